This is an optimization exercise on Yosys and OpenROAD, whose aim is small area, not a production implementation.
At most, simulation tests tie the RTL to the original design; equivalence was not proved.
Runs are listed by start time; runs that overlapped did not see each other's results, and the first one shown may already differ from the original design.
The series may have gaps, and a smaller design here may also do less where the tests do not look.
Function not checked in runs 5 and 6: the RTL went through the layout flow alone.

==> flow/design.v <==
module dff
  #(parameter [0:0] reset_val_p = 1'b0)
  (input [0:0] clk_i
  ,input [0:0] reset_i  
  ,input [0:0] d_i
  ,input [0:0] en_i
  ,output [0:0] q_o);
   logic [0:0] q_r;
   always_ff @(posedge clk_i) begin
      if(reset_i) begin  
	q_r <= reset_val_p;
      end else if (en_i) begin
	q_r <= d_i;
      end
   end
   assign q_o = q_r;
endmodule
module inv
  (input [0:0] a_i
  ,output [0:0] b_o);
   assign b_o = ~a_i;
endmodule
module mux2
  (input [0:0] a_i
  ,input [0:0] b_i
  ,input [0:0] select_i
  ,output [0:0] c_o);
  logic [0:0] c_l;
  always_comb begin
    c_l = a_i;
    if (select_i) begin
    c_l = b_i;
    end
  end
  assign c_o = c_l;
endmodule
module hex2ssd
  (input [3:0] hex_i
  ,output [6:0] ssd_o
  );
logic [6:0] ssd_l;
always_comb begin
  case (hex_i)
  4'h0 : ssd_l = 7'b1000000;  
  4'h1 : ssd_l = 7'b1111001;  
  4'h2 : ssd_l = 7'b0100100;  
  4'h3 : ssd_l = 7'b0110000;  
  4'h4 : ssd_l = 7'b0011001;  
  4'h5 : ssd_l = 7'b0010010;  
  4'h6 : ssd_l = 7'b0000010;  
  4'h7 : ssd_l = 7'b1111000;  
  4'h8 : ssd_l = 7'b0000000;  
  4'h9 : ssd_l = 7'b0011000;  
  4'hA : ssd_l = 7'b0001000;  
  4'hB : ssd_l = 7'b0000011;  
  4'hC : ssd_l = 7'b1000110;  
  4'hD : ssd_l = 7'b0100001;  
  4'hE : ssd_l = 7'b0000110;  
  4'hF : ssd_l = 7'b0001110;  
  default: ssd_l = 7'b1111111; 
  endcase
end
assign ssd_o = ssd_l;
endmodule
module counter
  #(parameter width_p = 4,
    /*verilator lint_off WIDTHTRUNC*/
    parameter [width_p-1:0] reset_val_p = '0)
    /*verilator lint_on WIDTHTRUNC*/
   (input [0:0] clk_i
   ,input [0:0] reset_i
   ,input [0:0] up_i
   ,input [0:0] down_i
   ,output [width_p-1:0] count_o);
   logic [width_p-1:0] count_l;
  always_ff @(posedge clk_i) begin
    if (reset_i)
      count_l <= reset_val_p;
    else if (up_i && !down_i)
      count_l <= count_l + 1'b1;
    else if (!up_i && down_i)
      count_l <= count_l - 1'b1;
    else
      count_l <= count_l;
  end
  assign count_o = count_l;
endmodule
module counter_sat
  #(parameter width_p = 4,
    /*verilator lint_off WIDTHTRUNC*/
    parameter [width_p-1:0] reset_val_p = '0,
    parameter [width_p-1:0] sat_val_p = '0
    )
    /*verilator lint_on WIDTHTRUNC*/
   (input [0:0] clk_i
   ,input [0:0] reset_i
   ,input [0:0] up_i
   ,input [0:0] down_i
   ,output [width_p-1:0] count_o);
  logic [width_p-1:0] count_l;
  always_ff @(posedge clk_i) begin
    if (reset_i)
      count_l <= reset_val_p;
    else if ((up_i && !down_i) && (count_l != sat_val_p))
      count_l <= count_l + 1'b1;
    else if ((!up_i && down_i) && (count_l != {width_p{1'b0}}))
      count_l <= count_l - 1'b1;
    else
      count_l <= count_l;
  end
  assign count_o = count_l;
endmodule
module debounce
  #(parameter min_delay_p = 4
    )
   (input [0:0] clk_i
   ,input [0:0] reset_i
   ,input [0:0] button_i
   ,output [0:0] button_o);
  wire [$clog2(min_delay_p):0] count_l;
  counter_sat
    #(.width_p($clog2(min_delay_p)+1),
      .reset_val_p(0),
      .sat_val_p(min_delay_p)
    )
  counter_sat_inst (
    .clk_i(clk_i),
    .reset_i(reset_i),
    .up_i(button_i),
    .down_i(~button_i),
    .count_o(count_l)
  );
  assign button_o = (count_l == (($clog2(min_delay_p)+1)'(min_delay_p)));
endmodule
module detect_edge
   (input [0:0] clk_i
   ,input [0:0] reset_i
   ,input [0:0] button_i
   ,output [0:0] button_o
   ,output [0:0] unbutton_o
   );
   logic [0:0] button_l;
   logic [0:0] unbutton_l;
   logic [0:0] prevbutton_l;
   always_ff @(posedge clk_i) begin
      if (reset_i) begin
         prevbutton_l <= 1'b0;
         button_l <= 1'b0;
         unbutton_l <= 1'b0;
      end
      else begin
         button_l <= (button_i && !prevbutton_l);
         unbutton_l <= (!button_i && prevbutton_l);
         prevbutton_l <= button_i;
      end
   end
   assign button_o = button_l;
   assign unbutton_o = unbutton_l;
endmodule
module top
  (input [0:0] clk_12mhz_i
  ,input [0:0] reset_n_async_unsafe_i
  ,input [3:1] button_async_unsafe_i
  ,output [7:0] ssd_o
  ,output [5:1] led_o);
   wire [0:0] reset_n_sync_r;
   wire [0:0] reset_sync_r;
   wire [0:0] reset_r;  
   dff
     #()
   sync_a
     (.clk_i(clk_12mhz_i)
     ,.reset_i(1'b0)
     ,.en_i(1'b1)
     ,.d_i(reset_n_async_unsafe_i)
     ,.q_o(reset_n_sync_r));
   inv
     #()
   inv
     (.a_i(reset_n_sync_r)
     ,.b_o(reset_sync_r));
   dff
     #()
   sync_b
     (.clk_i(clk_12mhz_i)
     ,.reset_i(1'b0)
     ,.en_i(1'b1)
     ,.d_i(reset_sync_r)
     ,.q_o(reset_r));
  wire [21:0] time_count_w;
  counter
    #(.width_p(22))
  counter_time_inst (
    .clk_i(clk_12mhz_i),
    .reset_i(reset_r),
    .up_i(1'b1),
    .down_i(1'b0),
    .count_o(time_count_w)
  );
  wire [0:0] button1_w;
  assign button1_w = button_async_unsafe_i[1];
  wire [0:0] button2_w;
  assign button2_w = button_async_unsafe_i[2];
  wire [0:0] button1_db;
  debounce
    #(.min_delay_p(4))
  debounce_button1_inst (
    .clk_i(clk_12mhz_i),
    .reset_i(reset_r),
    .button_i(button1_w),
    .button_o(button1_db)
  );
  wire [0:0] button2_db;
  debounce
    #(.min_delay_p(4))
  debounce_button2_inst (
    .clk_i(clk_12mhz_i),
    .reset_i(reset_r),
    .button_i(button2_w),
    .button_o(button2_db)
  );
  wire [0:0] button1_edge;
  wire [0:0] button1_unedge;
  detect_edge
    #()
  detect_button1edge_inst (
    .clk_i(clk_12mhz_i),
    .reset_i(reset_r),
    .button_i(button1_db),
    .button_o(button1_edge),
    .unbutton_o(button1_unedge)
  );
  wire [0:0] button2_edge;
  wire [0:0] button2_unedge;
  detect_edge
    #()
  detect_button2edge_inst (
    .clk_i(clk_12mhz_i),
    .reset_i(reset_r),
    .button_i(button2_db),
    .button_o(button2_edge),
    .unbutton_o(button2_unedge)
  );
  wire [7:0] count_w;
  counter
    #(.width_p(8))
  counter_count_inst (
    .clk_i(clk_12mhz_i),
    .reset_i(reset_r),
    .up_i(button1_edge),
    .down_i(button2_edge),
    .count_o(count_w)
  );
  wire [7:0] top8_w;
  assign top8_w = count_w[7:0];
  wire [3:0] tophex_w;
  assign tophex_w = top8_w[7:4];
  wire [3:0] bottomhex_w;
  assign bottomhex_w = top8_w[3:0];
  wire [6:0] topssd_w;
  wire [6:0] bottomssd_w;
  hex2ssd
    #()
  hex2ssd_top_inst (
    .hex_i(tophex_w),
    .ssd_o(topssd_w)
  );
  hex2ssd
    #()
  hex2ssd_bottom_inst (
    .hex_i(bottomhex_w),
    .ssd_o(bottomssd_w)
  );
  wire [13:0] digit_count_w;
  counter
    #(.width_p(14))
  counter_digit_inst (
    .clk_i(clk_12mhz_i),
    .reset_i(reset_r),
    .up_i(1'b1),
    .down_i(1'b0),
    .count_o(digit_count_w)
  );
  wire [0:0] digit_w;
  assign digit_w = digit_count_w[13];
  wire [6:0] ssd_w;
  genvar i;
  generate
    for (i = 0; i < 7; i++) begin : mux
      mux2 
        #()
      mux2_inst (
        .a_i(bottomssd_w[i]),   
        .b_i(topssd_w[i]),      
        .select_i(~digit_w),         
        .c_o(ssd_w[i])         
      );
    end
  endgenerate
  assign ssd_o = {digit_w, ssd_w}; 
  assign led_o = {time_count_w[21], button1_db, digit_count_w[13], button1_unedge, reset_r};
endmodule
==> flow/run.sh <==
#!/bin/bash
# synth_recipe.tcl (not shown) runs the flow's synth.tcl, then flattens the netlist and writes it again
# the make line also repeats each setting of config.mk as NAME=value (left out here)
make -C /OpenROAD-flow-scripts/flow DESIGN_CONFIG=/design/flow/config.mk WORK_HOME=/design/flow/orfs CLKGATE_MAP_FILE= SYNTH_SCRIPT=/design/flow/synth_recipe.tcl finish
==> flow/config.mk <==
export PLATFORM = sky130hd
export DESIGN_NAME = top
export DESIGN_NICKNAME = top
export VERILOG_FILES = /design/flow/design.v
export SDC_FILE = /design/flow/constraint.sdc
export NUM_CORES = 4
export LEC_CHECK = 0
export CAP_MARGIN = 20
export CORE_MARGIN = 2
export CORE_UTILIZATION = 40
export SLEW_MARGIN = 20
==> flow/constraint.sdc <==
create_clock -name core_clock -period 10.0 [get_ports {clk_12mhz_i}]
set_input_delay 2.0000 -clock core_clock [delete_from_list [all_inputs] [get_ports {clk_12mhz_i}]]
set_output_delay 2.0000 -clock core_clock [all_outputs]
set_load 0.01 [all_outputs]
==> impl_results.md, run 1 <==
* I/O pin count at 18
* Cts hold-fix bufs at 0
* Vias in the first global route at 2,491
* Max Freq at 259 MHz
* Reg clk slew, reported paths at 70 ps
* Total number of vias at 2,536
* TritonCTS Sinks at 71
* Port bufs at 16
* Routed wire length at 6030 um
* H-tree Lvls at 3
* Final Setup Violations at 0
* Diodes inserted at 0
* Setup crit start kind: flop
* Fin. max-slew vios at 0
* CTS Root Cell: clkbuf_8
* Die extent in x at 97.9 um
* GRT overflow at 0
* WL per Instance at 11.9 um
* Worst EP required at 8000 ps
* Total negative slack at 0 ps
* Top_reg_cell synth: dfxtp_1
* Area Growth Syn to Fin at 9.02%
* Vias per cell at 4.99
* Worst-Skew Late Latency at 340 ps
* EDFF count, synth at 0
* CP Data Arrival Time at 1860 ps
* Drt drc at 0
* Synth warnings at 8
* Final hold violations at 0
* Area share of the largest cell type after synthesis at 40.3%
* Initial Util at 40.8%
* Syn Area/Cell at 8.92 sq um
* Largest net degree at the start of global routing at 66
* # Max-Cap Violations at 0
* Final Net Count at 423
* Top post-synthesis cells by count: dfxtp_1 (71), nor2_1 (48), nand2_1 (27)
* Seq cells post-synth at 71
* Slowest cell on crit path: dfxtp_1
* Ys async rst share at 0%
* Crit path max fanout at 10
* Distinct cells, synth at 50
* Antenna violations before repair at 0
* Core area at 8640 sq um
* Layout cells sized above 1 at 7.25%
* Filler cells at 854
* Detail Route Antenna Nets at 0
* Critical path buffers and inverters at 1
* Worst hold path class: reg -> reg
* CTS tree: yes
* Fin crit period at 3860 ps
* Tcrit/Tclk final at 38.6%
* Routability Congestion at 0.771
* HPWL Detailed at 4070 um
* CP peak stage delay at 650 ps
* CP delay by family, top: flip-flops
* Clk_skew at 8.33 ps
* Syn Nets at 423
* Postcts setup bufs at 0
* RSZ-0062 raised after global routing: false
* Post-synthesis cell area at 3520 sq um
* Cell with the most instances after synthesis: dfxtp_1
* Cts repair resizes at 0
* Router iterations before antenna repair at 4
* Worst Tran Pin Value at 654 ps
* Num rows at 34
* Crit path kind: reg -> out
* Die Height at 97.9 um
* Mapped Cells at 395
* Clock buffer count from CTS at 9
* Full die area at 9580 sq um
* First-pass GRT wire length at 10,800 um
* Area leader, netlist: dfxtp_1
* Register area share after synthesis at 40.3%
* Gr usage total at 13.8%
* Status: finished clean
* CP Cell Sequence: mux2_2 > clkdlybuf4s50_1
* Largest cells by area after synthesis: dfxtp_1 (40%), ha_1 (7.1%), xor2_1 (5.5%)
* Clock Tree Buf Depth at 2
* Starting DRT DRC Count at 48
* CP endpoint kind: output pin
* Slew margin rel. at 56.4%
registers in the layout, summed over array words and instances, names as in the netlist:
register	flops
detect_button2edge_inst.prevbutton_l	1
hex2ssd_top_inst.ssd_l	7
detect_button2edge_inst.button_l	1
detect_button1edge_inst.unbutton_l	1
sync_a.q_r	1
counter_digit_inst.count_l	14
detect_button1edge_inst.button_l	1
sync_b.q_r	1
bottomssd_w	7
debounce_button1_inst.counter_sat_inst.count_l	3
debounce_button2_inst.counter_sat_inst.count_l	3
counter_count_inst.count_l	8
counter_time_inst.count_l	22
detect_button1edge_inst.prevbutton_l	1
path summary, 6_finish.rpt:
| kind | startpoint | to | slack, ps | cells past startpoint |
|---|---|---|---|---|
| min | sync_a.q_r | sync_b.q_r | 360 | 1 |
| max reg2reg | detect_button2edge_inst.button_l | hex2ssd_top_inst.ssd_l[3] | 6910 | 14 |
| min reg2reg | sync_a.q_r | sync_b.q_r | 360 | 1 |
| max | counter_digit_inst.count_l[13] | ssd_o[3] | 6140 | 2 |
metal layers:
| metal | routed length [um] | global-route usage (%) | vias up |
|---|---|---|---|
| met5 | 0 | 0 | - |
| met4 | 63 | 4.70 | 0 |
| met3 | 190 | 4.22 | 7 |
| met2 | 2890 | 22.9 | 28 |
| met1 | 2890 | 16.9 | 1169 |
| li1 | - | - | 1332 |
kinds of logic (layout without fill, tap and decap cells):
family | Yosys count | in the layout | share of synthesized area [%]
multiplexers | 17 | 17 | 5.26
adder cells (fa/ha/maj) | 23 | 23 | 8.81
flip-flops | 71 | 71 | 40.3
buffers and inverters | 50 | 55 | 6.96
XOR/XNOR | 34 | 34 | 8.45
AND/OR/NAND/NOR | 136 | 136 | 18.4
AO/OA/AOI/OAI | 64 | 64 | 11.8
metrics by stage:
stage	setup WS [ps]	util, %	instance area, sq um	cells	hold WS, ps
after detailed placement	6310	42.4	3660	492	352
after CTS	6090	44.5	3840	508	371
after floorplan	6890	-	3520	395	338
after global routing	6050	44.5	3840	508	379
final	6140	44.5	3840	508	364
after global placement	6400	42.4	3660	492	349
final cells by class:
| class | count | area (sq um) | share of cell area [%] |
|---|---|---|---|
| tap | 108 | 135 | 3.52 |
| clock inverter | 3 | 17.5 | 0.456 |
| timing repair buffer | 17 | 168 | 4.36 |
| inverter | 22 | 82.6 | 2.15 |
| multi-input combinational | 274 | 1860 | 48.3 |
| clock buffer | 13 | 159 | 4.14 |
| sequential | 71 | 1420 | 37.0 |
layout by cell type (no fill, tap or decap), drive strengths merged, types with 2 or more instances in the layout:
master / n
clkbuf: 13
nor3: 6
a211oi: 9
mux2i: 8
inv: 22
a21o: 3
dfxtp: 71
xor2: 22
nand4: 5
nand2b: 5
o31ai: 2
and3: 8
ha: 20
nor2b: 6
fa: 3
o22ai: 4
o2bb2ai: 4
nor2: 48
o21ai: 16
a21oi: 15
nor3b: 2
clkinv: 2
mux2: 9
xnor2: 12
nand2: 27
nand3: 19
or3: 5
o211ai: 2
clkdlybuf4s50: 16
Power of run 1 is not shown: the default activity estimate is doubtful for this run.
==> run 2, diff against run 1 <==
--- a/flow/design.v
+++ b/flow/design.v
@@ -163,140 +163,105 @@
   ,input [3:1] button_async_unsafe_i
   ,output [7:0] ssd_o
   ,output [5:1] led_o);
-   wire [0:0] reset_n_sync_r;
-   wire [0:0] reset_sync_r;
-   wire [0:0] reset_r;  
-   dff
-     #()
-   sync_a
-     (.clk_i(clk_12mhz_i)
-     ,.reset_i(1'b0)
-     ,.en_i(1'b1)
-     ,.d_i(reset_n_async_unsafe_i)
-     ,.q_o(reset_n_sync_r));
-   inv
-     #()
-   inv
-     (.a_i(reset_n_sync_r)
-     ,.b_o(reset_sync_r));
-   dff
-     #()
-   sync_b
-     (.clk_i(clk_12mhz_i)
-     ,.reset_i(1'b0)
-     ,.en_i(1'b1)
-     ,.d_i(reset_sync_r)
-     ,.q_o(reset_r));
-  wire [21:0] time_count_w;
-  counter
-    #(.width_p(22))
-  counter_time_inst (
-    .clk_i(clk_12mhz_i),
-    .reset_i(reset_r),
-    .up_i(1'b1),
-    .down_i(1'b0),
-    .count_o(time_count_w)
-  );
-  wire [0:0] button1_w;
-  assign button1_w = button_async_unsafe_i[1];
-  wire [0:0] button2_w;
-  assign button2_w = button_async_unsafe_i[2];
-  wire [0:0] button1_db;
-  debounce
-    #(.min_delay_p(4))
-  debounce_button1_inst (
-    .clk_i(clk_12mhz_i),
-    .reset_i(reset_r),
-    .button_i(button1_w),
-    .button_o(button1_db)
-  );
-  wire [0:0] button2_db;
-  debounce
-    #(.min_delay_p(4))
-  debounce_button2_inst (
-    .clk_i(clk_12mhz_i),
-    .reset_i(reset_r),
-    .button_i(button2_w),
-    .button_o(button2_db)
-  );
-  wire [0:0] button1_edge;
-  wire [0:0] button1_unedge;
-  detect_edge
-    #()
-  detect_button1edge_inst (
-    .clk_i(clk_12mhz_i),
-    .reset_i(reset_r),
-    .button_i(button1_db),
-    .button_o(button1_edge),
-    .unbutton_o(button1_unedge)
-  );
-  wire [0:0] button2_edge;
-  wire [0:0] button2_unedge;
-  detect_edge
-    #()
-  detect_button2edge_inst (
-    .clk_i(clk_12mhz_i),
-    .reset_i(reset_r),
-    .button_i(button2_db),
-    .button_o(button2_edge),
-    .unbutton_o(button2_unedge)
-  );
-  wire [7:0] count_w;
-  counter
-    #(.width_p(8))
-  counter_count_inst (
-    .clk_i(clk_12mhz_i),
-    .reset_i(reset_r),
-    .up_i(button1_edge),
-    .down_i(button2_edge),
-    .count_o(count_w)
-  );
-  wire [7:0] top8_w;
-  assign top8_w = count_w[7:0];
-  wire [3:0] tophex_w;
-  assign tophex_w = top8_w[7:4];
-  wire [3:0] bottomhex_w;
-  assign bottomhex_w = top8_w[3:0];
-  wire [6:0] topssd_w;
-  wire [6:0] bottomssd_w;
-  hex2ssd
-    #()
-  hex2ssd_top_inst (
-    .hex_i(tophex_w),
-    .ssd_o(topssd_w)
-  );
-  hex2ssd
-    #()
-  hex2ssd_bottom_inst (
-    .hex_i(bottomhex_w),
-    .ssd_o(bottomssd_w)
-  );
-  wire [13:0] digit_count_w;
-  counter
-    #(.width_p(14))
-  counter_digit_inst (
-    .clk_i(clk_12mhz_i),
-    .reset_i(reset_r),
-    .up_i(1'b1),
-    .down_i(1'b0),
-    .count_o(digit_count_w)
-  );
-  wire [0:0] digit_w;
-  assign digit_w = digit_count_w[13];
-  wire [6:0] ssd_w;
-  genvar i;
-  generate
-    for (i = 0; i < 7; i++) begin : mux
-      mux2 
-        #()
-      mux2_inst (
-        .a_i(bottomssd_w[i]),   
-        .b_i(topssd_w[i]),      
-        .select_i(~digit_w),         
-        .c_o(ssd_w[i])         
-      );
-    end
-  endgenerate
-  assign ssd_o = {digit_w, ssd_w}; 
-  assign led_o = {time_count_w[21], button1_db, digit_count_w[13], button1_unedge, reset_r};
-endmodule
+   logic [0:0] reset_n_sync_r;
+   logic [0:0] reset_r;
+   always_ff @(posedge clk_12mhz_i) begin
+      reset_n_sync_r <= reset_n_async_unsafe_i;
+      reset_r <= ~reset_n_sync_r;
+   end
+   logic [12:0] tlo_r;
+   logic [0:0]  t13_r;
+   logic [7:0]  thi_r;    
+   wire [0:0] tlo_zero_w = ~|tlo_r[11:0];
+   wire [0:0] tlo_fb_w = tlo_r[12] ^ tlo_r[3] ^ tlo_r[2] ^ tlo_r[0] ^ tlo_zero_w;
+   wire [0:0] tlo_wrap_w = tlo_r[12] & tlo_zero_w;
+   always_ff @(posedge clk_12mhz_i) begin
+      if (reset_r) begin
+         tlo_r <= '0;
+         t13_r <= 1'b0;
+         thi_r <= '0;
+      end else begin
+         tlo_r <= {tlo_r[11:0], tlo_fb_w};
+         t13_r <= t13_r ^ tlo_wrap_w;
+         thi_r <= thi_r + {7'b0, tlo_wrap_w & t13_r};
+      end
+   end
+   wire [2:0] b1_w;    
+   wire [0:0] b2_w;    
+   btn1_fsm btn1 (.clk_i(clk_12mhz_i), .reset_i(reset_r), .b_i(button_async_unsafe_i[1]), .o_o(b1_w));
+   btn2_fsm btn2 (.clk_i(clk_12mhz_i), .reset_i(reset_r), .b_i(button_async_unsafe_i[2]), .o_o(b2_w));
+   wire [0:0] rise1_w = b1_w[0];
+   wire [0:0] rise2_w = b2_w[0];
+   logic [7:0] count_r;
+   always_ff @(posedge clk_12mhz_i) begin
+      if (reset_r)
+        count_r <= '0;
+      else if (rise1_w && !rise2_w)
+        count_r <= count_r + 8'd1;
+      else if (rise2_w && !rise1_w)
+        count_r <= count_r - 8'd1;
+   end
+   wire [3:0] digit_w = t13_r ? count_r[3:0] : count_r[7:4];
+   logic [6:0] seg_l;
+   always_comb begin
+      case (digit_w)
+        4'h0 : seg_l = 7'b1000000;
+        4'h1 : seg_l = 7'b1111001;
+        4'h2 : seg_l = 7'b0100100;
+        4'h3 : seg_l = 7'b0110000;
+        4'h4 : seg_l = 7'b0011001;
+        4'h5 : seg_l = 7'b0010010;
+        4'h6 : seg_l = 7'b0000010;
+        4'h7 : seg_l = 7'b1111000;
+        4'h8 : seg_l = 7'b0000000;
+        4'h9 : seg_l = 7'b0011000;
+        4'hA : seg_l = 7'b0001000;
+        4'hB : seg_l = 7'b0000011;
+        4'hC : seg_l = 7'b1000110;
+        4'hD : seg_l = 7'b0100001;
+        4'hE : seg_l = 7'b0000110;
+        default : seg_l = 7'b0001110;
+      endcase
+   end
+   assign ssd_o = {t13_r, seg_l};
+   assign led_o = {thi_r[7], b1_w[2], t13_r, b1_w[1], reset_r};
+endmodule
+module btn1_fsm(input clk_i, input reset_i, input b_i, output [2:0] o_o);
+  logic [3:0] st_r, st_n; logic [2:0] o_l;
+  always_comb begin
+    case (st_r)
+      4'd0: begin st_n = b_i ? 4'd1 : 4'd0; o_l = 3'b000; end
+      4'd1: begin st_n = b_i ? 4'd2 : 4'd0; o_l = 3'b000; end
+      4'd2: begin st_n = b_i ? 4'd4 : 4'd1; o_l = 3'b000; end
+      4'd3: begin st_n = b_i ? 4'd4 : 4'd1; o_l = 3'b010; end
+      4'd4: begin st_n = b_i ? 4'd7 : 4'd2; o_l = 3'b000; end
+      4'd5: begin st_n = b_i ? 4'd8 : 4'd3; o_l = 3'b000; end
+      4'd6: begin st_n = b_i ? 4'd8 : 4'd3; o_l = 3'b001; end
+      4'd7: begin st_n = b_i ? 4'd10 : 4'd6; o_l = 3'b100; end
+      4'd8: begin st_n = b_i ? 4'd10 : 4'd6; o_l = 3'b110; end
+      4'd9: begin st_n = b_i ? 4'd9 : 4'd5; o_l = 3'b100; end
+      4'd10: begin st_n = b_i ? 4'd9 : 4'd5; o_l = 3'b101; end
+      default: begin st_n = '0; o_l = '0; end
+    endcase
+  end
+  always_ff @(posedge clk_i) st_r <= reset_i ? '0 : st_n;
+  assign o_o = o_l;
+endmodule
+module btn2_fsm(input clk_i, input reset_i, input b_i, output [0:0] o_o);
+  logic [2:0] st_r, st_n; logic [0:0] o_l;
+  always_comb begin
+    case (st_r)
+      3'd0: begin st_n = b_i ? 3'd1 : 3'd0; o_l = 1'b0; end
+      3'd1: begin st_n = b_i ? 3'd2 : 3'd0; o_l = 1'b0; end
+      3'd2: begin st_n = b_i ? 3'd3 : 3'd1; o_l = 1'b0; end
+      3'd3: begin st_n = b_i ? 3'd5 : 3'd2; o_l = 1'b0; end
+      3'd4: begin st_n = b_i ? 3'd5 : 3'd2; o_l = 1'b1; end
+      3'd5: begin st_n = b_i ? 3'd7 : 3'd4; o_l = 1'b0; end
+      3'd6: begin st_n = b_i ? 3'd6 : 3'd3; o_l = 1'b0; end
+      3'd7: begin st_n = b_i ? 3'd6 : 3'd3; o_l = 1'b1; end
+      default: begin st_n = '0; o_l = '0; end
+    endcase
+  end
+  always_ff @(posedge clk_i) st_r <= reset_i ? '0 : st_n;
+  assign o_o = o_l;
+endmodule
==> run 2 against run 1 <==
- still clean
- worst setup slack lost 940 ps
- non-clock buffer count unchanged
- synthesized area shrank 38%
- die area is 37% lower
- wire length decreased by 37%
- register-to-register slack better by 320 ps
- highest routed layer unchanged
==> impl_results.md, run 2 <==
* Clock Tree Buf Depth at 2 (unchanged)
* Slew margin rel. at 42.2% (was 56.4%)
* Top post-synthesis cells by count: dfxtp_1 (39), nor2_1 (28), nand2_1 (17), nor2b_1 (17) (was dfxtp_1 (71), nor2_1 (48), nand2_1 (27))
* TritonCTS Sinks at 39 (was 71)
* Final Setup Violations at 0 (unchanged)
* CTS Root Cell: clkbuf_8 (unchanged)
* RSZ-0062 raised after global routing: false (unchanged)
* Total number of vias at 1,709 (was 2,536)
* M3 GR Usage at 3.84% (was 4.22%)
* Die Height at 77.9 um (was 97.9 um)
* Routability Congestion at 0.727 (was 0.771)
* Distinct cells, synth at 51 (was 50)
* Register area share after synthesis at 35.7% (was 40.3%)
* GRT overflow at 0 (unchanged)
* Syn Area/Cell at 8.70 sq um (was 8.92 sq um)
* Status: finished clean (unchanged)
* Die extent in x at 77.9 um (was 97.9 um)
* Commonest cells after routing, fill and taps aside: dfxtp_1 (39), nor2_1 (28), nand2_1 (17), nor2b_1 (17), clkdlybuf4s50_1 (16) (was dfxtp_1 (70), nor2_1 (48), nand2_1 (27))
* Seq cells post-synth at 39 (was 71)
* Routed wire length at 3780 um (was 6030 um)
* Area Growth Syn to Fin at 12.1% (was 9.02%)
* Tcrit/Tclk final at 48.0% (was 38.6%)
* Antenna violations before repair at 0 (unchanged)
* Worst Tran Pin Value at 843 ps (was 654 ps)
* Diodes inserted at 0 (unchanged)
* Postcts setup bufs at 0 (unchanged)
* Full die area at 6070 sq um (was 9580 sq um)
* Final Net Count at 279 (was 423)
* Mapped Cells at 251 (was 395)
* I/O pin count at 18 (unchanged)
* Cell with the most instances after synthesis: dfxtp_1 (unchanged)
* Total negative slack at 0 ps (unchanged)
* Clock buffer count from CTS at 5 (was 9)
* Area share of the largest cell type after synthesis at 35.7% (was 40.3%)
* Synth warnings at 3 (was 8)
* Fin. max-slew vios at 0 (unchanged)
* Post-synthesis cell area at 2180 sq um (was 3520 sq um)
* Worst hold path class: reg -> reg (unchanged)
* H-tree Lvls at 2 (was 3)
* Clk_skew at 6.22 ps (was 8.33 ps)
* Drt drc at 0 (unchanged)
* GR peak layer: met2 (unchanged)
* Vias in the first global route at 1,608 (was 2,491)
* HPWL Detailed at 2620 um (was 4070 um)
* Ys async rst share at 0% (unchanged)
* Reg clk slew, reported paths at 80 ps (was 70 ps)
* Final hold violations at 0 (unchanged)
* Most common cell after layout, fill and taps aside: dfxtp_1 (unchanged)
* Crit path kind: reg -> out (unchanged)
* Largest Register: tlo_r (was counter_time_inst.count_l)
* First-pass GRT wire length at 6840 um (was 10,800 um)
* WL per Instance at 11.5 um (was 11.9 um)
* Cts repair resizes at 0 (unchanged)
* EDFF count, synth at 0 (unchanged)
* CP Data Arrival Time at 2800 ps (was 1860 ps)
* Largest net degree at the start of global routing at 40 (was 66)
* Fin crit period at 4800 ps (was 3860 ps)
* Setup crit start kind: flop (unchanged)
* Worst-Skew Late Latency at 290 ps (was 340 ps)
* Filler cells at 526 (was 854)
* Starting DRT DRC Count at 81 (was 48)
* Max Freq at 208 MHz (was 259 MHz)
* Layout cells sized above 1 at 6.18% (was 7.25%)
* Router iterations before antenna repair at 4 (unchanged)
* Port bufs at 16 (unchanged)
* CP endpoint kind: output pin (unchanged)
* Detail Route Antenna Nets at 0 (unchanged)
* CTS tree: yes (unchanged)
* Area leader, netlist: dfxtp_1 (unchanged)
* Met2 Use GR at 22.7% (was 22.9%)
* Num rows at 26 (was 34)
* Largest cells by area after synthesis: dfxtp_1 (36%), ha_1 (8.6%), nor2b_1 (4.9%) (was dfxtp_1 (40%), ha_1 (7.1%), xor2_1 (5.5%))
* Core area at 5200 sq um (was 8640 sq um)
* Max FFs per register at 13 (was 22)
* Initial Util at 42.0% (was 40.8%)
* Worst EP required at 8000 ps (about the same)
* Top_reg_cell synth: dfxtp_1 (unchanged)
* Vias per cell at 5.19 (was 4.99)
* Gr usage total at 13.7% (was 13.8%)
* # Max-Cap Violations at 0 (unchanged)
* Crit path max fanout at 8 (was 10)
* Cts hold-fix bufs at 0 (unchanged)
* GR Util met1 at 17.4% (was 16.9%)
* Regs by FF count: tlo_r: 13 flops, count_r: 8 flops, thi_r: 8 flops (was counter_time_inst.count_l: 22 flops, counter_digit_inst.count_l: 14 flops, counter_count_inst.count_l: 8 flops)
* Syn Nets at 272 (was 423)
==> run 2: worst paths after layout <==
| check | cells past startpoint | slack, ps | startpoint | end |
|---|---|---|---|---|
| worst max-delay path | 5 | 5200 | t13_r | ssd_o[3] |
| worst min-delay path | 1 | 360 | reset_n_sync_r | reset_r |
| worst max register to register | 10 | 7230 | btn1.st_r[2] | count_r[7] |
| worst min register to register | 1 | 360 | reset_n_sync_r | reset_r |
==> run 2: worst max-delay path, stage by stage, from the launching register on <==
cell,delay [ps]
dfxtp_1,600
mux2i_1,510
ha_1,390
mux2i_1,150
a221o_1,380
clkdlybuf4s50_1,470
==> run 2: cell families (layout without fill, tap and decap cells) <==
logic type      Yosys count  count (layout)  share of synthesized area [%]
buf+inv                  25              33                           6.13
fa+ha+maj                16              16                           9.51
xor+xnor                 16              16                           6.41
mux                      10              10                           5.10
flops                    39              39                           35.7
compound gates           50              50                           15.2
simple gates             95              95                           21.9
==> run 2: per-stage QoR <==
step	utilization [%]	hold WS (ps)	setup WS (ps)	area, sq um	instances
2_1_floorplan	-	338	6260	2180	251
3_3_place_gp	44.9	351	5560	2340	321
3_5_place_dp	44.9	348	5530	2340	321
4_1_cts	47.0	366	5190	2450	329
5_1_grt	47.0	387	5030	2450	329
6_report	47.0	361	5200	2450	329
==> run 2: layout make-up <==
cell class / instances / area, sq um / share of cell area (%)
clock inverter: 3 / 43.8 / 1.79
multi-input combinational: 187 / 1270 / 51.9
sequential: 39 / 781 / 31.9
timing repair buffer: 17 / 168 / 6.85
inverter: 8 / 30.0 / 1.23
tap: 70 / 87.6 / 3.58
clock buffer: 5 / 68.8 / 2.81
==> run 2: per-layer routing <==
layer	routed length, um	up-vias
met3	100	6
met4	45	0
li1	-	883
met1	1930	805
met5	0	-
met2	1700	15
Power of run 2 is not shown: the default activity estimate is doubtful for this run.
==> run 3, diff against run 2 <==
--- a/flow/design.v
+++ b/flow/design.v
@@ -170,22 +170,26 @@
       reset_r <= ~reset_n_sync_r;
    end
    logic [12:0] tlo_r;
-   logic [0:0]  t13_r;
-   logic [7:0]  thi_r;    
+   logic [8:0]  thi_r;    
    wire [0:0] tlo_zero_w = ~|tlo_r[11:0];
    wire [0:0] tlo_fb_w = tlo_r[12] ^ tlo_r[3] ^ tlo_r[2] ^ tlo_r[0] ^ tlo_zero_w;
-   wire [0:0] tlo_wrap_w = tlo_r[12] & tlo_zero_w;
+   logic [9:0] thi_carry_l;
+   always_comb begin
+      thi_carry_l[0] = tlo_r[12] & tlo_zero_w;
+      for (int j = 0; j < 9; j++)
+        thi_carry_l[j+1] = thi_carry_l[j] & thi_r[j];
+   end
    always_ff @(posedge clk_12mhz_i) begin
       if (reset_r) begin
          tlo_r <= '0;
-         t13_r <= 1'b0;
          thi_r <= '0;
       end else begin
          tlo_r <= {tlo_r[11:0], tlo_fb_w};
-         t13_r <= t13_r ^ tlo_wrap_w;
-         thi_r <= thi_r + {7'b0, tlo_wrap_w & t13_r};
-      end
-   end
+         thi_r <= thi_r ^ thi_carry_l[8:0];
+      end
+   end
+   wire [0:0] t13_w = thi_r[0];
+   wire [0:0] t21_w = thi_r[8];
    wire [2:0] b1_w;    
    wire [0:0] b2_w;    
    btn1_fsm btn1 (.clk_i(clk_12mhz_i), .reset_i(reset_r), .b_i(button_async_unsafe_i[1]), .o_o(b1_w));
@@ -193,15 +197,19 @@
    wire [0:0] rise1_w = b1_w[0];
    wire [0:0] rise2_w = b2_w[0];
    logic [7:0] count_r;
+   logic [8:0] count_carry_l;
+   always_comb begin
+      count_carry_l[0] = rise1_w ^ rise2_w;
+      for (int j = 0; j < 8; j++)
+        count_carry_l[j+1] = count_carry_l[j] & (count_r[j] ^ rise2_w);
+   end
    always_ff @(posedge clk_12mhz_i) begin
       if (reset_r)
         count_r <= '0;
-      else if (rise1_w && !rise2_w)
-        count_r <= count_r + 8'd1;
-      else if (rise2_w && !rise1_w)
-        count_r <= count_r - 8'd1;
-   end
-   wire [3:0] digit_w = t13_r ? count_r[3:0] : count_r[7:4];
+      else
+        count_r <= count_r ^ count_carry_l[7:0];
+   end
+   wire [3:0] digit_w = t13_w ? count_r[3:0] : count_r[7:4];
    logic [6:0] seg_l;
    always_comb begin
       case (digit_w)
@@ -223,25 +231,29 @@
         default : seg_l = 7'b0001110;
       endcase
    end
-   assign ssd_o = {t13_r, seg_l};
-   assign led_o = {thi_r[7], b1_w[2], t13_r, b1_w[1], reset_r};
+   assign ssd_o = {t13_w, seg_l};
+   assign led_o = {t21_w, b1_w[2], t13_w, b1_w[1], reset_r};
 endmodule
 module btn1_fsm(input clk_i, input reset_i, input b_i, output [2:0] o_o);
   logic [3:0] st_r, st_n; logic [2:0] o_l;
   always_comb begin
     case (st_r)
-      4'd0: begin st_n = b_i ? 4'd1 : 4'd0; o_l = 3'b000; end
-      4'd1: begin st_n = b_i ? 4'd2 : 4'd0; o_l = 3'b000; end
-      4'd2: begin st_n = b_i ? 4'd4 : 4'd1; o_l = 3'b000; end
-      4'd3: begin st_n = b_i ? 4'd4 : 4'd1; o_l = 3'b010; end
-      4'd4: begin st_n = b_i ? 4'd7 : 4'd2; o_l = 3'b000; end
-      4'd5: begin st_n = b_i ? 4'd8 : 4'd3; o_l = 3'b000; end
-      4'd6: begin st_n = b_i ? 4'd8 : 4'd3; o_l = 3'b001; end
-      4'd7: begin st_n = b_i ? 4'd10 : 4'd6; o_l = 3'b100; end
-      4'd8: begin st_n = b_i ? 4'd10 : 4'd6; o_l = 3'b110; end
-      4'd9: begin st_n = b_i ? 4'd9 : 4'd5; o_l = 3'b100; end
-      4'd10: begin st_n = b_i ? 4'd9 : 4'd5; o_l = 3'b101; end
-      default: begin st_n = '0; o_l = '0; end
+      4'd0: begin st_n = b_i ? 4'd4 : 4'd0; o_l = 3'b000; end
+      4'd1: begin st_n = b_i ? 4'd11 : 4'd10; o_l = 3'b000; end
+      4'd2: begin st_n = b_i ? 4'd4 : 4'd0; o_l = 3'b010; end  
+      4'd3: begin st_n = b_i ? 4'd4 : 4'd0; o_l = 3'b010; end  
+      4'd4: begin st_n = b_i ? 4'd8 : 4'd0; o_l = 3'b000; end
+      4'd5: begin st_n = b_i ? 4'd11 : 4'd10; o_l = 3'b001; end
+      4'd6: begin st_n = b_i ? 4'd4 : 4'd0; o_l = 3'b010; end  
+      4'd7: begin st_n = b_i ? 4'd4 : 4'd0; o_l = 3'b010; end  
+      4'd8: begin st_n = b_i ? 4'd12 : 4'd4; o_l = 3'b000; end
+      4'd9: begin st_n = b_i ? 4'd9 : 4'd1; o_l = 3'b100; end
+      4'd10: begin st_n = b_i ? 4'd12 : 4'd4; o_l = 3'b010; end
+      4'd11: begin st_n = b_i ? 4'd13 : 4'd5; o_l = 3'b110; end
+      4'd12: begin st_n = b_i ? 4'd15 : 4'd8; o_l = 3'b000; end
+      4'd13: begin st_n = b_i ? 4'd9 : 4'd1; o_l = 3'b101; end
+      4'd14: begin st_n = b_i ? 4'd4 : 4'd0; o_l = 3'b010; end  
+      default: begin st_n = b_i ? 4'd13 : 4'd5; o_l = 3'b100; end
     endcase
   end
   always_ff @(posedge clk_i) st_r <= reset_i ? '0 : st_n;
@@ -252,14 +264,13 @@
   always_comb begin
     case (st_r)
       3'd0: begin st_n = b_i ? 3'd1 : 3'd0; o_l = 1'b0; end
-      3'd1: begin st_n = b_i ? 3'd2 : 3'd0; o_l = 1'b0; end
-      3'd2: begin st_n = b_i ? 3'd3 : 3'd1; o_l = 1'b0; end
-      3'd3: begin st_n = b_i ? 3'd5 : 3'd2; o_l = 1'b0; end
-      3'd4: begin st_n = b_i ? 3'd5 : 3'd2; o_l = 1'b1; end
-      3'd5: begin st_n = b_i ? 3'd7 : 3'd4; o_l = 1'b0; end
-      3'd6: begin st_n = b_i ? 3'd6 : 3'd3; o_l = 1'b0; end
-      3'd7: begin st_n = b_i ? 3'd6 : 3'd3; o_l = 1'b1; end
-      default: begin st_n = '0; o_l = '0; end
+      3'd1: begin st_n = b_i ? 3'd3 : 3'd0; o_l = 1'b0; end
+      3'd2: begin st_n = b_i ? 3'd5 : 3'd4; o_l = 1'b0; end
+      3'd3: begin st_n = b_i ? 3'd7 : 3'd1; o_l = 1'b0; end
+      3'd4: begin st_n = b_i ? 3'd2 : 3'd3; o_l = 1'b1; end
+      3'd5: begin st_n = b_i ? 3'd6 : 3'd7; o_l = 1'b1; end
+      3'd6: begin st_n = b_i ? 3'd6 : 3'd7; o_l = 1'b0; end
+      default: begin st_n = b_i ? 3'd2 : 3'd3; o_l = 1'b0; end
     endcase
   end
   always_ff @(posedge clk_i) st_r <= reset_i ? '0 : st_n;
==> run 3 against run 2 <==
- clock-buffer cell count did not move
- cell count fell by 19%
- synthesized cell count fell by 20%
==> impl_results.md, run 3 <==
* EDFF count, synth at 0 (unchanged)
* Clock buffer count from CTS at 5 (unchanged)
* Fin crit period at 4690 ps (was 4800 ps)
* First-pass GRT wire length at 5420 um (was 6840 um)
* Post-synthesis cell area at 1890 sq um (was 2180 sq um)
* H-tree Lvls at 2 (unchanged)
* Die extent in x at 72.7 um (was 77.9 um)
* Filler cells at 440 (was 526)
* Max Freq at 213 MHz (was 208 MHz)
* Seq cells post-synth at 39 (unchanged)
* Slew margin rel. at 59.2% (was 42.2%)
* Area share of the largest cell type after synthesis at 41.4% (was 35.7%)
* CP peak stage delay at 570 ps (was 600 ps)
* Vias in the first global route at 1,239 (was 1,608)
* Layout cells sized above 1 at 6.48% (was 6.18%)
* Initial Util at 42.4% (was 42.0%)
* Largest Register: tlo_r (unchanged)
* TritonCTS Sinks at 39 (unchanged)
* Routed wire length at 3030 um (was 3780 um)
* RSZ-0062 raised after global routing: false (unchanged)
* Slowest cell on crit path: dfxtp_1 (unchanged)
* Distinct cells, synth at 34 (was 51)
* Clock Tree Buf Depth at 2 (unchanged)
* Worst hold path class: reg -> reg (unchanged)
* Synth warnings at 3 (unchanged)
* Vias per cell at 5.04 (was 5.19)
* Antenna violations before repair at 0 (unchanged)
* Final hold violations at 0 (unchanged)
* Syn Nets at 220 (was 272)
* Total number of vias at 1,351 (was 1,709)
* Gr usage total at 13.2% (was 13.7%)
* Starting DRT DRC Count at 51 (was 81)
* Reg clk slew, reported paths at 80 ps (about the same)
* Tcrit/Tclk final at 46.9% (was 48.0%)
* Status: finished clean (unchanged)
* Commonest cells after routing, fill and taps aside: dfxtp_1 (39), nor2b_1 (22), nor2_1 (21) (was dfxtp_1 (39), nor2_1 (28), nand2_1 (17), nor2b_1 (17), clkdlybuf4s50_1 (16))
* Largest cells by area after synthesis: dfxtp_1 (41%), ha_1 (9.3%), xnor2_1 (7.4%) (was dfxtp_1 (36%), ha_1 (8.6%), nor2b_1 (4.9%))
* Final Setup Violations at 0 (unchanged)
* Worst-Skew Late Latency at 290 ps (about the same)
* Die Height at 72.7 um (was 77.9 um)
* Total negative slack at 0 ps (unchanged)
* Setup crit start kind: flop (unchanged)
* Core area at 4440 sq um (was 5200 sq um)
* Cts repair resizes at 0 (unchanged)
* Num rows at 24 (was 26)
* Final setup margin at 5310 ps (was 5200 ps)
* Ys async rst share at 0% (unchanged)
* Final Net Count at 234 (was 279)
* Port bufs at 16 (unchanged)
* Area Growth Syn to Fin at 13.9% (was 12.1%)
* Top_reg_cell synth: dfxtp_1 (unchanged)
* Syn Area/Cell at 9.38 sq um (was 8.70 sq um)
* CTS Root Cell: clkbuf_8 (unchanged)
* Postcts setup bufs at 0 (unchanged)
* Worst slack at placement at 5590 ps (was 5530 ps)
* Max FFs per register at 13 (unchanged)
* Largest net degree at the start of global routing at 38 (was 40)
* GRT overflow at 0 (unchanged)
* Cell with the most instances after synthesis: dfxtp_1 (unchanged)
* Diodes inserted at 0 (unchanged)
* HPWL Detailed at 2080 um (was 2620 um)
* WL per Instance at 11.3 um (was 11.5 um)
* Register area share after synthesis at 41.4% (was 35.7%)
* Crit path max fanout at 9 (was 8)
* Crit path kind: reg -> out (unchanged)
* I/O pin count at 18 (unchanged)
* Fin. max-slew vios at 0 (unchanged)
* Most common cell after layout, fill and taps aside: dfxtp_1 (unchanged)
* Mapped Cells at 201 (was 251)
* Worst Tran Pin Value at 595 ps (was 843 ps)
* Cts hold-fix bufs at 0 (unchanged)
* Drt drc at 0 (unchanged)
* CP endpoint kind: output pin (unchanged)
* CTS tree: yes (unchanged)
* Regs by FF count: tlo_r: 13 flops, thi_r: 9 flops, count_r: 8 flops (was tlo_r: 13 flops, count_r: 8 flops, thi_r: 8 flops)
* Worst EP required at 8000 ps (about the same)
* # Max-Cap Violations at 0 (unchanged)
* Top post-synthesis cells by count: dfxtp_1 (39), nor2b_1 (22), nor2_1 (21) (was dfxtp_1 (39), nor2_1 (28), nand2_1 (17), nor2b_1 (17))
* CP Data Arrival Time at 2690 ps (was 2800 ps)
* Detail Route Antenna Nets at 0 (unchanged)
* Routability Congestion at 0.830 (was 0.727)
* Full die area at 5280 sq um (was 6070 sq um)
* CP Cell Sequence: mux2i_1 > inv_1 > ha_1 > o31ai_1 > clkdlybuf4s50_1 (was mux2i_1 > ha_1 > mux2i_1 > a221o_1 > clkdlybuf4s50_1)
* Clk_skew at 5.10 ps (was 6.22 ps)
* Area leader, netlist: dfxtp_1 (unchanged)
* Router iterations before antenna repair at 4 (unchanged)
==> run 3: kinds of logic (layout without fill, tap and decap cells) <==
kind of cell	count (synthesis)	count (layout)	synth area share [%]
multiplexers	7	7	3.85
AO/OA/AOI/OAI	33	33	12.7
AND/OR/NAND/NOR	76	76	21.0
XOR/XNOR	16	16	7.43
adder cells (fa/ha/maj)	14	14	9.29
flip-flops	39	39	41.4
buffers and inverters	16	31	4.38
==> run 3: critical path: cells and delay by family (launching register included) <==
kind | cells | cell delay, ps
DFF | 1 | 570
buffers and inverters | 2 | 730
adders and majority gates | 1 | 300
AOI/OAI and AO/OA | 1 | 250
muxes | 1 | 550
==> run 3: final cells by class <==
type / count / area (sq um) / area share, %
clock buffers: 5 / 68.8 / 3.21
clock inverters: 3 / 20.0 / 0.932
inverters: 6 / 22.5 / 1.05
multi-input cells: 146 / 1020 / 47.6
flip-flops and latches: 39 / 781 / 36.4
well taps: 52 / 65.1 / 3.03
repair buffers: 17 / 168 / 7.81
==> run 3: worst paths after layout <==
| kind | start | end | slack [ps] | depth (start not counted) |
|---|---|---|---|---|
| max | thi_r[0] | ssd_o[2] | 5310 | 5 |
| max reg2reg | tlo_r[2] | thi_r[7] | 7580 | 12 |
| min reg2reg | reset_n_sync_r | reset_r | 370 | 1 |
| min | reset_n_sync_r | reset_r | 370 | 1 |
==> run 3: per-layer routing <==
metal / part of all wire [%] / vias to the layer above / global-route usage, %
met5: 0 / - / 0
met4: 1.6 / 0 / 5.56
met3: 3.5 / 5 / 4.14
met2: 42 / 18 / 19.7
met1: 53 / 613 / 17.5
li1: - / 715 / -
==> run 3: metrics by stage <==
step | utilization [%] | instances | cell area (sq um) | hold slack [ps]
final | 48.3 | 268 | 2150 | 365
after global routing | 48.3 | 268 | 2150 | 397
after CTS | 48.3 | 268 | 2150 | 368
after detailed placement | 46.3 | 260 | 2060 | 346
after global placement | 46.3 | 260 | 2060 | 338
after floorplan | - | 201 | 1890 | 338
Power of run 3 is not shown: the default activity estimate is doubtful for this run.
==> run 4, diff against run 3 <==
==> flow/flow/run.sh (new file) <==
#!/bin/bash
# Own layout flow: the standard layout (standard.sh), with
#  - synthesis by flow/my_synth.tcl: the standard synthesis script with ABC's mapping
#    script replaced by flow/area.abc and no adder extraction (registers unchanged);
#  - small port buffers and a clock tree without dummy loads.
# Each step's full output goes to a log file of its own in this folder.
set -euo pipefail
here=$(pwd)
bash standard.sh SYNTH_SCRIPT="$here/flow/my_synth.tcl" ADDER_MAP_FILE= synth > "$here/synth.log" 2>&1
bash standard.sh \
  BUFFER_PORTS_ARGS="-buffer_cell sky130_fd_sc_hd__buf_1" \
  CTS_ARGS="-sink_clustering_enable -repair_clock_nets -dont_use_dummy_load -buf_list sky130_fd_sc_hd__clkbuf_4 sky130_fd_sc_hd__clkbuf_8" \
  finish > "$here/layout.log" 2>&1
==> flow/flow/area.abc (new file) <==
strash
&get -n
&syn2
&dch -f
&nf -R 1000
&put
strash
&get -n
&syn2
&dch -f
&nf -R 1000
&put
==> flow/flow/my_synth.tcl (new file) <==
# The standard synthesis (synth_recipe.tcl), with ABC's mapping script replaced by an
# area-oriented one. Registers are mapped by dfflibmap before ABC runs, so they are
# the standard synthesis's, with the same names and cells.
proc synth {args} { yosys synth -nofsm -noshare {*}$args }
set ::my_abc_script [file join [file dirname [file normalize [info script]]] area.abc]
proc abc {args} {
  set i [lsearch -exact $args -script]
  if { $i >= 0 } { lset args [expr { $i + 1 }] $::my_abc_script }
  yosys abc {*}$args
}
source $::env(SCRIPTS_DIR)/synth.tcl
# left out here: clear keep_hierarchy, flatten, clean up, hide names made inside functions, write 1_2_yosys.v
==> flow/standard.sh (new file) <==
#!/bin/bash
# synth_recipe.tcl (not shown) runs the flow's synth.tcl, then flattens the netlist and writes it again
# the make line also repeats each setting of config.mk as NAME=value (left out here)
make -C /OpenROAD-flow-scripts/flow DESIGN_CONFIG=/design/flow/config.mk WORK_HOME=/design/flow/orfs CLKGATE_MAP_FILE= SYNTH_SCRIPT=/design/flow/synth_recipe.tcl "${@:-finish}"
removed: flow/run.sh
==> run 4 against run 3 <==
- the flow now stops in clock tree synthesis (4_1_cts)
- synthesized cell count down 9.0%
- synthesized area down 13%
==> impl_results.md, run 4 <==
* Status: aborted with a tool error (was finished clean)
* Stop stage: clock tree synthesis (4_1_cts)
* Stop err: [ERROR STA-0564] clock_tree_synthesis positional arguments not supported.
* Die extent in x at 68.1 um (was 72.7 um)
* Area share of the largest cell type after synthesis at 47.6% (was 41.4%)
* Placed Area at 1740 sq um (was 2060 sq um)
* Syn Area/Cell at 8.97 sq um (was 9.38 sq um)
* EDFF count, synth at 0 (unchanged)
* Routability Congestion at 0.743 (was 0.830)
* Cells after DPL at 246 (was 260)
* Port bufs at 16 (unchanged)
* Register area share after synthesis at 47.6% (was 41.4%)
* Top_reg_cell synth: dfxtp_1 (unchanged)
* Ys async rst share at 0% (unchanged)
* Synth warnings at 3 (unchanged)
* HPWL Detailed at 2100 um (was 2080 um)
* Post-synthesis cell area at 1640 sq um (was 1890 sq um)
* Num rows at 23 (was 24)
* Cell with the most instances after synthesis: dfxtp_1 (unchanged)
* Mapped Cells at 183 (was 201)
* Die Height at 68.1 um (was 72.7 um)
* Distinct cells, synth at 29 (was 34)
* Area leader, netlist: dfxtp_1 (unchanged)
* Syn Nets at 188 (was 220)
* Initial Util at 41.3% (was 42.4%)
* Seq cells post-synth at 39 (unchanged)
* Top post-synthesis cells by count: dfxtp_1 (39), nor2_1 (21), a21oi_1 (16) (was dfxtp_1 (39), nor2b_1 (22), nor2_1 (21))
* I/O pin count at 18 (unchanged)
* Largest cells by area after synthesis: dfxtp_1 (48%), xnor2_1 (5.9%), nor2b_1 (5.0%) (was dfxtp_1 (41%), ha_1 (9.3%), xnor2_1 (7.4%))
-- run 4: kinds of logic after synthesis --
logic type	Yosys count	synth area share, %
xor+xnor	15	8.00
simple gates	82	26.0
compound gates	33	11.8
buf+inv	8	2.74
mux	6	3.89
flops	39	47.6
-- run 4: worst max-delay path by stage --
| stage | startpoint | endpoint | cells after the start |
|---|---|---|---|
| floorplan | thi_r[0] | ssd_o[0] | 4 |
| detailed placement | thi_r[0] | ssd_o[0] | 5 |
| global placement | thi_r[0] | ssd_o[0] | 5 |
-- run 4: per-stage QoR --
step,setup WS (ps),util [%]
detailed placement,6160,43.9
global placement,6320,43.9
floorplan,6460,-
==> run 5, diff against run 4 <==
==> flow/design.v (replaced) <==
module dff
  #(parameter [0:0] reset_val_p = 1'b0)
  (input [0:0] clk_i
  ,input [0:0] reset_i  
  ,input [0:0] d_i
  ,input [0:0] en_i
  ,output [0:0] q_o);
   logic [0:0] q_r;
   always_ff @(posedge clk_i) begin
      if(reset_i) begin  
	q_r <= reset_val_p;
      end else if (en_i) begin
	q_r <= d_i;
      end
   end
   assign q_o = q_r;
endmodule
module inv
  (input [0:0] a_i
  ,output [0:0] b_o);
   assign b_o = ~a_i;
endmodule
module mux2
  (input [0:0] a_i
  ,input [0:0] b_i
  ,input [0:0] select_i
  ,output [0:0] c_o);
  logic [0:0] c_l;
  always_comb begin
    c_l = a_i;
    if (select_i) begin
    c_l = b_i;
    end
  end
  assign c_o = c_l;
endmodule
module hex2ssd
  (input [3:0] hex_i
  ,output [6:0] ssd_o
  );
logic [6:0] ssd_l;
always_comb begin
  case (hex_i)
  4'h0 : ssd_l = 7'b1000000;  
  4'h1 : ssd_l = 7'b1111001;  
  4'h2 : ssd_l = 7'b0100100;  
  4'h3 : ssd_l = 7'b0110000;  
  4'h4 : ssd_l = 7'b0011001;  
  4'h5 : ssd_l = 7'b0010010;  
  4'h6 : ssd_l = 7'b0000010;  
  4'h7 : ssd_l = 7'b1111000;  
  4'h8 : ssd_l = 7'b0000000;  
  4'h9 : ssd_l = 7'b0011000;  
  4'hA : ssd_l = 7'b0001000;  
  4'hB : ssd_l = 7'b0000011;  
  4'hC : ssd_l = 7'b1000110;  
  4'hD : ssd_l = 7'b0100001;  
  4'hE : ssd_l = 7'b0000110;  
  4'hF : ssd_l = 7'b0001110;  
  default: ssd_l = 7'b1111111; 
  endcase
end
assign ssd_o = ssd_l;
endmodule
module counter
  #(parameter width_p = 4,
    /*verilator lint_off WIDTHTRUNC*/
    parameter [width_p-1:0] reset_val_p = '0)
    /*verilator lint_on WIDTHTRUNC*/
   (input [0:0] clk_i
   ,input [0:0] reset_i
   ,input [0:0] up_i
   ,input [0:0] down_i
   ,output [width_p-1:0] count_o);
   logic [width_p-1:0] count_l;
  always_ff @(posedge clk_i) begin
    if (reset_i)
      count_l <= reset_val_p;
    else if (up_i && !down_i)
      count_l <= count_l + 1'b1;
    else if (!up_i && down_i)
      count_l <= count_l - 1'b1;
    else
      count_l <= count_l;
  end
  assign count_o = count_l;
endmodule
module counter_sat
  #(parameter width_p = 4,
    /*verilator lint_off WIDTHTRUNC*/
    parameter [width_p-1:0] reset_val_p = '0,
    parameter [width_p-1:0] sat_val_p = '0
    )
    /*verilator lint_on WIDTHTRUNC*/
   (input [0:0] clk_i
   ,input [0:0] reset_i
   ,input [0:0] up_i
   ,input [0:0] down_i
   ,output [width_p-1:0] count_o);
  logic [width_p-1:0] count_l;
  always_ff @(posedge clk_i) begin
    if (reset_i)
      count_l <= reset_val_p;
    else if ((up_i && !down_i) && (count_l != sat_val_p))
      count_l <= count_l + 1'b1;
    else if ((!up_i && down_i) && (count_l != {width_p{1'b0}}))
      count_l <= count_l - 1'b1;
    else
      count_l <= count_l;
  end
  assign count_o = count_l;
endmodule
module debounce
  #(parameter min_delay_p = 4
    )
   (input [0:0] clk_i
   ,input [0:0] reset_i
   ,input [0:0] button_i
   ,output [0:0] button_o);
  wire [$clog2(min_delay_p):0] count_l;
  counter_sat
    #(.width_p($clog2(min_delay_p)+1),
      .reset_val_p(0),
      .sat_val_p(min_delay_p)
    )
  counter_sat_inst (
    .clk_i(clk_i),
    .reset_i(reset_i),
    .up_i(button_i),
    .down_i(~button_i),
    .count_o(count_l)
  );
  assign button_o = (count_l == (($clog2(min_delay_p)+1)'(min_delay_p)));
endmodule
module detect_edge
   (input [0:0] clk_i
   ,input [0:0] reset_i
   ,input [0:0] button_i
   ,output [0:0] button_o
   ,output [0:0] unbutton_o
   );
   logic [0:0] button_l;
   logic [0:0] unbutton_l;
   logic [0:0] prevbutton_l;
   always_ff @(posedge clk_i) begin
      if (reset_i) begin
         prevbutton_l <= 1'b0;
         button_l <= 1'b0;
         unbutton_l <= 1'b0;
      end
      else begin
         button_l <= (button_i && !prevbutton_l);
         unbutton_l <= (!button_i && prevbutton_l);
         prevbutton_l <= button_i;
      end
   end
   assign button_o = button_l;
   assign unbutton_o = unbutton_l;
endmodule
module top
  (input [0:0] clk_12mhz_i
  ,input [0:0] reset_n_async_unsafe_i
  ,input [3:1] button_async_unsafe_i
  ,output [7:0] ssd_o
  ,output [5:1] led_o);
   logic [0:0] btn1_st_r_0;
   logic [0:0] btn1_st_r_1;
   logic [0:0] btn1_st_r_2;
   logic [0:0] btn1_st_r_3;
   logic [0:0] btn2_st_r_0;
   logic [0:0] btn2_st_r_1;
   logic [0:0] btn2_st_r_2;
   logic [0:0] count_r_0;
   logic [0:0] count_r_1;
   logic [0:0] count_r_2;
   logic [0:0] count_r_3;
   logic [0:0] count_r_4;
   logic [0:0] count_r_5;
   logic [0:0] count_r_6;
   logic [0:0] count_r_7;
   logic [0:0] reset_n_sync_r;
   logic [0:0] reset_r;
   logic [0:0] thi_r_0;
   logic [0:0] thi_r_1;
   logic [0:0] thi_r_2;
   logic [0:0] thi_r_3;
   logic [0:0] thi_r_4;
   logic [0:0] thi_r_5;
   logic [0:0] thi_r_6;
   logic [0:0] thi_r_7;
   logic [0:0] thi_r_8;
   logic [0:0] tlo_r_0;
   logic [0:0] tlo_r_1;
   logic [0:0] tlo_r_10;
   logic [0:0] tlo_r_11;
   logic [0:0] tlo_r_12;
   logic [0:0] tlo_r_2;
   logic [0:0] tlo_r_3;
   logic [0:0] tlo_r_4;
   logic [0:0] tlo_r_5;
   logic [0:0] tlo_r_6;
   logic [0:0] tlo_r_7;
   logic [0:0] tlo_r_8;
   logic [0:0] tlo_r_9;
   wire [0:0] n20;
   wire [0:0] n21;
   wire [0:0] n23;
   wire [0:0] n25;
   wire [0:0] n27;
   wire [0:0] n29;
   wire [0:0] n31;
   wire [0:0] n32;
   wire [0:0] n34;
   wire [0:0] n36;
   wire [0:0] n38;
   wire [0:0] n40;
   wire [0:0] n42;
   wire [0:0] n44;
   wire [0:0] n46;
   wire [0:0] n48;
   wire [0:0] n50;
   wire [0:0] n52;
   wire [0:0] n54;
   wire [0:0] n56;
   wire [0:0] n58;
   wire [0:0] n59;
   wire [0:0] n61;
   wire [0:0] n62;
   wire [0:0] n64;
   wire [0:0] n65;
   wire [0:0] n67;
   wire [0:0] n68;
   wire [0:0] n69;
   wire [0:0] n72;
   wire [0:0] n73;
   wire [0:0] n74;
   wire [0:0] n75;
   wire [0:0] n76;
   wire [0:0] n77;
   wire [0:0] n78;
   wire [0:0] n79;
   wire [0:0] n80;
   wire [0:0] n81;
   wire [0:0] n82;
   wire [0:0] n85;
   wire [0:0] n86;
   wire [0:0] n87;
   wire [0:0] n88;
   wire [0:0] n89;
   wire [0:0] n90;
   wire [0:0] n91;
   wire [0:0] n92;
   wire [0:0] n93;
   wire [0:0] n94;
   wire [0:0] n95;
   wire [0:0] n96;
   wire [0:0] n97;
   wire [0:0] n98;
   wire [0:0] n99;
   wire [0:0] n100;
   wire [0:0] n101;
   wire [0:0] n102;
   wire [0:0] n103;
   wire [0:0] n104;
   wire [0:0] n105;
   wire [0:0] n106;
   wire [0:0] n107;
   wire [0:0] n108;
   wire [0:0] n109;
   wire [0:0] n110;
   wire [0:0] n111;
   wire [0:0] n112;
   wire [0:0] n113;
   wire [0:0] n114;
   wire [0:0] n115;
   wire [0:0] n116;
   wire [0:0] n117;
   wire [0:0] n119;
   wire [0:0] n120;
   wire [0:0] n121;
   wire [0:0] n122;
   wire [0:0] n123;
   wire [0:0] n124;
   wire [0:0] n125;
   wire [0:0] n127;
   wire [0:0] n128;
   wire [0:0] n130;
   wire [0:0] n131;
   wire [0:0] n132;
   wire [0:0] n133;
   wire [0:0] n134;
   wire [0:0] n135;
   wire [0:0] n136;
   wire [0:0] n137;
   wire [0:0] n138;
   wire [0:0] n139;
   wire [0:0] n140;
   wire [0:0] n141;
   wire [0:0] n142;
   wire [0:0] n144;
   wire [0:0] n146;
   wire [0:0] n148;
   wire [0:0] n150;
   wire [0:0] n152;
   wire [0:0] n154;
   wire [0:0] n156;
   wire [0:0] n157;
   wire [0:0] n158;
   wire [0:0] n159;
   wire [0:0] n160;
   wire [0:0] n161;
   wire [0:0] n162;
   wire [0:0] n163;
   wire [0:0] n164;
   wire [0:0] n165;
   wire [0:0] n166;
   wire [0:0] n167;
   wire [0:0] n168;
   wire [0:0] n169;
   wire [0:0] n170;
   wire [0:0] n171;
   wire [0:0] n172;
   wire [0:0] n173;
   wire [0:0] n174;
   wire [0:0] n175;
   wire [0:0] n176;
   wire [0:0] n177;
   wire [0:0] n178;
   wire [0:0] n179;
   wire [0:0] n180;
   wire [0:0] n181;
   wire [0:0] n182;
   wire [0:0] n183;
   wire [0:0] n184;
   wire [0:0] n185;
   wire [0:0] n186;
   wire [0:0] n187;
   wire [0:0] n188;
   wire [0:0] n189;
   wire [0:0] n190;
   wire [0:0] n191;
   wire [0:0] n192;
   wire [0:0] n193;
   wire [0:0] n194;
   wire [0:0] n195;
   wire [0:0] n196;
   wire [0:0] n197;
   wire [0:0] n198;
   wire [0:0] n199;
   wire [0:0] n200;
   wire [0:0] n201;
   wire [0:0] n202;
   wire [0:0] n203;
   wire [0:0] n204;
   wire [0:0] n205;
   wire [0:0] n206;
   wire [0:0] n207;
   wire [0:0] n208;
   wire [0:0] n209;
   wire [0:0] n210;
   wire [0:0] n211;
   wire [0:0] n212;
   wire [0:0] n213;
   always_ff @(posedge clk_12mhz_i) btn1_st_r_0 <= n179;
   always_ff @(posedge clk_12mhz_i) btn1_st_r_1 <= n178;
   always_ff @(posedge clk_12mhz_i) btn1_st_r_2 <= n176;
   always_ff @(posedge clk_12mhz_i) btn1_st_r_3 <= n196;
   always_ff @(posedge clk_12mhz_i) btn2_st_r_0 <= n188;
   always_ff @(posedge clk_12mhz_i) btn2_st_r_1 <= n182;
   always_ff @(posedge clk_12mhz_i) btn2_st_r_2 <= n206;
   always_ff @(posedge clk_12mhz_i) count_r_0 <= n115;
   always_ff @(posedge clk_12mhz_i) count_r_1 <= n111;
   always_ff @(posedge clk_12mhz_i) count_r_2 <= n107;
   always_ff @(posedge clk_12mhz_i) count_r_3 <= n105;
   always_ff @(posedge clk_12mhz_i) count_r_4 <= n213;
   always_ff @(posedge clk_12mhz_i) count_r_5 <= n210;
   always_ff @(posedge clk_12mhz_i) count_r_6 <= n194;
   always_ff @(posedge clk_12mhz_i) count_r_7 <= n204;
   always_ff @(posedge clk_12mhz_i) reset_n_sync_r <= reset_n_async_unsafe_i[0];
   always_ff @(posedge clk_12mhz_i) reset_r <= n58;
   always_ff @(posedge clk_12mhz_i) thi_r_0 <= n172;
   always_ff @(posedge clk_12mhz_i) thi_r_1 <= n170;
   always_ff @(posedge clk_12mhz_i) thi_r_2 <= n168;
   always_ff @(posedge clk_12mhz_i) thi_r_3 <= n166;
   always_ff @(posedge clk_12mhz_i) thi_r_4 <= n164;
   always_ff @(posedge clk_12mhz_i) thi_r_5 <= n162;
   always_ff @(posedge clk_12mhz_i) thi_r_6 <= n160;
   always_ff @(posedge clk_12mhz_i) thi_r_7 <= n158;
   always_ff @(posedge clk_12mhz_i) thi_r_8 <= n198;
   always_ff @(posedge clk_12mhz_i) tlo_r_0 <= n140;
   always_ff @(posedge clk_12mhz_i) tlo_r_1 <= n128;
   always_ff @(posedge clk_12mhz_i) tlo_r_10 <= n117;
   always_ff @(posedge clk_12mhz_i) tlo_r_11 <= n116;
   always_ff @(posedge clk_12mhz_i) tlo_r_12 <= n199;
   always_ff @(posedge clk_12mhz_i) tlo_r_2 <= n127;
   always_ff @(posedge clk_12mhz_i) tlo_r_3 <= n125;
   always_ff @(posedge clk_12mhz_i) tlo_r_4 <= n124;
   always_ff @(posedge clk_12mhz_i) tlo_r_5 <= n123;
   always_ff @(posedge clk_12mhz_i) tlo_r_6 <= n122;
   always_ff @(posedge clk_12mhz_i) tlo_r_7 <= n121;
   always_ff @(posedge clk_12mhz_i) tlo_r_8 <= n120;
   always_ff @(posedge clk_12mhz_i) tlo_r_9 <= n119;
   g_inv u0 (.A(count_r_2), .Y(n20));
   g_inv u1 (.A(thi_r_0), .Y(n21));
   g_inv u2 (.A(btn1_st_r_1), .Y(n23));
   g_inv u3 (.A(btn1_st_r_2), .Y(n25));
   g_inv u4 (.A(btn2_st_r_0), .Y(n27));
   g_inv u5 (.A(btn2_st_r_1), .Y(n29));
   g_inv u6 (.A(btn2_st_r_2), .Y(n31));
   g_inv u7 (.A(button_async_unsafe_i[2]), .Y(n32));
   g_inv u8 (.A(count_r_4), .Y(n34));
   g_inv u9 (.A(count_r_5), .Y(n36));
   g_inv u10 (.A(tlo_r_0), .Y(n38));
   g_inv u11 (.A(tlo_r_3), .Y(n40));
   g_inv u12 (.A(tlo_r_2), .Y(n42));
   g_inv u13 (.A(tlo_r_5), .Y(n44));
   g_inv u14 (.A(tlo_r_4), .Y(n46));
   g_inv u15 (.A(tlo_r_7), .Y(n48));
   g_inv u16 (.A(tlo_r_6), .Y(n50));
   g_inv u17 (.A(tlo_r_9), .Y(n52));
   g_inv u18 (.A(tlo_r_10), .Y(n54));
   g_inv u19 (.A(tlo_r_12), .Y(n56));
   g_inv u20 (.A(reset_n_sync_r), .Y(n58));
   g_inv u21 (.A(reset_r), .Y(n59));
   g_o22ai u22 (.A1(thi_r_0), .A2(count_r_4), .B1(n21), .B2(count_r_0), .Y(n61));
   g_inv u23 (.A(n61), .Y(n62));
   g_o22ai u24 (.A1(count_r_6), .A2(thi_r_0), .B1(count_r_2), .B2(n21), .Y(n64));
   g_inv u25 (.A(n64), .Y(n65));
   g_o22ai u26 (.A1(thi_r_0), .A2(count_r_5), .B1(n21), .B2(count_r_1), .Y(n67));
   g_inv u27 (.A(n67), .Y(n68));
   g_nor2 u28 (.A(n64), .B(n68), .Y(n69));
   g_o22ai u29 (.A1(thi_r_0), .A2(count_r_7), .B1(n21), .B2(count_r_3), .Y(n72));
   g_nand2 u30 (.A(n69), .B(n72), .Y(n73));
   g_nand3 u31 (.A(n69), .B(n72), .C(n61), .Y(n74));
   g_nor2 u32 (.A(n65), .B(n68), .Y(n75));
   g_o21ai u33 (.A1(n62), .A2(n65), .B1(n74), .Y(n76));
   g_nor2 u34 (.A(n75), .B(n76), .Y(n77));
   g_inv u35 (.A(n77), .Y(n78));
   g_nor2 u36 (.A(n65), .B(n67), .Y(n79));
   g_nor2 u37 (.A(n62), .B(n79), .Y(n80));
   g_or2 u38 (.A(n69), .B(n72), .X(n81));
   g_nand2 u39 (.A(n73), .B(n81), .Y(n82));
   g_nor2 u40 (.A(n80), .B(n82), .Y(ssd_o[5]));
   g_nor2 u41 (.A(n78), .B(ssd_o[5]), .Y(ssd_o[1]));
   g_and2 u42 (.A(btn1_st_r_0), .B(btn1_st_r_3), .X(led_o[4]));
   g_a31oi u43 (.A1(btn1_st_r_0), .A2(btn1_st_r_3), .A3(btn1_st_r_2), .B1(n23), .Y(led_o[2]));
   g_nor2 u44 (.A(n62), .B(n72), .Y(n85));
   g_o22ai u45 (.A1(n69), .A2(n79), .B1(n62), .B2(n72), .Y(n86));
   g_inv u46 (.A(n86), .Y(n87));
   g_o21ai u47 (.A1(n80), .A2(n87), .B1(n74), .Y(ssd_o[3]));
   g_o21ai u48 (.A1(n62), .A2(n65), .B1(n72), .Y(n88));
   g_o22ai u49 (.A1(n77), .A2(n88), .B1(n72), .B2(n86), .Y(ssd_o[0]));
   g_o22a u50 (.A1(n72), .A2(n75), .B1(n62), .B2(n69), .X(ssd_o[4]));
   g_o21ai u51 (.A1(n62), .A2(n67), .B1(n81), .Y(n89));
   g_nor2 u52 (.A(n87), .B(n89), .Y(ssd_o[6]));
   g_o221a u53 (.A1(n68), .A2(n85), .B1(n65), .B2(n72), .C1(n88), .X(ssd_o[2]));
   g_nor2 u54 (.A(btn2_st_r_1), .B(n31), .Y(n90));
   g_inv u55 (.A(n90), .Y(n91));
   g_nand2 u56 (.A(n23), .B(btn1_st_r_0), .Y(n92));
   g_nor2 u57 (.A(n25), .B(n92), .Y(n93));
   g_inv u58 (.A(n93), .Y(n94));
   g_nand2 u59 (.A(count_r_0), .B(n91), .Y(n95));
   g_nand4 u60 (.A(count_r_0), .B(n91), .C(n93), .D(count_r_1), .Y(n96));
   g_or3 u61 (.A(n91), .B(n93), .C(count_r_0), .X(n97));
   g_o21ai u62 (.A1(count_r_1), .A2(n97), .B1(n96), .Y(n98));
   g_nand2 u63 (.A(n20), .B(n98), .Y(n99));
   g_nor2 u64 (.A(n91), .B(n99), .Y(n100));
   g_inv u65 (.A(n100), .Y(n101));
   g_o21ai u66 (.A1(n20), .A2(n96), .B1(n101), .Y(n102));
   g_and2 u67 (.A(count_r_3), .B(n102), .X(n103));
   g_o21ai u68 (.A1(count_r_3), .A2(n102), .B1(n59), .Y(n104));
   g_nor2 u69 (.A(n103), .B(n104), .Y(n105));
   g_o21a u70 (.A1(n20), .A2(n98), .B1(n99), .X(n106));
   g_nor2 u71 (.A(reset_r), .B(n106), .Y(n107));
   g_o21ai u72 (.A1(n94), .A2(n95), .B1(n97), .Y(n108));
   g_nand2 u73 (.A(count_r_1), .B(n108), .Y(n109));
   g_o21ai u74 (.A1(count_r_1), .A2(n108), .B1(n109), .Y(n110));
   g_nor2 u75 (.A(reset_r), .B(n110), .Y(n111));
   g_o21ai u76 (.A1(count_r_0), .A2(n91), .B1(n95), .Y(n112));
   g_nand2 u77 (.A(n93), .B(n112), .Y(n113));
   g_o21ai u78 (.A1(n93), .A2(n112), .B1(n113), .Y(n114));
   g_nor2 u79 (.A(reset_r), .B(n114), .Y(n115));
   g_nor2 u80 (.A(n54), .B(reset_r), .Y(n116));
   g_nor2 u81 (.A(n52), .B(reset_r), .Y(n117));
   g_and2 u82 (.A(tlo_r_8), .B(n59), .X(n119));
   g_nor2 u83 (.A(n48), .B(reset_r), .Y(n120));
   g_nor2 u84 (.A(n50), .B(reset_r), .Y(n121));
   g_nor2 u85 (.A(n44), .B(reset_r), .Y(n122));
   g_nor2 u86 (.A(n46), .B(reset_r), .Y(n123));
   g_nor2 u87 (.A(n40), .B(reset_r), .Y(n124));
   g_nor2 u88 (.A(n42), .B(reset_r), .Y(n125));
   g_and2 u89 (.A(tlo_r_1), .B(n59), .X(n127));
   g_nor2 u90 (.A(n38), .B(reset_r), .Y(n128));
   g_nor2 u91 (.A(tlo_r_8), .B(tlo_r_11), .Y(n130));
   g_nand4 u92 (.A(n44), .B(n46), .C(n48), .D(n50), .Y(n131));
   g_or4 u93 (.A(tlo_r_0), .B(tlo_r_3), .C(tlo_r_1), .D(tlo_r_2), .X(n132));
   g_nor2 u94 (.A(n131), .B(n132), .Y(n133));
   g_nand4 u95 (.A(n52), .B(n54), .C(n130), .D(n133), .Y(n134));
   g_nand3 u96 (.A(n40), .B(n134), .C(n38), .Y(n135));
   g_o21ai u97 (.A1(n38), .A2(n40), .B1(n135), .Y(n136));
   g_o22ai u98 (.A1(tlo_r_2), .A2(tlo_r_12), .B1(n42), .B2(n56), .Y(n137));
   g_nand2 u99 (.A(n136), .B(n137), .Y(n138));
   g_o21ai u100 (.A1(n136), .A2(n137), .B1(n138), .Y(n139));
   g_nor2 u101 (.A(reset_r), .B(n139), .Y(n140));
   g_nor2 u102 (.A(n56), .B(n134), .Y(n141));
   g_and2 u103 (.A(thi_r_0), .B(n141), .X(n142));
   g_and3 u104 (.A(thi_r_0), .B(n141), .C(thi_r_1), .X(n144));
   g_and2 u105 (.A(thi_r_2), .B(n144), .X(n146));
   g_and2 u106 (.A(thi_r_3), .B(n146), .X(n148));
   g_and2 u107 (.A(thi_r_4), .B(n148), .X(n150));
   g_and2 u108 (.A(thi_r_5), .B(n150), .X(n152));
   g_and3 u109 (.A(thi_r_5), .B(n150), .C(thi_r_6), .X(n154));
   g_and2 u110 (.A(thi_r_7), .B(n154), .X(n156));
   g_o21ai u111 (.A1(thi_r_7), .A2(n154), .B1(n59), .Y(n157));
   g_nor2 u112 (.A(n156), .B(n157), .Y(n158));
   g_o21ai u113 (.A1(thi_r_6), .A2(n152), .B1(n59), .Y(n159));
   g_nor2 u114 (.A(n154), .B(n159), .Y(n160));
   g_o21ai u115 (.A1(thi_r_5), .A2(n150), .B1(n59), .Y(n161));
   g_nor2 u116 (.A(n152), .B(n161), .Y(n162));
   g_o21ai u117 (.A1(thi_r_4), .A2(n148), .B1(n59), .Y(n163));
   g_nor2 u118 (.A(n150), .B(n163), .Y(n164));
   g_o21ai u119 (.A1(thi_r_3), .A2(n146), .B1(n59), .Y(n165));
   g_nor2 u120 (.A(n148), .B(n165), .Y(n166));
   g_o21ai u121 (.A1(thi_r_2), .A2(n144), .B1(n59), .Y(n167));
   g_nor2 u122 (.A(n146), .B(n167), .Y(n168));
   g_o21ai u123 (.A1(thi_r_1), .A2(n142), .B1(n59), .Y(n169));
   g_nor2 u124 (.A(n144), .B(n169), .Y(n170));
   g_o21ai u125 (.A1(thi_r_0), .A2(n141), .B1(n59), .Y(n171));
   g_nor2 u126 (.A(n142), .B(n171), .Y(n172));
   g_o21ai u127 (.A1(btn1_st_r_0), .A2(n25), .B1(btn1_st_r_3), .Y(n173));
   g_nand2 u128 (.A(button_async_unsafe_i[1]), .B(n59), .Y(n174));
   g_o21ai u129 (.A1(reset_r), .A2(n173), .B1(n174), .Y(n175));
   g_o311a u130 (.A1(btn1_st_r_1), .A2(n25), .A3(btn1_st_r_3), .B1(n175), .C1(n92), .X(n176));
   g_o2111a u131 (.A1(btn1_st_r_0), .A2(btn1_st_r_3), .B1(n23), .C1(n59), .D1(n173), .X(n177));
   g_o21a u132 (.A1(btn1_st_r_0), .A2(button_async_unsafe_i[1]), .B1(n177), .X(n178));
   g_o21a u133 (.A1(led_o[4]), .A2(n177), .B1(n175), .X(n179));
   g_nor2 u134 (.A(n27), .B(n32), .Y(n180));
   g_nor2 u135 (.A(btn2_st_r_2), .B(n180), .Y(n181));
   g_nor2 u136 (.A(reset_r), .B(n181), .Y(n182));
   g_nor2 u137 (.A(btn2_st_r_2), .B(n32), .Y(n183));
   g_nor2 u138 (.A(n27), .B(n29), .Y(n184));
   g_nor2 u139 (.A(btn2_st_r_2), .B(n184), .Y(n185));
   g_nor2 u140 (.A(button_async_unsafe_i[2]), .B(n185), .Y(n186));
   g_nor2 u141 (.A(n183), .B(n186), .Y(n187));
   g_nor2 u142 (.A(reset_r), .B(n187), .Y(n188));
   g_nand2 u143 (.A(n34), .B(n100), .Y(n189));
   g_nor2 u144 (.A(count_r_3), .B(n189), .Y(n190));
   g_and3 u145 (.A(count_r_4), .B(n101), .C(n103), .X(n191));
   g_o22ai u146 (.A1(n36), .A2(n191), .B1(count_r_5), .B2(n190), .Y(n192));
   g_xor2 u147 (.A(count_r_6), .B(n192), .X(n193));
   g_nor2 u148 (.A(reset_r), .B(n193), .Y(n194));
   g_o21ai u149 (.A1(btn1_st_r_1), .A2(n25), .B1(n173), .Y(n195));
   g_a31o u150 (.A1(button_async_unsafe_i[1]), .A2(n59), .A3(n195), .B1(n177), .X(n196));
   g_o21ai u151 (.A1(thi_r_8), .A2(n156), .B1(n59), .Y(n197));
   g_a31oi u152 (.A1(thi_r_8), .A2(n154), .A3(thi_r_7), .B1(n197), .Y(n198));
   g_and2 u153 (.A(tlo_r_11), .B(n59), .X(n199));
   g_nor2 u154 (.A(count_r_6), .B(n90), .Y(n200));
   g_a311oi u155 (.A1(n29), .A2(btn2_st_r_2), .A3(count_r_6), .B1(n200), .C1(n192), .Y(n201));
   g_nand2 u156 (.A(count_r_7), .B(n201), .Y(n202));
   g_o21ai u157 (.A1(count_r_7), .A2(n201), .B1(n202), .Y(n203));
   g_nor2 u158 (.A(reset_r), .B(n203), .Y(n204));
   g_o21ai u159 (.A1(n27), .A2(n31), .B1(n29), .Y(n205));
   g_o311a u160 (.A1(n27), .A2(n29), .A3(n183), .B1(n205), .C1(n59), .X(n206));
   g_nor2 u161 (.A(n190), .B(n191), .Y(n207));
   g_nand2 u162 (.A(n36), .B(n207), .Y(n208));
   g_o21ai u163 (.A1(n36), .A2(n207), .B1(n208), .Y(n209));
   g_nor2 u164 (.A(reset_r), .B(n209), .Y(n210));
   g_o21ai u165 (.A1(n34), .A2(n100), .B1(n189), .Y(n211));
   g_o21ai u166 (.A1(n103), .A2(n211), .B1(n59), .Y(n212));
   g_a31oi u167 (.A1(count_r_3), .A2(n102), .A3(n211), .B1(n212), .Y(n213));
   assign ssd_o[7] = thi_r_0;
   assign led_o[1] = reset_r;
   assign led_o[3] = thi_r_0;
   assign led_o[5] = thi_r_8;
endmodule
module g_a311oi (input [0:0] A1, input [0:0] A2, input [0:0] A3, input [0:0] B1, input [0:0] C1, output [0:0] Y);
   assign Y = (~A1&~B1&~C1) | (~A2&~B1&~C1) | (~A3&~B1&~C1);
endmodule
module g_a31o (input [0:0] A1, input [0:0] A2, input [0:0] A3, input [0:0] B1, output [0:0] X);
   assign X = (A1&A2&A3) | (B1);
endmodule
module g_a31oi (input [0:0] A1, input [0:0] A2, input [0:0] A3, input [0:0] B1, output [0:0] Y);
   assign Y = (~A1&~B1) | (~A2&~B1) | (~A3&~B1);
endmodule
module g_and2 (input [0:0] A, input [0:0] B, output [0:0] X);
   assign X = (A&B);
endmodule
module g_and3 (input [0:0] A, input [0:0] B, input [0:0] C, output [0:0] X);
   assign X = (A&B&C);
endmodule
module g_inv (input [0:0] A, output [0:0] Y);
   assign Y = (~A);
endmodule
module g_nand2 (input [0:0] A, input [0:0] B, output [0:0] Y);
   assign Y = (~A) | (~B);
endmodule
module g_nand3 (input [0:0] A, input [0:0] B, input [0:0] C, output [0:0] Y);
   assign Y = (~A) | (~B) | (~C);
endmodule
module g_nand4 (input [0:0] A, input [0:0] B, input [0:0] C, input [0:0] D, output [0:0] Y);
   assign Y = (~A) | (~B) | (~C) | (~D);
endmodule
module g_nor2 (input [0:0] A, input [0:0] B, output [0:0] Y);
   assign Y = (~A&~B);
endmodule
module g_o2111a (input [0:0] A1, input [0:0] A2, input [0:0] B1, input [0:0] C1, input [0:0] D1, output [0:0] X);
   assign X = (A1&B1&C1&D1) | (A2&B1&C1&D1);
endmodule
module g_o21a (input [0:0] A1, input [0:0] A2, input [0:0] B1, output [0:0] X);
   assign X = (A1&B1) | (A2&B1);
endmodule
module g_o21ai (input [0:0] A1, input [0:0] A2, input [0:0] B1, output [0:0] Y);
   assign Y = (~A1&~A2) | (~B1);
endmodule
module g_o221a (input [0:0] A1, input [0:0] A2, input [0:0] B1, input [0:0] B2, input [0:0] C1, output [0:0] X);
   assign X = (A1&B1&C1) | (A2&B1&C1) | (A1&B2&C1) | (A2&B2&C1);
endmodule
module g_o22a (input [0:0] A1, input [0:0] A2, input [0:0] B1, input [0:0] B2, output [0:0] X);
   assign X = (A1&B1) | (A2&B1) | (A1&B2) | (A2&B2);
endmodule
module g_o22ai (input [0:0] A1, input [0:0] A2, input [0:0] B1, input [0:0] B2, output [0:0] Y);
   assign Y = (~B1&~B2) | (~A1&~A2);
endmodule
module g_o311a (input [0:0] A1, input [0:0] A2, input [0:0] A3, input [0:0] B1, input [0:0] C1, output [0:0] X);
   assign X = (A1&B1&C1) | (A2&B1&C1) | (A3&B1&C1);
endmodule
module g_or2 (input [0:0] A, input [0:0] B, output [0:0] X);
   assign X = (A) | (B);
endmodule
module g_or3 (input [0:0] A, input [0:0] B, input [0:0] C, output [0:0] X);
   assign X = (A) | (B) | (C);
endmodule
module g_or4 (input [0:0] A, input [0:0] B, input [0:0] C, input [0:0] D, output [0:0] X);
   assign X = (A) | (B) | (C) | (D);
endmodule
module g_xor2 (input [0:0] A, input [0:0] B, output [0:0] X);
   assign X = (A&~B) | (~A&B);
endmodule
==> flow/run.sh (new file) <==
#!/bin/bash
# synth_recipe.tcl (not shown) runs the flow's synth.tcl, then flattens the netlist and writes it again
# the make line also repeats each setting of config.mk as NAME=value (left out here)
make -C /OpenROAD-flow-scripts/flow DESIGN_CONFIG=/design/flow/config.mk WORK_HOME=/design/flow/orfs CLKGATE_MAP_FILE= SYNTH_SCRIPT=/design/flow/synth_recipe.tcl finish
--- a/flow/config.mk
+++ b/flow/config.mk
@@ -8,4 +8,9 @@
 export CAP_MARGIN = 20
 export CORE_MARGIN = 2
 export CORE_UTILIZATION = 40
+export CTS_BUF_LIST = sky130_fd_sc_hd__clkbuf_4
+export CTS_CLUSTER_DIAMETER = 200
+export CTS_CLUSTER_SIZE = 50
 export SLEW_MARGIN = 20
+export SYNTH_HIERARCHICAL = 1
+export SYNTH_MINIMUM_KEEP_SIZE = 0
removed: flow/flow/run.sh
removed: flow/flow/area.abc
removed: flow/flow/my_synth.tcl
removed: flow/standard.sh
==> run 5 against run 4 <==
- the run now finishes clean
- synthesized area down 1.4%
- synthesized cell count up 15%
==> impl_results.md, run 5 <==
* Top post-synthesis cells by count: nor2_1 (52), dfxtp_1 (39), inv_1 (30), o21ai_1 (30), nand2_1 (12) (was dfxtp_1 (39), nor2_1 (21), a21oi_1 (16))
* Cell with the most instances after synthesis: nor2_1 (was dfxtp_1)
* Crit path kind: reg -> out
* CP peak stage delay at 550 ps
* Antenna violations before repair at 0
* Final hold violations at 0
* Final Setup Violations at 0
* Register area share after synthesis at 48.2% (was 47.6%)
* Syn Nets at 216 (was 188)
* Slew margin rel. at 49.3%
* First-pass GRT wire length at 4800 um
* CP Data Arrival Time at 2650 ps
* Gr usage total at 14.0%
* CP Cell Sequence: inv_1 > o22ai_1 > inv_1 > nor2_1 > nand3_1 > o21ai_1 > nor2_1 > o22ai_1 > clkdlybuf4s50_1
* Vias in the first global route at 1,194
* Largest cells by area after synthesis: dfxtp_1 (48%), nor2_1 (12%), o21ai_1 (9.3%) (was dfxtp_1 (48%), xnor2_1 (5.9%), nor2b_1 (5.0%))
* Clock buffer count from CTS at 5
* Syn Area/Cell at 7.67 sq um (was 8.97 sq um)
* Full die area at 4570 sq um
* HPWL Detailed at 1950 um (was 2100 um)
* Fin crit period at 4650 ps
* CP endpoint kind: output pin
* Starting DRT DRC Count at 40
* Die Height at 67.6 um (was 68.1 um)
* Largest net degree at the start of global routing at 22
* Setup crit start kind: flop
* WL per Instance at 9.80 um
* Max Freq at 215 MHz
* Worst EP required at 8000 ps
* Postcts setup bufs at 0
* Vias per cell at 4.72
* Reg clk slew, reported paths at 110 ps
* Core area at 3940 sq um
* Synth warnings at 7 (was 3)
* GRT overflow at 0
* Total negative slack at 0 ps
* Final Net Count at 235
* Initial Util at 41.1% (was 41.3%)
* Worst-Skew Late Latency at 330 ps
* Area Growth Syn to Fin at 15.1%
* Router iterations before antenna repair at 6
* I/O pin count at 18 (unchanged)
* Crit path max fanout at 10
* Port bufs at 16 (unchanged)
* Status: finished clean (was aborted with a tool error)
* Seq cells post-synth at 39 (unchanged)
* Fin. max-slew vios at 0
* Cts repair resizes at 0
* Most common cell after layout, fill and taps aside: nor2_1
* RSZ-0062 raised after global routing: false
* Slowest cell on crit path: clkdlybuf4s50_1
* Reg2reg setup slack at 7050 ps
* Worst Tran Pin Value at 760 ps
* Top_reg_cell synth: dfxtp_1 (unchanged)
* Clk_skew at 7.67 ps
* Routability Congestion at 0.751 (was 0.743)
* Distinct cells, synth at 23 (was 29)
* Clock Tree Buf Depth at 2
* Tcrit/Tclk final at 46.5%
* # Max-Cap Violations at 0
* Routed wire length at 2750 um
* Ys async rst share at 0% (unchanged)
* Area share of the largest cell type after synthesis at 48.2% (was 47.6%)
* TritonCTS Sinks at 39
* Layout cells sized above 1 at 2.60%
* Num rows at 23 (unchanged)
* Detail Route Antenna Nets at 0
* Diodes inserted at 0
* Die extent in x at 67.6 um (was 68.1 um)
* Drt drc at 0
* Area leader, netlist: dfxtp_1 (unchanged)
* Commonest cells after routing, fill and taps aside: nor2_1 (52), dfxtp_1 (39), inv_1 (30), o21ai_1 (30), clkdlybuf4s50_1 (16)
* CTS Root Cell: clkbuf_4
* Total number of vias at 1,326
* H-tree Lvls at 2
* CTS tree: yes
* Mapped Cells at 211 (was 183)
* EDFF count, synth at 0 (unchanged)
* Cts hold-fix bufs at 0
* Worst hold path class: reg -> reg
* Post-synthesis cell area at 1620 sq um (was 1640 sq um)
==> run 5: cell count changes after synthesis, sizes merged, moves of 6 or more <==
cell,before,now
xnor2,11,0
o22ai,0,8
nor2b,13,0
nor2,21,52
inv,0,30
a21oi,16,0
and2,4,11
and3,9,3
o21ai,6,30
nor3,13,0
==> run 5: worst max-delay path, delay by kind of cell (launching register included) <==
| family | cells | cell delay [ps] |
|---|---|---|
| AOI/OAI and AO/OA | 3 | 490 |
| buffers and inverters | 3 | 800 |
| DFF | 1 | 520 |
| and+or+nand+nor | 3 | 510 |
==> run 5: final cells by class <==
cell class              count  area, sq um
flip-flops and latches     39          781
clock buffers               6         45.0
multi-input cells         138          696
inverters                  30          113
clock inverters             2         7.51
well taps                  50         62.6
repair buffers             16          160
fillers                   404         2080
==> run 5: final timing paths <==
kind | endpoint | cells past startpoint | start
worst min-delay path | reset_r | 1 | reset_n_sync_r
worst max-delay path | ssd_o[0] | 9 | thi_r_0
worst min register to register | reset_r | 1 | reset_n_sync_r
worst max register to register | count_r_7 | 16 | btn2_st_r_2
==> run 5: metrics by stage <==
step                      std cells  hold WS [ps]  utilization, %  instance area, sq um  setup WS, ps
after floorplan                 211           338               -                  1620          6440
after global placement          273           339            46.0                  1810          5740
after CTS                       281           369            47.3                  1860          5330
final                           281           365            47.3                  1860          5350
after detailed placement        273           343            46.0                  1810          5740
after global routing            281           374            47.3                  1860          5010
==> run 5: logic make-up (layout without fill, tap and decap cells) <==
group	after synthesis	after routing	synth area share, %
flip-flops	39	39	48.2
AND/OR/NAND/NOR	86	86	23.3
AO/OA/AOI/OAI	51	51	19.2
XOR/XNOR	1	1	0.541
buffers and inverters	34	54	8.81
==> run 5: Yosys stat by module, one instance, submodules excluded, a selection <==
module	copies in the design	flip-flops and latches	area, sq um	cells
g_nor2	52	0	3.75	1
g_and2	11	0	6.26	1
g_o311a	2	0	10.0	1
g_o22ai	8	0	6.26	1
g_a31o	1	0	8.76	1
g_nand2	12	0	3.75	1
g_or2	1	0	6.26	1
g_or4	1	0	7.51	1
g_or3	1	0	6.26	1
g_nand4	3	0	6.26	1
==> run 5: per-layer routing <==
metal | wire, um | GRT usage, % | up-vias
li1 | - | - | 735
met1 | 1380 | 16.5 | 569
met2 | 1210 | 23.3 | 16
met3 | 104 | 4.50 | 6
met4 | 55 | 6.12 | 0
met5 | 0 | 0 | -
Power of run 5 is not shown: the default activity estimate is doubtful for this run.
==> run 6, diff against run 5 <==
--- a/flow/config.mk
+++ b/flow/config.mk
@@ -8,9 +8,6 @@
 export CAP_MARGIN = 20
 export CORE_MARGIN = 2
 export CORE_UTILIZATION = 40
-export CTS_BUF_LIST = sky130_fd_sc_hd__clkbuf_4
-export CTS_CLUSTER_DIAMETER = 200
-export CTS_CLUSTER_SIZE = 50
 export SLEW_MARGIN = 20
 export SYNTH_HIERARCHICAL = 1
 export SYNTH_MINIMUM_KEEP_SIZE = 0
==> run 6 against run 5 <==
- clock skew down 4.5 ps
- sequential cell count unchanged
- worst hold slack got worse by 8.0 ps
- register-to-register slack hardly changed
- critical path type unchanged
- wire length grew 2.0%
- sequential share of layout area is 1.0 points lower
- final area is 2.6% higher
- synthesized area did not move
- global-route usage rose by 0.33 points
- maximum frequency is 1.6% higher
- worst setup slack better by 75 ps
==> impl_results.md, run 6 <==
* Die Height at 67.6 um (unchanged)
* HPWL Detailed at 1950 um (unchanged)
* Total negative slack at 0 ps (unchanged)
* Area Growth Syn to Fin at 18.1% (was 15.1%)
* WL per Instance at 9.99 um (was 9.80 um)
* Crit path max fanout at 10 (unchanged)
* Worst hold path endpoint: reset_r (unchanged)
* Core area at 3940 sq um (unchanged)
* Routability Congestion at 0.751 (unchanged)
* Filler cells at 397 (was 404)
* Largest net degree at the start of global routing at 22 (unchanged)
* Setup crit start kind: flop (unchanged)
* Worst Tran Pin Value at 762 ps (was 760 ps)
* Cell count of the worst hold path at 1 (unchanged)
* Layout cells sized above 1 at 3.03% (was 2.60%)
* HP Start: reset_n_sync_r (unchanged)
* Post-Synth Adder-Cell Area at 0% (unchanged)
* Top post-synthesis cells by count: nor2_1 (52), dfxtp_1 (39), inv_1 (30), o21ai_1 (30), nand2_1 (12) (unchanged)
* Cts hold-fix bufs at 0 (unchanged)
* CP peak stage delay at 550 ps (about the same)
* Largest cells by area after synthesis: dfxtp_1 (48%), nor2_1 (12%), o21ai_1 (9.3%) (unchanged)
* Post-synthesis mux area share at 0% (unchanged)
* Distinct cells, synth at 23 (unchanged)
* Num rows at 23 (unchanged)
* Main combinational cell family by area after synthesis: simple AND/OR/NAND/NOR gates (unchanged)
* XOR/XNOR Fraction of Synth Area at 0.541% (unchanged)
* Status: finished clean (unchanged)
* Seq cells post-synth at 39 (unchanged)
* Crit path from: thi_r_0 (unchanged)
* Reg2reg path depth at 16 (unchanged)
* Fin. max-slew vios at 0 (unchanged)
* Starting DRT DRC Count at 23 (was 40)
* Critical R2R Launch: btn2_st_r_2 (unchanged)
* Antenna violations before repair at 0 (unchanged)
* Mapped Cells at 211 (unchanged)
* Cts repair resizes at 0 (unchanged)
* Commonest cells after routing, fill and taps aside: nor2_1 (52), dfxtp_1 (39), inv_1 (30), o21ai_1 (30), clkdlybuf4s50_1 (16) (unchanged)
* Final hold violations at 0 (unchanged)
* Synth warnings at 7 (unchanged)
* Slew margin rel. at 49.1% (was 49.3%)
* Compound-Gate Fraction of Synth Area at 19.2% (unchanged)
* H-tree Lvls at 2 (unchanged)
* Clk_skew at 3.20 ps (was 7.67 ps)
* Most common cell after layout, fill and taps aside: nor2_1 (unchanged)
* Post-synthesis cell area at 1620 sq um (unchanged)
* Crit path kind: reg -> out (unchanged)
* First-pass GRT wire length at 4820 um (was 4800 um)
* Initial Util at 41.1% (unchanged)
* I/O pin count at 18 (unchanged)
* Vias per cell at 4.69 (was 4.72)
* Detail Route Antenna Nets at 0 (unchanged)
* Critical path buffers and inverters at 3 (unchanged)
* CP endpoint kind: output pin (unchanged)
* EDFF count, synth at 0 (unchanged)
* Reg clk slew, reported paths at 70 ps (was 110 ps)
* Postcts setup bufs at 0 (unchanged)
* Vias in the first global route at 1,194 (unchanged)
* CTS Root Cell: clkbuf_8 (was clkbuf_4)
* Final Setup Violations at 0 (unchanged)
* CTS tree: yes (unchanged)
* Ys async rst share at 0% (unchanged)
* Register area share after synthesis at 48.2% (unchanged)
* Worst EP required at 8000 ps (about the same)
* Port bufs at 16 (unchanged)
* Top_reg_cell synth: dfxtp_1 (unchanged)
* R2R Path End: count_r_7 (unchanged)
* Max Freq at 219 MHz (was 215 MHz)
* # Max-Cap Violations at 0 (unchanged)
* CP Data Arrival Time at 2570 ps (was 2650 ps)
* Routed wire length at 2810 um (was 2750 um)
* CP delay by family, top: buffers and inverters (unchanged)
* CP Cell Sequence: inv_1 > o22ai_1 > inv_1 > nor2_1 > nand3_1 > o21ai_1 > nor2_1 > o22ai_1 > clkdlybuf4s50_1 (unchanged)
* Diodes inserted at 0 (unchanged)
* Worst-Skew Late Latency at 290 ps (was 330 ps)
* RSZ-0062 raised after global routing: false (unchanged)
* Cell with the most instances after synthesis: nor2_1 (unchanged)
* Clock Tree Buf Depth at 2 (unchanged)
* Drt drc at 0 (unchanged)
* Syn Nets at 216 (unchanged)
* Full die area at 4570 sq um (unchanged)
* Clock buffer count from CTS at 5 (unchanged)
* GRT overflow at 0 (unchanged)
* Reg2reg setup slack at 7040 ps (was 7050 ps)
* Die extent in x at 67.6 um (unchanged)
* Gr usage total at 14.4% (was 14.0%)
* Tcrit/Tclk final at 45.7% (was 46.5%)
* Slowest cell on crit path: clkdlybuf4s50_1 (unchanged)
* Area share of the largest cell type after synthesis at 48.2% (unchanged)
* Final Net Count at 235 (unchanged)
* TritonCTS Sinks at 39 (unchanged)
* Total number of vias at 1,317 (was 1,326)
* Area leader, netlist: dfxtp_1 (unchanged)
* Worst hold path class: reg -> reg (unchanged)
* Router iterations before antenna repair at 4 (was 6)
* Syn Area/Cell at 7.67 sq um (unchanged)
* Simple-gate share of the synthesized area at 23.3% (unchanged)
* Fin crit period at 4570 ps (was 4650 ps)
run 6: stage by stage:
stage	area, sq um	std cells	setup WS, ps	hold slack, ps	utilization, %
after floorplan	1620	211	6440	338	-
after global placement	1810	273	5740	339	46.0
after detailed placement	1810	273	5740	343	46.0
after CTS	1910	281	5410	360	48.5
after global routing	1910	281	5080	363	48.5
final	1910	281	5430	357	48.5
run 6: how the worst max path moves through the flow:
stage / end / slack [ps] / depth (start not counted)
after floorplan: ssd_o[1] / 6440 / 8
after global placement: ssd_o[0] / 5740 / 9
after detailed placement: ssd_o[0] / 5740 / 9
after CTS: ssd_o[0] / 5410 / 9
after global routing: ssd_o[0] / 5080 / 9
final: ssd_o[0] / 5430 / 9
run 6: area by class of cell:
class | instances | area (sq um) | share of cell area [%]
Sequential cell | 39 | 781 | 40.8
Clock buffer | 8 | 100 | 5.24
Multi-Input combinational cell | 138 | 696 | 36.4
Timing Repair Buffer | 16 | 160 | 8.38
Inverter | 30 | 113 | 5.89
Tap cell | 50 | 62.6 | 3.27
run 6: per-layer routing:
layer	track usage (%)	share of wire (%)	vias up
li1	-	-	736
met1	16.8	52	564
met2	23.0	43	13
met3	4.50	2.7	4
met4	8.42	1.6	0
met5	0	0	-
run 6: logic make-up after synthesis:
kind of cell | after synthesis
buf+inv | 34
simple gates | 86
flops | 39
xor+xnor | 1
compound gates | 51
run 6: modules after synthesis (local to each module, per instance), a selection:
module    times used  cells inside  flops+latches  cell area [sq um]
g_nand4            3             1              0               6.26
g_or3              1             1              0               6.26
g_o221a            1             1              0               11.3
g_or2              1             1              0               6.26
g_o2111a           1             1              0               11.3
g_a31oi            3             1              0               6.26
g_inv             30             1              0               3.75
g_or4              1             1              0               7.51
g_o22ai            8             1              0               6.26
g_o22a             1             1              0               8.76
g_and3             3             1              0               6.26
g_o21ai           30             1              0               5.00
g_nand2           12             1              0               3.75
run 6: worst reg2reg max path, stage by stage, from the launching register on:
cell	delay, ps
dfxtp_1	400
inv_1	80
nor2_1	170
inv_1	120
or3_1	380
o21ai_1	180
nand2_1	90
nor2_1	180
inv_1	80
o21ai_1	140
and2_1	200
and3_1	190
o22ai_1	120
a311oi_1	290
nand2_1	80
o21ai_1	80
nor2_1	60
Power of run 6 is not shown: the default activity estimate is doubtful for this run.
==> run 7, diff against run 6 <==
==> flow/design.v (replaced) <==
module dff
  #(parameter [0:0] reset_val_p = 1'b0)
  (input [0:0] clk_i
  ,input [0:0] reset_i  
  ,input [0:0] d_i
  ,input [0:0] en_i
  ,output [0:0] q_o);
   logic [0:0] q_r;
   always_ff @(posedge clk_i) begin
      if(reset_i) begin  
	q_r <= reset_val_p;
      end else if (en_i) begin
	q_r <= d_i;
      end
   end
   assign q_o = q_r;
endmodule
module inv
  (input [0:0] a_i
  ,output [0:0] b_o);
   assign b_o = ~a_i;
endmodule
module mux2
  (input [0:0] a_i
  ,input [0:0] b_i
  ,input [0:0] select_i
  ,output [0:0] c_o);
  logic [0:0] c_l;
  always_comb begin
    c_l = a_i;
    if (select_i) begin
    c_l = b_i;
    end
  end
  assign c_o = c_l;
endmodule
module hex2ssd
  (input [3:0] hex_i
  ,output [6:0] ssd_o
  );
logic [6:0] ssd_l;
always_comb begin
  case (hex_i)
  4'h0 : ssd_l = 7'b1000000;  
  4'h1 : ssd_l = 7'b1111001;  
  4'h2 : ssd_l = 7'b0100100;  
  4'h3 : ssd_l = 7'b0110000;  
  4'h4 : ssd_l = 7'b0011001;  
  4'h5 : ssd_l = 7'b0010010;  
  4'h6 : ssd_l = 7'b0000010;  
  4'h7 : ssd_l = 7'b1111000;  
  4'h8 : ssd_l = 7'b0000000;  
  4'h9 : ssd_l = 7'b0011000;  
  4'hA : ssd_l = 7'b0001000;  
  4'hB : ssd_l = 7'b0000011;  
  4'hC : ssd_l = 7'b1000110;  
  4'hD : ssd_l = 7'b0100001;  
  4'hE : ssd_l = 7'b0000110;  
  4'hF : ssd_l = 7'b0001110;  
  default: ssd_l = 7'b1111111; 
  endcase
end
assign ssd_o = ssd_l;
endmodule
module counter
  #(parameter width_p = 4,
    /*verilator lint_off WIDTHTRUNC*/
    parameter [width_p-1:0] reset_val_p = '0)
    /*verilator lint_on WIDTHTRUNC*/
   (input [0:0] clk_i
   ,input [0:0] reset_i
   ,input [0:0] up_i
   ,input [0:0] down_i
   ,output [width_p-1:0] count_o);
   logic [width_p-1:0] count_l;
  always_ff @(posedge clk_i) begin
    if (reset_i)
      count_l <= reset_val_p;
    else if (up_i && !down_i)
      count_l <= count_l + 1'b1;
    else if (!up_i && down_i)
      count_l <= count_l - 1'b1;
    else
      count_l <= count_l;
  end
  assign count_o = count_l;
endmodule
module counter_sat
  #(parameter width_p = 4,
    /*verilator lint_off WIDTHTRUNC*/
    parameter [width_p-1:0] reset_val_p = '0,
    parameter [width_p-1:0] sat_val_p = '0
    )
    /*verilator lint_on WIDTHTRUNC*/
   (input [0:0] clk_i
   ,input [0:0] reset_i
   ,input [0:0] up_i
   ,input [0:0] down_i
   ,output [width_p-1:0] count_o);
  logic [width_p-1:0] count_l;
  always_ff @(posedge clk_i) begin
    if (reset_i)
      count_l <= reset_val_p;
    else if ((up_i && !down_i) && (count_l != sat_val_p))
      count_l <= count_l + 1'b1;
    else if ((!up_i && down_i) && (count_l != {width_p{1'b0}}))
      count_l <= count_l - 1'b1;
    else
      count_l <= count_l;
  end
  assign count_o = count_l;
endmodule
module debounce
  #(parameter min_delay_p = 4
    )
   (input [0:0] clk_i
   ,input [0:0] reset_i
   ,input [0:0] button_i
   ,output [0:0] button_o);
  wire [$clog2(min_delay_p):0] count_l;
  counter_sat
    #(.width_p($clog2(min_delay_p)+1),
      .reset_val_p(0),
      .sat_val_p(min_delay_p)
    )
  counter_sat_inst (
    .clk_i(clk_i),
    .reset_i(reset_i),
    .up_i(button_i),
    .down_i(~button_i),
    .count_o(count_l)
  );
  assign button_o = (count_l == (($clog2(min_delay_p)+1)'(min_delay_p)));
endmodule
module detect_edge
   (input [0:0] clk_i
   ,input [0:0] reset_i
   ,input [0:0] button_i
   ,output [0:0] button_o
   ,output [0:0] unbutton_o
   );
   logic [0:0] button_l;
   logic [0:0] unbutton_l;
   logic [0:0] prevbutton_l;
   always_ff @(posedge clk_i) begin
      if (reset_i) begin
         prevbutton_l <= 1'b0;
         button_l <= 1'b0;
         unbutton_l <= 1'b0;
      end
      else begin
         button_l <= (button_i && !prevbutton_l);
         unbutton_l <= (!button_i && prevbutton_l);
         prevbutton_l <= button_i;
      end
   end
   assign button_o = button_l;
   assign unbutton_o = unbutton_l;
endmodule
module top
  (input [0:0] clk_12mhz_i
  ,input [0:0] reset_n_async_unsafe_i
  ,input [3:1] button_async_unsafe_i
  ,output [7:0] ssd_o
  ,output [5:1] led_o);
   logic [0:0] btn1_st_r_0;
   logic [0:0] btn1_st_r_1;
   logic [0:0] btn1_st_r_2;
   logic [0:0] btn1_st_r_3;
   logic [0:0] btn2_st_r_0;
   logic [0:0] btn2_st_r_1;
   logic [0:0] btn2_st_r_2;
   logic [0:0] count_r_0;
   logic [0:0] count_r_1;
   logic [0:0] count_r_2;
   logic [0:0] count_r_3;
   logic [0:0] count_r_4;
   logic [0:0] count_r_5;
   logic [0:0] count_r_6;
   logic [0:0] count_r_7;
   logic [0:0] reset_n_sync_r;
   logic [0:0] reset_r;
   logic [0:0] thi_r_0;
   logic [0:0] thi_r_1;
   logic [0:0] thi_r_2;
   logic [0:0] thi_r_3;
   logic [0:0] thi_r_4;
   logic [0:0] thi_r_5;
   logic [0:0] thi_r_6;
   logic [0:0] thi_r_7;
   logic [0:0] thi_r_8;
   logic [0:0] tlo_r_0;
   logic [0:0] tlo_r_1;
   logic [0:0] tlo_r_10;
   logic [0:0] tlo_r_11;
   logic [0:0] tlo_r_12;
   logic [0:0] tlo_r_2;
   logic [0:0] tlo_r_3;
   logic [0:0] tlo_r_4;
   logic [0:0] tlo_r_5;
   logic [0:0] tlo_r_6;
   logic [0:0] tlo_r_7;
   logic [0:0] tlo_r_8;
   logic [0:0] tlo_r_9;
   wire [0:0] n20;
   wire [0:0] n21;
   wire [0:0] n23;
   wire [0:0] n25;
   wire [0:0] n27;
   wire [0:0] n29;
   wire [0:0] n31;
   wire [0:0] n32;
   wire [0:0] n34;
   wire [0:0] n36;
   wire [0:0] n38;
   wire [0:0] n40;
   wire [0:0] n42;
   wire [0:0] n44;
   wire [0:0] n46;
   wire [0:0] n48;
   wire [0:0] n50;
   wire [0:0] n52;
   wire [0:0] n54;
   wire [0:0] n56;
   wire [0:0] n58;
   wire [0:0] n59;
   wire [0:0] n61;
   wire [0:0] n62;
   wire [0:0] n64;
   wire [0:0] n65;
   wire [0:0] n67;
   wire [0:0] n68;
   wire [0:0] n69;
   wire [0:0] n72;
   wire [0:0] n73;
   wire [0:0] n74;
   wire [0:0] n75;
   wire [0:0] n76;
   wire [0:0] n77;
   wire [0:0] n78;
   wire [0:0] n79;
   wire [0:0] n80;
   wire [0:0] n81;
   wire [0:0] n82;
   wire [0:0] n85;
   wire [0:0] n86;
   wire [0:0] n87;
   wire [0:0] n88;
   wire [0:0] n89;
   wire [0:0] n90;
   wire [0:0] n91;
   wire [0:0] n92;
   wire [0:0] n93;
   wire [0:0] n94;
   wire [0:0] n95;
   wire [0:0] n96;
   wire [0:0] n97;
   wire [0:0] n98;
   wire [0:0] n99;
   wire [0:0] n100;
   wire [0:0] n101;
   wire [0:0] n102;
   wire [0:0] n103;
   wire [0:0] n104;
   wire [0:0] n105;
   wire [0:0] n106;
   wire [0:0] n107;
   wire [0:0] n108;
   wire [0:0] n109;
   wire [0:0] n110;
   wire [0:0] n111;
   wire [0:0] n112;
   wire [0:0] n113;
   wire [0:0] n114;
   wire [0:0] n115;
   wire [0:0] n116;
   wire [0:0] n117;
   wire [0:0] n119;
   wire [0:0] n120;
   wire [0:0] n121;
   wire [0:0] n122;
   wire [0:0] n123;
   wire [0:0] n124;
   wire [0:0] n125;
   wire [0:0] n127;
   wire [0:0] n128;
   wire [0:0] n130;
   wire [0:0] n131;
   wire [0:0] n132;
   wire [0:0] n133;
   wire [0:0] n134;
   wire [0:0] n135;
   wire [0:0] n136;
   wire [0:0] n137;
   wire [0:0] n138;
   wire [0:0] n139;
   wire [0:0] n140;
   wire [0:0] n141;
   wire [0:0] n142;
   wire [0:0] n144;
   wire [0:0] n146;
   wire [0:0] n148;
   wire [0:0] n150;
   wire [0:0] n152;
   wire [0:0] n154;
   wire [0:0] n156;
   wire [0:0] n157;
   wire [0:0] n158;
   wire [0:0] n159;
   wire [0:0] n160;
   wire [0:0] n161;
   wire [0:0] n162;
   wire [0:0] n163;
   wire [0:0] n164;
   wire [0:0] n165;
   wire [0:0] n166;
   wire [0:0] n167;
   wire [0:0] n168;
   wire [0:0] n169;
   wire [0:0] n170;
   wire [0:0] n171;
   wire [0:0] n172;
   wire [0:0] n173;
   wire [0:0] n174;
   wire [0:0] n175;
   wire [0:0] n176;
   wire [0:0] n177;
   wire [0:0] n178;
   wire [0:0] n179;
   wire [0:0] n180;
   wire [0:0] n181;
   wire [0:0] n182;
   wire [0:0] n183;
   wire [0:0] n184;
   wire [0:0] n185;
   wire [0:0] n186;
   wire [0:0] n187;
   wire [0:0] n188;
   wire [0:0] n189;
   wire [0:0] n190;
   wire [0:0] n191;
   wire [0:0] n192;
   wire [0:0] n193;
   wire [0:0] n194;
   wire [0:0] n195;
   wire [0:0] n196;
   wire [0:0] n197;
   wire [0:0] n198;
   wire [0:0] n199;
   wire [0:0] n200;
   wire [0:0] n201;
   wire [0:0] n202;
   wire [0:0] n203;
   wire [0:0] n204;
   wire [0:0] n205;
   wire [0:0] n206;
   wire [0:0] n207;
   wire [0:0] n208;
   wire [0:0] n209;
   wire [0:0] n210;
   wire [0:0] n211;
   wire [0:0] n212;
   wire [0:0] n213;
   always_ff @(posedge clk_12mhz_i) btn1_st_r_0 <= n179;
   always_ff @(posedge clk_12mhz_i) btn1_st_r_1 <= n178;
   always_ff @(posedge clk_12mhz_i) btn1_st_r_2 <= n176;
   always_ff @(posedge clk_12mhz_i) btn1_st_r_3 <= n196;
   always_ff @(posedge clk_12mhz_i) btn2_st_r_0 <= n188;
   always_ff @(posedge clk_12mhz_i) btn2_st_r_1 <= n182;
   always_ff @(posedge clk_12mhz_i) btn2_st_r_2 <= n206;
   always_ff @(posedge clk_12mhz_i) count_r_0 <= n115;
   always_ff @(posedge clk_12mhz_i) count_r_1 <= n111;
   always_ff @(posedge clk_12mhz_i) count_r_2 <= n107;
   always_ff @(posedge clk_12mhz_i) count_r_3 <= n105;
   always_ff @(posedge clk_12mhz_i) count_r_4 <= n213;
   always_ff @(posedge clk_12mhz_i) count_r_5 <= n210;
   always_ff @(posedge clk_12mhz_i) count_r_6 <= n194;
   always_ff @(posedge clk_12mhz_i) count_r_7 <= n204;
   always_ff @(posedge clk_12mhz_i) reset_n_sync_r <= reset_n_async_unsafe_i[0];
   always_ff @(posedge clk_12mhz_i) reset_r <= n58;
   always_ff @(posedge clk_12mhz_i) thi_r_0 <= n172;
   always_ff @(posedge clk_12mhz_i) thi_r_1 <= n170;
   always_ff @(posedge clk_12mhz_i) thi_r_2 <= n168;
   always_ff @(posedge clk_12mhz_i) thi_r_3 <= n166;
   always_ff @(posedge clk_12mhz_i) thi_r_4 <= n164;
   always_ff @(posedge clk_12mhz_i) thi_r_5 <= n162;
   always_ff @(posedge clk_12mhz_i) thi_r_6 <= n160;
   always_ff @(posedge clk_12mhz_i) thi_r_7 <= n158;
   always_ff @(posedge clk_12mhz_i) thi_r_8 <= n198;
   always_ff @(posedge clk_12mhz_i) tlo_r_0 <= n140;
   always_ff @(posedge clk_12mhz_i) tlo_r_1 <= n128;
   always_ff @(posedge clk_12mhz_i) tlo_r_10 <= n117;
   always_ff @(posedge clk_12mhz_i) tlo_r_11 <= n116;
   always_ff @(posedge clk_12mhz_i) tlo_r_12 <= n199;
   always_ff @(posedge clk_12mhz_i) tlo_r_2 <= n127;
   always_ff @(posedge clk_12mhz_i) tlo_r_3 <= n125;
   always_ff @(posedge clk_12mhz_i) tlo_r_4 <= n124;
   always_ff @(posedge clk_12mhz_i) tlo_r_5 <= n123;
   always_ff @(posedge clk_12mhz_i) tlo_r_6 <= n122;
   always_ff @(posedge clk_12mhz_i) tlo_r_7 <= n121;
   always_ff @(posedge clk_12mhz_i) tlo_r_8 <= n120;
   always_ff @(posedge clk_12mhz_i) tlo_r_9 <= n119;
   cell_inv u0 (.A(count_r_2), .Y(n20));
   cell_inv u1 (.A(thi_r_0), .Y(n21));
   cell_inv u2 (.A(btn1_st_r_1), .Y(n23));
   cell_inv u3 (.A(btn1_st_r_2), .Y(n25));
   cell_inv u4 (.A(btn2_st_r_0), .Y(n27));
   cell_inv u5 (.A(btn2_st_r_1), .Y(n29));
   cell_inv u6 (.A(btn2_st_r_2), .Y(n31));
   cell_inv u7 (.A(button_async_unsafe_i[2]), .Y(n32));
   cell_inv u8 (.A(count_r_4), .Y(n34));
   cell_inv u9 (.A(count_r_5), .Y(n36));
   cell_inv u10 (.A(tlo_r_0), .Y(n38));
   cell_inv u11 (.A(tlo_r_3), .Y(n40));
   cell_inv u12 (.A(tlo_r_2), .Y(n42));
   cell_inv u13 (.A(tlo_r_5), .Y(n44));
   cell_inv u14 (.A(tlo_r_4), .Y(n46));
   cell_inv u15 (.A(tlo_r_7), .Y(n48));
   cell_inv u16 (.A(tlo_r_6), .Y(n50));
   cell_inv u17 (.A(tlo_r_9), .Y(n52));
   cell_inv u18 (.A(tlo_r_10), .Y(n54));
   cell_inv u19 (.A(tlo_r_12), .Y(n56));
   cell_inv u20 (.A(reset_n_sync_r), .Y(n58));
   cell_inv u21 (.A(reset_r), .Y(n59));
   cell_o22ai u22 (.A1(thi_r_0), .A2(count_r_4), .B1(n21), .B2(count_r_0), .Y(n61));
   cell_inv u23 (.A(n61), .Y(n62));
   cell_o22ai u24 (.A1(count_r_6), .A2(thi_r_0), .B1(count_r_2), .B2(n21), .Y(n64));
   cell_inv u25 (.A(n64), .Y(n65));
   cell_o22ai u26 (.A1(thi_r_0), .A2(count_r_5), .B1(n21), .B2(count_r_1), .Y(n67));
   cell_inv u27 (.A(n67), .Y(n68));
   cell_nor2 u28 (.A(n64), .B(n68), .Y(n69));
   cell_o22ai u29 (.A1(thi_r_0), .A2(count_r_7), .B1(n21), .B2(count_r_3), .Y(n72));
   cell_nand2 u30 (.A(n69), .B(n72), .Y(n73));
   cell_nand3 u31 (.A(n69), .B(n72), .C(n61), .Y(n74));
   cell_nor2 u32 (.A(n65), .B(n68), .Y(n75));
   cell_o21ai u33 (.A1(n62), .A2(n65), .B1(n74), .Y(n76));
   cell_nor2 u34 (.A(n75), .B(n76), .Y(n77));
   cell_inv u35 (.A(n77), .Y(n78));
   cell_nor2 u36 (.A(n65), .B(n67), .Y(n79));
   cell_nor2 u37 (.A(n62), .B(n79), .Y(n80));
   cell_or2 u38 (.A(n69), .B(n72), .X(n81));
   cell_nand2 u39 (.A(n73), .B(n81), .Y(n82));
   cell_nor2 u40 (.A(n80), .B(n82), .Y(ssd_o[5]));
   cell_nor2 u41 (.A(n78), .B(ssd_o[5]), .Y(ssd_o[1]));
   cell_and2 u42 (.A(btn1_st_r_0), .B(btn1_st_r_3), .X(led_o[4]));
   cell_a31oi u43 (.A1(btn1_st_r_0), .A2(btn1_st_r_3), .A3(btn1_st_r_2), .B1(n23), .Y(led_o[2]));
   cell_nor2 u44 (.A(n62), .B(n72), .Y(n85));
   cell_o22ai u45 (.A1(n69), .A2(n79), .B1(n62), .B2(n72), .Y(n86));
   cell_inv u46 (.A(n86), .Y(n87));
   cell_o21ai u47 (.A1(n80), .A2(n87), .B1(n74), .Y(ssd_o[3]));
   cell_o21ai u48 (.A1(n62), .A2(n65), .B1(n72), .Y(n88));
   cell_o22ai u49 (.A1(n77), .A2(n88), .B1(n72), .B2(n86), .Y(ssd_o[0]));
   cell_o22a u50 (.A1(n72), .A2(n75), .B1(n62), .B2(n69), .X(ssd_o[4]));
   cell_o21ai u51 (.A1(n62), .A2(n67), .B1(n81), .Y(n89));
   cell_nor2 u52 (.A(n87), .B(n89), .Y(ssd_o[6]));
   cell_o221a u53 (.A1(n68), .A2(n85), .B1(n65), .B2(n72), .C1(n88), .X(ssd_o[2]));
   cell_nor2 u54 (.A(btn2_st_r_1), .B(n31), .Y(n90));
   cell_inv u55 (.A(n90), .Y(n91));
   cell_nand2 u56 (.A(n23), .B(btn1_st_r_0), .Y(n92));
   cell_nor2 u57 (.A(n25), .B(n92), .Y(n93));
   cell_inv u58 (.A(n93), .Y(n94));
   cell_nand2 u59 (.A(count_r_0), .B(n91), .Y(n95));
   cell_nand4 u60 (.A(count_r_0), .B(n91), .C(n93), .D(count_r_1), .Y(n96));
   cell_or3 u61 (.A(n91), .B(n93), .C(count_r_0), .X(n97));
   cell_o21ai u62 (.A1(count_r_1), .A2(n97), .B1(n96), .Y(n98));
   cell_nand2 u63 (.A(n20), .B(n98), .Y(n99));
   cell_nor2 u64 (.A(n91), .B(n99), .Y(n100));
   cell_inv u65 (.A(n100), .Y(n101));
   cell_o21ai u66 (.A1(n20), .A2(n96), .B1(n101), .Y(n102));
   cell_and2 u67 (.A(count_r_3), .B(n102), .X(n103));
   cell_o21ai u68 (.A1(count_r_3), .A2(n102), .B1(n59), .Y(n104));
   cell_nor2 u69 (.A(n103), .B(n104), .Y(n105));
   cell_o21a u70 (.A1(n20), .A2(n98), .B1(n99), .X(n106));
   cell_nor2 u71 (.A(reset_r), .B(n106), .Y(n107));
   cell_o21ai u72 (.A1(n94), .A2(n95), .B1(n97), .Y(n108));
   cell_nand2 u73 (.A(count_r_1), .B(n108), .Y(n109));
   cell_o21ai u74 (.A1(count_r_1), .A2(n108), .B1(n109), .Y(n110));
   cell_nor2 u75 (.A(reset_r), .B(n110), .Y(n111));
   cell_o21ai u76 (.A1(count_r_0), .A2(n91), .B1(n95), .Y(n112));
   cell_nand2 u77 (.A(n93), .B(n112), .Y(n113));
   cell_o21ai u78 (.A1(n93), .A2(n112), .B1(n113), .Y(n114));
   cell_nor2 u79 (.A(reset_r), .B(n114), .Y(n115));
   cell_nor2 u80 (.A(n54), .B(reset_r), .Y(n116));
   cell_nor2 u81 (.A(n52), .B(reset_r), .Y(n117));
   cell_and2 u82 (.A(tlo_r_8), .B(n59), .X(n119));
   cell_nor2 u83 (.A(n48), .B(reset_r), .Y(n120));
   cell_nor2 u84 (.A(n50), .B(reset_r), .Y(n121));
   cell_nor2 u85 (.A(n44), .B(reset_r), .Y(n122));
   cell_nor2 u86 (.A(n46), .B(reset_r), .Y(n123));
   cell_nor2 u87 (.A(n40), .B(reset_r), .Y(n124));
   cell_nor2 u88 (.A(n42), .B(reset_r), .Y(n125));
   cell_and2 u89 (.A(tlo_r_1), .B(n59), .X(n127));
   cell_nor2 u90 (.A(n38), .B(reset_r), .Y(n128));
   cell_nor2 u91 (.A(tlo_r_8), .B(tlo_r_11), .Y(n130));
   cell_nand4 u92 (.A(n44), .B(n46), .C(n48), .D(n50), .Y(n131));
   cell_or4 u93 (.A(tlo_r_0), .B(tlo_r_3), .C(tlo_r_1), .D(tlo_r_2), .X(n132));
   cell_nor2 u94 (.A(n131), .B(n132), .Y(n133));
   cell_nand4 u95 (.A(n52), .B(n54), .C(n130), .D(n133), .Y(n134));
   cell_nand3 u96 (.A(n40), .B(n134), .C(n38), .Y(n135));
   cell_o21ai u97 (.A1(n38), .A2(n40), .B1(n135), .Y(n136));
   cell_o22ai u98 (.A1(tlo_r_2), .A2(tlo_r_12), .B1(n42), .B2(n56), .Y(n137));
   cell_nand2 u99 (.A(n136), .B(n137), .Y(n138));
   cell_o21ai u100 (.A1(n136), .A2(n137), .B1(n138), .Y(n139));
   cell_nor2 u101 (.A(reset_r), .B(n139), .Y(n140));
   cell_nor2 u102 (.A(n56), .B(n134), .Y(n141));
   cell_and2 u103 (.A(thi_r_0), .B(n141), .X(n142));
   cell_and3 u104 (.A(thi_r_0), .B(n141), .C(thi_r_1), .X(n144));
   cell_and2 u105 (.A(thi_r_2), .B(n144), .X(n146));
   cell_and2 u106 (.A(thi_r_3), .B(n146), .X(n148));
   cell_and2 u107 (.A(thi_r_4), .B(n148), .X(n150));
   cell_and2 u108 (.A(thi_r_5), .B(n150), .X(n152));
   cell_and3 u109 (.A(thi_r_5), .B(n150), .C(thi_r_6), .X(n154));
   cell_and2 u110 (.A(thi_r_7), .B(n154), .X(n156));
   cell_o21ai u111 (.A1(thi_r_7), .A2(n154), .B1(n59), .Y(n157));
   cell_nor2 u112 (.A(n156), .B(n157), .Y(n158));
   cell_o21ai u113 (.A1(thi_r_6), .A2(n152), .B1(n59), .Y(n159));
   cell_nor2 u114 (.A(n154), .B(n159), .Y(n160));
   cell_o21ai u115 (.A1(thi_r_5), .A2(n150), .B1(n59), .Y(n161));
   cell_nor2 u116 (.A(n152), .B(n161), .Y(n162));
   cell_o21ai u117 (.A1(thi_r_4), .A2(n148), .B1(n59), .Y(n163));
   cell_nor2 u118 (.A(n150), .B(n163), .Y(n164));
   cell_o21ai u119 (.A1(thi_r_3), .A2(n146), .B1(n59), .Y(n165));
   cell_nor2 u120 (.A(n148), .B(n165), .Y(n166));
   cell_o21ai u121 (.A1(thi_r_2), .A2(n144), .B1(n59), .Y(n167));
   cell_nor2 u122 (.A(n146), .B(n167), .Y(n168));
   cell_o21ai u123 (.A1(thi_r_1), .A2(n142), .B1(n59), .Y(n169));
   cell_nor2 u124 (.A(n144), .B(n169), .Y(n170));
   cell_o21ai u125 (.A1(thi_r_0), .A2(n141), .B1(n59), .Y(n171));
   cell_nor2 u126 (.A(n142), .B(n171), .Y(n172));
   cell_o21ai u127 (.A1(btn1_st_r_0), .A2(n25), .B1(btn1_st_r_3), .Y(n173));
   cell_nand2 u128 (.A(button_async_unsafe_i[1]), .B(n59), .Y(n174));
   cell_o21ai u129 (.A1(reset_r), .A2(n173), .B1(n174), .Y(n175));
   cell_o311a u130 (.A1(btn1_st_r_1), .A2(n25), .A3(btn1_st_r_3), .B1(n175), .C1(n92), .X(n176));
   cell_o2111a u131 (.A1(btn1_st_r_0), .A2(btn1_st_r_3), .B1(n23), .C1(n59), .D1(n173), .X(n177));
   cell_o21a u132 (.A1(btn1_st_r_0), .A2(button_async_unsafe_i[1]), .B1(n177), .X(n178));
   cell_o21a u133 (.A1(led_o[4]), .A2(n177), .B1(n175), .X(n179));
   cell_nor2 u134 (.A(n27), .B(n32), .Y(n180));
   cell_nor2 u135 (.A(btn2_st_r_2), .B(n180), .Y(n181));
   cell_nor2 u136 (.A(reset_r), .B(n181), .Y(n182));
   cell_nor2 u137 (.A(btn2_st_r_2), .B(n32), .Y(n183));
   cell_nor2 u138 (.A(n27), .B(n29), .Y(n184));
   cell_nor2 u139 (.A(btn2_st_r_2), .B(n184), .Y(n185));
   cell_nor2 u140 (.A(button_async_unsafe_i[2]), .B(n185), .Y(n186));
   cell_nor2 u141 (.A(n183), .B(n186), .Y(n187));
   cell_nor2 u142 (.A(reset_r), .B(n187), .Y(n188));
   cell_nand2 u143 (.A(n34), .B(n100), .Y(n189));
   cell_nor2 u144 (.A(count_r_3), .B(n189), .Y(n190));
   cell_and3 u145 (.A(count_r_4), .B(n101), .C(n103), .X(n191));
   cell_o22ai u146 (.A1(n36), .A2(n191), .B1(count_r_5), .B2(n190), .Y(n192));
   cell_xor2 u147 (.A(count_r_6), .B(n192), .X(n193));
   cell_nor2 u148 (.A(reset_r), .B(n193), .Y(n194));
   cell_o21ai u149 (.A1(btn1_st_r_1), .A2(n25), .B1(n173), .Y(n195));
   cell_a31o u150 (.A1(button_async_unsafe_i[1]), .A2(n59), .A3(n195), .B1(n177), .X(n196));
   cell_o21ai u151 (.A1(thi_r_8), .A2(n156), .B1(n59), .Y(n197));
   cell_a31oi u152 (.A1(thi_r_8), .A2(n154), .A3(thi_r_7), .B1(n197), .Y(n198));
   cell_and2 u153 (.A(tlo_r_11), .B(n59), .X(n199));
   cell_nor2 u154 (.A(count_r_6), .B(n90), .Y(n200));
   cell_a311oi u155 (.A1(n29), .A2(btn2_st_r_2), .A3(count_r_6), .B1(n200), .C1(n192), .Y(n201));
   cell_nand2 u156 (.A(count_r_7), .B(n201), .Y(n202));
   cell_o21ai u157 (.A1(count_r_7), .A2(n201), .B1(n202), .Y(n203));
   cell_nor2 u158 (.A(reset_r), .B(n203), .Y(n204));
   cell_o21ai u159 (.A1(n27), .A2(n31), .B1(n29), .Y(n205));
   cell_o311a u160 (.A1(n27), .A2(n29), .A3(n183), .B1(n205), .C1(n59), .X(n206));
   cell_nor2 u161 (.A(n190), .B(n191), .Y(n207));
   cell_nand2 u162 (.A(n36), .B(n207), .Y(n208));
   cell_o21ai u163 (.A1(n36), .A2(n207), .B1(n208), .Y(n209));
   cell_nor2 u164 (.A(reset_r), .B(n209), .Y(n210));
   cell_o21ai u165 (.A1(n34), .A2(n100), .B1(n189), .Y(n211));
   cell_o21ai u166 (.A1(n103), .A2(n211), .B1(n59), .Y(n212));
   cell_a31oi u167 (.A1(count_r_3), .A2(n102), .A3(n211), .B1(n212), .Y(n213));
   assign ssd_o[7] = thi_r_0;
   assign led_o[1] = reset_r;
   assign led_o[3] = thi_r_0;
   assign led_o[5] = thi_r_8;
endmodule
module cell_a311oi (input [0:0] A1, input [0:0] A2, input [0:0] A3, input [0:0] B1, input [0:0] C1, output [0:0] Y);
   assign Y = (~A1&~B1&~C1) | (~A2&~B1&~C1) | (~A3&~B1&~C1);
endmodule
module cell_a31o (input [0:0] A1, input [0:0] A2, input [0:0] A3, input [0:0] B1, output [0:0] X);
   assign X = (A1&A2&A3) | (B1);
endmodule
module cell_a31oi (input [0:0] A1, input [0:0] A2, input [0:0] A3, input [0:0] B1, output [0:0] Y);
   assign Y = (~A1&~B1) | (~A2&~B1) | (~A3&~B1);
endmodule
module cell_and2 (input [0:0] A, input [0:0] B, output [0:0] X);
   assign X = (A&B);
endmodule
module cell_and3 (input [0:0] A, input [0:0] B, input [0:0] C, output [0:0] X);
   assign X = (A&B&C);
endmodule
module cell_inv (input [0:0] A, output [0:0] Y);
   assign Y = (~A);
endmodule
module cell_nand2 (input [0:0] A, input [0:0] B, output [0:0] Y);
   assign Y = (~A) | (~B);
endmodule
module cell_nand3 (input [0:0] A, input [0:0] B, input [0:0] C, output [0:0] Y);
   assign Y = (~A) | (~B) | (~C);
endmodule
module cell_nand4 (input [0:0] A, input [0:0] B, input [0:0] C, input [0:0] D, output [0:0] Y);
   assign Y = (~A) | (~B) | (~C) | (~D);
endmodule
module cell_nor2 (input [0:0] A, input [0:0] B, output [0:0] Y);
   assign Y = (~A&~B);
endmodule
module cell_o2111a (input [0:0] A1, input [0:0] A2, input [0:0] B1, input [0:0] C1, input [0:0] D1, output [0:0] X);
   assign X = (A1&B1&C1&D1) | (A2&B1&C1&D1);
endmodule
module cell_o21a (input [0:0] A1, input [0:0] A2, input [0:0] B1, output [0:0] X);
   assign X = (A1&B1) | (A2&B1);
endmodule
module cell_o21ai (input [0:0] A1, input [0:0] A2, input [0:0] B1, output [0:0] Y);
   assign Y = (~A1&~A2) | (~B1);
endmodule
module cell_o221a (input [0:0] A1, input [0:0] A2, input [0:0] B1, input [0:0] B2, input [0:0] C1, output [0:0] X);
   assign X = (A1&B1&C1) | (A2&B1&C1) | (A1&B2&C1) | (A2&B2&C1);
endmodule
module cell_o22a (input [0:0] A1, input [0:0] A2, input [0:0] B1, input [0:0] B2, output [0:0] X);
   assign X = (A1&B1) | (A2&B1) | (A1&B2) | (A2&B2);
endmodule
module cell_o22ai (input [0:0] A1, input [0:0] A2, input [0:0] B1, input [0:0] B2, output [0:0] Y);
   assign Y = (~B1&~B2) | (~A1&~A2);
endmodule
module cell_o311a (input [0:0] A1, input [0:0] A2, input [0:0] A3, input [0:0] B1, input [0:0] C1, output [0:0] X);
   assign X = (A1&B1&C1) | (A2&B1&C1) | (A3&B1&C1);
endmodule
module cell_or2 (input [0:0] A, input [0:0] B, output [0:0] X);
   assign X = (A) | (B);
endmodule
module cell_or3 (input [0:0] A, input [0:0] B, input [0:0] C, output [0:0] X);
   assign X = (A) | (B) | (C);
endmodule
module cell_or4 (input [0:0] A, input [0:0] B, input [0:0] C, input [0:0] D, output [0:0] X);
   assign X = (A) | (B) | (C) | (D);
endmodule
module cell_xor2 (input [0:0] A, input [0:0] B, output [0:0] X);
   assign X = (A&~B) | (~A&B);
endmodule
--- a/flow/config.mk
+++ b/flow/config.mk
@@ -8,6 +8,9 @@
 export CAP_MARGIN = 20
 export CORE_MARGIN = 2
 export CORE_UTILIZATION = 40
+export CTS_BUF_LIST = sky130_fd_sc_hd__clkbuf_16
+export CTS_CLUSTER_DIAMETER = 200
+export CTS_CLUSTER_SIZE = 50
 export SLEW_MARGIN = 20
 export SYNTH_HIERARCHICAL = 1
 export SYNTH_MINIMUM_KEEP_SIZE = 0
==> run 7 against run 6 <==
- non-clock buffer count is the same
- largest cell class unchanged
- first-iteration DRC count is 13% higher
- register-to-register slack improved by 20 ps
- synthesized cell count stayed put
- worst setup slack better by 16 ps
- critical path type unchanged
- via count up 0.38%
==> impl_results.md, run 7 <==
* Slew margin rel. at 49.3% (was 49.1%)
* Area leader, netlist: dfxtp_1 (unchanged)
* Drt drc at 0 (unchanged)
* Clock buffer count from CTS at 5 (unchanged)
* Highest metal used: met4 (unchanged)
* Initial Util at 41.1% (unchanged)
* Final Net Count at 235 (unchanged)
* # Max-Cap Violations at 0 (unchanged)
* Commonest cells after routing, fill and taps aside: nor2_1 (52), dfxtp_1 (39), inv_1 (31) (was nor2_1 (52), dfxtp_1 (39), inv_1 (30), o21ai_1 (30), clkdlybuf4s50_1 (16))
* CP endpoint kind: output pin (unchanged)
* Vias in the first global route at 1,197 (was 1,194)
* Total number of vias at 1,322 (was 1,317)
* Routed wire length at 2760 um (was 2810 um)
* Syn Nets at 216 (unchanged)
* Cts repair resizes at 0 (unchanged)
* Ys async rst share at 0% (unchanged)
* Die extent in x at 67.6 um (unchanged)
* Worst-Skew Late Latency at 270 ps (was 290 ps)
* Status: finished clean (unchanged)
* CP Data Arrival Time at 2560 ps (was 2570 ps)
* Clock Tree Buf Depth at 2 (unchanged)
* Core area at 3940 sq um (unchanged)
* Max Freq at 219 MHz (about the same)
* Compound-Gate Fraction of Synth Area at 19.2% (unchanged)
* Routability Congestion at 0.751 (unchanged)
* Starting DRT DRC Count at 26 (was 23)
* XOR/XNOR Fraction of Synth Area at 0.541% (unchanged)
* Gr usage total at 14.2% (was 14.4%)
* Seq cells post-synth at 39 (unchanged)
* R2R Path End: count_r_7 (unchanged)
* Tcrit/Tclk final at 45.6% (was 45.7%)
* First-pass GRT wire length at 4820 um (about the same)
* Register area share after synthesis at 48.2% (unchanged)
* I/O pin count at 18 (unchanged)
* Vias per cell at 4.70 (was 4.69)
* Setup crit start kind: flop (unchanged)
* Synth warnings at 7 (unchanged)
* Postcts setup bufs at 0 (unchanged)
* GRT overflow at 0 (unchanged)
* Worst hold path endpoint: reset_r (unchanged)
* HPWL Detailed at 1950 um (unchanged)
* Mapped Cells at 211 (unchanged)
* Reg2reg path depth at 16 (unchanged)
* Top_reg_cell synth: dfxtp_1 (unchanged)
* HP Start: reset_n_sync_r (unchanged)
* Final Setup Violations at 0 (unchanged)
* Num rows at 23 (unchanged)
* Main combinational cell family by area after synthesis: simple AND/OR/NAND/NOR gates (unchanged)
* Distinct cells, synth at 23 (unchanged)
* Routed wl met2 at 1190 um (was 1220 um)
* Largest net degree at the start of global routing at 22 (unchanged)
* Clk_skew at 2.14 ps (was 3.20 ps)
* Post-synthesis mux area share at 0% (unchanged)
* Reg clk slew, reported paths at 50 ps (was 70 ps)
* TritonCTS Sinks at 39 (unchanged)
* CTS Root Cell: clkbuf_16 (was clkbuf_8)
* Area share of the largest cell type after synthesis at 48.2% (unchanged)
* WL per Instance at 9.83 um (was 9.99 um)
* Wl on met1 at 1410 um (was 1470 um)
* Die Height at 67.6 um (unchanged)
* Final hold violations at 0 (unchanged)
* Antenna violations before repair at 0 (unchanged)
* Layout cells sized above 1 at 2.16% (was 3.03%)
* DR WL met3 at 111 um (was 77 um)
* Simple-gate share of the synthesized area at 23.3% (unchanged)
* Cell count of the worst hold path at 1 (unchanged)
* Critical R2R Launch: btn2_st_r_2 (unchanged)
* Reg2reg setup slack at 7060 ps (was 7040 ps)
* Largest cells by area after synthesis: dfxtp_1 (48%), nor2_1 (12%), o21ai_1 (9.3%) (unchanged)
* Fin. max-slew vios at 0 (unchanged)
* Port bufs at 16 (unchanged)
* Post-synthesis cell area at 1620 sq um (unchanged)
* Router iterations before antenna repair at 4 (unchanged)
* CTS tree: yes (unchanged)
* Area Growth Syn to Fin at 20.3% (was 18.1%)
* Worst hold path class: reg -> reg (unchanged)
* EDFF count, synth at 0 (unchanged)
* Fin crit period at 4560 ps (was 4570 ps)
* Cts hold-fix bufs at 0 (unchanged)
* Syn Area/Cell at 7.67 sq um (unchanged)
* Cell with the most instances after synthesis: nor2_1 (unchanged)
* Worst EP required at 8000 ps (about the same)
* Crit path kind: reg -> out (unchanged)
* Top post-synthesis cells by count: nor2_1 (52), dfxtp_1 (39), inv_1 (30), o21ai_1 (30), nand2_1 (12) (unchanged)
* Diodes inserted at 0 (unchanged)
* Crit path max fanout at 10 (unchanged)
* RSZ-0062 raised after global routing: false (unchanged)
* Worst Tran Pin Value at 759 ps (was 762 ps)
* Post-Synth Adder-Cell Area at 0% (unchanged)
* Full die area at 4570 sq um (unchanged)
* H-tree Lvls at 2 (unchanged)
* Detail Route Antenna Nets at 0 (unchanged)
* Total negative slack at 0 ps (unchanged)
* Most common cell after layout, fill and taps aside: nor2_1 (unchanged)
-- run 7: cell count changes in the layout (fill, tap and decap cells not counted) --
cell,delta
clkbuf_8,-7
clkbuf_16,+5
clkinv_1,+2
clkbuf_1,-1
inv_1,+1
-- run 7: worst max path at each step --
stage | start | end | slack [ps] | depth (start not counted)
final | thi_r_0 | ssd_o[0] | 5440 | 9
after global routing | thi_r_0 | ssd_o[0] | 5100 | 9
after CTS | thi_r_0 | ssd_o[0] | 5430 | 9
after detailed placement | thi_r_0 | ssd_o[0] | 5740 | 9
after global placement | thi_r_0 | ssd_o[0] | 5740 | 9
after floorplan | thi_r_0 | ssd_o[1] | 6440 | 8
-- run 7: cell families (layout without fill, tap and decap cells) --
kind of cell | Yosys count | count (layout)
buffers and inverters | 34 | 54
flip-flops | 39 | 39
AO/OA/AOI/OAI | 51 | 51
XOR/XNOR | 1 | 1
AND/OR/NAND/NOR | 86 | 86
-- run 7: metrics by stage --
stage	setup slack [ps]	util [%]	cell area [sq um]	std cells	hold slack [ps]
after floorplan	6440	-	1620	211	338
after global placement	5740	46.0	1810	273	339
after detailed placement	5740	46.0	1810	273	343
after CTS	5430	49.4	1950	281	356
after global routing	5100	49.4	1950	281	358
final	5440	49.4	1950	281	353
-- run 7: layout make-up --
cell class	count	area, sq um
Fill cell	397	1990
Sequential cell	39	781
Multi-Input combinational cell	138	696
Timing Repair Buffer	16	160
Clock buffer	5	125
Inverter	30	113
Tap cell	50	62.6
Clock inverter	3	11.3
-- run 7: per-module statistics from Yosys, one instance, submodules excluded, a selection --
module / cells / flops+latches / times used / cell area, sq um
cell_o22a: 1 / 0 / 1 / 8.76
cell_or2: 1 / 0 / 1 / 6.26
cell_and3: 1 / 0 / 3 / 6.26
cell_xor2: 1 / 0 / 1 / 8.76
cell_o2111a: 1 / 0 / 1 / 11.3
cell_o21ai: 1 / 0 / 30 / 5.00
-- run 7: metal layers --
layer	GRT usage (%)	vias to the layer above
li1	-	735
met1	16.8	561
met2	23.2	21
met3	4.50	5
met4	6.89	0
met5	0	-
-- run 7: critical path, cell delays in order, from the launching register on --
cell and delay (ps):
dfxtp_1 490, inv_1 130, o22ai_1 260, inv_1 120, nor2_1 280, nand3_1 150, o21ai_1 130, nor2_1 80
o22ai_1 100, clkdlybuf4s50_1 550
Power of run 7 is not shown: the default activity estimate is doubtful for this run.
==> run 8, diff against run 7 <==
--- a/flow/config.mk
+++ b/flow/config.mk
@@ -8,7 +8,7 @@
 export CAP_MARGIN = 20
 export CORE_MARGIN = 2
 export CORE_UTILIZATION = 40
-export CTS_BUF_LIST = sky130_fd_sc_hd__clkbuf_16
+export CTS_BUF_LIST = sky130_fd_sc_hd__clkbuf_8
 export CTS_CLUSTER_DIAMETER = 200
 export CTS_CLUSTER_SIZE = 50
 export SLEW_MARGIN = 20
==> run 8 against run 7 <==
- still clean on timing, DRC and antenna
- sequential share of layout area rose by 0.76 points
- non-clock buffer count did not move
- first-iteration DRC count fell by 12%
- register-to-register slack got worse by 20 ps
- wire length rose by 1.7%
- synthesized area did not move
- cell count did not move
- clock skew rose by 1.1 ps
- maximum frequency fell by 0.36%
- synthesized cell count did not move
- global-route usage rose by 0.15 points
==> impl_results.md, run 8 <==
* Worst-Skew Late Latency at 290 ps (was 270 ps)
* Vias per cell at 4.69 (was 4.70)
* First-pass GRT wire length at 4820 um (about the same)
* Layout cells sized above 1 at 3.03% (was 2.16%)
* Port bufs at 16 (unchanged)
* Status: finished clean (unchanged)
* Max Freq at 219 MHz (about the same)
* Slowest cell on crit path: clkdlybuf4s50_1 (unchanged)
* Core area at 3940 sq um (unchanged)
* Largest net degree at the start of global routing at 22 (unchanged)
* # Max-Cap Violations at 0 (unchanged)
* CP Data Arrival Time at 2570 ps (was 2560 ps)
* Diodes inserted at 0 (unchanged)
* Area leader, netlist: dfxtp_1 (unchanged)
* CTS Root Cell: clkbuf_8 (was clkbuf_16)
* Cts hold-fix bufs at 0 (unchanged)
* Total number of vias at 1,317 (was 1,322)
* Routability Congestion at 0.751 (unchanged)
* EDFF count, synth at 0 (unchanged)
* I/O pin count at 18 (unchanged)
* HPWL Detailed at 1950 um (unchanged)
* Filler cells at 397 (unchanged)
* Seq cells post-synth at 39 (unchanged)
* Detail Route Antenna Nets at 0 (unchanged)
* Setup crit start kind: flop (unchanged)
* CTS tree: yes (unchanged)
* Syn Nets at 216 (unchanged)
* Crit path max fanout at 10 (unchanged)
* GRT overflow at 0 (unchanged)
* Initial Util at 41.1% (unchanged)
* Register area share after synthesis at 48.2% (unchanged)
* Area Growth Syn to Fin at 18.1% (was 20.3%)
* Final Net Count at 235 (unchanged)
* Tcrit/Tclk final at 45.7% (was 45.6%)
* Gr usage total at 14.4% (was 14.2%)
* Area share of the largest cell type after synthesis at 48.2% (unchanged)
* Clock Tree Buf Depth at 2 (unchanged)
* Top_reg_cell synth: dfxtp_1 (unchanged)
* Synth warnings at 7 (unchanged)
* Worst hold path class: reg -> reg (unchanged)
* Cts repair resizes at 0 (unchanged)
* Full die area at 4570 sq um (unchanged)
* Routed wire length at 2810 um (was 2760 um)
* Commonest cells after routing, fill and taps aside: nor2_1 (52), dfxtp_1 (39), inv_1 (31) (unchanged)
* Drt drc at 0 (unchanged)
* Die extent in x at 67.6 um (unchanged)
* HP Start: reset_n_sync_r (unchanged)
* Post-synthesis cell area at 1620 sq um (unchanged)
* Cell with the most instances after synthesis: nor2_1 (unchanged)
* Crit path kind: reg -> out (unchanged)
* Total negative slack at 0 ps (unchanged)
* RSZ-0062 raised after global routing: false (unchanged)
* Syn Area/Cell at 7.67 sq um (unchanged)
* WL per Instance at 9.99 um (was 9.83 um)
* Worst Tran Pin Value at 762 ps (was 759 ps)
* Largest cells by area after synthesis: dfxtp_1 (48%), nor2_1 (12%), o21ai_1 (9.3%) (unchanged)
* Die Height at 67.6 um (unchanged)
* H-tree Lvls at 2 (unchanged)
* Reg clk slew, reported paths at 70 ps (was 50 ps)
* Num rows at 23 (unchanged)
* Antenna violations before repair at 0 (unchanged)
* Ys async rst share at 0% (unchanged)
* Worst EP required at 8000 ps (about the same)
* Reg2reg setup slack at 7040 ps (was 7060 ps)
* Final hold violations at 0 (unchanged)
* Final hold slack at 357 ps (was 353 ps)
* Fin. max-slew vios at 0 (unchanged)
* TritonCTS Sinks at 39 (unchanged)
* CP endpoint kind: output pin (unchanged)
* CP Cell Sequence: inv_1 > o22ai_1 > inv_1 > nor2_1 > nand3_1 > o21ai_1 > nor2_1 > o22ai_1 > clkdlybuf4s50_1 (unchanged)
* Starting DRT DRC Count at 23 (was 26)
* Postcts setup bufs at 0 (unchanged)
* Distinct cells, synth at 23 (unchanged)
* Slew margin rel. at 49.1% (was 49.3%)
* Top post-synthesis cells by count: nor2_1 (52), dfxtp_1 (39), inv_1 (30), o21ai_1 (30), nand2_1 (12) (unchanged)
* CP peak stage delay at 550 ps (about the same)
* Mapped Cells at 211 (unchanged)
* Clock buffer count from CTS at 5 (unchanged)
* Most common cell after layout, fill and taps aside: nor2_1 (unchanged)
* Critical R2R Launch: btn2_st_r_2 (unchanged)
* Crit path from: thi_r_0 (unchanged)
* Router iterations before antenna repair at 4 (unchanged)
* Fin crit period at 4570 ps (was 4560 ps)
* Vias in the first global route at 1,194 (was 1,197)
* Final Setup Violations at 0 (unchanged)
* Clk_skew at 3.20 ps (was 2.14 ps)
[run 8: cell counts after synthesis]
No cell type changed its count.
[run 8: layer usage]
metal,wire (um),track usage [%],up-vias
met4,44,8.42,0
met1,1470,16.8,564
met2,1220,23.0,13
met3,77,4.50,4
li1,-,-,736
met5,0,0,-
[run 8: logic make-up after synthesis]
logic type,synth area share (%)
buf+inv,8.81
simple gates,23.3
xor+xnor,0.541
flops,48.2
compound gates,19.2
[run 8: worst paths after layout]
check | to | cells after the start
worst min register to register | reset_r | 1
worst max register to register | count_r_7 | 16
worst min-delay path | reset_r | 1
worst max-delay path | ssd_o[0] | 9
[run 8: per-module statistics from Yosys, one instance, submodules excluded, excerpt]
| module | times used | cells | area [sq um] | flip-flops and latches |
|---|---|---|---|---|
| cell_o2111a | 1 | 1 | 11.3 | 0 |
| cell_o311a | 2 | 1 | 10.0 | 0 |
| cell_xor2 | 1 | 1 | 8.76 | 0 |
| cell_a31o | 1 | 1 | 8.76 | 0 |
| cell_or4 | 1 | 1 | 7.51 | 0 |
| cell_nand4 | 3 | 1 | 6.26 | 0 |
| cell_and2 | 11 | 1 | 6.26 | 0 |
| cell_or3 | 1 | 1 | 6.26 | 0 |
| cell_and3 | 3 | 1 | 6.26 | 0 |
| cell_or2 | 1 | 1 | 6.26 | 0 |
| cell_o22ai | 8 | 1 | 6.26 | 0 |
| cell_nand3 | 2 | 1 | 5.00 | 0 |
| cell_nor2 | 52 | 1 | 3.75 | 0 |
| cell_inv | 30 | 1 | 3.75 | 0 |
| cell_nand2 | 12 | 1 | 3.75 | 0 |
[run 8: through the flow]
stage          setup slack, ps  instance area, sq um  std cells  util, %
4_1_cts                   5410                  1910        281     48.5
3_3_place_gp              5740                  1810        273     46.0
2_1_floorplan             6440                  1620        211        -
5_1_grt                   5080                  1910        281     48.5
3_5_place_dp              5740                  1810        273     46.0
6_report                  5430                  1910        281     48.5
[run 8: layout make-up]
type                            instances  area (sq um)  area share, %
Sequential cell                        39           781           40.8
Inverter                               30           113           5.89
Tap cell                               50          62.6           3.27
Clock inverter                          1          3.75          0.196
Clock buffer                            7          96.3           5.04
Timing Repair Buffer                   16           160           8.38
Multi-Input combinational cell        138           696           36.4
[run 8: worst max-delay path: cells and delay by family, from the launching register on]
kind,cells,cell delay [ps]
and+or+nand+nor,3,510
DFF,1,490
buffers and inverters,3,800
AOI/OAI and AO/OA,3,490
Power of run 8 is not shown: the default activity estimate is doubtful for this run.
==> run 9, diff against run 8 <==
--- a/flow/config.mk
+++ b/flow/config.mk
@@ -8,7 +8,7 @@
 export CAP_MARGIN = 20
 export CORE_MARGIN = 2
 export CORE_UTILIZATION = 40
-export CTS_BUF_LIST = sky130_fd_sc_hd__clkbuf_8
+export CTS_BUF_LIST = sky130_fd_sc_hd__clkbuf_4
 export CTS_CLUSTER_DIAMETER = 200
 export CTS_CLUSTER_SIZE = 50
 export SLEW_MARGIN = 20
==> run 9 against run 8 <==
- largest cell class unchanged
- sequential cell count stayed put
- first-iteration DRC count is 74% higher
- global-route usage is 0.33 points lower
- wire length is 2.0% lower
- final area is 2.5% lower
==> impl_results.md, run 9 <==
* Cell with the most instances after synthesis: nor2_1 (unchanged)
* Final hold slack at 365 ps (was 357 ps)
* Register area share after synthesis at 48.2% (unchanged)
* Status: finished clean (unchanged)
* Detail Route Antenna Nets at 0 (unchanged)
* Drt drc at 0 (unchanged)
* Filler cells at 404 (was 397)
* Ys async rst share at 0% (unchanged)
* Syn Area/Cell at 7.67 sq um (unchanged)
* Seq cells post-synth at 39 (unchanged)
* Die extent in x at 67.6 um (unchanged)
* Top_reg_cell synth: dfxtp_1 (unchanged)
* Worst hold path class: reg -> reg (unchanged)
* TritonCTS Sinks at 39 (unchanged)
* Synth warnings at 7 (unchanged)
* First-pass GRT wire length at 4800 um (was 4820 um)
* CP endpoint kind: output pin (unchanged)
* Distinct cells, synth at 23 (unchanged)
* RSZ-0062 raised after global routing: false (unchanged)
* CTS Root Cell: clkbuf_4 (was clkbuf_8)
* Worst slack at placement at 5740 ps (unchanged)
* GRT overflow at 0 (unchanged)
* Routability Congestion at 0.751 (unchanged)
* Cts hold-fix bufs at 0 (unchanged)
* Core area at 3940 sq um (unchanged)
* Num rows at 23 (unchanged)
* Worst-Skew Late Latency at 330 ps (was 290 ps)
* Design area at 1860 sq um (was 1910 sq um)
* CP delay by family, top: buffers and inverters (unchanged)
* Initial Util at 41.1% (unchanged)
* Total negative slack at 0 ps (unchanged)
* Routed wire length at 2750 um (was 2810 um)
* CTS tree: yes (unchanged)
* Final hold violations at 0 (unchanged)
* Reg2reg setup slack at 7050 ps (was 7040 ps)
* CP Cell Sequence: inv_1 > o22ai_1 > inv_1 > nor2_1 > nand3_1 > o21ai_1 > nor2_1 > o22ai_1 > clkdlybuf4s50_1 (unchanged)
* Largest cells by area after synthesis: dfxtp_1 (48%), nor2_1 (12%), o21ai_1 (9.3%) (unchanged)
* # Max-Cap Violations at 0 (unchanged)
* Area Growth Syn to Fin at 15.1% (was 18.1%)
* Setup crit start kind: flop (unchanged)
* EDFF count, synth at 0 (unchanged)
* Worst EP required at 8000 ps (about the same)
* Tcrit/Tclk final at 46.5% (was 45.7%)
* Max Freq at 215 MHz (was 219 MHz)
* Slowest cell on crit path: clkdlybuf4s50_1 (unchanged)
* H-tree Lvls at 2 (unchanged)
* Area of the multi-input gates at 696 sq um (unchanged)
* Slew margin rel. at 49.3% (was 49.1%)
* Reg clk slew, reported paths at 110 ps (was 70 ps)
* Register Area at 781 sq um (unchanged)
* Clock Tree Buf Depth at 2 (unchanged)
* Final Setup Violations at 0 (unchanged)
* Vias in the first global route at 1,194 (unchanged)
* Crit path max fanout at 10 (unchanged)
* Placed Area at 1810 sq um (unchanged)
* Commonest cells after routing, fill and taps aside: nor2_1 (52), dfxtp_1 (39), inv_1 (30), o21ai_1 (30), clkdlybuf4s50_1 (16) (was nor2_1 (52), dfxtp_1 (39), inv_1 (31))
* Final setup margin at 5350 ps (was 5430 ps)
* Starting DRT DRC Count at 40 (was 23)
* Most common cell after layout, fill and taps aside: nor2_1 (unchanged)
* I/O pin count at 18 (unchanged)
* CP Data Arrival Time at 2650 ps (was 2570 ps)
* CP peak stage delay at 550 ps (about the same)
* Vias per cell at 4.72 (was 4.69)
* Worst Tran Pin Value at 760 ps (was 762 ps)
* Layout cells sized above 1 at 2.60% (was 3.03%)
* Cts repair resizes at 0 (unchanged)
* Die Height at 67.6 um (unchanged)
* HPWL Detailed at 1950 um (unchanged)
* Clk_skew at 7.67 ps (was 3.20 ps)
* Diodes inserted at 0 (unchanged)
* Fin. max-slew vios at 0 (unchanged)
* Post-synthesis cell area at 1620 sq um (unchanged)
* Mapped Cells at 211 (unchanged)
* Clock buffer count from CTS at 5 (unchanged)
* Largest net degree at the start of global routing at 22 (unchanged)
* Antenna violations before repair at 0 (unchanged)
* Final Net Count at 235 (unchanged)
* Postcts setup bufs at 0 (unchanged)
* WL per Instance at 9.80 um (was 9.99 um)
* Area leader, netlist: dfxtp_1 (unchanged)
* Fin crit period at 4650 ps (was 4570 ps)
* Gr usage total at 14.0% (was 14.4%)
* Area share of the largest cell type after synthesis at 48.2% (unchanged)
* Syn Nets at 216 (unchanged)
* Full die area at 4570 sq um (unchanged)
* Total number of vias at 1,326 (was 1,317)
* Crit path kind: reg -> out (unchanged)
* Port bufs at 16 (unchanged)
* Top post-synthesis cells by count: nor2_1 (52), dfxtp_1 (39), inv_1 (30), o21ai_1 (30), nand2_1 (12) (unchanged)
* Critical path buffers and inverters at 3 (unchanged)
* Router iterations before antenna repair at 6 (was 4)
==> run 9: worst paths after layout <==
kind	start	endpoint	cells after the start
hold / removal	reset_n_sync_r	reset_r	1
hold reg to reg	reset_n_sync_r	reset_r	1
setup / recovery	thi_r_0	ssd_o[0]	9
setup reg to reg	btn2_st_r_2	count_r_7	16
==> run 9: logic make-up after synthesis <==
family          Yosys count  synth area share, %
buf+inv                  34                 8.81
flops                    39                 48.2
xor+xnor                  1                0.541
compound gates           51                 19.2
simple gates             86                 23.3
==> run 9: final cells by class <==
type | count | area share, %
inverter | 30 | 6.04
timing repair buffer | 16 | 8.59
tap | 50 | 3.36
sequential | 39 | 41.9
multi-input combinational | 138 | 37.3
clock buffer | 6 | 2.42
clock inverter | 2 | 0.403
==> run 9: layer usage <==
metal / global-route usage, % / wire length, um
met1: 16.5 / 1380
met2: 23.3 / 1210
met3: 4.50 / 104
met4: 6.12 / 55
met5: 0 / 0
==> run 9: modules after synthesis (local to each module, per instance), a selection <==
module       times used  flops+latches  cells  area, sq um
cell_nor2            52              0      1         3.75
cell_or3              1              0      1         6.26
cell_o21a             3              0      1         7.51
cell_o22ai            8              0      1         6.26
cell_a31o             1              0      1         8.76
cell_o2111a           1              0      1         11.3
cell_o22a             1              0      1         8.76
cell_nand4            3              0      1         6.26
cell_and3             3              0      1         6.26
cell_nand3            2              0      1         5.00
==> run 9: stage by stage <==
step | util (%) | std cells
finish | 47.3 | 281
global route | 47.3 | 281
CTS | 47.3 | 281
detailed placement | 46.0 | 273
global placement | 46.0 | 273
floorplan | - | 211
Power of run 9 is not shown: the default activity estimate is doubtful for this run.
==> run 10, diff against run 9 <==
--- a/flow/config.mk
+++ b/flow/config.mk
@@ -9,8 +9,8 @@
 export CORE_MARGIN = 2
 export CORE_UTILIZATION = 40
 export CTS_BUF_LIST = sky130_fd_sc_hd__clkbuf_4
-export CTS_CLUSTER_DIAMETER = 200
-export CTS_CLUSTER_SIZE = 50
+export CTS_CLUSTER_DIAMETER = 50
+export CTS_CLUSTER_SIZE = 20
 export SLEW_MARGIN = 20
 export SYNTH_HIERARCHICAL = 1
 export SYNTH_MINIMUM_KEEP_SIZE = 0
==> run 10 against run 9 <==
- still clean on timing, DRC and antenna
- clock skew did not move
- synthesized cell count is the same
- sequential share of layout area did not move
- register-to-register slack about the same
- via count unchanged
- die area unchanged
- maximum frequency unchanged
- core utilization stayed put
- non-clock buffer count stayed put
- first-iteration DRC count did not move
- wire length is the same
- worst setup slack unchanged
==> impl_results.md, run 10 <==
* Status: finished clean (unchanged)
* Tcrit/Tclk final at 46.5% (unchanged)
* Final Core Density at 47.3% (unchanged)
* Clk_skew at 7.67 ps (unchanged)
* Reg2reg setup slack at 7050 ps (about the same)
* Crit path kind: reg -> out (unchanged)
* CP endpoint kind: output pin (unchanged)
* Antenna violations before repair at 0 (unchanged)
* Router iterations before antenna repair at 6 (unchanged)
* Vias in the first global route at 1,194 (unchanged)
* Worst hold path endpoint: reset_r (unchanged)
* Clock Tree Buf Depth at 2 (unchanged)
* Area Growth Syn to Fin at 15.1% (unchanged)
* RSZ-0062 raised after global routing: false (unchanged)
* WL per Instance at 9.80 um (unchanged)
* Fin. max-slew vios at 0 (unchanged)
* Top post-synthesis cells by count: nor2_1 (52), dfxtp_1 (39), inv_1 (30), o21ai_1 (30), nand2_1 (12) (unchanged)
* Drt drc at 0 (unchanged)
* Postcts setup bufs at 0 (unchanged)
* Port bufs at 16 (unchanged)
* Area leader, netlist: dfxtp_1 (unchanged)
* Design area at 1860 sq um (unchanged)
* Highest metal used: met4 (unchanged)
* Vias per cell at 4.72 (unchanged)
* Routability Congestion at 0.751 (unchanged)
* EDFF count, synth at 0 (unchanged)
* Post-synthesis cell area at 1620 sq um (unchanged)
* Ys async rst share at 0% (unchanged)
* Mapped Cells at 211 (unchanged)
* Largest cells by area after synthesis: dfxtp_1 (48%), nor2_1 (12%), o21ai_1 (9.3%) (unchanged)
* CP peak stage delay at 550 ps (about the same)
* H-tree Lvls at 2 (unchanged)
* Total negative slack at 0 ps (unchanged)
* Cell with the most instances after synthesis: nor2_1 (unchanged)
* Total number of vias at 1,326 (unchanged)
* Crit path max fanout at 10 (unchanged)
* Commonest cells after routing, fill and taps aside: nor2_1 (52), dfxtp_1 (39), inv_1 (30), o21ai_1 (30), clkdlybuf4s50_1 (16) (unchanged)
* Seq cells post-synth at 39 (unchanged)
* Distinct cells, synth at 23 (unchanged)
* Final Net Count at 235 (unchanged)
* First-pass GRT wire length at 4800 um (unchanged)
* GRT overflow at 0 (unchanged)
* Critical R2R Launch: btn2_st_r_2 (unchanged)
* CTS tree: yes (unchanged)
* CP Data Arrival Time at 2650 ps (about the same)
* Cts hold-fix bufs at 0 (unchanged)
* Gr usage total at 14.0% (unchanged)
* Setup crit start kind: flop (unchanged)
* Fin crit period at 4650 ps (unchanged)
* Layout cells sized above 1 at 2.60% (unchanged)
* Final hold violations at 0 (unchanged)
* Top_reg_cell synth: dfxtp_1 (unchanged)
* Full die area at 4570 sq um (unchanged)
* Worst EP required at 8000 ps (about the same)
* # Max-Cap Violations at 0 (unchanged)
* Placed Area at 1810 sq um (unchanged)
* Reg clk slew, reported paths at 110 ps (about the same)
* Num rows at 23 (unchanged)
* Syn Area/Cell at 7.67 sq um (unchanged)
* Starting DRT DRC Count at 40 (unchanged)
* Filler cells at 404 (unchanged)
* Reg2reg path depth at 16 (unchanged)
* Cell count of the worst hold path at 1 (unchanged)
* Syn Nets at 216 (unchanged)
* Routed wl met2 at 1210 um (unchanged)
* Worst-Skew Late Latency at 330 ps (about the same)
* Diodes inserted at 0 (unchanged)
* Cts repair resizes at 0 (unchanged)
* Die extent in x at 67.6 um (unchanged)
* Max Freq at 215 MHz (unchanged)
* Worst Tran Pin Value at 760 ps (unchanged)
* I/O pin count at 18 (unchanged)
* Die Height at 67.6 um (unchanged)
* TritonCTS Sinks at 39 (unchanged)
* Final Setup Violations at 0 (unchanged)
* Area share of the largest cell type after synthesis at 48.2% (unchanged)
* Wl on met1 at 1380 um (unchanged)
* CP Cell Sequence: inv_1 > o22ai_1 > inv_1 > nor2_1 > nand3_1 > o21ai_1 > nor2_1 > o22ai_1 > clkdlybuf4s50_1 (unchanged)
* Routed wire length at 2750 um (unchanged)
* CTS Root Cell: clkbuf_4 (unchanged)
* Core area at 3940 sq um (unchanged)
* DR WL met3 at 104 um (unchanged)
* Register area share after synthesis at 48.2% (unchanged)
* Most common cell after layout, fill and taps aside: nor2_1 (unchanged)
* Slowest cell on crit path: clkdlybuf4s50_1 (unchanged)
* Initial Util at 41.1% (unchanged)
* Largest net degree at the start of global routing at 22 (unchanged)
* Detail Route Antenna Nets at 0 (unchanged)
* Worst hold path class: reg -> reg (unchanged)
* HP Start: reset_n_sync_r (unchanged)
* Clock buffer count from CTS at 5 (unchanged)
* Synth warnings at 7 (unchanged)
* HPWL Detailed at 1950 um (unchanged)
* R2R Path End: count_r_7 (unchanged)
* Slew margin rel. at 49.3% (unchanged)
run 10: cell counts after synthesis:
No cell type changed its count.
run 10: worst max-delay path, delay by kind of cell, from the launching register on:
family / cells / cell delay (ps)
AO/OA/AOI/OAI: 3 / 490
buffers and inverters: 3 / 800
flip-flops: 1 / 520
AND/OR/NAND/NOR: 3 / 510
run 10: cell families (layout without fill, tap and decap cells):
group	count (synthesis)	after routing	share of synthesized area (%)
simple gates	86	86	23.3
compound gates	51	51	19.2
flops	39	39	48.2
buf+inv	34	54	8.81
xor+xnor	1	1	0.541
run 10: final cells by class:
| cell class | instances | area, sq um | share of cell area [%] |
|---|---|---|---|
| multi-input combinational | 138 | 696 | 37.3 |
| inverter | 30 | 113 | 6.04 |
| clock inverter | 2 | 7.51 | 0.403 |
| clock buffer | 6 | 45.0 | 2.42 |
| sequential | 39 | 781 | 41.9 |
| timing repair buffer | 16 | 160 | 8.59 |
| tap | 50 | 62.6 | 3.36 |
run 10: metal layers:
layer | up-vias | track usage (%)
met2 | 16 | 23.3
met3 | 6 | 4.50
met1 | 569 | 16.5
li1 | 735 | -
met5 | - | 0
met4 | 0 | 6.12
run 10: how the worst max path moves through the flow:
stage,depth (start not counted),from,slack [ps],endpoint
after global placement,9,thi_r_0,5740,ssd_o[0]
after detailed placement,9,thi_r_0,5740,ssd_o[0]
after floorplan,8,thi_r_0,6440,ssd_o[1]
final,9,thi_r_0,5350,ssd_o[0]
after CTS,9,thi_r_0,5330,ssd_o[0]
after global routing,9,thi_r_0,5010,ssd_o[0]
run 10: modules after synthesis, one instance, submodules excluded, excerpt:
module	cells	flops+latches	times used	cell area, sq um
cell_and3	1	0	3	6.26
cell_o221a	1	0	1	11.3
cell_or3	1	0	1	6.26
top	43	39	1	811
cell_nor2	1	0	52	3.75
cell_nand3	1	0	2	5.00
cell_xor2	1	0	1	8.76
cell_nand2	1	0	12	3.75
run 10: stage by stage:
stage / std cells / worst slack [ps] / hold WS, ps
floorplan: 211 / 6440 / 338
global placement: 273 / 5740 / 339
detailed placement: 273 / 5740 / 343
CTS: 281 / 5330 / 369
global route: 281 / 5010 / 374
finish: 281 / 5350 / 365
Power of run 10 is not shown: the default activity estimate is doubtful for this run.
==> run 11, diff against run 10 <==
--- a/flow/config.mk
+++ b/flow/config.mk
@@ -8,9 +8,9 @@
 export CAP_MARGIN = 20
 export CORE_MARGIN = 2
 export CORE_UTILIZATION = 40
-export CTS_BUF_LIST = sky130_fd_sc_hd__clkbuf_4
-export CTS_CLUSTER_DIAMETER = 50
-export CTS_CLUSTER_SIZE = 20
+export CTS_BUF_LIST = sky130_fd_sc_hd__clkbuf_2 sky130_fd_sc_hd__clkbuf_4
+export CTS_CLUSTER_DIAMETER = 200
+export CTS_CLUSTER_SIZE = 50
 export SLEW_MARGIN = 20
 export SYNTH_HIERARCHICAL = 1
 export SYNTH_MINIMUM_KEEP_SIZE = 0
==> run 11 against run 10 <==
- critical endpoint unchanged
- register-to-register slack is essentially flat
- still clean
- critical path type unchanged
- maximum frequency is the same
- clock-buffer cell count is the same
- highest routed layer unchanged
==> impl_results.md, run 11 <==
* Status: finished clean (unchanged)
* Most common cell after layout, fill and taps aside: nor2_1 (unchanged)
* DR WL met3 at 104 um (unchanged)
* Core area at 3940 sq um (unchanged)
* Register area share after synthesis at 48.2% (unchanged)
* Ys async rst share at 0% (unchanged)
* Worst hold path class: reg -> reg (unchanged)
* Syn Area/Cell at 7.67 sq um (unchanged)
* Initial Util at 41.1% (unchanged)
* Routed wire length at 2750 um (unchanged)
* Total number of vias at 1,326 (unchanged)
* Tcrit/Tclk final at 46.5% (unchanged)
* Worst-Skew Late Latency at 330 ps (about the same)
* Starting DRT DRC Count at 40 (unchanged)
* GRT overflow at 0 (unchanged)
* Wl on met1 at 1380 um (unchanged)
* CP Data Arrival Time at 2650 ps (about the same)
* Die Height at 67.6 um (unchanged)
* First-pass GRT wire length at 4800 um (unchanged)
* Vias per cell at 4.72 (unchanged)
* Final hold violations at 0 (unchanged)
* Total negative slack at 0 ps (unchanged)
* Fin. max-slew vios at 0 (unchanged)
* Design area at 1860 sq um (unchanged)
* Cell with the most instances after synthesis: nor2_1 (unchanged)
* Drt drc at 0 (unchanged)
* Clock Tree Buf Depth at 2 (unchanged)
* Gr usage total at 14.0% (unchanged)
* Clock buffer count from CTS at 5 (unchanged)
* Layout cells sized above 1 at 2.60% (unchanged)
* Largest cells by area after synthesis: dfxtp_1 (48%), nor2_1 (12%), o21ai_1 (9.3%) (unchanged)
* Syn Nets at 216 (unchanged)
* Area share of the largest cell type after synthesis at 48.2% (unchanged)
* Clk_skew at 7.67 ps (unchanged)
* Fin crit period at 4650 ps (unchanged)
* Area of the multi-input gates at 696 sq um (unchanged)
* Full die area at 4570 sq um (unchanged)
* Crit path kind: reg -> out (unchanged)
* Worst EP required at 8000 ps (about the same)
* Filler cells at 404 (unchanged)
* WL per Instance at 9.80 um (unchanged)
* Setup crit start kind: flop (unchanged)
* Area leader, netlist: dfxtp_1 (unchanged)
* RSZ-0062 raised after global routing: false (unchanged)
* Highest metal used: met4 (unchanged)
* Seq cells post-synth at 39 (unchanged)
* # Max-Cap Violations at 0 (unchanged)
* Port bufs at 16 (unchanged)
* Die extent in x at 67.6 um (unchanged)
* CTS Root Cell: clkbuf_4 (unchanged)
* Top_reg_cell synth: dfxtp_1 (unchanged)
* Vias in the first global route at 1,194 (unchanged)
* Mapped Cells at 211 (unchanged)
* Largest net degree at the start of global routing at 22 (unchanged)
* Antenna violations before repair at 0 (unchanged)
* Worst Tran Pin Value at 760 ps (unchanged)
* Crit path max fanout at 10 (unchanged)
* Diodes inserted at 0 (unchanged)
* Reg clk slew, reported paths at 110 ps (about the same)
* Post-synthesis cell area at 1620 sq um (unchanged)
* Final Setup Violations at 0 (unchanged)
* Router iterations before antenna repair at 6 (unchanged)
* HPWL Detailed at 1950 um (unchanged)
* Num rows at 23 (unchanged)
* TritonCTS Sinks at 39 (unchanged)
* Distinct cells, synth at 23 (unchanged)
* I/O pin count at 18 (unchanged)
* Postcts setup bufs at 0 (unchanged)
* Slew margin rel. at 49.3% (unchanged)
* Top post-synthesis cells by count: nor2_1 (52), dfxtp_1 (39), inv_1 (30), o21ai_1 (30), nand2_1 (12) (unchanged)
* Cts hold-fix bufs at 0 (unchanged)
* Routability Congestion at 0.751 (unchanged)
* EDFF count, synth at 0 (unchanged)
* Max Freq at 215 MHz (unchanged)
* CP endpoint kind: output pin (unchanged)
* Final Net Count at 235 (unchanged)
* Commonest cells after routing, fill and taps aside: nor2_1 (52), dfxtp_1 (39), inv_1 (30), o21ai_1 (30), clkdlybuf4s50_1 (16) (unchanged)
* Detail Route Antenna Nets at 0 (unchanged)
* Placed Area at 1810 sq um (unchanged)
* Area Growth Syn to Fin at 15.1% (unchanged)
* CTS tree: yes (unchanged)
* Routed wl met2 at 1210 um (unchanged)
* Cts repair resizes at 0 (unchanged)
* Register Area at 781 sq um (unchanged)
* H-tree Lvls at 2 (unchanged)
* Synth warnings at 7 (unchanged)
run 11: routing by layer:
metal,vias up,GRT usage [%]
met5,-,0
met4,0,6.12
met3,6,4.50
met2,16,23.3
met1,569,16.5
li1,735,-
run 11: kinds of logic after synthesis:
group           synth area share, %
compound gates                 19.2
xor+xnor                      0.541
buf+inv                        8.81
flops                          48.2
simple gates                   23.3
run 11: path summary, 6_finish.rpt:
kind | start | endpoint | slack [ps] | cells past startpoint
worst min register to register | reset_n_sync_r | reset_r | 370 | 1
worst max register to register | btn2_st_r_2 | count_r_7 | 7050 | 16
worst min-delay path | reset_n_sync_r | reset_r | 370 | 1
worst max-delay path | thi_r_0 | ssd_o[0] | 5350 | 9
run 11: area by class of cell:
class                           instances  share of cell area, %
Tap cell                               50                   3.36
Inverter                               30                   6.04
Clock buffer                            6                   2.42
Sequential cell                        39                   41.9
Timing Repair Buffer                   16                   8.59
Multi-Input combinational cell        138                   37.3
Clock inverter                          2                  0.403
run 11: critical path: stages, from the launching register on:
cell and delay, ps:
dfxtp_1 520, inv_1 130, o22ai_1 260, inv_1 120, nor2_1 280, nand3_1 150
o21ai_1 130, nor2_1 80, o22ai_1 100, clkdlybuf4s50_1 550
run 11: Yosys stat by module, one instance, submodules excluded, a selection:
module / copies in the design / flops+latches / cells
cell_a31oi: 3 / 0 / 1
cell_or4: 1 / 0 / 1
cell_o22ai: 8 / 0 / 1
cell_nor2: 52 / 0 / 1
cell_a311oi: 1 / 0 / 1
cell_and3: 3 / 0 / 1
cell_and2: 11 / 0 / 1
cell_nand4: 3 / 0 / 1
cell_nand2: 12 / 0 / 1
cell_inv: 30 / 0 / 1
top: 1 / 39 / 43
cell_o21ai: 30 / 0 / 1
cell_a31o: 1 / 0 / 1
cell_or3: 1 / 0 / 1
cell_o2111a: 1 / 0 / 1
run 11: metrics by stage:
stage                     hold slack (ps)  util, %  setup slack, ps  std cells
after global placement                339     46.0             5740        273
after detailed placement              343     46.0             5740        273
after floorplan                       338        -             6440        211
after global routing                  374     47.3             5010        281
after CTS                             369     47.3             5330        281
final                                 365     47.3             5350        281
Power of run 11 is not shown: the default activity estimate is doubtful for this run.
==> run 12, diff against run 11 <==
--- a/flow/config.mk
+++ b/flow/config.mk
@@ -7,10 +7,11 @@
 export LEC_CHECK = 0
 export CAP_MARGIN = 20
 export CORE_MARGIN = 2
-export CORE_UTILIZATION = 40
-export CTS_BUF_LIST = sky130_fd_sc_hd__clkbuf_2 sky130_fd_sc_hd__clkbuf_4
+export CORE_UTILIZATION = 70
+export CTS_BUF_LIST = sky130_fd_sc_hd__clkbuf_4
 export CTS_CLUSTER_DIAMETER = 200
 export CTS_CLUSTER_SIZE = 50
+export PLACE_DENSITY = 0.8
 export SLEW_MARGIN = 20
 export SYNTH_HIERARCHICAL = 1
 export SYNTH_MINIMUM_KEEP_SIZE = 0
==> run 12 against run 11 <==
- synthesized area did not move
- clock-buffer cell count fell by 1
- critical path depth unchanged
- via count grew 8.8%
- sequential share of layout area is 0.085 points higher
- still clean on timing, DRC and antenna
- global-route usage is 13 points higher
==> impl_results.md, run 12 <==
* Drt drc at 0 (unchanged)
* Syn Nets at 216 (unchanged)
* Ys async rst share at 0% (unchanged)
* Postcts setup bufs at 0 (unchanged)
* CTS Root Cell: clkbuf_4 (unchanged)
* Worst Tran Pin Value at 710 ps (was 760 ps)
* Final Net Count at 235 (unchanged)
* Cts hold-fix bufs at 0 (unchanged)
* First-pass GRT wire length at 5470 um (was 4800 um)
* Die Height at 52.1 um (was 67.6 um)
* Fin. max-slew vios at 0 (unchanged)
* CTS tree: yes (unchanged)
* Area leader, netlist: dfxtp_1 (unchanged)
* Most common cell after layout, fill and taps aside: nor2_1 (unchanged)
* CP endpoint kind: output pin (unchanged)
* Total number of vias at 1,443 (was 1,326)
* Reg clk slew, reported paths at 110 ps (about the same)
* Worst slack at placement at 5770 ps (was 5740 ps)
* Register area share after synthesis at 48.2% (unchanged)
* CP Cell Sequence: inv_1 > o22ai_1 > inv_1 > nor2_1 > nand3_1 > o21ai_1 > nor2_1 > o22ai_1 > clkdlybuf4s50_1 (unchanged)
* Routed wire length at 3250 um (was 2750 um)
* Largest net degree at the start of global routing at 22 (unchanged)
* Num rows at 17 (was 23)
* Detail Route Antenna Nets at 0 (unchanged)
* Final hold slack at 374 ps (was 365 ps)
* Max Freq at 213 MHz (was 215 MHz)
* Crit path kind: reg -> out (unchanged)
* Worst-Skew Late Latency at 330 ps (about the same)
* Total negative slack at 0 ps (unchanged)
* WL per Instance at 12.6 um (was 9.80 um)
* Top_reg_cell synth: dfxtp_1 (unchanged)
* Slowest cell on crit path: clkdlybuf4s50_1 (unchanged)
* Vias in the first global route at 1,369 (was 1,194)
* Diodes inserted at 0 (unchanged)
* Core area at 2190 sq um (was 3940 sq um)
* Fin crit period at 4690 ps (was 4650 ps)
* # Max-Cap Violations at 0 (unchanged)
* Die extent in x at 52.1 um (was 67.6 um)
* Setup crit start kind: flop (unchanged)
* Syn Area/Cell at 7.67 sq um (unchanged)
* Vias per cell at 5.57 (was 4.72)
* Router iterations before antenna repair at 4 (was 6)
* TritonCTS Sinks at 39 (unchanged)
* Layout cells sized above 1 at 3.03% (was 2.60%)
* Cts repair resizes at 0 (unchanged)
* Final hold violations at 0 (unchanged)
* Starting DRT DRC Count at 52 (was 40)
* Filler cells at 125 (was 404)
* Slew margin rel. at 52.6% (was 49.3%)
* Crit path max fanout at 10 (unchanged)
* Status: finished clean (unchanged)
* Clock buffer count from CTS at 5 (unchanged)
* Worst hold path class: reg -> reg (unchanged)
* Seq cells post-synth at 39 (unchanged)
* Initial Util at 73.9% (was 41.1%)
* Cell with the most instances after synthesis: nor2_1 (unchanged)
* H-tree Lvls at 2 (unchanged)
* Port bufs at 16 (unchanged)
* Top post-synthesis cells by count: nor2_1 (52), dfxtp_1 (39), inv_1 (30), o21ai_1 (30), nand2_1 (12) (unchanged)
* Gr usage total at 27.4% (was 14.0%)
* Clock Tree Buf Depth at 2 (unchanged)
* Area share of the largest cell type after synthesis at 48.2% (unchanged)
* Worst EP required at 8000 ps (about the same)
* Clk_skew at 6.69 ps (was 7.67 ps)
* CP Data Arrival Time at 2690 ps (was 2650 ps)
* Distinct cells, synth at 23 (unchanged)
* GRT overflow at 0 (unchanged)
* Routability Congestion at 0.826 (was 0.751)
* HPWL Detailed at 2230 um (was 1950 um)
* Full die area at 2710 sq um (was 4570 sq um)
* CP peak stage delay at 560 ps (was 550 ps)
* Mapped Cells at 211 (unchanged)
* Post-synthesis cell area at 1620 sq um (unchanged)
* Commonest cells after routing, fill and taps aside: nor2_1 (52), dfxtp_1 (39), inv_1 (30), o21ai_1 (30), clkdlybuf4s50_1 (16) (unchanged)
* Antenna violations before repair at 0 (unchanged)
* Area Growth Syn to Fin at 14.9% (was 15.1%)
* Final setup margin at 5310 ps (was 5350 ps)
* Final Setup Violations at 0 (unchanged)
* RSZ-0062 raised after global routing: false (unchanged)
* I/O pin count at 18 (unchanged)
* Synth warnings at 7 (unchanged)
* Tcrit/Tclk final at 46.9% (was 46.5%)
* EDFF count, synth at 0 (unchanged)
* Largest cells by area after synthesis: dfxtp_1 (48%), nor2_1 (12%), o21ai_1 (9.3%) (unchanged)
==> run 12: cell types whose count changed in the layout (fill, tap and decap cells not counted), sizes merged <==
cell / delta
bufinv: +1
clkbuf: -1
==> run 12: worst paths after layout <==
path                   from         to  slack, ps  cells past startpoint
max                 thi_r_0   ssd_o[0]       5310                      9
min          reset_n_sync_r    reset_r        370                      1
max reg2reg     btn2_st_r_2  count_r_7       6740                     16
min reg2reg  reset_n_sync_r    reset_r        370                      1
==> run 12: layer usage <==
metal  wire length [um]  track usage (%)  part of all wire [%]
met4                 57             13.2                   1.8
met2               1630             47.3                    50
met1               1430             30.0                    44
met5                  0                0                     0
met3                133             8.91                   4.1
==> run 12: stage by stage <==
stage,cells,util [%],area [sq um]
after floorplan,211,-,1620
after global placement,251,81.4,1780
after detailed placement,251,81.4,1780
after CTS,259,84.9,1860
after global routing,259,84.9,1860
final,259,84.9,1860
==> run 12: cells by family (layout without fill, tap and decap cells) <==
group,after synthesis,count (layout),share of synthesized area [%]
buffers and inverters,34,54,8.81
flip-flops,39,39,48.2
AO/OA/AOI/OAI,51,51,19.2
AND/OR/NAND/NOR,86,86,23.3
XOR/XNOR,1,1,0.541
==> run 12: modules after synthesis, one instance, submodules excluded, a selection <==
module       flip-flops and latches  area [sq um]  cells inside  times used
cell_a311oi                       0          8.76             1           1
cell_a31oi                        0          6.26             1           3
cell_and2                         0          6.26             1          11
cell_nand2                        0          3.75             1          12
cell_nor2                         0          3.75             1          52
cell_o21a                         0          7.51             1           3
cell_o21ai                        0          5.00             1          30
cell_o221a                        0          11.3             1           1
cell_o22a                         0          8.76             1           1
cell_o311a                        0          10.0             1           2
cell_or4                          0          7.51             1           1
cell_xor2                         0          8.76             1           1
==> run 12: cell type report <==
cell class | instances | area [sq um] | share of cell area (%)
clock buffer | 5 | 37.5 | 2.02
multi-input combinational | 138 | 696 | 37.4
tap | 28 | 35.0 | 1.88
inverter | 30 | 113 | 6.05
timing repair buffer | 16 | 160 | 8.61
clock inverter | 3 | 38.8 | 2.08
sequential | 39 | 781 | 42.0
==> run 12: critical path: cells and delay by family (launching register included) <==
family | cells | cell delay [ps]
buf+inv | 3 | 830
flops | 1 | 530
compound gates | 3 | 520
simple gates | 3 | 480
Power of run 12 is not shown: the default activity estimate is doubtful for this run.
==> run 13, diff against run 12 <==
==> flow/design.v (replaced) <==
module dff
  #(parameter [0:0] reset_val_p = 1'b0)
  (input [0:0] clk_i
  ,input [0:0] reset_i  
  ,input [0:0] d_i
  ,input [0:0] en_i
  ,output [0:0] q_o);
   logic [0:0] q_r;
   always_ff @(posedge clk_i) begin
      if(reset_i) begin  
	q_r <= reset_val_p;
      end else if (en_i) begin
	q_r <= d_i;
      end
   end
   assign q_o = q_r;
endmodule
module inv
  (input [0:0] a_i
  ,output [0:0] b_o);
   assign b_o = ~a_i;
endmodule
module mux2
  (input [0:0] a_i
  ,input [0:0] b_i
  ,input [0:0] select_i
  ,output [0:0] c_o);
  logic [0:0] c_l;
  always_comb begin
    c_l = a_i;
    if (select_i) begin
    c_l = b_i;
    end
  end
  assign c_o = c_l;
endmodule
module hex2ssd
  (input [3:0] hex_i
  ,output [6:0] ssd_o
  );
logic [6:0] ssd_l;
always_comb begin
  case (hex_i)
  4'h0 : ssd_l = 7'b1000000;  
  4'h1 : ssd_l = 7'b1111001;  
  4'h2 : ssd_l = 7'b0100100;  
  4'h3 : ssd_l = 7'b0110000;  
  4'h4 : ssd_l = 7'b0011001;  
  4'h5 : ssd_l = 7'b0010010;  
  4'h6 : ssd_l = 7'b0000010;  
  4'h7 : ssd_l = 7'b1111000;  
  4'h8 : ssd_l = 7'b0000000;  
  4'h9 : ssd_l = 7'b0011000;  
  4'hA : ssd_l = 7'b0001000;  
  4'hB : ssd_l = 7'b0000011;  
  4'hC : ssd_l = 7'b1000110;  
  4'hD : ssd_l = 7'b0100001;  
  4'hE : ssd_l = 7'b0000110;  
  4'hF : ssd_l = 7'b0001110;  
  default: ssd_l = 7'b1111111; 
  endcase
end
assign ssd_o = ssd_l;
endmodule
module counter
  #(parameter width_p = 4,
    /*verilator lint_off WIDTHTRUNC*/
    parameter [width_p-1:0] reset_val_p = '0)
    /*verilator lint_on WIDTHTRUNC*/
   (input [0:0] clk_i
   ,input [0:0] reset_i
   ,input [0:0] up_i
   ,input [0:0] down_i
   ,output [width_p-1:0] count_o);
   logic [width_p-1:0] count_l;
  always_ff @(posedge clk_i) begin
    if (reset_i)
      count_l <= reset_val_p;
    else if (up_i && !down_i)
      count_l <= count_l + 1'b1;
    else if (!up_i && down_i)
      count_l <= count_l - 1'b1;
    else
      count_l <= count_l;
  end
  assign count_o = count_l;
endmodule
module counter_sat
  #(parameter width_p = 4,
    /*verilator lint_off WIDTHTRUNC*/
    parameter [width_p-1:0] reset_val_p = '0,
    parameter [width_p-1:0] sat_val_p = '0
    )
    /*verilator lint_on WIDTHTRUNC*/
   (input [0:0] clk_i
   ,input [0:0] reset_i
   ,input [0:0] up_i
   ,input [0:0] down_i
   ,output [width_p-1:0] count_o);
  logic [width_p-1:0] count_l;
  always_ff @(posedge clk_i) begin
    if (reset_i)
      count_l <= reset_val_p;
    else if ((up_i && !down_i) && (count_l != sat_val_p))
      count_l <= count_l + 1'b1;
    else if ((!up_i && down_i) && (count_l != {width_p{1'b0}}))
      count_l <= count_l - 1'b1;
    else
      count_l <= count_l;
  end
  assign count_o = count_l;
endmodule
module debounce
  #(parameter min_delay_p = 4
    )
   (input [0:0] clk_i
   ,input [0:0] reset_i
   ,input [0:0] button_i
   ,output [0:0] button_o);
  wire [$clog2(min_delay_p):0] count_l;
  counter_sat
    #(.width_p($clog2(min_delay_p)+1),
      .reset_val_p(0),
      .sat_val_p(min_delay_p)
    )
  counter_sat_inst (
    .clk_i(clk_i),
    .reset_i(reset_i),
    .up_i(button_i),
    .down_i(~button_i),
    .count_o(count_l)
  );
  assign button_o = (count_l == (($clog2(min_delay_p)+1)'(min_delay_p)));
endmodule
module detect_edge
   (input [0:0] clk_i
   ,input [0:0] reset_i
   ,input [0:0] button_i
   ,output [0:0] button_o
   ,output [0:0] unbutton_o
   );
   logic [0:0] button_l;
   logic [0:0] unbutton_l;
   logic [0:0] prevbutton_l;
   always_ff @(posedge clk_i) begin
      if (reset_i) begin
         prevbutton_l <= 1'b0;
         button_l <= 1'b0;
         unbutton_l <= 1'b0;
      end
      else begin
         button_l <= (button_i && !prevbutton_l);
         unbutton_l <= (!button_i && prevbutton_l);
         prevbutton_l <= button_i;
      end
   end
   assign button_o = button_l;
   assign unbutton_o = unbutton_l;
endmodule
module top
  (input [0:0] clk_12mhz_i
  ,input [0:0] reset_n_async_unsafe_i
  ,input [3:1] button_async_unsafe_i
  ,output [7:0] ssd_o
  ,output [5:1] led_o);
   logic [0:0] btn1_st_r_0;
   logic [0:0] btn1_st_r_1;
   logic [0:0] btn1_st_r_2;
   logic [0:0] btn1_st_r_3;
   logic [0:0] btn2_st_r_0;
   logic [0:0] btn2_st_r_1;
   logic [0:0] btn2_st_r_2;
   logic [0:0] count_r_0;
   logic [0:0] count_r_1;
   logic [0:0] count_r_2;
   logic [0:0] count_r_3;
   logic [0:0] count_r_4;
   logic [0:0] count_r_5;
   logic [0:0] count_r_6;
   logic [0:0] count_r_7;
   logic [0:0] reset_n_sync_r;
   logic [0:0] reset_r;
   logic [0:0] thi_r_0;
   logic [0:0] thi_r_1;
   logic [0:0] thi_r_2;
   logic [0:0] thi_r_3;
   logic [0:0] thi_r_4;
   logic [0:0] thi_r_5;
   logic [0:0] thi_r_6;
   logic [0:0] thi_r_7;
   logic [0:0] thi_r_8;
   logic [0:0] tlo_r_0;
   logic [0:0] tlo_r_1;
   logic [0:0] tlo_r_10;
   logic [0:0] tlo_r_11;
   logic [0:0] tlo_r_12;
   logic [0:0] tlo_r_2;
   logic [0:0] tlo_r_3;
   logic [0:0] tlo_r_4;
   logic [0:0] tlo_r_5;
   logic [0:0] tlo_r_6;
   logic [0:0] tlo_r_7;
   logic [0:0] tlo_r_8;
   logic [0:0] tlo_r_9;
   wire [0:0] n20;
   wire [0:0] n22;
   wire [0:0] n23;
   wire [0:0] n25;
   wire [0:0] n27;
   wire [0:0] n29;
   wire [0:0] n31;
   wire [0:0] n33;
   wire [0:0] n35;
   wire [0:0] n37;
   wire [0:0] n39;
   wire [0:0] n41;
   wire [0:0] n43;
   wire [0:0] n45;
   wire [0:0] n47;
   wire [0:0] n49;
   wire [0:0] n51;
   wire [0:0] n53;
   wire [0:0] n55;
   wire [0:0] n56;
   wire [0:0] n61;
   wire [0:0] n62;
   wire [0:0] n63;
   wire [0:0] n64;
   wire [0:0] n66;
   wire [0:0] n67;
   wire [0:0] n68;
   wire [0:0] n69;
   wire [0:0] n70;
   wire [0:0] n73;
   wire [0:0] n74;
   wire [0:0] n75;
   wire [0:0] n76;
   wire [0:0] n77;
   wire [0:0] n78;
   wire [0:0] n79;
   wire [0:0] n80;
   wire [0:0] n81;
   wire [0:0] n82;
   wire [0:0] n83;
   wire [0:0] n84;
   wire [0:0] n85;
   wire [0:0] n86;
   wire [0:0] n87;
   wire [0:0] n88;
   wire [0:0] n89;
   wire [0:0] n90;
   wire [0:0] n91;
   wire [0:0] n92;
   wire [0:0] n93;
   wire [0:0] n94;
   wire [0:0] n95;
   wire [0:0] n96;
   wire [0:0] n97;
   wire [0:0] n98;
   wire [0:0] n99;
   wire [0:0] n100;
   wire [0:0] n101;
   wire [0:0] n102;
   wire [0:0] n103;
   wire [0:0] n104;
   wire [0:0] n105;
   wire [0:0] n106;
   wire [0:0] n107;
   wire [0:0] n108;
   wire [0:0] n109;
   wire [0:0] n110;
   wire [0:0] n111;
   wire [0:0] n112;
   wire [0:0] n113;
   wire [0:0] n114;
   wire [0:0] n115;
   wire [0:0] n116;
   wire [0:0] n117;
   wire [0:0] n118;
   wire [0:0] n119;
   wire [0:0] n120;
   wire [0:0] n122;
   wire [0:0] n123;
   wire [0:0] n124;
   wire [0:0] n125;
   wire [0:0] n126;
   wire [0:0] n127;
   wire [0:0] n128;
   wire [0:0] n130;
   wire [0:0] n131;
   wire [0:0] n133;
   wire [0:0] n134;
   wire [0:0] n135;
   wire [0:0] n136;
   wire [0:0] n137;
   wire [0:0] n138;
   wire [0:0] n139;
   wire [0:0] n140;
   wire [0:0] n141;
   wire [0:0] n142;
   wire [0:0] n143;
   wire [0:0] n144;
   wire [0:0] n145;
   wire [0:0] n147;
   wire [0:0] n149;
   wire [0:0] n151;
   wire [0:0] n153;
   wire [0:0] n155;
   wire [0:0] n157;
   wire [0:0] n159;
   wire [0:0] n160;
   wire [0:0] n161;
   wire [0:0] n162;
   wire [0:0] n163;
   wire [0:0] n164;
   wire [0:0] n165;
   wire [0:0] n166;
   wire [0:0] n167;
   wire [0:0] n168;
   wire [0:0] n169;
   wire [0:0] n170;
   wire [0:0] n171;
   wire [0:0] n172;
   wire [0:0] n173;
   wire [0:0] n174;
   wire [0:0] n175;
   wire [0:0] n176;
   wire [0:0] n177;
   wire [0:0] n178;
   wire [0:0] n179;
   wire [0:0] n180;
   wire [0:0] n181;
   wire [0:0] n182;
   wire [0:0] n184;
   wire [0:0] n185;
   wire [0:0] n186;
   wire [0:0] n187;
   wire [0:0] n188;
   wire [0:0] n189;
   wire [0:0] n190;
   wire [0:0] n191;
   wire [0:0] n192;
   wire [0:0] n193;
   wire [0:0] n194;
   wire [0:0] n195;
   wire [0:0] n196;
   wire [0:0] n197;
   wire [0:0] n198;
   wire [0:0] n199;
   wire [0:0] n200;
   wire [0:0] n201;
   wire [0:0] n202;
   wire [0:0] n203;
   wire [0:0] n204;
   wire [0:0] n205;
   wire [0:0] n206;
   wire [0:0] n207;
   wire [0:0] n208;
   wire [0:0] n209;
   wire [0:0] n210;
   wire [0:0] n211;
   always_ff @(posedge clk_12mhz_i) btn1_st_r_0 <= n182;
   always_ff @(posedge clk_12mhz_i) btn1_st_r_1 <= n181;
   always_ff @(posedge clk_12mhz_i) btn1_st_r_2 <= n179;
   always_ff @(posedge clk_12mhz_i) btn1_st_r_3 <= n191;
   always_ff @(posedge clk_12mhz_i) btn2_st_r_0 <= n189;
   always_ff @(posedge clk_12mhz_i) btn2_st_r_1 <= n187;
   always_ff @(posedge clk_12mhz_i) btn2_st_r_2 <= n204;
   always_ff @(posedge clk_12mhz_i) count_r_0 <= n118;
   always_ff @(posedge clk_12mhz_i) count_r_1 <= n114;
   always_ff @(posedge clk_12mhz_i) count_r_2 <= n110;
   always_ff @(posedge clk_12mhz_i) count_r_3 <= n106;
   always_ff @(posedge clk_12mhz_i) count_r_4 <= n102;
   always_ff @(posedge clk_12mhz_i) count_r_5 <= n211;
   always_ff @(posedge clk_12mhz_i) count_r_6 <= n208;
   always_ff @(posedge clk_12mhz_i) count_r_7 <= n202;
   always_ff @(posedge clk_12mhz_i) reset_n_sync_r <= reset_n_async_unsafe_i[0];
   always_ff @(posedge clk_12mhz_i) reset_r <= n55;
   always_ff @(posedge clk_12mhz_i) thi_r_0 <= n175;
   always_ff @(posedge clk_12mhz_i) thi_r_1 <= n173;
   always_ff @(posedge clk_12mhz_i) thi_r_2 <= n171;
   always_ff @(posedge clk_12mhz_i) thi_r_3 <= n169;
   always_ff @(posedge clk_12mhz_i) thi_r_4 <= n167;
   always_ff @(posedge clk_12mhz_i) thi_r_5 <= n165;
   always_ff @(posedge clk_12mhz_i) thi_r_6 <= n163;
   always_ff @(posedge clk_12mhz_i) thi_r_7 <= n161;
   always_ff @(posedge clk_12mhz_i) thi_r_8 <= n193;
   always_ff @(posedge clk_12mhz_i) tlo_r_0 <= n143;
   always_ff @(posedge clk_12mhz_i) tlo_r_1 <= n131;
   always_ff @(posedge clk_12mhz_i) tlo_r_10 <= n120;
   always_ff @(posedge clk_12mhz_i) tlo_r_11 <= n119;
   always_ff @(posedge clk_12mhz_i) tlo_r_12 <= n194;
   always_ff @(posedge clk_12mhz_i) tlo_r_2 <= n130;
   always_ff @(posedge clk_12mhz_i) tlo_r_3 <= n128;
   always_ff @(posedge clk_12mhz_i) tlo_r_4 <= n127;
   always_ff @(posedge clk_12mhz_i) tlo_r_5 <= n126;
   always_ff @(posedge clk_12mhz_i) tlo_r_6 <= n125;
   always_ff @(posedge clk_12mhz_i) tlo_r_7 <= n124;
   always_ff @(posedge clk_12mhz_i) tlo_r_8 <= n123;
   always_ff @(posedge clk_12mhz_i) tlo_r_9 <= n122;
   cell_inv u0 (.A(btn1_st_r_2), .Y(n20));
   cell_inv u1 (.A(btn1_st_r_1), .Y(n22));
   cell_inv u2 (.A(thi_r_0), .Y(n23));
   cell_inv u3 (.A(count_r_5), .Y(n25));
   cell_inv u4 (.A(count_r_1), .Y(n27));
   cell_inv u5 (.A(count_r_6), .Y(n29));
   cell_inv u6 (.A(btn2_st_r_0), .Y(n31));
   cell_inv u7 (.A(btn2_st_r_2), .Y(n33));
   cell_inv u8 (.A(tlo_r_0), .Y(n35));
   cell_inv u9 (.A(tlo_r_3), .Y(n37));
   cell_inv u10 (.A(tlo_r_2), .Y(n39));
   cell_inv u11 (.A(tlo_r_5), .Y(n41));
   cell_inv u12 (.A(tlo_r_4), .Y(n43));
   cell_inv u13 (.A(tlo_r_7), .Y(n45));
   cell_inv u14 (.A(tlo_r_6), .Y(n47));
   cell_inv u15 (.A(tlo_r_9), .Y(n49));
   cell_inv u16 (.A(tlo_r_10), .Y(n51));
   cell_inv u17 (.A(tlo_r_12), .Y(n53));
   cell_inv u18 (.A(reset_n_sync_r), .Y(n55));
   cell_inv u19 (.A(reset_r), .Y(n56));
   cell_and2 u20 (.A(btn1_st_r_3), .B(btn1_st_r_0), .X(led_o[4]));
   cell_a31oi u21 (.A1(btn1_st_r_3), .A2(btn1_st_r_0), .A3(btn1_st_r_2), .B1(n22), .Y(led_o[2]));
   cell_o22ai u22 (.A1(count_r_0), .A2(n23), .B1(count_r_4), .B2(thi_r_0), .Y(n61));
   cell_inv u23 (.A(n61), .Y(n62));
   cell_o22ai u24 (.A1(thi_r_0), .A2(count_r_5), .B1(n23), .B2(count_r_1), .Y(n63));
   cell_inv u25 (.A(n63), .Y(n64));
   cell_nand2 u26 (.A(thi_r_0), .B(count_r_2), .Y(n66));
   cell_o21ai u27 (.A1(thi_r_0), .A2(n29), .B1(n66), .Y(n67));
   cell_nor2 u28 (.A(n63), .B(n67), .Y(n68));
   cell_nor2 u29 (.A(n62), .B(n68), .Y(n69));
   cell_and2 u30 (.A(n63), .B(n67), .X(n70));
   cell_o22ai u31 (.A1(thi_r_0), .A2(count_r_7), .B1(n23), .B2(count_r_3), .Y(n73));
   cell_inv u32 (.A(n73), .Y(n74));
   cell_nand2 u33 (.A(n70), .B(n73), .Y(n75));
   cell_inv u34 (.A(n75), .Y(n76));
   cell_o21ai u35 (.A1(n70), .A2(n73), .B1(n75), .Y(n77));
   cell_nor2 u36 (.A(n69), .B(n77), .Y(ssd_o[5]));
   cell_inv u37 (.A(ssd_o[5]), .Y(n78));
   cell_nor2 u38 (.A(n62), .B(n78), .Y(n79));
   cell_a31o u39 (.A1(n67), .A2(n74), .A3(n78), .B1(n79), .X(ssd_o[2]));
   cell_o21ai u40 (.A1(n68), .A2(n70), .B1(n62), .Y(n80));
   cell_nor2 u41 (.A(n69), .B(n79), .Y(n81));
   cell_o21ai u42 (.A1(n76), .A2(n81), .B1(n80), .Y(n82));
   cell_inv u43 (.A(n82), .Y(ssd_o[3]));
   cell_nor2 u44 (.A(n61), .B(n74), .Y(n83));
   cell_inv u45 (.A(n83), .Y(n84));
   cell_o21ai u46 (.A1(n64), .A2(n82), .B1(n84), .Y(ssd_o[4]));
   cell_nand2 u47 (.A(n62), .B(n74), .Y(n85));
   cell_nand3 u48 (.A(n67), .B(n85), .C(n82), .Y(n86));
   cell_o21ai u49 (.A1(n63), .A2(n85), .B1(n86), .Y(ssd_o[1]));
   cell_nor2 u50 (.A(n64), .B(n77), .Y(n87));
   cell_nor2 u51 (.A(n84), .B(n87), .Y(n88));
   cell_a31oi u52 (.A1(n80), .A2(n84), .A3(n75), .B1(n88), .Y(ssd_o[0]));
   cell_o21a u53 (.A1(n83), .A2(n87), .B1(n80), .X(ssd_o[6]));
   cell_nand2 u54 (.A(n22), .B(btn1_st_r_0), .Y(n89));
   cell_nand3 u55 (.A(n22), .B(btn1_st_r_0), .C(btn1_st_r_2), .Y(n90));
   cell_nor2 u56 (.A(btn2_st_r_0), .B(n33), .Y(n91));
   cell_nand2 u57 (.A(n90), .B(n91), .Y(n92));
   cell_or3 u58 (.A(count_r_0), .B(n92), .C(count_r_1), .X(n93));
   cell_or3 u59 (.A(count_r_2), .B(n93), .C(count_r_3), .X(n94));
   cell_nor2 u60 (.A(n90), .B(n91), .Y(n95));
   cell_nand2 u61 (.A(count_r_0), .B(n95), .Y(n96));
   cell_nand4 u62 (.A(count_r_0), .B(n95), .C(count_r_1), .D(count_r_2), .Y(n97));
   cell_nand2b u63 (.A_N(n97), .B(count_r_3), .Y(n98));
   cell_nand2 u64 (.A(n94), .B(n98), .Y(n99));
   cell_nand2 u65 (.A(count_r_4), .B(n99), .Y(n100));
   cell_o21ai u66 (.A1(count_r_4), .A2(n99), .B1(n100), .Y(n101));
   cell_nor2 u67 (.A(reset_r), .B(n101), .Y(n102));
   cell_o21ai u68 (.A1(count_r_2), .A2(n93), .B1(n97), .Y(n103));
   cell_nand2 u69 (.A(count_r_3), .B(n103), .Y(n104));
   cell_o21ai u70 (.A1(count_r_3), .A2(n103), .B1(n104), .Y(n105));
   cell_nor2 u71 (.A(reset_r), .B(n105), .Y(n106));
   cell_o21ai u72 (.A1(n27), .A2(n96), .B1(n93), .Y(n107));
   cell_nand2 u73 (.A(count_r_2), .B(n107), .Y(n108));
   cell_o21ai u74 (.A1(count_r_2), .A2(n107), .B1(n108), .Y(n109));
   cell_nor2 u75 (.A(reset_r), .B(n109), .Y(n110));
   cell_o21ai u76 (.A1(count_r_0), .A2(n92), .B1(n96), .Y(n111));
   cell_nand2 u77 (.A(count_r_1), .B(n111), .Y(n112));
   cell_o21ai u78 (.A1(count_r_1), .A2(n111), .B1(n112), .Y(n113));
   cell_nor2 u79 (.A(reset_r), .B(n113), .Y(n114));
   cell_o21ai u80 (.A1(n90), .A2(n91), .B1(n92), .Y(n115));
   cell_nand2 u81 (.A(count_r_0), .B(n115), .Y(n116));
   cell_o21ai u82 (.A1(count_r_0), .A2(n115), .B1(n116), .Y(n117));
   cell_nor2 u83 (.A(reset_r), .B(n117), .Y(n118));
   cell_nor2 u84 (.A(n51), .B(reset_r), .Y(n119));
   cell_nor2 u85 (.A(n49), .B(reset_r), .Y(n120));
   cell_and2 u86 (.A(tlo_r_8), .B(n56), .X(n122));
   cell_nor2 u87 (.A(n45), .B(reset_r), .Y(n123));
   cell_nor2 u88 (.A(n47), .B(reset_r), .Y(n124));
   cell_nor2 u89 (.A(n41), .B(reset_r), .Y(n125));
   cell_nor2 u90 (.A(n43), .B(reset_r), .Y(n126));
   cell_nor2 u91 (.A(n37), .B(reset_r), .Y(n127));
   cell_nor2 u92 (.A(n39), .B(reset_r), .Y(n128));
   cell_and2 u93 (.A(tlo_r_1), .B(n56), .X(n130));
   cell_nor2 u94 (.A(n35), .B(reset_r), .Y(n131));
   cell_nor2 u95 (.A(tlo_r_8), .B(tlo_r_11), .Y(n133));
   cell_nand4 u96 (.A(n41), .B(n43), .C(n45), .D(n47), .Y(n134));
   cell_or4 u97 (.A(tlo_r_0), .B(tlo_r_3), .C(tlo_r_1), .D(tlo_r_2), .X(n135));
   cell_nor2 u98 (.A(n134), .B(n135), .Y(n136));
   cell_nand4 u99 (.A(n49), .B(n51), .C(n133), .D(n136), .Y(n137));
   cell_nand3 u100 (.A(n37), .B(n137), .C(n35), .Y(n138));
   cell_o21ai u101 (.A1(n35), .A2(n37), .B1(n138), .Y(n139));
   cell_o22ai u102 (.A1(tlo_r_2), .A2(tlo_r_12), .B1(n39), .B2(n53), .Y(n140));
   cell_nand2 u103 (.A(n139), .B(n140), .Y(n141));
   cell_o21ai u104 (.A1(n139), .A2(n140), .B1(n141), .Y(n142));
   cell_nor2 u105 (.A(reset_r), .B(n142), .Y(n143));
   cell_nor2 u106 (.A(n53), .B(n137), .Y(n144));
   cell_and2 u107 (.A(thi_r_0), .B(n144), .X(n145));
   cell_and3 u108 (.A(thi_r_0), .B(n144), .C(thi_r_1), .X(n147));
   cell_and2 u109 (.A(thi_r_2), .B(n147), .X(n149));
   cell_and2 u110 (.A(thi_r_3), .B(n149), .X(n151));
   cell_and2 u111 (.A(thi_r_4), .B(n151), .X(n153));
   cell_and2 u112 (.A(thi_r_5), .B(n153), .X(n155));
   cell_and3 u113 (.A(thi_r_5), .B(n153), .C(thi_r_6), .X(n157));
   cell_and2 u114 (.A(thi_r_7), .B(n157), .X(n159));
   cell_o21ai u115 (.A1(thi_r_7), .A2(n157), .B1(n56), .Y(n160));
   cell_nor2 u116 (.A(n159), .B(n160), .Y(n161));
   cell_o21ai u117 (.A1(thi_r_6), .A2(n155), .B1(n56), .Y(n162));
   cell_nor2 u118 (.A(n157), .B(n162), .Y(n163));
   cell_o21ai u119 (.A1(thi_r_5), .A2(n153), .B1(n56), .Y(n164));
   cell_nor2 u120 (.A(n155), .B(n164), .Y(n165));
   cell_o21ai u121 (.A1(thi_r_4), .A2(n151), .B1(n56), .Y(n166));
   cell_nor2 u122 (.A(n153), .B(n166), .Y(n167));
   cell_o21ai u123 (.A1(thi_r_3), .A2(n149), .B1(n56), .Y(n168));
   cell_nor2 u124 (.A(n151), .B(n168), .Y(n169));
   cell_o21ai u125 (.A1(thi_r_2), .A2(n147), .B1(n56), .Y(n170));
   cell_nor2 u126 (.A(n149), .B(n170), .Y(n171));
   cell_o21ai u127 (.A1(thi_r_1), .A2(n145), .B1(n56), .Y(n172));
   cell_nor2 u128 (.A(n147), .B(n172), .Y(n173));
   cell_o21ai u129 (.A1(thi_r_0), .A2(n144), .B1(n56), .Y(n174));
   cell_nor2 u130 (.A(n145), .B(n174), .Y(n175));
   cell_o21ai u131 (.A1(n20), .A2(btn1_st_r_0), .B1(btn1_st_r_3), .Y(n176));
   cell_nand2 u132 (.A(button_async_unsafe_i[1]), .B(n56), .Y(n177));
   cell_o21ai u133 (.A1(reset_r), .A2(n176), .B1(n177), .Y(n178));
   cell_o311a u134 (.A1(n20), .A2(btn1_st_r_1), .A3(btn1_st_r_3), .B1(n178), .C1(n89), .X(n179));
   cell_o2111a u135 (.A1(btn1_st_r_3), .A2(btn1_st_r_0), .B1(n22), .C1(n56), .D1(n176), .X(n180));
   cell_o21a u136 (.A1(btn1_st_r_0), .A2(button_async_unsafe_i[1]), .B1(n180), .X(n181));
   cell_o21a u137 (.A1(led_o[4]), .A2(n180), .B1(n178), .X(n182));
   cell_nor2 u138 (.A(btn2_st_r_1), .B(n33), .Y(n184));
   cell_nand2 u139 (.A(n31), .B(n33), .Y(n185));
   cell_o21ai u140 (.A1(button_async_unsafe_i[2]), .A2(n184), .B1(n185), .Y(n186));
   cell_nor2 u141 (.A(reset_r), .B(n186), .Y(n187));
   cell_o22ai u142 (.A1(btn2_st_r_1), .A2(button_async_unsafe_i[2]), .B1(n31), .B2(btn2_st_r_2), .Y(n188));
   cell_nor2 u143 (.A(reset_r), .B(n188), .Y(n189));
   cell_o21ai u144 (.A1(n20), .A2(btn1_st_r_1), .B1(n176), .Y(n190));
   cell_a31o u145 (.A1(button_async_unsafe_i[1]), .A2(n56), .A3(n190), .B1(n180), .X(n191));
   cell_nor2 u146 (.A(thi_r_8), .B(n159), .Y(n192));
   cell_a311oi u147 (.A1(thi_r_7), .A2(n157), .A3(thi_r_8), .B1(reset_r), .C1(n192), .Y(n193));
   cell_and2 u148 (.A(tlo_r_11), .B(n56), .X(n194));
   cell_nand2b u149 (.A_N(n98), .B(count_r_4), .Y(n195));
   cell_nor2 u150 (.A(n25), .B(n195), .Y(n196));
   cell_o21ai u151 (.A1(count_r_4), .A2(n94), .B1(n195), .Y(n197));
   cell_and3 u152 (.A(n25), .B(n197), .C(n91), .X(n198));
   cell_a22o u153 (.A1(count_r_6), .A2(n196), .B1(n29), .B2(n198), .X(n199));
   cell_nand2 u154 (.A(count_r_7), .B(n199), .Y(n200));
   cell_o21ai u155 (.A1(count_r_7), .A2(n199), .B1(n200), .Y(n201));
   cell_nor2 u156 (.A(reset_r), .B(n201), .Y(n202));
   cell_o21ai u157 (.A1(button_async_unsafe_i[2]), .A2(n185), .B1(btn2_st_r_1), .Y(n203));
   cell_nor2 u158 (.A(reset_r), .B(n203), .Y(n204));
   cell_nor2 u159 (.A(n196), .B(n198), .Y(n205));
   cell_nand2 u160 (.A(n29), .B(n205), .Y(n206));
   cell_o21ai u161 (.A1(n29), .A2(n205), .B1(n206), .Y(n207));
   cell_nor2 u162 (.A(reset_r), .B(n207), .Y(n208));
   cell_nand2 u163 (.A(count_r_5), .B(n197), .Y(n209));
   cell_o21ai u164 (.A1(count_r_5), .A2(n197), .B1(n209), .Y(n210));
   cell_nor2 u165 (.A(reset_r), .B(n210), .Y(n211));
   assign ssd_o[7] = thi_r_0;
   assign led_o[1] = reset_r;
   assign led_o[3] = thi_r_0;
   assign led_o[5] = thi_r_8;
endmodule
module cell_a22o (input [0:0] A1, input [0:0] A2, input [0:0] B1, input [0:0] B2, output [0:0] X);
   assign X = (B1&B2) | (A1&A2);
endmodule
module cell_a311oi (input [0:0] A1, input [0:0] A2, input [0:0] A3, input [0:0] B1, input [0:0] C1, output [0:0] Y);
   assign Y = (~A1&~B1&~C1) | (~A2&~B1&~C1) | (~A3&~B1&~C1);
endmodule
module cell_a31o (input [0:0] A1, input [0:0] A2, input [0:0] A3, input [0:0] B1, output [0:0] X);
   assign X = (A1&A2&A3) | (B1);
endmodule
module cell_a31oi (input [0:0] A1, input [0:0] A2, input [0:0] A3, input [0:0] B1, output [0:0] Y);
   assign Y = (~A1&~B1) | (~A2&~B1) | (~A3&~B1);
endmodule
module cell_and2 (input [0:0] A, input [0:0] B, output [0:0] X);
   assign X = (A&B);
endmodule
module cell_and3 (input [0:0] A, input [0:0] B, input [0:0] C, output [0:0] X);
   assign X = (A&B&C);
endmodule
module cell_inv (input [0:0] A, output [0:0] Y);
   assign Y = (~A);
endmodule
module cell_nand2 (input [0:0] A, input [0:0] B, output [0:0] Y);
   assign Y = (~A) | (~B);
endmodule
module cell_nand2b (input [0:0] A_N, input [0:0] B, output [0:0] Y);
   assign Y = (A_N) | (~B);
endmodule
module cell_nand3 (input [0:0] A, input [0:0] B, input [0:0] C, output [0:0] Y);
   assign Y = (~A) | (~B) | (~C);
endmodule
module cell_nand4 (input [0:0] A, input [0:0] B, input [0:0] C, input [0:0] D, output [0:0] Y);
   assign Y = (~A) | (~B) | (~C) | (~D);
endmodule
module cell_nor2 (input [0:0] A, input [0:0] B, output [0:0] Y);
   assign Y = (~A&~B);
endmodule
module cell_o2111a (input [0:0] A1, input [0:0] A2, input [0:0] B1, input [0:0] C1, input [0:0] D1, output [0:0] X);
   assign X = (A1&B1&C1&D1) | (A2&B1&C1&D1);
endmodule
module cell_o21a (input [0:0] A1, input [0:0] A2, input [0:0] B1, output [0:0] X);
   assign X = (A1&B1) | (A2&B1);
endmodule
module cell_o21ai (input [0:0] A1, input [0:0] A2, input [0:0] B1, output [0:0] Y);
   assign Y = (~A1&~A2) | (~B1);
endmodule
module cell_o22ai (input [0:0] A1, input [0:0] A2, input [0:0] B1, input [0:0] B2, output [0:0] Y);
   assign Y = (~B1&~B2) | (~A1&~A2);
endmodule
module cell_o311a (input [0:0] A1, input [0:0] A2, input [0:0] A3, input [0:0] B1, input [0:0] C1, output [0:0] X);
   assign X = (A1&B1&C1) | (A2&B1&C1) | (A3&B1&C1);
endmodule
module cell_or3 (input [0:0] A, input [0:0] B, input [0:0] C, output [0:0] X);
   assign X = (A) | (B) | (C);
endmodule
module cell_or4 (input [0:0] A, input [0:0] B, input [0:0] C, input [0:0] D, output [0:0] X);
   assign X = (A) | (B) | (C) | (D);
endmodule
--- a/flow/config.mk
+++ b/flow/config.mk
@@ -7,11 +7,10 @@
 export LEC_CHECK = 0
 export CAP_MARGIN = 20
 export CORE_MARGIN = 2
-export CORE_UTILIZATION = 70
+export CORE_UTILIZATION = 40
 export CTS_BUF_LIST = sky130_fd_sc_hd__clkbuf_4
 export CTS_CLUSTER_DIAMETER = 200
 export CTS_CLUSTER_SIZE = 50
-export PLACE_DENSITY = 0.8
 export SLEW_MARGIN = 20
 export SYNTH_HIERARCHICAL = 1
 export SYNTH_MINIMUM_KEEP_SIZE = 0
==> run 13 against run 12 <==
- die area is 67% higher
- synthesized cell count is 0.95% lower
- register-to-register slack better by 530 ps
- sequential share of layout area is 0.31 points higher
- core utilization is 36 points lower
- non-clock buffer count stayed put
- highest routed layer unchanged
- wire length is 21% lower
- global-route usage is 14 points lower
- worst hold slack worse by 6.1 ps
- largest cell class unchanged
==> impl_results.md, run 13 <==
* H-tree Lvls at 2 (unchanged)
* # Max-Cap Violations at 0 (unchanged)
* Reg2reg setup slack at 7270 ps (was 6740 ps)
* Synth warnings at 7 (unchanged)
* Commonest cells after routing, fill and taps aside: nor2_1 (46), dfxtp_1 (39), o21ai_1 (34) (was nor2_1 (52), dfxtp_1 (39), inv_1 (30), o21ai_1 (30), clkdlybuf4s50_1 (16))
* Drt drc at 0 (unchanged)
* Vias per cell at 4.65 (was 5.57)
* Post-Synth Adder-Cell Area at 0% (unchanged)
* Area leader, netlist: dfxtp_1 (unchanged)
* CTS Root Cell: clkbuf_4 (unchanged)
* XOR/XNOR Fraction of Synth Area at 0% (was 0.541%)
* Num rows at 22 (was 17)
* Cts hold-fix bufs at 0 (unchanged)
* Clock Tree Buf Depth at 2 (unchanged)
* Diodes inserted at 0 (unchanged)
* Main combinational cell family by area after synthesis: simple AND/OR/NAND/NOR gates (unchanged)
* TritonCTS Sinks at 39 (unchanged)
* Ys async rst share at 0% (unchanged)
* Routability Congestion at 0.770 (was 0.826)
* Total number of vias at 1,287 (was 1,443)
* CP endpoint kind: output pin (unchanged)
* Filler cells at 401 (was 125)
* Worst Tran Pin Value at 856 ps (was 710 ps)
* Starting DRT DRC Count at 57 (was 52)
* Top post-synthesis cells by count: nor2_1 (46), dfxtp_1 (39), o21ai_1 (34) (was nor2_1 (52), dfxtp_1 (39), inv_1 (30), o21ai_1 (30), nand2_1 (12))
* Router iterations before antenna repair at 4 (unchanged)
* CP Cell Sequence: inv_1 > o22ai_1 > and2_1 > o21ai_1 > nor2_1 > inv_1 > nor2_1 > nor2_1 > o21ai_1 > nand3_1 > o21ai_1 > clkdlybuf4s50_1 (was inv_1 > o22ai_1 > inv_1 > nor2_1 > nand3_1 > o21ai_1 > nor2_1 > o22ai_1 > clkdlybuf4s50_1)
* Distinct cells, synth at 21 (was 23)
* Syn Nets at 214 (was 216)
* Area Growth Syn to Fin at 15.5% (was 14.9%)
* Final Net Count at 233 (was 235)
* EDFF count, synth at 0 (unchanged)
* Max Freq at 200 MHz (was 213 MHz)
* Mapped Cells at 209 (was 211)
* Antenna violations before repair at 0 (unchanged)
* Die Height at 67.2 um (was 52.1 um)
* Worst-Skew Late Latency at 340 ps (was 330 ps)
* Crit path max fanout at 11 (was 10)
* Vias in the first global route at 1,105 (was 1,369)
* Area share of the largest cell type after synthesis at 48.8% (was 48.2%)
* Layout cells sized above 1 at 3.06% (was 3.03%)
* RSZ-0062 raised after global routing: false (unchanged)
* Reg clk slew, reported paths at 120 ps (was 110 ps)
* Slew margin rel. at 42.9% (was 52.6%)
* Die extent in x at 67.2 um (was 52.1 um)
* Slowest cell on crit path: clkdlybuf4s50_1 (unchanged)
* Largest cells by area after synthesis: dfxtp_1 (49%), nor2_1 (11%), o21ai_1 (11%) (was dfxtp_1 (48%), nor2_1 (12%), o21ai_1 (9.3%))
* Worst EP required at 8000 ps (about the same)
* Final Setup Violations at 0 (unchanged)
* Port bufs at 16 (unchanged)
* First-pass GRT wire length at 4620 um (was 5470 um)
* Setup crit start kind: flop (unchanged)
* Compound-Gate Fraction of Synth Area at 18.3% (was 19.2%)
* Simple-gate share of the synthesized area at 24.6% (was 23.3%)
* Register area share after synthesis at 48.8% (was 48.2%)
* Detail Route Antenna Nets at 0 (unchanged)
* Full die area at 4520 sq um (was 2710 sq um)
* Cts repair resizes at 0 (unchanged)
* CP peak stage delay at 550 ps (was 560 ps)
* Most common cell after layout, fill and taps aside: nor2_1 (unchanged)
* Seq cells post-synth at 39 (unchanged)
* Routed wire length at 2590 um (was 3250 um)
* GRT overflow at 0 (unchanged)
* Final hold violations at 0 (unchanged)
* HPWL Detailed at 1860 um (was 2230 um)
* Top_reg_cell synth: dfxtp_1 (unchanged)
* Clock buffer count from CTS at 5 (unchanged)
* I/O pin count at 18 (unchanged)
* Post-synthesis cell area at 1600 sq um (was 1620 sq um)
* Status: finished clean (unchanged)
* CTS tree: yes (unchanged)
* Cell with the most instances after synthesis: nor2_1 (unchanged)
* CP Data Arrival Time at 2990 ps (was 2690 ps)
* Clk_skew at 9.66 ps (was 6.69 ps)
* Initial Util at 42.7% (was 73.9%)
* Core area at 3740 sq um (was 2190 sq um)
* Fin crit period at 4990 ps (was 4690 ps)
* Largest net degree at the start of global routing at 26 (was 22)
* Worst hold path class: reg -> reg (unchanged)
* Fin. max-slew vios at 0 (unchanged)
* Crit path kind: reg -> out (unchanged)
* Syn Area/Cell at 7.65 sq um (was 7.67 sq um)
* Post-synthesis mux area share at 0% (unchanged)
* Gr usage total at 13.8% (was 27.4%)
* Total negative slack at 0 ps (unchanged)
* WL per Instance at 9.33 um (was 12.6 um)
* Postcts setup bufs at 0 (unchanged)
* Tcrit/Tclk final at 49.9% (was 46.9%)
## run 13: area by class of cell
type | count | area [sq um] | share of cell area (%)
clock inverter | 3 | 20.0 | 1.08
timing repair buffer | 16 | 160 | 8.67
clock buffer | 5 | 37.5 | 2.03
tap | 48 | 60.1 | 3.25
multi-input combinational | 139 | 687 | 37.2
sequential | 39 | 781 | 42.3
inverter | 27 | 101 | 5.49
## run 13: cell families (layout without fill, tap and decap cells)
group,after synthesis,after routing
simple gates,89,89
compound gates,50,50
flops,39,39
buf+inv,31,51
## run 13: modules after synthesis, one instance, submodules excluded, a selection
module	cells inside	area, sq um	times used
cell_inv	1	3.75	27
cell_a311oi	1	8.76	1
top	43	811	1
cell_o311a	1	10.0	1
cell_a22o	1	8.76	1
cell_nand2	1	3.75	18
cell_nand2b	1	6.26	2
cell_or4	1	7.51	1
cell_o2111a	1	11.3	1
cell_o21ai	1	5.00	34
cell_o21a	1	7.51	3
cell_nand3	1	5.00	3
cell_or3	1	6.26	2
cell_nor2	1	3.75	46
cell_and3	1	6.26	3
cell_a31oi	1	6.26	2
## run 13: per-layer routing
| metal | track usage [%] | part of all wire, % |
|---|---|---|
| met4 | 5.36 | 0.70 |
| met3 | 6.50 | 4.3 |
| met1 | 17.3 | 53 |
| met5 | 0 | 0 |
| met2 | 20.5 | 42 |
## run 13: path summary, 6_finish.rpt
path / depth (start not counted) / endpoint / start
setup / recovery: 12 / ssd_o[1] / thi_r_0
hold / removal: 1 / reset_r / reset_n_sync_r
setup reg to reg: 12 / thi_r_8 / tlo_r_3
hold reg to reg: 1 / reset_r / reset_n_sync_r
## run 13: per-stage QoR
step	utilization, %	hold slack [ps]	cells	setup slack [ps]	area [sq um]
4_1_cts	49.3	370	277	4970	1850
5_1_grt	49.3	417	277	4650	1850
6_report	49.3	368	277	5010	1850
3_5_place_dp	47.8	341	269	5390	1790
2_1_floorplan	-	338	209	6060	1600
3_3_place_gp	47.8	339	269	5410	1790
## run 13: critical path: cells and delay by family, from the launching register on
family                 cells  cell delay, ps
AO/OA/AOI/OAI              4             710
buffers and inverters      3             740
AND/OR/NAND/NOR            5             660
flip-flops                 1             540
Power of run 13 is not shown: the default activity estimate is doubtful for this run.
==> run 14, diff against run 13 <==
--- a/flow/config.mk
+++ b/flow/config.mk
@@ -9,8 +9,8 @@
 export CORE_MARGIN = 2
 export CORE_UTILIZATION = 40
 export CTS_BUF_LIST = sky130_fd_sc_hd__clkbuf_4
-export CTS_CLUSTER_DIAMETER = 200
-export CTS_CLUSTER_SIZE = 50
+export CTS_CLUSTER_DIAMETER = 100
+export CTS_CLUSTER_SIZE = 10
 export SLEW_MARGIN = 20
 export SYNTH_HIERARCHICAL = 1
 export SYNTH_MINIMUM_KEEP_SIZE = 0
==> run 14 against run 13 <==
- still clean on timing, DRC and antenna
- die area unchanged
- sequential cell count stayed put
- critical path depth unchanged
- non-clock buffer count unchanged
- final area did not move
- critical path type unchanged
- largest cell class unchanged
==> impl_results.md, run 14 <==
* Status: finished clean (unchanged)
* Detail Route Antenna Nets at 0 (unchanged)
* Num rows at 22 (unchanged)
* First-pass GRT wire length at 4620 um (unchanged)
* HP Start: reset_n_sync_r (unchanged)
* Gr usage total at 13.8% (unchanged)
* Postcts setup bufs at 0 (unchanged)
* Layout cells sized above 1 at 3.06% (unchanged)
* Max Freq at 200 MHz (unchanged)
* Core area at 3740 sq um (unchanged)
* Most common cell after layout, fill and taps aside: nor2_1 (unchanged)
* Crit path from: thi_r_0 (unchanged)
* CTS tree: yes (unchanged)
* EDFF count, synth at 0 (unchanged)
* HPWL Detailed at 1860 um (unchanged)
* H-tree Lvls at 2 (unchanged)
* Area Growth Syn to Fin at 15.5% (unchanged)
* Critical R2R Launch: tlo_r_3 (unchanged)
* Initial Util at 42.7% (unchanged)
* Worst hold path class: reg -> reg (unchanged)
* CP Cell Sequence: inv_1 > o22ai_1 > and2_1 > o21ai_1 > nor2_1 > inv_1 > nor2_1 > nor2_1 > o21ai_1 > nand3_1 > o21ai_1 > clkdlybuf4s50_1 (unchanged)
* Full die area at 4520 sq um (unchanged)
* Post-synthesis cell area at 1600 sq um (unchanged)
* GRT overflow at 0 (unchanged)
* Antenna violations before repair at 0 (unchanged)
* Cts repair resizes at 0 (unchanged)
* Routability Congestion at 0.770 (unchanged)
* Router iterations before antenna repair at 4 (unchanged)
* CP Data Arrival Time at 2990 ps (about the same)
* Vias in the first global route at 1,105 (unchanged)
* Final hold slack at 368 ps (unchanged)
* Largest net degree at the start of global routing at 26 (unchanged)
* Slew margin rel. at 42.9% (unchanged)
* Total number of vias at 1,287 (unchanged)
* Slowest cell on crit path: clkdlybuf4s50_1 (unchanged)
* Worst Tran Pin Value at 856 ps (unchanged)
* Fin crit period at 4990 ps (unchanged)
* Ys async rst share at 0% (unchanged)
* Worst-Skew Late Latency at 340 ps (about the same)
* Crit path kind: reg -> out (unchanged)
* Diodes inserted at 0 (unchanged)
* Die extent in x at 67.2 um (unchanged)
* Crit path max fanout at 11 (unchanged)
* # Max-Cap Violations at 0 (unchanged)
* Routed wire length at 2590 um (unchanged)
* Filler cells at 401 (unchanged)
* Cell with the most instances after synthesis: nor2_1 (unchanged)
* Final hold violations at 0 (unchanged)
* CP delay by family, top: buffers and inverters (unchanged)
* Vias per cell at 4.65 (unchanged)
* CTS Root Cell: clkbuf_4 (unchanged)
* CP peak stage delay at 550 ps (about the same)
* Cts hold-fix bufs at 0 (unchanged)
* Syn Area/Cell at 7.65 sq um (unchanged)
* Die Height at 67.2 um (unchanged)
* Top_reg_cell synth: dfxtp_1 (unchanged)
* WL per Instance at 9.33 um (unchanged)
* Area share of the largest cell type after synthesis at 48.8% (unchanged)
* Largest cells by area after synthesis: dfxtp_1 (49%), nor2_1 (11%), o21ai_1 (11%) (unchanged)
* Distinct cells, synth at 21 (unchanged)
* Area leader, netlist: dfxtp_1 (unchanged)
* Tcrit/Tclk final at 49.9% (unchanged)
* Final Setup Violations at 0 (unchanged)
* Seq cells post-synth at 39 (unchanged)
* Register area share after synthesis at 48.8% (unchanged)
* Commonest cells after routing, fill and taps aside: nor2_1 (46), dfxtp_1 (39), o21ai_1 (34) (unchanged)
* Starting DRT DRC Count at 57 (unchanged)
* Area of the multi-input gates at 687 sq um (unchanged)
* Synth warnings at 7 (unchanged)
* Reg clk slew, reported paths at 120 ps (about the same)
* Final Net Count at 233 (unchanged)
* Register Area at 781 sq um (unchanged)
* Top post-synthesis cells by count: nor2_1 (46), dfxtp_1 (39), o21ai_1 (34) (unchanged)
* Setup crit start kind: flop (unchanged)
* Drt drc at 0 (unchanged)
* TritonCTS Sinks at 39 (unchanged)
* Fin. max-slew vios at 0 (unchanged)
* Total negative slack at 0 ps (unchanged)
* Clk_skew at 9.66 ps (unchanged)
* Clock Tree Buf Depth at 2 (unchanged)
* Mapped Cells at 209 (unchanged)
* Worst EP required at 8000 ps (about the same)
* RSZ-0062 raised after global routing: false (unchanged)
* Port bufs at 16 (unchanged)
* Clock buffer count from CTS at 5 (unchanged)
* Reg2reg setup slack at 7270 ps (about the same)
* I/O pin count at 18 (unchanged)
* CP endpoint kind: output pin (unchanged)
* Syn Nets at 214 (unchanged)
* Critical path buffers and inverters at 3 (unchanged)
[run 14: cell counts after synthesis]
No cell type changed its count.
[run 14: final cells by class]
class | count | area share [%]
timing repair buffer | 16 | 8.67
clock buffer | 5 | 2.03
tap | 48 | 3.25
clock inverter | 3 | 1.08
inverter | 27 | 5.49
multi-input combinational | 139 | 37.2
sequential | 39 | 42.3
[run 14: path summary, 6_finish.rpt]
path                            depth (start not counted)  endpoint
worst max-delay path                                   12  ssd_o[1]
worst min-delay path                                    1   reset_r
worst max register to register                         12   thi_r_8
worst min register to register                          1   reset_r
[run 14: cell families (layout without fill, tap and decap cells)]
| kind of cell | Yosys count | in the layout | synth area share [%] |
|---|---|---|---|
| buffers and inverters | 31 | 51 | 8.22 |
| and+or+nand+nor | 89 | 89 | 24.6 |
| AOI/OAI and AO/OA | 50 | 50 | 18.3 |
| DFF | 39 | 39 | 48.8 |
[run 14: metal layers]
metal	vias up	track usage (%)	wire length, um
li1	731	-	-
met1	535	17.3	1360
met3	2	6.50	110
met2	19	20.5	1090
met4	0	5.36	18
met5	-	0	0
[run 14: worst reg2reg max path, cell delays in order, from the launching register on]
cell and delay (ps):
dfxtp_1 330, or4_1 510, nor2_1 150, nand4_1 150, nor2_1 180, and3_1 210
and2_1 170, and2_1 160, and2_1 170, and3_1 220, and2_1 160, nor2_1 50
a311oi_1 180
[run 14: stage by stage]
stage	area [sq um]	util (%)	setup slack (ps)	std cells
2_1_floorplan	1600	-	6060	209
3_3_place_gp	1790	47.8	5410	269
3_5_place_dp	1790	47.8	5390	269
4_1_cts	1850	49.3	4970	277
5_1_grt	1850	49.3	4650	277
6_report	1850	49.3	5010	277
[run 14: per-module statistics from Yosys (local to each module, per instance), excerpt]
module / times used / cells / area, sq um / flops+latches
cell_a31oi: 2 / 1 / 6.26 / 0
cell_o22ai: 5 / 1 / 6.26 / 0
cell_nand2b: 2 / 1 / 6.26 / 0
cell_o311a: 1 / 1 / 10.0 / 0
cell_nor2: 46 / 1 / 3.75 / 0
cell_nand2: 18 / 1 / 3.75 / 0
cell_or4: 1 / 1 / 7.51 / 0
top: 1 / 43 / 811 / 39
cell_or3: 2 / 1 / 6.26 / 0
cell_nand3: 3 / 1 / 5.00 / 0
Power of run 14 is not shown: the default activity estimate is doubtful for this run.
==> run 15, diff against run 14 <==
--- a/flow/config.mk
+++ b/flow/config.mk
@@ -7,10 +7,10 @@
 export LEC_CHECK = 0
 export CAP_MARGIN = 20
 export CORE_MARGIN = 2
-export CORE_UTILIZATION = 40
+export CORE_UTILIZATION = 30
 export CTS_BUF_LIST = sky130_fd_sc_hd__clkbuf_4
-export CTS_CLUSTER_DIAMETER = 100
-export CTS_CLUSTER_SIZE = 10
+export CTS_CLUSTER_DIAMETER = 200
+export CTS_CLUSTER_SIZE = 50
 export SLEW_MARGIN = 20
 export SYNTH_HIERARCHICAL = 1
 export SYNTH_MINIMUM_KEEP_SIZE = 0
==> run 15 against run 14 <==
- still clean
- via count increased by 2.2%
- sequential cell count unchanged
- wire length increased by 4.4%
==> impl_results.md, run 15 <==
* Final Net Count at 233 (unchanged)
* Worst Tran Pin Value at 861 ps (was 856 ps)
* Top_reg_cell synth: dfxtp_1 (unchanged)
* Clock Tree Buf Depth at 2 (unchanged)
* Seq cells post-synth at 39 (unchanged)
* Ys async rst share at 0% (unchanged)
* Area leader, netlist: dfxtp_1 (unchanged)
* Drt drc at 0 (unchanged)
* Commonest cells after routing, fill and taps aside: nor2_1 (46), dfxtp_1 (39), o21ai_1 (34) (unchanged)
* Syn Area/Cell at 7.65 sq um (unchanged)
* Vias in the first global route at 1,208 (was 1,105)
* Tcrit/Tclk final at 49.3% (was 49.9%)
* HPWL Detailed at 1970 um (was 1860 um)
* Largest net degree at the start of global routing at 26 (unchanged)
* Port bufs at 16 (unchanged)
* Diodes inserted at 0 (unchanged)
* # Max-Cap Violations at 0 (unchanged)
* Fin crit period at 4930 ps (was 4990 ps)
* Cell with the most instances after synthesis: nor2_1 (unchanged)
* Detail Route Antenna Nets at 0 (unchanged)
* Total number of vias at 1,315 (was 1,287)
* Worst EP required at 8000 ps (about the same)
* Slew margin rel. at 42.5% (was 42.9%)
* I/O pin count at 18 (unchanged)
* Top post-synthesis cells by count: nor2_1 (46), dfxtp_1 (39), o21ai_1 (34) (unchanged)
* Fin. max-slew vios at 0 (unchanged)
* Distinct cells, synth at 21 (unchanged)
* Cts hold-fix bufs at 0 (unchanged)
* Most common cell after layout, fill and taps aside: nor2_1 (unchanged)
* Routability Congestion at 0.731 (was 0.770)
* Worst-Skew Late Latency at 330 ps (was 340 ps)
* Router iterations before antenna repair at 4 (unchanged)
* Register area share after synthesis at 48.8% (unchanged)
* GRT overflow at 0 (unchanged)
* CTS tree: yes (unchanged)
* EDFF count, synth at 0 (unchanged)
* Clk_skew at 8.34 ps (was 9.66 ps)
* Crit path max fanout at 11 (unchanged)
* Design area at 1870 sq um (was 1850 sq um)
* Slowest cell on crit path: dfxtp_1 (was clkdlybuf4s50_1)
* Max Freq at 203 MHz (was 200 MHz)
* CP Cell Sequence: inv_1 > o22ai_1 > and2_1 > o21ai_1 > nor2_1 > inv_1 > nor2_1 > nor2_1 > o21ai_1 > nand3_1 > o21ai_1 > clkdlybuf4s50_1 (unchanged)
* M3 GR Usage at 3.88% (was 6.50%)
* Final hold slack at 369 ps (was 368 ps)
* Largest cells by area after synthesis: dfxtp_1 (49%), nor2_1 (11%), o21ai_1 (11%) (unchanged)
* Reg clk slew, reported paths at 110 ps (was 120 ps)
* Compound-Gate Fraction of Synth Area at 18.3% (unchanged)
* Initial Util at 31.1% (was 42.7%)
* Post-synthesis mux area share at 0% (unchanged)
* CP delay by family, top: buffers and inverters (unchanged)
* Cts repair resizes at 0 (unchanged)
* Synth warnings at 7 (unchanged)
* XOR/XNOR Fraction of Synth Area at 0% (unchanged)
* H-tree Lvls at 2 (unchanged)
* GR Util met1 at 11.8% (was 17.3%)
* Post-synthesis cell area at 1600 sq um (unchanged)
* Simple-gate share of the synthesized area at 24.6% (unchanged)
* Final hold violations at 0 (unchanged)
* Area share of the largest cell type after synthesis at 48.8% (unchanged)
* Gr usage total at 10.2% (was 13.8%)
* Total negative slack at 0 ps (unchanged)
* Post-Synth Adder-Cell Area at 0% (unchanged)
* Postcts setup bufs at 0 (unchanged)
* Main combinational cell family by area after synthesis: simple AND/OR/NAND/NOR gates (unchanged)
* First-pass GRT wire length at 4920 um (was 4620 um)
* Met2 Use GR at 16.8% (was 20.5%)
* Core area at 5140 sq um (was 3740 sq um)
* Syn Nets at 214 (unchanged)
* Die Height at 77.0 um (was 67.2 um)
* RSZ-0062 raised after global routing: false (unchanged)
* CTS Root Cell: clkbuf_4 (unchanged)
* TritonCTS Sinks at 39 (unchanged)
* Placed Area at 1820 sq um (was 1790 sq um)
* Setup crit start kind: flop (unchanged)
* WL per Instance at 9.03 um (was 9.33 um)
* Die extent in x at 77.0 um (was 67.2 um)
* Mapped Cells at 209 (unchanged)
* Area Growth Syn to Fin at 17.2% (was 15.5%)
* Num rows at 26 (was 22)
* Full die area at 5930 sq um (was 4520 sq um)
* Status: finished clean (unchanged)
* CP Data Arrival Time at 2930 ps (was 2990 ps)
* Vias per cell at 4.40 (was 4.65)
* CP endpoint kind: output pin (unchanged)
* CP peak stage delay at 540 ps (was 550 ps)
* Final Setup Violations at 0 (unchanged)
* Crit path kind: reg -> out (unchanged)
* Clock buffer count from CTS at 5 (unchanged)
* GR peak layer: met2 (unchanged)
* Critical path buffers and inverters at 3 (unchanged)
* Starting DRT DRC Count at 41 (was 57)
* Worst hold path class: reg -> reg (unchanged)
* Layout cells sized above 1 at 3.49% (was 3.06%)
* Antenna violations before repair at 0 (unchanged)
* Routed wire length at 2700 um (was 2590 um)
[run 15: final cells by class]
type                       count  area [sq um]
fill                         597          3270
tap                           70          87.6
inverter                      27           101
clock buffer                   7          52.6
multi-input combinational    139           687
clock inverter                 1          5.00
sequential                    39           781
timing repair buffer          16           160
[run 15: routing by layer]
metal  share of wire (%)  vias to the layer above
li1                    -                      728
met1                  52                      566
met2                  43                       19
met3                 4.3                        2
met4                 1.1                        0
met5                   0                        -
[run 15: logic make-up after synthesis]
kind of cell / Yosys count
AOI/OAI and AO/OA: 50
buffers and inverters: 31
DFF: 39
and+or+nand+nor: 89
[run 15: final timing paths]
path	start	to	slack, ps	cells past startpoint
hold / removal	reset_n_sync_r	reset_r	370	1
hold reg to reg	reset_n_sync_r	reset_r	370	1
setup / recovery	thi_r_0	ssd_o[1]	5070	12
setup reg to reg	tlo_r_3	thi_r_8	7260	12
[run 15: stage by stage]
step	instances	utilization [%]	setup slack [ps]
after detailed placement	291	35.3	5430
after global routing	299	36.5	4660
final	299	36.5	5070
after global placement	291	35.3	5420
after floorplan	209	-	6060
after CTS	299	36.5	5020
[run 15: per-module statistics from Yosys, one instance, submodules excluded, excerpt]
| module | copies in the design | cell area (sq um) | flops+latches |
|---|---|---|---|
| cell_a311oi | 1 | 8.76 | 0 |
| cell_a31o | 2 | 8.76 | 0 |
| cell_and3 | 3 | 6.26 | 0 |
| cell_inv | 27 | 3.75 | 0 |
| cell_nand2b | 2 | 6.26 | 0 |
| cell_nand4 | 3 | 6.26 | 0 |
| cell_nor2 | 46 | 3.75 | 0 |
| cell_o2111a | 1 | 11.3 | 0 |
| cell_o21a | 3 | 7.51 | 0 |
| cell_o21ai | 34 | 5.00 | 0 |
| cell_o22ai | 5 | 6.26 | 0 |
| cell_o311a | 1 | 10.0 | 0 |
| cell_or3 | 2 | 6.26 | 0 |
| cell_or4 | 1 | 7.51 | 0 |
[run 15: worst register-to-register path: stages, from the launching register on]
cell      delay, ps
dfxtp_1         320
or4_1           530
nor2_1          120
nand4_1         130
nor2_1          190
and3_1          220
and2_1          170
and2_1          170
and2_1          190
and3_1          220
and2_1          150
nor2_1           50
a311oi_1        210
Power of run 15 is not shown: the default activity estimate is doubtful for this run.
==> run 16, diff against run 15 <==
==> flow/design.v (replaced) <==
module dff
  #(parameter [0:0] reset_val_p = 1'b0)
  (input [0:0] clk_i
  ,input [0:0] reset_i  
  ,input [0:0] d_i
  ,input [0:0] en_i
  ,output [0:0] q_o);
   logic [0:0] q_r;
   always_ff @(posedge clk_i) begin
      if(reset_i) begin  
	q_r <= reset_val_p;
      end else if (en_i) begin
	q_r <= d_i;
      end
   end
   assign q_o = q_r;
endmodule
module inv
  (input [0:0] a_i
  ,output [0:0] b_o);
   assign b_o = ~a_i;
endmodule
module mux2
  (input [0:0] a_i
  ,input [0:0] b_i
  ,input [0:0] select_i
  ,output [0:0] c_o);
  logic [0:0] c_l;
  always_comb begin
    c_l = a_i;
    if (select_i) begin
    c_l = b_i;
    end
  end
  assign c_o = c_l;
endmodule
module hex2ssd
  (input [3:0] hex_i
  ,output [6:0] ssd_o
  );
logic [6:0] ssd_l;
always_comb begin
  case (hex_i)
  4'h0 : ssd_l = 7'b1000000;  
  4'h1 : ssd_l = 7'b1111001;  
  4'h2 : ssd_l = 7'b0100100;  
  4'h3 : ssd_l = 7'b0110000;  
  4'h4 : ssd_l = 7'b0011001;  
  4'h5 : ssd_l = 7'b0010010;  
  4'h6 : ssd_l = 7'b0000010;  
  4'h7 : ssd_l = 7'b1111000;  
  4'h8 : ssd_l = 7'b0000000;  
  4'h9 : ssd_l = 7'b0011000;  
  4'hA : ssd_l = 7'b0001000;  
  4'hB : ssd_l = 7'b0000011;  
  4'hC : ssd_l = 7'b1000110;  
  4'hD : ssd_l = 7'b0100001;  
  4'hE : ssd_l = 7'b0000110;  
  4'hF : ssd_l = 7'b0001110;  
  default: ssd_l = 7'b1111111; 
  endcase
end
assign ssd_o = ssd_l;
endmodule
module counter
  #(parameter width_p = 4,
    /*verilator lint_off WIDTHTRUNC*/
    parameter [width_p-1:0] reset_val_p = '0)
    /*verilator lint_on WIDTHTRUNC*/
   (input [0:0] clk_i
   ,input [0:0] reset_i
   ,input [0:0] up_i
   ,input [0:0] down_i
   ,output [width_p-1:0] count_o);
   logic [width_p-1:0] count_l;
  always_ff @(posedge clk_i) begin
    if (reset_i)
      count_l <= reset_val_p;
    else if (up_i && !down_i)
      count_l <= count_l + 1'b1;
    else if (!up_i && down_i)
      count_l <= count_l - 1'b1;
    else
      count_l <= count_l;
  end
  assign count_o = count_l;
endmodule
module counter_sat
  #(parameter width_p = 4,
    /*verilator lint_off WIDTHTRUNC*/
    parameter [width_p-1:0] reset_val_p = '0,
    parameter [width_p-1:0] sat_val_p = '0
    )
    /*verilator lint_on WIDTHTRUNC*/
   (input [0:0] clk_i
   ,input [0:0] reset_i
   ,input [0:0] up_i
   ,input [0:0] down_i
   ,output [width_p-1:0] count_o);
  logic [width_p-1:0] count_l;
  always_ff @(posedge clk_i) begin
    if (reset_i)
      count_l <= reset_val_p;
    else if ((up_i && !down_i) && (count_l != sat_val_p))
      count_l <= count_l + 1'b1;
    else if ((!up_i && down_i) && (count_l != {width_p{1'b0}}))
      count_l <= count_l - 1'b1;
    else
      count_l <= count_l;
  end
  assign count_o = count_l;
endmodule
module debounce
  #(parameter min_delay_p = 4
    )
   (input [0:0] clk_i
   ,input [0:0] reset_i
   ,input [0:0] button_i
   ,output [0:0] button_o);
  wire [$clog2(min_delay_p):0] count_l;
  counter_sat
    #(.width_p($clog2(min_delay_p)+1),
      .reset_val_p(0),
      .sat_val_p(min_delay_p)
    )
  counter_sat_inst (
    .clk_i(clk_i),
    .reset_i(reset_i),
    .up_i(button_i),
    .down_i(~button_i),
    .count_o(count_l)
  );
  assign button_o = (count_l == (($clog2(min_delay_p)+1)'(min_delay_p)));
endmodule
module detect_edge
   (input [0:0] clk_i
   ,input [0:0] reset_i
   ,input [0:0] button_i
   ,output [0:0] button_o
   ,output [0:0] unbutton_o
   );
   logic [0:0] button_l;
   logic [0:0] unbutton_l;
   logic [0:0] prevbutton_l;
   always_ff @(posedge clk_i) begin
      if (reset_i) begin
         prevbutton_l <= 1'b0;
         button_l <= 1'b0;
         unbutton_l <= 1'b0;
      end
      else begin
         button_l <= (button_i && !prevbutton_l);
         unbutton_l <= (!button_i && prevbutton_l);
         prevbutton_l <= button_i;
      end
   end
   assign button_o = button_l;
   assign unbutton_o = unbutton_l;
endmodule
module top
  (input [0:0] clk_12mhz_i
  ,input [0:0] reset_n_async_unsafe_i
  ,input [3:1] button_async_unsafe_i
  ,output [7:0] ssd_o
  ,output [5:1] led_o);
   logic [0:0] btn1_st_r_0;
   logic [0:0] btn1_st_r_1;
   logic [0:0] btn1_st_r_2;
   logic [0:0] btn1_st_r_3;
   logic [0:0] btn2_st_r_0;
   logic [0:0] btn2_st_r_1;
   logic [0:0] btn2_st_r_2;
   logic [0:0] count_r_0;
   logic [0:0] count_r_1;
   logic [0:0] count_r_2;
   logic [0:0] count_r_3;
   logic [0:0] count_r_4;
   logic [0:0] count_r_5;
   logic [0:0] count_r_6;
   logic [0:0] count_r_7;
   logic [0:0] reset_n_sync_q;
   logic [0:0] reset_r;
   logic [0:0] thi_r_0;
   logic [0:0] thi_r_1;
   logic [0:0] thi_r_2;
   logic [0:0] thi_r_3;
   logic [0:0] thi_r_4;
   logic [0:0] thi_r_5;
   logic [0:0] thi_r_6;
   logic [0:0] thi_r_7;
   logic [0:0] thi_r_8;
   logic [0:0] tlo_r_0;
   logic [0:0] tlo_r_1;
   logic [0:0] tlo_r_10;
   logic [0:0] tlo_r_11;
   logic [0:0] tlo_r_12;
   logic [0:0] tlo_r_2;
   logic [0:0] tlo_r_3;
   logic [0:0] tlo_r_4;
   logic [0:0] tlo_r_5;
   logic [0:0] tlo_r_6;
   logic [0:0] tlo_r_7;
   logic [0:0] tlo_r_8;
   logic [0:0] tlo_r_9;
   wire [0:0] n20;
   wire [0:0] n22;
   wire [0:0] n24;
   wire [0:0] n25;
   wire [0:0] n27;
   wire [0:0] n29;
   wire [0:0] n31;
   wire [0:0] n33;
   wire [0:0] n35;
   wire [0:0] n37;
   wire [0:0] n39;
   wire [0:0] n41;
   wire [0:0] n43;
   wire [0:0] n44;
   wire [0:0] n48;
   wire [0:0] n49;
   wire [0:0] n51;
   wire [0:0] n52;
   wire [0:0] n53;
   wire [0:0] n54;
   wire [0:0] n57;
   wire [0:0] n58;
   wire [0:0] n59;
   wire [0:0] n61;
   wire [0:0] n62;
   wire [0:0] n63;
   wire [0:0] n64;
   wire [0:0] n65;
   wire [0:0] n66;
   wire [0:0] n67;
   wire [0:0] n68;
   wire [0:0] n69;
   wire [0:0] n70;
   wire [0:0] n71;
   wire [0:0] n72;
   wire [0:0] n74;
   wire [0:0] n76;
   wire [0:0] n78;
   wire [0:0] n79;
   wire [0:0] n80;
   wire [0:0] n82;
   wire [0:0] n83;
   wire [0:0] n85;
   wire [0:0] n87;
   wire [0:0] n88;
   wire [0:0] n90;
   wire [0:0] n91;
   wire [0:0] n92;
   wire [0:0] n94;
   wire [0:0] n95;
   wire [0:0] n97;
   wire [0:0] n98;
   wire [0:0] n99;
   wire [0:0] n100;
   wire [0:0] n101;
   wire [0:0] n102;
   wire [0:0] n103;
   wire [0:0] n104;
   wire [0:0] n105;
   wire [0:0] n106;
   wire [0:0] n107;
   wire [0:0] n108;
   wire [0:0] n109;
   wire [0:0] n110;
   wire [0:0] n111;
   wire [0:0] n112;
   wire [0:0] n113;
   wire [0:0] n114;
   wire [0:0] n115;
   wire [0:0] n116;
   wire [0:0] n117;
   wire [0:0] n118;
   wire [0:0] n119;
   wire [0:0] n120;
   wire [0:0] n121;
   wire [0:0] n122;
   wire [0:0] n123;
   wire [0:0] n124;
   wire [0:0] n125;
   wire [0:0] n126;
   wire [0:0] n127;
   wire [0:0] n128;
   wire [0:0] n129;
   wire [0:0] n130;
   wire [0:0] n131;
   wire [0:0] n132;
   wire [0:0] n133;
   wire [0:0] n134;
   wire [0:0] n135;
   wire [0:0] n136;
   wire [0:0] n137;
   wire [0:0] n138;
   wire [0:0] n139;
   wire [0:0] n140;
   wire [0:0] n141;
   wire [0:0] n142;
   wire [0:0] n143;
   wire [0:0] n144;
   wire [0:0] n145;
   wire [0:0] n146;
   wire [0:0] n148;
   wire [0:0] n149;
   wire [0:0] n150;
   wire [0:0] n151;
   wire [0:0] n152;
   wire [0:0] n153;
   wire [0:0] n154;
   wire [0:0] n155;
   wire [0:0] n156;
   wire [0:0] n157;
   wire [0:0] n158;
   wire [0:0] n159;
   wire [0:0] n161;
   wire [0:0] n163;
   wire [0:0] n165;
   wire [0:0] n167;
   wire [0:0] n169;
   wire [0:0] n171;
   wire [0:0] n173;
   wire [0:0] n174;
   wire [0:0] n175;
   wire [0:0] n176;
   wire [0:0] n177;
   wire [0:0] n178;
   wire [0:0] n179;
   wire [0:0] n180;
   wire [0:0] n181;
   wire [0:0] n182;
   wire [0:0] n183;
   wire [0:0] n184;
   wire [0:0] n185;
   wire [0:0] n186;
   wire [0:0] n187;
   wire [0:0] n188;
   wire [0:0] n189;
   wire [0:0] n190;
   wire [0:0] n191;
   wire [0:0] n192;
   wire [0:0] n193;
   wire [0:0] n194;
   wire [0:0] n195;
   wire [0:0] n196;
   wire [0:0] n197;
   wire [0:0] n198;
   wire [0:0] n199;
   always_ff @(posedge clk_12mhz_i) btn1_st_r_0 <= n146;
   always_ff @(posedge clk_12mhz_i) btn1_st_r_1 <= n145;
   always_ff @(posedge clk_12mhz_i) btn1_st_r_2 <= n143;
   always_ff @(posedge clk_12mhz_i) btn1_st_r_3 <= n155;
   always_ff @(posedge clk_12mhz_i) btn2_st_r_0 <= n153;
   always_ff @(posedge clk_12mhz_i) btn2_st_r_1 <= n151;
   always_ff @(posedge clk_12mhz_i) btn2_st_r_2 <= n157;
   always_ff @(posedge clk_12mhz_i) count_r_0 <= n139;
   always_ff @(posedge clk_12mhz_i) count_r_1 <= n135;
   always_ff @(posedge clk_12mhz_i) count_r_2 <= n131;
   always_ff @(posedge clk_12mhz_i) count_r_3 <= n127;
   always_ff @(posedge clk_12mhz_i) count_r_4 <= n123;
   always_ff @(posedge clk_12mhz_i) count_r_5 <= n121;
   always_ff @(posedge clk_12mhz_i) count_r_6 <= n119;
   always_ff @(posedge clk_12mhz_i) count_r_7 <= n193;
   always_ff @(posedge clk_12mhz_i) reset_n_sync_q <= reset_n_async_unsafe_i[0];
   always_ff @(posedge clk_12mhz_i) reset_r <= n43;
   always_ff @(posedge clk_12mhz_i) thi_r_0 <= n195;
   always_ff @(posedge clk_12mhz_i) thi_r_1 <= n187;
   always_ff @(posedge clk_12mhz_i) thi_r_2 <= n185;
   always_ff @(posedge clk_12mhz_i) thi_r_3 <= n183;
   always_ff @(posedge clk_12mhz_i) thi_r_4 <= n181;
   always_ff @(posedge clk_12mhz_i) thi_r_5 <= n179;
   always_ff @(posedge clk_12mhz_i) thi_r_6 <= n177;
   always_ff @(posedge clk_12mhz_i) thi_r_7 <= n175;
   always_ff @(posedge clk_12mhz_i) thi_r_8 <= n198;
   always_ff @(posedge clk_12mhz_i) tlo_r_0 <= n101;
   always_ff @(posedge clk_12mhz_i) tlo_r_1 <= n88;
   always_ff @(posedge clk_12mhz_i) tlo_r_10 <= n74;
   always_ff @(posedge clk_12mhz_i) tlo_r_11 <= n199;
   always_ff @(posedge clk_12mhz_i) tlo_r_12 <= n196;
   always_ff @(posedge clk_12mhz_i) tlo_r_2 <= n87;
   always_ff @(posedge clk_12mhz_i) tlo_r_3 <= n85;
   always_ff @(posedge clk_12mhz_i) tlo_r_4 <= n83;
   always_ff @(posedge clk_12mhz_i) tlo_r_5 <= n82;
   always_ff @(posedge clk_12mhz_i) tlo_r_6 <= n80;
   always_ff @(posedge clk_12mhz_i) tlo_r_7 <= n79;
   always_ff @(posedge clk_12mhz_i) tlo_r_8 <= n78;
   always_ff @(posedge clk_12mhz_i) tlo_r_9 <= n76;
   cell_inv u0 (.A(btn1_st_r_2), .Y(n20));
   cell_inv u1 (.A(btn1_st_r_1), .Y(n22));
   cell_inv u2 (.A(count_r_4), .Y(n24));
   cell_inv u3 (.A(thi_r_0), .Y(n25));
   cell_inv u4 (.A(count_r_1), .Y(n27));
   cell_inv u5 (.A(count_r_2), .Y(n29));
   cell_inv u6 (.A(btn2_st_r_0), .Y(n31));
   cell_inv u7 (.A(btn2_st_r_2), .Y(n33));
   cell_inv u8 (.A(tlo_r_0), .Y(n35));
   cell_inv u9 (.A(tlo_r_3), .Y(n37));
   cell_inv u10 (.A(tlo_r_5), .Y(n39));
   cell_inv u11 (.A(tlo_r_6), .Y(n41));
   cell_inv u12 (.A(reset_n_sync_q), .Y(n43));
   cell_inv u13 (.A(reset_r), .Y(n44));
   cell_and2 u14 (.A(btn1_st_r_3), .B(btn1_st_r_0), .X(led_o[4]));
   cell_a31oi u15 (.A1(btn1_st_r_3), .A2(btn1_st_r_0), .A3(btn1_st_r_2), .B1(n22), .Y(led_o[2]));
   cell_o22ai u16 (.A1(count_r_4), .A2(thi_r_0), .B1(count_r_0), .B2(n25), .Y(n48));
   cell_inv u17 (.A(n48), .Y(n49));
   cell_o22ai u18 (.A1(thi_r_0), .A2(count_r_5), .B1(n25), .B2(count_r_1), .Y(n51));
   cell_inv u19 (.A(n51), .Y(n52));
   cell_nor2 u20 (.A(n48), .B(n52), .Y(n53));
   cell_inv u21 (.A(n53), .Y(n54));
   cell_o22ai u22 (.A1(thi_r_0), .A2(count_r_7), .B1(n25), .B2(count_r_3), .Y(n57));
   cell_o21a u23 (.A1(n49), .A2(n51), .B1(n57), .X(n58));
   cell_nor2 u24 (.A(n53), .B(n58), .Y(n59));
   cell_o22ai u25 (.A1(thi_r_0), .A2(count_r_6), .B1(n25), .B2(count_r_2), .Y(n61));
   cell_inv u26 (.A(n61), .Y(n62));
   cell_nor2 u27 (.A(n57), .B(n62), .Y(n63));
   cell_nand2 u28 (.A(n48), .B(n61), .Y(n64));
   cell_o21ai u29 (.A1(n57), .A2(n61), .B1(n64), .Y(n65));
   cell_nand2 u30 (.A(n59), .B(n65), .Y(n66));
   cell_nor2 u31 (.A(n63), .B(n66), .Y(ssd_o[2]));
   cell_nor2 u32 (.A(n51), .B(n62), .Y(n67));
   cell_nor2 u33 (.A(n49), .B(n67), .Y(n68));
   cell_nor2 u34 (.A(n52), .B(n61), .Y(n69));
   cell_o22ai u35 (.A1(n67), .A2(n69), .B1(n49), .B2(n57), .Y(n70));
   cell_xor2 u36 (.A(n68), .B(n70), .X(ssd_o[3]));
   cell_nor2 u37 (.A(n59), .B(n65), .Y(ssd_o[4]));
   cell_a32o u38 (.A1(n57), .A2(n62), .A3(n53), .B1(n59), .B2(n64), .X(ssd_o[1]));
   cell_nor2 u39 (.A(n63), .B(n68), .Y(n71));
   cell_or3 u40 (.A(n63), .B(n68), .C(ssd_o[1]), .X(n72));
   cell_inv u41 (.A(n72), .Y(ssd_o[5]));
   cell_o22ai u42 (.A1(n70), .A2(n71), .B1(n54), .B2(n72), .Y(ssd_o[0]));
   cell_o21a u43 (.A1(n58), .A2(n69), .B1(n70), .X(ssd_o[6]));
   cell_and2 u44 (.A(tlo_r_9), .B(n44), .X(n74));
   cell_and2 u45 (.A(tlo_r_8), .B(n44), .X(n76));
   cell_and2 u46 (.A(tlo_r_7), .B(n44), .X(n78));
   cell_nor2 u47 (.A(n41), .B(reset_r), .Y(n79));
   cell_nor2 u48 (.A(n39), .B(reset_r), .Y(n80));
   cell_and2 u49 (.A(tlo_r_4), .B(n44), .X(n82));
   cell_nor2 u50 (.A(n37), .B(reset_r), .Y(n83));
   cell_and2 u51 (.A(tlo_r_2), .B(n44), .X(n85));
   cell_and2 u52 (.A(tlo_r_1), .B(n44), .X(n87));
   cell_nor2 u53 (.A(n35), .B(reset_r), .Y(n88));
   cell_or3 u54 (.A(tlo_r_8), .B(tlo_r_11), .C(tlo_r_9), .X(n90));
   cell_or4 u55 (.A(tlo_r_1), .B(tlo_r_2), .C(tlo_r_4), .D(tlo_r_7), .X(n91));
   cell_nand4 u56 (.A(n35), .B(n37), .C(n39), .D(n41), .Y(n92));
   cell_or4 u57 (.A(tlo_r_10), .B(n90), .C(n92), .D(n91), .X(n94));
   cell_a32oi u58 (.A1(n35), .A2(n37), .A3(n94), .B1(tlo_r_0), .B2(tlo_r_3), .Y(n95));
   cell_nand2 u59 (.A(tlo_r_2), .B(tlo_r_12), .Y(n97));
   cell_o21ai u60 (.A1(tlo_r_2), .A2(tlo_r_12), .B1(n97), .Y(n98));
   cell_nand2 u61 (.A(n95), .B(n98), .Y(n99));
   cell_o21ai u62 (.A1(n95), .A2(n98), .B1(n99), .Y(n100));
   cell_nor2 u63 (.A(reset_r), .B(n100), .Y(n101));
   cell_nor2 u64 (.A(count_r_5), .B(n29), .Y(n102));
   cell_nand2 u65 (.A(n22), .B(btn1_st_r_0), .Y(n103));
   cell_nor2 u66 (.A(n20), .B(n103), .Y(n104));
   cell_inv u67 (.A(n104), .Y(n105));
   cell_nor2 u68 (.A(btn2_st_r_0), .B(n33), .Y(n106));
   cell_inv u69 (.A(n106), .Y(n107));
   cell_or3 u70 (.A(n104), .B(n107), .C(count_r_0), .X(n108));
   cell_nor2 u71 (.A(count_r_1), .B(n108), .Y(n109));
   cell_nand2 u72 (.A(n29), .B(n109), .Y(n110));
   cell_nor2 u73 (.A(count_r_3), .B(n110), .Y(n111));
   cell_nand3 u74 (.A(n104), .B(n107), .C(count_r_0), .Y(n112));
   cell_nor2 u75 (.A(n27), .B(n112), .Y(n113));
   cell_nand2 u76 (.A(count_r_2), .B(n113), .Y(n114));
   cell_and3 u77 (.A(count_r_2), .B(n113), .C(count_r_3), .X(n115));
   cell_o22ai u78 (.A1(count_r_4), .A2(n111), .B1(n24), .B2(n115), .Y(n116));
   cell_a211o u79 (.A1(count_r_5), .A2(n29), .B1(n102), .C1(n116), .X(n117));
   cell_xor2 u80 (.A(count_r_6), .B(n117), .X(n118));
   cell_nor2 u81 (.A(reset_r), .B(n118), .Y(n119));
   cell_xor2 u82 (.A(count_r_5), .B(n116), .X(n120));
   cell_nor2 u83 (.A(reset_r), .B(n120), .Y(n121));
   cell_o21ai u84 (.A1(n111), .A2(n115), .B1(count_r_4), .Y(n122));
   cell_o311a u85 (.A1(count_r_4), .A2(n111), .A3(n115), .B1(n122), .C1(n44), .X(n123));
   cell_nand2 u86 (.A(n110), .B(n114), .Y(n124));
   cell_nand2 u87 (.A(count_r_3), .B(n124), .Y(n125));
   cell_o21ai u88 (.A1(count_r_3), .A2(n124), .B1(n125), .Y(n126));
   cell_nor2 u89 (.A(reset_r), .B(n126), .Y(n127));
   cell_nor2 u90 (.A(n109), .B(n113), .Y(n128));
   cell_nand2 u91 (.A(n29), .B(n128), .Y(n129));
   cell_o21ai u92 (.A1(n29), .A2(n128), .B1(n129), .Y(n130));
   cell_nor2 u93 (.A(reset_r), .B(n130), .Y(n131));
   cell_nand2 u94 (.A(n108), .B(n112), .Y(n132));
   cell_nand2 u95 (.A(count_r_1), .B(n132), .Y(n133));
   cell_o21ai u96 (.A1(count_r_1), .A2(n132), .B1(n133), .Y(n134));
   cell_nor2 u97 (.A(reset_r), .B(n134), .Y(n135));
   cell_o22ai u98 (.A1(n104), .A2(n107), .B1(n105), .B2(n106), .Y(n136));
   cell_nand2 u99 (.A(count_r_0), .B(n136), .Y(n137));
   cell_o21ai u100 (.A1(count_r_0), .A2(n136), .B1(n137), .Y(n138));
   cell_nor2 u101 (.A(reset_r), .B(n138), .Y(n139));
   cell_o21ai u102 (.A1(n20), .A2(btn1_st_r_0), .B1(btn1_st_r_3), .Y(n140));
   cell_nand2 u103 (.A(button_async_unsafe_i[1]), .B(n44), .Y(n141));
   cell_o21ai u104 (.A1(reset_r), .A2(n140), .B1(n141), .Y(n142));
   cell_o311a u105 (.A1(n20), .A2(btn1_st_r_1), .A3(btn1_st_r_3), .B1(n142), .C1(n103), .X(n143));
   cell_o2111a u106 (.A1(btn1_st_r_3), .A2(btn1_st_r_0), .B1(n22), .C1(n44), .D1(n140), .X(n144));
   cell_o21a u107 (.A1(btn1_st_r_0), .A2(button_async_unsafe_i[1]), .B1(n144), .X(n145));
   cell_o21a u108 (.A1(led_o[4]), .A2(n144), .B1(n142), .X(n146));
   cell_nor2 u109 (.A(btn2_st_r_1), .B(n33), .Y(n148));
   cell_nand2 u110 (.A(n31), .B(n33), .Y(n149));
   cell_o21ai u111 (.A1(button_async_unsafe_i[2]), .A2(n148), .B1(n149), .Y(n150));
   cell_nor2 u112 (.A(reset_r), .B(n150), .Y(n151));
   cell_o22ai u113 (.A1(btn2_st_r_1), .A2(button_async_unsafe_i[2]), .B1(n31), .B2(btn2_st_r_2), .Y(n152));
   cell_nor2 u114 (.A(reset_r), .B(n152), .Y(n153));
   cell_o21ai u115 (.A1(n20), .A2(btn1_st_r_1), .B1(n140), .Y(n154));
   cell_a31o u116 (.A1(button_async_unsafe_i[1]), .A2(n44), .A3(n154), .B1(n144), .X(n155));
   cell_o21ai u117 (.A1(button_async_unsafe_i[2]), .A2(n149), .B1(btn2_st_r_1), .Y(n156));
   cell_nor2 u118 (.A(reset_r), .B(n156), .Y(n157));
   cell_nor2 u119 (.A(tlo_r_12), .B(n94), .Y(n158));
   cell_and2 u120 (.A(thi_r_0), .B(n158), .X(n159));
   cell_and3 u121 (.A(thi_r_0), .B(n158), .C(thi_r_1), .X(n161));
   cell_and2 u122 (.A(thi_r_2), .B(n161), .X(n163));
   cell_and2 u123 (.A(thi_r_3), .B(n163), .X(n165));
   cell_and2 u124 (.A(thi_r_4), .B(n165), .X(n167));
   cell_and2 u125 (.A(thi_r_5), .B(n167), .X(n169));
   cell_and3 u126 (.A(thi_r_5), .B(n167), .C(thi_r_6), .X(n171));
   cell_and2 u127 (.A(thi_r_7), .B(n171), .X(n173));
   cell_o21ai u128 (.A1(thi_r_7), .A2(n171), .B1(n44), .Y(n174));
   cell_nor2 u129 (.A(n173), .B(n174), .Y(n175));
   cell_o21ai u130 (.A1(thi_r_6), .A2(n169), .B1(n44), .Y(n176));
   cell_nor2 u131 (.A(n171), .B(n176), .Y(n177));
   cell_o21ai u132 (.A1(thi_r_5), .A2(n167), .B1(n44), .Y(n178));
   cell_nor2 u133 (.A(n169), .B(n178), .Y(n179));
   cell_o21ai u134 (.A1(thi_r_4), .A2(n165), .B1(n44), .Y(n180));
   cell_nor2 u135 (.A(n167), .B(n180), .Y(n181));
   cell_o21ai u136 (.A1(thi_r_3), .A2(n163), .B1(n44), .Y(n182));
   cell_nor2 u137 (.A(n165), .B(n182), .Y(n183));
   cell_o21ai u138 (.A1(thi_r_2), .A2(n161), .B1(n44), .Y(n184));
   cell_nor2 u139 (.A(n163), .B(n184), .Y(n185));
   cell_o21ai u140 (.A1(thi_r_1), .A2(n159), .B1(n44), .Y(n186));
   cell_nor2 u141 (.A(n161), .B(n186), .Y(n187));
   cell_nand2 u142 (.A(count_r_6), .B(n105), .Y(n188));
   cell_o21ai u143 (.A1(count_r_6), .A2(n105), .B1(n188), .Y(n189));
   cell_nor2 u144 (.A(n117), .B(n189), .Y(n190));
   cell_nand2 u145 (.A(count_r_7), .B(n190), .Y(n191));
   cell_o21ai u146 (.A1(count_r_7), .A2(n190), .B1(n191), .Y(n192));
   cell_nor2 u147 (.A(reset_r), .B(n192), .Y(n193));
   cell_o21ai u148 (.A1(thi_r_0), .A2(n158), .B1(n44), .Y(n194));
   cell_nor2 u149 (.A(n159), .B(n194), .Y(n195));
   cell_nand2 u150 (.A(tlo_r_11), .B(n44), .Y(n196));
   cell_nor2 u151 (.A(thi_r_8), .B(n173), .Y(n197));
   cell_a311oi u152 (.A1(thi_r_7), .A2(n171), .A3(thi_r_8), .B1(reset_r), .C1(n197), .Y(n198));
   cell_and2 u153 (.A(tlo_r_10), .B(n44), .X(n199));
   assign ssd_o[7] = thi_r_0;
   assign led_o[1] = reset_r;
   assign led_o[3] = thi_r_0;
   assign led_o[5] = thi_r_8;
endmodule
module cell_a211o (input [0:0] A1, input [0:0] A2, input [0:0] B1, input [0:0] C1, output [0:0] X);
   assign X = (A1&A2) | (B1) | (C1);
endmodule
module cell_a311oi (input [0:0] A1, input [0:0] A2, input [0:0] A3, input [0:0] B1, input [0:0] C1, output [0:0] Y);
   assign Y = (~A1&~B1&~C1) | (~A2&~B1&~C1) | (~A3&~B1&~C1);
endmodule
module cell_a31o (input [0:0] A1, input [0:0] A2, input [0:0] A3, input [0:0] B1, output [0:0] X);
   assign X = (A1&A2&A3) | (B1);
endmodule
module cell_a31oi (input [0:0] A1, input [0:0] A2, input [0:0] A3, input [0:0] B1, output [0:0] Y);
   assign Y = (~A1&~B1) | (~A2&~B1) | (~A3&~B1);
endmodule
module cell_a32o (input [0:0] A1, input [0:0] A2, input [0:0] A3, input [0:0] B1, input [0:0] B2, output [0:0] X);
   assign X = (A1&A2&A3) | (B1&B2);
endmodule
module cell_a32oi (input [0:0] A1, input [0:0] A2, input [0:0] A3, input [0:0] B1, input [0:0] B2, output [0:0] Y);
   assign Y = (~A1&~B1) | (~A1&~B2) | (~A2&~B1) | (~A3&~B1) | (~A2&~B2) | (~A3&~B2);
endmodule
module cell_and2 (input [0:0] A, input [0:0] B, output [0:0] X);
   assign X = (A&B);
endmodule
module cell_and3 (input [0:0] A, input [0:0] B, input [0:0] C, output [0:0] X);
   assign X = (A&B&C);
endmodule
module cell_inv (input [0:0] A, output [0:0] Y);
   assign Y = (~A);
endmodule
module cell_nand2 (input [0:0] A, input [0:0] B, output [0:0] Y);
   assign Y = (~A) | (~B);
endmodule
module cell_nand3 (input [0:0] A, input [0:0] B, input [0:0] C, output [0:0] Y);
   assign Y = (~A) | (~B) | (~C);
endmodule
module cell_nand4 (input [0:0] A, input [0:0] B, input [0:0] C, input [0:0] D, output [0:0] Y);
   assign Y = (~A) | (~B) | (~C) | (~D);
endmodule
module cell_nor2 (input [0:0] A, input [0:0] B, output [0:0] Y);
   assign Y = (~A&~B);
endmodule
module cell_o2111a (input [0:0] A1, input [0:0] A2, input [0:0] B1, input [0:0] C1, input [0:0] D1, output [0:0] X);
   assign X = (A1&B1&C1&D1) | (A2&B1&C1&D1);
endmodule
module cell_o21a (input [0:0] A1, input [0:0] A2, input [0:0] B1, output [0:0] X);
   assign X = (A1&B1) | (A2&B1);
endmodule
module cell_o21ai (input [0:0] A1, input [0:0] A2, input [0:0] B1, output [0:0] Y);
   assign Y = (~A1&~A2) | (~B1);
endmodule
module cell_o22ai (input [0:0] A1, input [0:0] A2, input [0:0] B1, input [0:0] B2, output [0:0] Y);
   assign Y = (~B1&~B2) | (~A1&~A2);
endmodule
module cell_o311a (input [0:0] A1, input [0:0] A2, input [0:0] A3, input [0:0] B1, input [0:0] C1, output [0:0] X);
   assign X = (A1&B1&C1) | (A2&B1&C1) | (A3&B1&C1);
endmodule
module cell_or3 (input [0:0] A, input [0:0] B, input [0:0] C, output [0:0] X);
   assign X = (A) | (B) | (C);
endmodule
module cell_or4 (input [0:0] A, input [0:0] B, input [0:0] C, input [0:0] D, output [0:0] X);
   assign X = (A) | (B) | (C) | (D);
endmodule
module cell_xor2 (input [0:0] A, input [0:0] B, output [0:0] X);
   assign X = (A&~B) | (~A&B);
endmodule
--- a/flow/config.mk
+++ b/flow/config.mk
@@ -7,7 +7,7 @@
 export LEC_CHECK = 0
 export CAP_MARGIN = 20
 export CORE_MARGIN = 2
-export CORE_UTILIZATION = 30
+export CORE_UTILIZATION = 40
 export CTS_BUF_LIST = sky130_fd_sc_hd__clkbuf_4
 export CTS_CLUSTER_DIAMETER = 200
 export CTS_CLUSTER_SIZE = 50
==> run 16 against run 15 <==
- first-iteration DRC count up 61%
- wire length is 4.0% higher
- sequential cell count stayed put
- critical path type unchanged
==> impl_results.md, run 16 <==
* Register area share after synthesis at 49.4% (was 48.8%)
* First-pass GRT wire length at 4960 um (was 4920 um)
* HPWL Detailed at 2050 um (was 1970 um)
* Status: finished clean (unchanged)
* Router iterations before antenna repair at 4 (unchanged)
* Final Net Count at 221 (was 233)
* Clock buffer count from CTS at 5 (unchanged)
* Synth warnings at 7 (unchanged)
* Postcts setup bufs at 0 (unchanged)
* Setup crit start kind: flop (unchanged)
* Distinct cells, synth at 23 (was 21)
* Total number of vias at 1,293 (was 1,315)
* Fin. max-slew vios at 0 (unchanged)
* Vias in the first global route at 1,203 (was 1,208)
* Worst hold path class: reg -> reg (unchanged)
* Full die area at 4470 sq um (was 5930 sq um)
* Routed wire length at 2810 um (was 2700 um)
* Initial Util at 42.5% (was 31.1%)
* Diodes inserted at 0 (unchanged)
* Reg2reg setup slack at 6990 ps (was 7260 ps)
* EDFF count, synth at 0 (unchanged)
* Cts repair resizes at 0 (unchanged)
* Largest net degree at the start of global routing at 21 (was 26)
* Area Growth Syn to Fin at 15.7% (was 17.2%)
* # Max-Cap Violations at 0 (unchanged)
* Clk_skew at 3.97 ps (was 8.34 ps)
* Detail Route Antenna Nets at 0 (unchanged)
* Final hold violations at 0 (unchanged)
* Commonest cells after routing, fill and taps aside: nor2_1 (43), dfxtp_1 (39), o21ai_1 (23) (was nor2_1 (46), dfxtp_1 (39), o21ai_1 (34))
* CP Data Arrival Time at 2950 ps (was 2930 ps)
* Top post-synthesis cells by count: nor2_1 (43), dfxtp_1 (39), o21ai_1 (23) (was nor2_1 (46), dfxtp_1 (39), o21ai_1 (34))
* Worst-Skew Late Latency at 330 ps (about the same)
* Area leader, netlist: dfxtp_1 (unchanged)
* CP peak stage delay at 550 ps (was 540 ps)
* Most common cell after layout, fill and taps aside: nor2_1 (unchanged)
* Vias per cell at 4.88 (was 4.40)
* Port bufs at 16 (unchanged)
* Critical R2R Launch: tlo_r_2 (was tlo_r_3)
* HP Start: reset_n_sync_q (was reset_n_sync_r)
* RSZ-0062 raised after global routing: false (unchanged)
* Die Height at 66.9 um (was 77.0 um)
* Slowest cell on crit path: clkdlybuf4s50_1 (was dfxtp_1)
* I/O pin count at 18 (unchanged)
* Final Setup Violations at 0 (unchanged)
* Max Freq at 202 MHz (was 203 MHz)
* Ys async rst share at 0% (unchanged)
* Cell count of the worst hold path at 1 (unchanged)
* Area share of the largest cell type after synthesis at 49.4% (was 48.8%)
* Reg clk slew, reported paths at 110 ps (about the same)
* CP Cell Sequence: inv_1 > o22ai_1 > inv_1 > nor2_1 > nor2_1 > a32o_1 > or3_1 > o22ai_1 > clkdlybuf4s50_1 (was inv_1 > o22ai_1 > and2_1 > o21ai_1 > nor2_1 > inv_1 > nor2_1 > nor2_1 > o21ai_1 > nand3_1 > o21ai_1 > clkdlybuf4s50_1)
* Syn Nets at 202 (was 214)
* Slew margin rel. at 52.4% (was 42.5%)
* GRT overflow at 0 (unchanged)
* R2R Path End: thi_r_8 (unchanged)
* CTS tree: yes (unchanged)
* Tcrit/Tclk final at 49.5% (was 49.3%)
* CP endpoint kind: output pin (unchanged)
* Worst Tran Pin Value at 714 ps (was 861 ps)
* CTS Root Cell: clkbuf_4 (unchanged)
* Drt drc at 0 (unchanged)
* Total negative slack at 0 ps (unchanged)
* Worst EP required at 8000 ps (about the same)
* Num rows at 22 (was 26)
* Seq cells post-synth at 39 (unchanged)
* Syn Area/Cell at 8.02 sq um (was 7.65 sq um)
* Top_reg_cell synth: dfxtp_1 (unchanged)
* Cell with the most instances after synthesis: nor2_1 (unchanged)
* Core area at 3720 sq um (was 5140 sq um)
* TritonCTS Sinks at 39 (unchanged)
* Cts hold-fix bufs at 0 (unchanged)
* Gr usage total at 14.7% (was 10.2%)
* Fin crit period at 4950 ps (was 4930 ps)
* Layout cells sized above 1 at 3.23% (was 3.49%)
* Clock Tree Buf Depth at 2 (unchanged)
* Crit path kind: reg -> out (unchanged)
* Largest cells by area after synthesis: dfxtp_1 (49%), nor2_1 (10%), o21ai_1 (7.3%) (was dfxtp_1 (49%), nor2_1 (11%), o21ai_1 (11%))
* Worst hold path endpoint: reset_r (unchanged)
* Crit path max fanout at 10 (was 11)
* Antenna violations before repair at 0 (unchanged)
* Post-synthesis cell area at 1580 sq um (was 1600 sq um)
* WL per Instance at 10.6 um (was 9.03 um)
* Routability Congestion at 0.821 (was 0.731)
* H-tree Lvls at 2 (unchanged)
* Die extent in x at 66.9 um (was 77.0 um)
* Mapped Cells at 197 (was 209)
* Starting DRT DRC Count at 66 (was 41)
* Reg2reg path depth at 11 (was 12)
-- run 16: through the flow --
step | cells | setup WS (ps) | hold WS, ps | utilization, % | cell area [sq um]
after floorplan | 197 | 6110 | 338 | - | 1580
after global placement | 257 | 5540 | 341 | 47.6 | 1770
after detailed placement | 257 | 5430 | 346 | 47.6 | 1770
after CTS | 265 | 5040 | 374 | 49.2 | 1830
after global routing | 265 | 4770 | 382 | 49.2 | 1830
final | 265 | 5050 | 372 | 49.2 | 1830
-- run 16: cells by family (layout without fill, tap and decap cells) --
family / Yosys count / after routing / share of synthesized area, %
and+or+nand+nor: 85 / 85 / 24.1
AOI/OAI and AO/OA: 45 / 45 / 18.0
DFF: 39 / 39 / 49.4
buffers and inverters: 25 / 45 / 6.89
xor gates and xnor gates: 3 / 3 / 1.66
-- run 16: worst max path at each step --
stage / from / slack (ps) / to
6_report: thi_r_0 / 5050 / ssd_o[0]
3_5_place_dp: thi_r_0 / 5430 / ssd_o[0]
3_3_place_gp: thi_r_0 / 5540 / ssd_o[0]
4_1_cts: thi_r_0 / 5040 / ssd_o[0]
5_1_grt: thi_r_0 / 4770 / ssd_o[0]
2_1_floorplan: thi_r_0 / 6110 / ssd_o[0]
-- run 16: final cells by class --
| cell class | instances | area, sq um |
|---|---|---|
| fillers | 369 | 1890 |
| flip-flops and latches | 39 | 781 |
| well taps | 48 | 60.1 |
| clock buffers | 5 | 37.5 |
| inverters | 21 | 78.8 |
| clock inverters | 3 | 20.0 |
| multi-input cells | 133 | 691 |
| repair buffers | 16 | 160 |
-- run 16: per-module statistics from Yosys (local to each module, per instance), excerpt --
module,copies in the design,area [sq um],flip-flops and latches,cells
cell_a211o,1,8.76,0,1
cell_a31o,1,8.76,0,1
cell_xor2,3,8.76,0,1
cell_o22ai,9,6.26,0,1
top,1,811,39,43
cell_nor2,43,3.75,0,1
cell_o311a,2,10.0,0,1
cell_or4,2,7.51,0,1
cell_nand4,1,6.26,0,1
cell_inv,21,3.75,0,1
cell_o21ai,23,5.00,0,1
-- run 16: worst max-delay path: cells and delay by family (launching register included) --
| family | cells | cell delay, ps |
|---|---|---|
| buf+inv | 3 | 780 |
| compound gates | 3 | 690 |
| simple gates | 3 | 620 |
| flops | 1 | 540 |
-- run 16: metal layers --
metal	vias up	track usage (%)	routed length [um]
met5	-	0	0
met4	0	6.12	35
met3	4	4.05	93
met2	17	25.3	1340
met1	580	17.0	1330
li1	692	-	-
Power of run 16 is not shown: the default activity estimate is doubtful for this run.
